From an optimization exercise on the open Yosys and OpenROAD flow, aimed at small area; shortcuts taken in it are not production practice. At most, simulation tests tie the RTL to the original design; equivalence was not proved. The runs stand in the order in which they began. Some may have run side by side, so a run need not build on the results above it, and the first need not be the original design. Not every run is shown, and edits may drop behaviour that the tests do not exercise. The RTL of runs 3 and 4 was laid out without a check of its function. No activity file was given, so power comes from the tool's default toggle rates.

==> flow/design.v <==
package core_pkg;
  parameter    INSTR_WIDTH    = 32;  
  parameter    DATA_WIDTH     = 32;  
  parameter    REG_WIDTH      = 32;  
  parameter    ADDR_WIDTH     = 32;  
endpackage
package alu_control_pkg;
  parameter ALU_WIDTH_CODE = 4;
  parameter alu_none       = 4'b0000;
  parameter alu_add        = 4'b0000;
  parameter alu_sub        = 4'b0001;
  parameter alu_and        = 4'b0010;
  parameter alu_or         = 4'b0011;
  parameter alu_slt        = 4'b0101;
  parameter alu_xor        = 4'b1000;
  parameter alu_sltu       = 4'b1101;
endpackage
package shift_control_pkg;
  parameter SHIFT_WIDTH_CODE = 2;
  parameter shift_none       = 2'b10;
  parameter shift_sll        = 2'b00;
  parameter shift_srl        = 2'b01;
  parameter shift_sra        = 2'b11;
endpackage
package comparator_control_pkg;
  parameter COMPARATOR_WIDTH_CODE = 3;
  parameter comparator_none       = 3'b000;
  parameter comparator_beq        = 3'b000;
  parameter comparator_bne        = 3'b001;
  parameter comparator_blt        = 3'b010;
  parameter comparator_bge        = 3'b011;
  parameter comparator_bltu       = 3'b100;
  parameter comparator_bgeu       = 3'b101;
endpackage
package mem_control_pkg;
    parameter MEM_WIDTH_CODE    = 3;
    parameter mem_lb            = 3'b000;
    parameter mem_lbu           = 3'b001;
    parameter mem_lh            = 3'b010;
    parameter mem_lhu           = 3'b011;
    parameter mem_lw            = 3'b100;
    parameter mem_sb            = 3'b101;
    parameter mem_sh            = 3'b110;
    parameter mem_sw            = 3'b111;
endpackage
package imm_types_pkg;
  parameter IMM_WIDTH_CODE = 4;
  parameter imm_i_use      = 3'b000;
  parameter imm_s_use      = 3'b001;
  parameter imm_b_use      = 3'b010;
  parameter imm_u_use      = 3'b011;
  parameter imm_j_use      = 3'b100;
  parameter imm_none       = 3'b000;
endpackage
import core_pkg::*;  
module instruction_fetch_unit 
(
    input  logic                     clk,           
    input  logic                     rst,           
    input  logic  [ADDR_WIDTH - 1: 0]new_pc,         
    input  logic                     is_branch,
    input  logic                     fetch_stall,
    input  logic  [ADDR_WIDTH-1:0]   pc_write,
    input  logic                     pc_write_en,
    input  logic                     RVALID,
    output logic  [ADDR_WIDTH - 1: 0]pc_value        
);
    logic [ADDR_WIDTH-1:0] pc;  
    typedef enum logic [1:0] {
        State_zero            = 2'b00,     
        State_wait            = 2'b01,     
        State_free_pipe       = 2'b10,     
        State_is_branch       = 2'b11
    } statetype;
    statetype state, nextstate;
    always_comb      
    begin
        nextstate = state;
        case(state)
            State_zero:                                             nextstate = State_free_pipe;
            State_wait:      if(RVALID)                             nextstate = State_free_pipe;
            State_is_branch:                                        nextstate = State_wait;
            State_free_pipe:                                        nextstate = is_branch ? State_is_branch : State_wait;
            default:                                                nextstate = State_zero;
        endcase
    end
    always_ff @(posedge clk)  
    begin
        case(state)
            State_zero:      pc <= pc_write_en ? pc_write : 32'b0;
            State_wait:      pc <= pc_write_en ? pc_write : pc;
            State_is_branch: pc <= pc_write_en ? pc_write : pc + 4;
            State_free_pipe: pc <= pc_write_en ? pc_write : (is_branch ? new_pc : pc + 4);  
            default:         pc <= 32'b0;                               
        endcase
    end
    always_ff @(posedge clk)  
    begin
        if     (!rst) state <= State_zero;
        else           state <= nextstate;
    end
    assign pc_value = pc;
endmodule
import core_pkg::*;
module core_fetch_stage
(
    input  logic                            clk,           
    input  logic                            rst,           
    input  logic                            fetch_stall,   
    input  logic  [ADDR_WIDTH  - 1: 0]      new_pc,        
    input  logic                            is_branch,     
    output logic  [INSTR_WIDTH  - 1: 0]     instr,         
    output logic  [DATA_WIDTH     - 1: 0]   cur_pc,        
    input  logic  [DATA_WIDTH-1:0]     RDATA,
    input  logic                       RVALID,
    output logic                       RREADY,
    input  logic                       ARREADY,
    output logic  [ADDR_WIDTH-1:0]     ARADDR,
    output logic                       ARVALID
);
    logic [31:0] pc_value;
    logic                       memory_stall;
    logic [ADDR_WIDTH-1:0]      pc_write;
    logic                       pc_write_en;
    instruction_fetch_unit IFU0(
        .clk          (clk         ),
        .rst          (rst         ),
        .is_branch    (is_branch   ),
        .fetch_stall  (fetch_stall ),
        .pc_write     (pc_write    ),
        .pc_write_en  (pc_write_en ),
        .RVALID       (RVALID      ),
        .new_pc       (new_pc      ),
        .pc_value     (pc_value    )
    );
    always_ff @(posedge clk) 
    begin
        if(!rst) begin
            ARVALID <= 'b0;
            ARADDR  <= 'b0;
            RREADY  <= 'b0;
            memory_stall <= 1'b0;
            pc_write_en  <= 1'b0;
            cur_pc  <= 'b0;
        end
        else if(fetch_stall) begin
            ARVALID         <= 'b0;
            ARADDR          <= cur_pc >> 2;
            RREADY          <= 'b0;
            pc_write        <= cur_pc + 4;
            pc_write_en     <= 1'b1;
            memory_stall    <= 1;
        end
        else if(memory_stall) begin
            memory_stall    <= 1'b0;
            pc_write        <= pc_value + 4;
            cur_pc          <= pc_value + 4;
            pc_write_en     <= 1'b1;
        end
        else if(ARREADY & ARVALID) begin
            RREADY          <= 1'b1;
            ARVALID         <= 1'b0;
            pc_write_en     <= 1'b0;
        end
        else if(RREADY & RVALID) begin
            RREADY          <= 1'b0;
            pc_write_en     <= 1'b0;
        end
        else if(is_branch) begin
            ARVALID         <= 'b0;
            pc_write_en     <= 1'b0;
        end
        else if(ARREADY & !memory_stall) begin
            ARVALID         <= 1'b1;
            ARADDR          <= pc_value >> 2;
            cur_pc          <= pc_value;
            pc_write_en     <= 1'b0;
        end
    end
    assign instr        = RDATA;
endmodule
import core_pkg::*;           
import alu_control_pkg::*;    
import shift_control_pkg::*;  
import imm_types_pkg::*;      
import comparator_control_pkg::*;
import mem_control_pkg::*;
module instruction_decode_unit
(
    input logic  [   INSTR_WIDTH-1:0]           instr,               
    output logic                                mem_op,              
    output logic                                alu_op,              
    output logic                               shift_op,            
    output logic                               comparator_op,       
    output logic [ALU_WIDTH_CODE  -1:0]         alu_control,         
    output logic [SHIFT_WIDTH_CODE-1:0]         shift_control,       
    output logic [COMPARATOR_WIDTH_CODE-1:0] comparator_control,  
    output logic [MEM_WIDTH_CODE-1:0]         mem_control,          
    output logic                                rs1_use,                
    output logic                               rs2_use,             
    output logic                               rd_use,                 
    output logic                               imm_use,             
    output logic                               is_branch,           
    output logic  [   DATA_WIDTH-1:0]  imm,                         
    output logic  [   4:0]             rs1_addr,                    
    output logic  [   4:0]             rs2_addr,                    
    output logic  [   4:0]             rd_addr                      
);
    logic [6:0] funct7;
    logic [6:0] opcode;
    logic [2:0] funct3;
    logic [IMM_WIDTH_CODE-1:0]       imm_use_code;
    logic [11:0]                     imm_i_type;
    logic [11:0]                     imm_s_type;
    logic [12:0]                     imm_b_type;
    logic [31:0]                     imm_u_type;
    logic [20:0]                     imm_j_type; 
    logic                            imm_sign_ext;
    assign imm_i_type = instr[31:20];
    assign imm_s_type = {instr[31:25], instr[11:7]};
    assign imm_b_type = {instr[31], instr[7], instr[30:25], instr[11:8], 1'b0};
    assign imm_u_type = {instr[31:12], 12'b0};
    assign imm_j_type = {instr[31], instr[19:12], instr[20], instr[30:21], 1'b0};
    assign rs1_addr = instr[19:15];
    assign rs2_addr = instr[24:20];
    assign rd_addr  = instr[11: 7];
    assign opcode = instr[6:0  ];
    assign funct3 = instr[14:12];
    assign funct7 = instr[31:25];     
    always_comb  
    begin
        imm = 32'b0;
        case(imm_use_code)
            imm_i_use: imm = (imm_sign_ext & imm_i_type[11]) ? (32'hfffff000 | imm_i_type) : (32'h00000fff & imm_i_type); 
            imm_s_use: imm = (imm_sign_ext & imm_s_type[11]) ? (32'hfffff000 | imm_s_type) : {20'b0, imm_s_type}; 
            imm_b_use: imm = (imm_sign_ext & imm_b_type[12]) ? (32'hffffe000 | imm_b_type) : {19'b0, imm_b_type}; 
            imm_u_use: imm = imm_u_type; 
            imm_j_use: imm = (imm_sign_ext & imm_j_type[20]) ? (32'hffe00000 | imm_j_type) : {11'b0, imm_j_type}; 
        endcase
    end
    always_comb  
    begin
        mem_op                  = 0;    
        alu_op                  = 0;
        shift_op                = 0;          
        comparator_op           = 0;          
        imm_use                 = 0; 
        imm_use_code            = imm_none;
        imm_sign_ext            = 0;
        rs1_use                 = 0;
        rs2_use                 = 0;
        rd_use                  = 0;
        is_branch               = 0;
        alu_control             = alu_none;
        shift_control           = shift_none;
        comparator_control      = comparator_none;
        mem_control             = 0;
        case(opcode)
                7'b0110011:    
                begin                    
                    imm_use     = 0; 
                    rs1_use     = 1;
                    rs2_use     = 1;
                    rd_use      = 1;
                    is_branch   = 0;
                    case(funct3)
                        3'b000:
                            begin
                                case(funct7)
                                    7'b0000000:              
                                        begin
                                            alu_control     = alu_add; 
                                            alu_op          = 1; 
                                            shift_op        = 0; 
                                            shift_control   = shift_none;
                                        end
                                    7'b0100000:              
                                        begin
                                            alu_control     = alu_sub; 
                                            alu_op          = 1; 
                                            shift_op        = 0; 
                                            shift_control   = shift_none;
                                        end         
                                endcase
                            end
                        3'b001:
                            begin
                                case(funct7)
                                    7'b0000000:              
                                    begin
                                        shift_control      = shift_sll; 
                                        alu_op             = 0; 
                                        shift_op           = 1; 
                                        alu_control        = alu_none;
                                    end
                                endcase
                            end
                        3'b010:
                            begin
                                case(funct7)
                                    7'b0000000:              
                                    begin
                                        alu_control         = alu_slt; 
                                        alu_op                 = 1; 
                                        shift_op             = 0; 
                                        shift_control         = shift_none;
                                    end
                                endcase
                            end
                        3'b011:
                            begin
                                case(funct7)
                                    7'b0000000:              
                                    begin
                                        alu_control         = alu_sltu; 
                                        alu_op                 = 1; 
                                        shift_op             = 0; 
                                        shift_control         = shift_none;
                                    end
                                endcase
                            end
                        3'b100:
                            begin
                                case(funct7)
                                    7'b0000000:              
                                    begin
                                        alu_control             = alu_xor; 
                                        alu_op                  = 1; 
                                        shift_op                = 0; 
                                        shift_control           = shift_none;
                                    end
                                endcase
                            end
                        3'b101:
                            begin
                                case(funct7)
                                    7'b0000000:              
                                    begin
                                        shift_control           = shift_srl; 
                                        alu_op                  = 0; 
                                        shift_op                = 1; 
                                        alu_control             = alu_none;
                                    end
                                    7'b0100000:              
                                    begin
                                        shift_control           = shift_sra;
                                        alu_op                  = 0;
                                        shift_op                = 1;
                                        alu_control             = alu_none;
                                    end
                                endcase
                            end
                        3'b110:
                            begin
                                case(funct7)
                                    7'b0000000:              
                                    begin
                                        alu_control             = alu_or;
                                        alu_op                  = 1;
                                        shift_op                = 0;
                                        shift_control           = shift_none;
                                    end
                                endcase
                            end
                        3'b111:
                            begin
                                case(funct7)
                                    7'b0000000:              
                                    begin 
                                        alu_control             = alu_and;
                                        alu_op                  = 1;
                                        shift_op                = 0;
                                        shift_control           = shift_none;
                                    end
                                endcase
                            end
                    endcase
                end
            7'b0010011:     
            begin                     
                imm_use         = 1; 
                imm_use_code    = imm_i_use;
                rs1_use         = 1;
                rs2_use         = 0;
                rd_use          = 1;
                is_branch       = 0;
                case(funct3)
                    3'b000:                                     
                        begin 
                                        alu_control             = alu_add; 
                                        alu_op                  = 1;
                                        imm_sign_ext            = 1;
                                        shift_op                = 0; 
                                        shift_control           = shift_none;
                        end
                    3'b001:
                        begin
                                case(funct7)
                                    7'b0000000:             
                                    begin
                                        shift_control           = shift_sll; 
                                        alu_op                  = 0; 
                                        imm_sign_ext            = 0;
                                        shift_op                = 1; 
                                        alu_control             = alu_none;
                                    end
                                endcase
                        end
                    3'b010:                             
                        begin
                                        alu_control     = alu_slt; 
                                        alu_op             = 1; 
                                        imm_sign_ext    = 1;
                                        shift_op         = 0; 
                                        shift_control     = shift_none;
                        end
                    3'b011:                             
                        begin
                                        alu_control        = alu_sltu; 
                                        alu_op             = 1; 
                                        imm_sign_ext     = 1;
                                        shift_op         = 0; 
                                        shift_control     = shift_none;
                        end
                    3'b100:                             
                        begin
                                        alu_control     = alu_xor; 
                                        alu_op             = 1;
                                        imm_sign_ext     = 1; 
                                        shift_op         = 0; 
                                        shift_control     = shift_none;
                        end
                    3'b101:
                        begin
                                case(funct7)
                                    7'b0000000:            
                                    begin
                                        shift_control         = shift_srl; 
                                        alu_op                 = 0; 
                                        imm_sign_ext         = 0;
                                        shift_op             = 1; 
                                        alu_control         = alu_none;
                                    end
                                    7'b0100000:          
                                    begin
                                        shift_control         = shift_sra;
                                        alu_op                 = 0;
                                        imm_sign_ext         = 0;
                                        shift_op             = 1;
                                        alu_control         = alu_none;
                                    end
                                endcase
                        end
                    3'b110:                            
                        begin
                                        alu_control         = alu_or;
                                        alu_op                 = 1;
                                        imm_sign_ext         = 1;
                                        shift_op             = 0;
                                        shift_control         = shift_none;
                        end
                    3'b111:                           
                        begin
                                        alu_control         = alu_and;
                                        alu_op                 = 1;
                                        imm_sign_ext         = 1;
                                        shift_op             = 0;
                                        shift_control         = shift_none;
                        end
                endcase
            end
            7'b0110111:               
                begin                 
                    alu_op              = 1;              
                    imm_use             = 1; 
                    imm_use_code        = imm_u_use;
                    imm_sign_ext        = 1;
                    rs1_use             = 0;
                    rs2_use             = 0;
                    rd_use              = 1;
                    is_branch           = 0;
                    alu_control         = alu_add;
                end
                7'b1100011:             
                begin
                    mem_op        = 0;
                    alu_op        = 1;
                    alu_control   = alu_add;
                    shift_op      = 0;
                    comparator_op = 1;
                    rs1_use       = 1;
                    rs2_use       = 1;
                    rd_use        = 0;
                    imm_use       = 1;
                    imm_use_code  = imm_b_use;
                    imm_sign_ext  = 1;
                    is_branch     = 1;
                    case(funct3)
                        3'b000: comparator_control = comparator_beq;   
                        3'b001: comparator_control = comparator_bne;   
                        3'b100: comparator_control = comparator_blt;   
                        3'b101: comparator_control = comparator_bge;   
                        3'b110: comparator_control = comparator_bltu;  
                        3'b111: comparator_control = comparator_bgeu;  
                    endcase
                end
                7'b0010111:          
                begin                  
                    alu_op          = 1;              
                    imm_use         = 1; 
                    imm_use_code    = imm_u_use;
                    imm_sign_ext    = 1;
                    rs1_use         = 0;
                    rs2_use         = 0;
                    rd_use          = 1;
                    is_branch       = 0;
                    alu_control     = alu_add;
                end
                7'b0000011:                 
                begin
                    mem_op            = 1;
                    alu_op            = 1;
                    alu_control       = alu_add;
                    shift_op          = 0;
                    comparator_op     = 0;
                    rs1_use           = 1;
                    rs2_use           = 0;
                    rd_use            = 1;    
                    imm_use           = 1;
                    imm_use_code      = imm_i_use;
                    imm_sign_ext      = 1;
                    is_branch         = 0;
                    case(funct3)
                        3'b000: mem_control = mem_lb;   
                        3'b001: mem_control = mem_lh;   
                        3'b010: mem_control = mem_lw;   
                        3'b100: mem_control = mem_lbu;  
                        3'b101: mem_control = mem_lhu;  
                    endcase
                end
                7'b0100011:          
                begin    
                    mem_op            = 1;
                    alu_op            = 1;
                    alu_control       = alu_add;
                    shift_op          = 0;
                    comparator_op     = 0;
                    rs1_use           = 1;
                    rs2_use           = 2;
                    rd_use            = 1;    
                    imm_use           = 1;
                    imm_use_code      = imm_s_use;
                    imm_sign_ext      = 1;
                    is_branch         = 0;
                    case(funct3)
                        3'b000: mem_control = mem_sb;   
                        3'b001: mem_control = mem_sh;   
                        3'b010: mem_control = mem_sw;   
                    endcase
                end
                7'b1100111:          
                begin                 
                    case(funct3)
                        3'b000:
                            begin
                                mem_op        = 0;
                                alu_op        = 1;
                                alu_control   = alu_add;
                                shift_op      = 0;
                                comparator_op = 0;
                                rs1_use       = 1;
                                rs2_use       = 0;
                                rd_use        = 1;
                                imm_use       = 1;
                                imm_use_code  = imm_i_use;
                                imm_sign_ext  = 1;
                                is_branch     = 1;
                            end
                    endcase
                end
                7'b1101111:          
                begin                 
                    mem_op        = 0;
                    alu_op        = 1;
                    alu_control   = alu_add;
                    shift_op      = 0;
                    comparator_op = 0;
                    rs1_use       = 0;
                    rs2_use       = 0;
                    rd_use        = 1;
                    imm_use       = 1;
                    imm_use_code  = imm_j_use;
                    imm_sign_ext  = 1;
                    is_branch     = 1;
                end
        endcase
    end
endmodule
import core_pkg::*;
module core_register_file (
    input logic                   clk,               
    input  logic [ 4:0]           read_addr0,        
    input  logic [ 4:0]           read_addr1,        
    output logic [DATA_WIDTH-1:0] read_data0,        
    output logic [DATA_WIDTH-1:0] read_data1,        
    input  logic [DATA_WIDTH-1:0] write_data,        
    input  logic [ 4:0]           write_addr,        
    input logic                   we                 
);
    logic [31:0] register_memory[31:0];
    always_ff @(posedge clk)
        if (we) register_memory[write_addr] <= write_data;
    assign read_data0 = (read_addr0 != 0) ? register_memory[read_addr0] : 0;
    assign read_data1 = (read_addr1 != 0) ? register_memory[read_addr1] : 0;
endmodule
import core_pkg::*;                 
import alu_control_pkg::*;          
import shift_control_pkg::*;        
import comparator_control_pkg::*;   
import mem_control_pkg::*;		    
module core_decode_stage
(
	input  logic                       		clk,
	input  logic [INSTR_WIDTH-1:0]    		instr,           	 
	input  logic                       		rf_we,           	 
	input  logic [DATA_WIDTH-1:0]      		rf_data,         	 
	input  logic [4:0]      				rf_addr,         	 
	output logic                       		mem_op,         	 
	output logic                       		alu_op,         	 
	output logic                       		shift_op,	    	 
	output logic                       		comparator_op,  	 
	output logic [ALU_WIDTH_CODE  -1:0]		alu_control,    	 
	output logic [SHIFT_WIDTH_CODE-1:0]		shift_control,  	 
	output logic [MEM_WIDTH_CODE-1:0]		mem_control,		 
	output logic [COMPARATOR_WIDTH_CODE-1:0]comparator_control,  
	output logic                      	 	rs1_use,        	 
	output logic                       		rs2_use,	      	 
	output logic                       		rd_use,         	 
	output logic                       		imm_use,        	 
	output logic                       		is_branch,      	 
	output logic  [DATA_WIDTH-1:0]  imm,           				 
	output logic  [DATA_WIDTH-1:0]  rs1_value,      			 
	output logic  [DATA_WIDTH-1:0]  rs2_value,      			 
	output logic  [4:0]             rd_addr         			 
);
	logic [4:0] rs1_addr;
	logic [4:0] rs2_addr;
	instruction_decode_unit IDU0(
		.instr        		(instr        		), 
		.mem_op       		(mem_op       		),
		.alu_op       		(alu_op       		),
		.shift_op     		(shift_op     		),
		.comparator_op		(comparator_op		),
		.alu_control  		(alu_control  		),
		.shift_control		(shift_control		),
		.comparator_control	(comparator_control ),
		.mem_control		(mem_control		),
		.rs1_use      		(rs1_use     	 	),
		.rs2_use     		(rs2_use      		),
		.rd_use       		(rd_use       		),
		.imm_use      		(imm_use      		),
		.is_branch    		(is_branch    		),
		.imm         	 	(imm          		),
		.rs1_addr     		(rs1_addr     		),
		.rs2_addr     		(rs2_addr     		),
		.rd_addr      		(rd_addr      		)
	);
	core_register_file GPR(
		.clk       (clk      ), 
		.read_addr0(rs1_addr ),
		.read_addr1(rs2_addr ),
		.read_data0(rs1_value),
		.read_data1(rs2_value),
		.write_data(rf_data  ),
		.write_addr(rf_addr  ),
		.we        (rf_we    )
	);
endmodule
import core_pkg::*; 
import alu_control_pkg::*;  
module core_alu 
(
    input  logic [ALU_WIDTH_CODE-1: 0] alu_control,
	input  logic unsigned     	[DATA_WIDTH-1:0] alu_in_a,
	input  logic unsigned     	[DATA_WIDTH-1:0] alu_in_b,
	output logic      			[DATA_WIDTH-1:0] alu_out
);
    logic [DATA_WIDTH-1:0] alu_add_res;
	logic [DATA_WIDTH-1:0] alu_sub_res;
	logic [DATA_WIDTH-1:0] alu_and_res;
	logic [DATA_WIDTH-1:0] alu_xor_res;
	logic [DATA_WIDTH-1:0] alu_or_res;
	logic [DATA_WIDTH-1:0] alu_slt_res;
	logic [DATA_WIDTH-1:0] alu_sltu_res;
	assign alu_add_res     = alu_in_a + alu_in_b;
	assign alu_sub_res     = alu_in_a - alu_in_b;
	assign alu_and_res     = alu_in_a & alu_in_b;
	assign alu_or_res      = alu_in_a | alu_in_b;
	assign alu_xor_res     = alu_in_a ^ alu_in_b;
	assign alu_sltu_res    = alu_in_a < alu_in_b;
	assign alu_slt_res     = alu_sub_res[DATA_WIDTH-1];
	always_comb
	begin
		alu_out = 'b0;
		case(alu_control)
			alu_add : alu_out = alu_add_res;
			alu_sub : alu_out = alu_sub_res;
			alu_and : alu_out = alu_and_res;
			alu_xor : alu_out = alu_xor_res;
			alu_or  : alu_out = alu_or_res;
			alu_slt : alu_out = alu_slt_res;
			alu_sltu: alu_out = alu_sltu_res;
			default : alu_out = alu_none;
		endcase
	end
endmodule
import core_pkg::*;
import shift_control_pkg::*;  
module core_shift
(
    input  logic [ SHIFT_WIDTH_CODE-1:0] shift_control,
	input  logic signed [DATA_WIDTH-1:0] shift_in_a,
	input  logic signed [DATA_WIDTH-1:0] shift_in_b,
	output logic        [DATA_WIDTH-1:0] shift_out
);
	logic [DATA_WIDTH-1:0] shift_sll_res;
	logic [DATA_WIDTH-1:0] shift_srl_res;
	logic [DATA_WIDTH-1:0] shift_sra_res;
	assign shift_sll_res = shift_in_a <<  shift_in_b[4:0];
	assign shift_srl_res = shift_in_a >>  shift_in_b[4:0];
	assign shift_sra_res = shift_in_a >>> shift_in_b[4:0];
	always_comb
	begin
		shift_out = 'b0;
	    case(shift_control)
			shift_sll: shift_out = shift_sll_res;
			shift_srl: shift_out = shift_srl_res;
			shift_sra: shift_out = shift_sra_res;
			default  : shift_out = shift_none;
		endcase
	end
endmodule
import core_pkg::*;
import alu_control_pkg::*;
import shift_control_pkg::*;
module core_execution_stage 
(
    input  logic                                alu_op,
    input  logic                                shift_op,
    input  logic [ALU_WIDTH_CODE  -1:0]          alu_control,
    input  logic [SHIFT_WIDTH_CODE-1:0]          shift_control,
    input  logic [DATA_WIDTH-1:0]                 ex_in_a,
    input  logic [DATA_WIDTH-1:0]                 ex_in_b,
    output logic [DATA_WIDTH-1:0]                 ex_out
);
    logic [31:0] alu_out;
    logic [31:0] shift_out;
    core_alu alu0 (
    .alu_control(alu_control),
    .alu_in_a   (ex_in_a    ),
    .alu_in_b   (ex_in_b    ),
    .alu_out    (alu_out    )
    );
    core_shift shift0 (
    .shift_control(shift_control),
    .shift_in_a   (ex_in_a      ),
    .shift_in_b   (ex_in_b      ),
    .shift_out    (shift_out    )
    );
    always_comb
    begin
        ex_out = 'b0;
        if     (alu_op  ) ex_out = alu_out;
        else if(shift_op) ex_out = shift_out;
    end
endmodule
import core_pkg::*;
import comparator_control_pkg::*;
module core_comparator
(
    input  logic [COMPARATOR_WIDTH_CODE-1:0] comparator_control,
	input  logic [DATA_WIDTH-1:           0] comparator_in_a,
	input  logic [DATA_WIDTH-1:           0] comparator_in_b,
	output logic                             comparator_out
);
    logic  comparator_beq_res;
	logic  comparator_bne_res;
	logic  comparator_blt_res;
	logic  comparator_bge_res;
	logic  comparator_bltu_res;
	logic  comparator_bgeu_res; 
	assign comparator_beq_res  = (comparator_in_a == comparator_in_b);
	assign comparator_bne_res  = !(comparator_beq_res);
	assign comparator_blt_res  = (comparator_in_a - comparator_in_b) >>> 31;
	assign comparator_bge_res  = !(comparator_blt_res);
	assign comparator_bltu_res = (comparator_in_a < comparator_in_b);
	assign comparator_bgeu_res = !(comparator_bltu_res);
	always_comb
	begin
		case(comparator_control)
			comparator_beq: comparator_out = comparator_beq_res;
			comparator_bne: comparator_out = comparator_bne_res;
			comparator_blt: comparator_out = comparator_blt_res;
			comparator_bge: comparator_out = comparator_bge_res;
			comparator_bltu:comparator_out = comparator_bltu_res;
			comparator_bgeu:comparator_out = comparator_bgeu_res;
			default:        comparator_out = comparator_none;
		endcase
	end 
endmodule
import core_pkg::*;
import mem_control_pkg::*;
module load_store_unit
(
   	input  logic							clk,
	input  logic							rst,
	input  logic                 			mem_op,
    output logic                            mem_op_read,
	input  logic [ADDR_WIDTH-1:0]			mem_addr,		 
	input  logic [MEM_WIDTH_CODE-1:0]		mem_control,
	output logic 							mem_op_valid,    
	input  logic [DATA_WIDTH-1:0]			mem_write_data,
    output logic                            mem_op_read_sync,
    output logic                            mem_op_sync,
	output logic [DATA_WIDTH-1:0]			mem_read_data,
    output logic                            fetch_stall,
    input  logic [4:0]                      rd_addr,
    output logic [4:0]                      rd_addr_sync,      
	output  logic [ADDR_WIDTH-1:0]			ARADDR,
	output  logic							ARVALID,
	input 	logic 							ARREADY,
	output logic 							RREADY,
	input  logic [DATA_WIDTH-1:0]			RDATA,
	input  logic 							RVALID,
	output logic [ADDR_WIDTH-1:0]			AWADDR,
	output logic 							AWVALID,
	input  logic							AWREADY,
	output  logic [DATA_WIDTH-1:0]			WDATA,
	output  logic 							WVALID,
	input 	logic 							WREADY
);
    logic [DATA_WIDTH-1:0] mem_write_data_wdata;
    logic [DATA_WIDTH-1:0] mem_write_data_wdata_sync;
    logic [ADDR_WIDTH-1:0] mem_addr_sync;
    logic [MEM_WIDTH_CODE-1:0] mem_control_sync;
    typedef enum logic [1:0] {               
        State_zero            = 2'b00,       
        State_wait_rd         = 2'b01,
        State_wait_wr         = 2'b10     
    } statetype;
    statetype state, nextstate;
    always_comb      
    begin
        nextstate = state;
        case(state)
            State_zero:         if(mem_op )             nextstate = mem_op_read ? State_wait_rd : State_wait_wr;
            State_wait_rd:      if(RVALID )             nextstate = State_zero;
            State_wait_wr:      if(WVALID )             nextstate = State_zero;
            default:                                    nextstate = State_zero;
        endcase
    end
    always_ff @(posedge clk)  
    begin
        case(state)
            State_zero: begin
                mem_write_data_wdata_sync   <= mem_write_data_wdata;
                mem_op_read_sync            <= mem_op_read;
                mem_addr_sync               <= mem_addr;
                mem_op_sync                 <= mem_op;
                rd_addr_sync                <= rd_addr;
                mem_control_sync            <= mem_control;
            end
            State_wait_rd: begin 
                mem_write_data_wdata_sync   <= 'b0;
                mem_op_read_sync            <= mem_op_read_sync;
                mem_control_sync            <= mem_control_sync;
                mem_addr_sync               <= mem_addr_sync;
                mem_op_sync                 <= mem_op_sync;
                rd_addr_sync                <= rd_addr_sync;
            end
            State_wait_wr: begin
                mem_write_data_wdata_sync   <= mem_write_data_wdata_sync;
                mem_op_read_sync            <= mem_op_read_sync;
                mem_addr_sync               <= mem_addr_sync;
                mem_op_sync                 <= mem_op_sync;
                rd_addr_sync                <= rd_addr_sync;
            end
            default: begin
                mem_write_data_wdata_sync   <= mem_write_data_wdata_sync;
                mem_op_read_sync            <= mem_op_read_sync;
                mem_addr_sync               <= mem_addr_sync;
                mem_op_sync                 <= mem_op_sync;
                rd_addr_sync                <= rd_addr_sync;
            end                       
        endcase
    end
    assign fetch_stall = mem_op | mem_op_sync;
    always_ff @(posedge clk)  
    begin
        if(!rst)        state <= State_zero;
        else            state <= nextstate;
    end
	always_ff @(posedge clk)
    begin
        if(!rst) begin
            ARVALID <= 'b0;
            ARADDR  <= 'b0;
            RREADY  <= 'b0;
			ARADDR  <= 'b0;
        end
        else if(ARREADY & ARVALID & mem_op_read_sync & mem_op_sync) begin
            RREADY  <= 1'b1;
            ARVALID <= 1'b0;
        end
        else if(RREADY & RVALID & mem_op_read_sync & mem_op_sync) begin
            RREADY  <= 1'b0;
        end
        else if(ARREADY & mem_op_read_sync & mem_op_sync) begin
            ARVALID <= 1'b1;
            ARADDR  <= mem_addr_sync >> 2;
        end
        else begin
            ARVALID <= 'b0;
        end
    end
	always_ff @(posedge clk)
    begin
        if(!rst) begin
            AWVALID <= 'b0;
            AWADDR  <= 'b0;
            WVALID  <= 'b0;
            WDATA   <= 'b0;
        end
        else if(AWREADY & AWVALID & !mem_op_read_sync & mem_op_sync) begin
            WVALID  <= 1'b1;
            AWVALID <= 1'b0;
        end
        else if(WREADY & WVALID & !mem_op_read_sync & mem_op_sync) begin
            WVALID  <= 1'b0;
            WDATA   <= mem_write_data_wdata_sync;
        end
        else if(AWREADY & !mem_op_read_sync & mem_op_sync) begin
            AWVALID <= 1'b1;
            AWADDR  <= mem_addr_sync >> 2;
        end
        else begin
            AWVALID <= 'b0;
            AWADDR  <= 'b0;
            WVALID  <= 'b0;
            WDATA   <= 'b0;
        end
    end
    assign mem_op_read = (mem_control == mem_lb  | 
                        mem_control == mem_lbu |
                        mem_control == mem_lh  |
                        mem_control == mem_lhu |
                        mem_control == mem_lw);
    assign mem_op_valid = mem_op_read_sync ? RVALID : WVALID;
    always_comb
    begin
        mem_read_data           = 'b0;
        case(mem_control_sync)   
			mem_lb:
				begin
					case(mem_addr_sync[1:0])
						2'b00: mem_read_data = RDATA[7]  ? (32'hffffff00 | RDATA[7:0])   : (32'h000000ff & RDATA[7:0]);    
						2'b01: mem_read_data = RDATA[15] ? (32'hffffff00 | RDATA[15:8])  : (32'h000000ff & RDATA[15:8]);   
						2'b10: mem_read_data = RDATA[23] ? (32'hffffff00 | RDATA[23:16]) : (32'h000000ff & RDATA[23:16]);  
						2'b11: mem_read_data = RDATA[31] ? (32'hffffff00 | RDATA[31:24]) : (32'h000000ff & RDATA[31:24]);  
					endcase
				end
			mem_lh:
				begin
					case(mem_addr_sync[1:0])
						2'b00: mem_read_data = RDATA[15] ? (32'hffff0000 | RDATA[15:0])  : (32'h0000ffff & RDATA[15:0]);   
						2'b01: mem_read_data = RDATA[23] ? (32'hffff0000 | RDATA[23:8])  : (32'h0000ffff & RDATA[23:8]);   
						2'b10: mem_read_data = RDATA[31] ? (32'hffff0000 | RDATA[31:16]) : (32'h0000ffff & RDATA[31:16]);  
						2'b11: mem_read_data = RDATA[31] ? (32'hffffff00 | RDATA[31:24]) : (32'h000000ff & RDATA[31:24]);  
					endcase
				end
			mem_lw:
				begin
					case(mem_addr_sync[1:0])
						2'b00: mem_read_data = RDATA[31:0];
						2'b01: mem_read_data = RDATA[31:8];
						2'b10: mem_read_data = RDATA[31:16];
						2'b11: mem_read_data = RDATA[31:24];
					endcase
				end
			mem_lbu:
				begin
					case(mem_addr_sync[1:0])
						2'b00: mem_read_data = 32'h000000ff & RDATA[7:0]; 		 
						2'b01: mem_read_data = 32'h000000ff & RDATA[15:8];  	 
						2'b10: mem_read_data = 32'h000000ff & RDATA[23:16]; 	 
						2'b11: mem_read_data = 32'h000000ff & RDATA[31:24]; 	 
					endcase
				end
			mem_lhu:
				begin
					case(mem_addr_sync[1:0])
						2'b00: mem_read_data = 32'h0000ffff & RDATA[15:0];   
						2'b01: mem_read_data = 32'h0000ffff & RDATA[23:8];   
						2'b10: mem_read_data = 32'h0000ffff & RDATA[31:16];  
						2'b11: mem_read_data = 32'h000000ff & RDATA[31:24];  
					endcase
				end
        endcase
    end
	always_comb
	begin
		mem_write_data_wdata    = 'b0;
		case(mem_control)
			mem_sb:
				begin
					casez(mem_addr[1:0])
						2'b00: mem_write_data_wdata = {24'h000000, mem_write_data[7:0]}; 
						2'b01: mem_write_data_wdata = {16'h0000, mem_write_data[7:0], 8'h00};
						2'b10: mem_write_data_wdata = {8'h00, mem_write_data[7:0], 16'h0000};
						2'b11: mem_write_data_wdata = {mem_write_data[7:0], 24'h000000};
					endcase
				end
			mem_sh:
				begin
					casez(mem_addr[1:0])
						2'b00: mem_write_data_wdata = {16'h0000, mem_write_data[15:0]}; 
						2'b01: mem_write_data_wdata = {8'h00, mem_write_data[15:0], 8'h00};
						2'b10: mem_write_data_wdata = {mem_write_data[15:0], 16'h0000};
						2'b11: mem_write_data_wdata = {mem_write_data[7:0], 24'h000000};
					endcase
				end
			mem_sw:
				begin
					casez(mem_addr[1:0])
						2'b00: mem_write_data_wdata = mem_write_data[31:0]; 
						2'b01: mem_write_data_wdata = {mem_write_data[31:8], 8'h00};
						2'b10: mem_write_data_wdata = {mem_write_data[31:16], 16'h0000};
						2'b11: mem_write_data_wdata = {mem_write_data[31:24], 24'h000000};
					endcase
				end
		endcase
	end
endmodule
import core_pkg::*;
import alu_control_pkg::*;
import shift_control_pkg::*;
import comparator_control_pkg::*;
import mem_control_pkg::*;
module soc_riscv_core
(
    input  logic                     clk,           
    input  logic                     rst,           
    input  logic  [DATA_WIDTH-1:0]    core_instr_RDATA, 
    input  logic                      core_instr_RVALID,
    output logic                      core_instr_RREADY,
    input  logic                     core_instr_ARREADY,
    output logic  [ADDR_WIDTH-1:0]   core_instr_ARADDR,
    output logic                     core_instr_ARVALID,
    output  logic [ADDR_WIDTH-1:0]     core_data_ARADDR,
    output  logic                     core_data_ARVALID,
    input     logic                      core_data_ARREADY,
    output logic                       core_data_RREADY,
    input  logic [DATA_WIDTH-1:0]     core_data_RDATA,
    input  logic                      core_data_RVALID,
    output logic [ADDR_WIDTH-1:0]      core_data_AWADDR,
    output logic                      core_data_AWVALID,
    input  logic                     core_data_AWREADY,
    output logic [DATA_WIDTH-1:0]     core_data_WDATA,
    input  logic                      core_data_WREADY,
    output logic                      core_data_WVALID
);
    logic                           fetch_stall;    
    logic                           is_branch;             
    logic [DATA_WIDTH-1:0]          fetched_instr;
    logic [DATA_WIDTH-1:0]          new_pc;                  
    logic [REG_WIDTH-1:0]           cur_pc;                  
    logic                           new_pc_valid;
    logic                           rf_we;            
    logic [DATA_WIDTH-1:0]          rf_data;          
    logic [4:0]                     rf_addr;          
    logic                           mem_op;           
    logic                           alu_op;           
    logic                           mdu_op;           
    logic                           shift_op;         
    logic [ALU_WIDTH_CODE  -1:0]    alu_control;      
    logic [SHIFT_WIDTH_CODE-1:0]    shift_control;    
    logic                           mdu_control;      
    logic [MEM_WIDTH_CODE-1:0]      mem_control;      
    logic                           rs1_use;          
    logic                           rs2_use;          
    logic                           rd_use;           
    logic                           imm_use;          
    logic  [DATA_WIDTH-1:0]         imm;              
    logic  [DATA_WIDTH-1:0]         rs1_value;        
    logic  [DATA_WIDTH-1:0]         rs2_value;        
    logic  [4:0]                    rd_addr;          
    logic  [DATA_WIDTH-1:0]         ex_in_a;
    logic  [DATA_WIDTH-1:0]         ex_in_b;
    logic  [DATA_WIDTH-1:0]         ex_out;
    logic                                  comparator_out;
    logic  [COMPARATOR_WIDTH_CODE-1:0]     comparator_control;
    logic                                  comparator_op;
    logic                           mem_op_valid;
    logic [DATA_WIDTH-1:0]          mem_read_data;
    logic                           mem_op_read;
    logic                           mem_op_read_sync;
    logic                           mem_op_sync;
    logic [4:0]                     rd_addr_memory_read;
    core_fetch_stage IF
    (
        .clk        (clk                ),
        .rst        (rst                ),
        .fetch_stall(fetch_stall        ),
        .new_pc     (new_pc             ),
        .is_branch  (is_branch          ),
        .instr      (fetched_instr      ),
        .cur_pc     (cur_pc             ),
        .RDATA      (core_instr_RDATA   ),
        .RVALID     (core_instr_RVALID  ),
        .RREADY     (core_instr_RREADY  ),
        .ARREADY    (core_instr_ARREADY ),
        .ARADDR     (core_instr_ARADDR  ),
        .ARVALID    (core_instr_ARVALID )
    );
    core_decode_stage ID
    (
        .clk               (clk               ),
        .instr             (fetched_instr     ),
        .rf_we             (rf_we             ),
        .rf_data           (rf_data           ),
        .rf_addr           (rf_addr           ),
        .mem_op            (mem_op            ),
        .alu_op            (alu_op            ),
        .shift_op          (shift_op          ),
        .comparator_op     (comparator_op     ),
        .comparator_control(comparator_control),
        .alu_control       (alu_control       ),
        .shift_control     (shift_control     ),
        .mem_control       (mem_control       ),
        .rs1_use           (rs1_use           ),
        .rs2_use           (rs2_use           ),
        .rd_use            (rd_use            ),
        .imm_use           (imm_use           ),
        .is_branch         (is_branch         ),
        .imm               (imm               ),
        .rs1_value         (rs1_value         ),
        .rs2_value         (rs2_value         ),
        .rd_addr           (rd_addr           )
    );
    always_comb  
    begin
        ex_in_a         = '0;
        ex_in_b         = '0;
        if(rs1_use & rs2_use & !is_branch) begin          
            ex_in_a     = rs1_value;
            ex_in_b     = rs2_value;
        end
        else if(rs1_use & imm_use & !is_branch) begin      
            ex_in_a     = rs1_value;
            ex_in_b     = imm;
        end
        else if(!rs2_use & imm_use & is_branch) begin     
            ex_in_a     = rs1_use ? rs1_value : cur_pc;
            ex_in_b     = imm;
        end
        else if(!rs1_use & !rs2_use & !is_branch) begin  
            ex_in_a     = (fetched_instr[6:0] == 7'b0010111) ? cur_pc : 0;      
            ex_in_b     = imm;
        end
        else if(rs1_use & rs2_use & is_branch) begin      
            ex_in_a     = cur_pc;
            ex_in_b     = imm;
        end
    end
    core_execution_stage IE
    (
        .alu_op             (alu_op       ),
        .shift_op           (shift_op     ),
        .alu_control        (alu_control  ),
        .shift_control      (shift_control),
        .ex_in_a            (ex_in_a      ),
        .ex_in_b            (ex_in_b      ),
        .ex_out             (ex_out       )
    );
    always_comb  
    begin
        rf_we           = 'b0;
        rf_data         = 'b0;
        rf_addr         = 'b0;
        if(mem_op_valid & mem_op_read_sync) begin                    
            rf_we       = 1;
            rf_data     = mem_read_data;
            rf_addr     = rd_addr_memory_read;
        end
        if(rd_use & !is_branch & !(mem_op_sync | mem_op)) begin      
                rf_we   = 1;
                rf_data = ex_out;
                rf_addr = rd_addr;
        end
        else if(rd_use & is_branch) begin                            
            rf_we       = 1;
            rf_data     = cur_pc + 4;
            rf_addr     = rd_addr;
        end
    end
    always_comb
    begin
        new_pc_valid = 'b0;
        if(rs1_use & rs2_use & is_branch) begin  
            if(comparator_op) begin
                new_pc              = comparator_out ? ex_out : cur_pc + 4;
                new_pc_valid        = 1'b1;
            end else begin
                new_pc              = ex_out;
                new_pc_valid        = 1'b1;
            end
        end
        else if(!rs2_use & is_branch) begin  
            new_pc                  = ex_out;
            new_pc_valid            = 1'b1;
        end
        else begin
            new_pc                  = 0;
            new_pc_valid            = 0;
        end 
    end
    load_store_unit LSU(
        .clk                (clk                ),
        .rst                (rst                ),
        .mem_op             (mem_op             ),
        .mem_op_read        (mem_op_read        ),
        .mem_op_read_sync   (mem_op_read_sync  ),
        .mem_control        (mem_control        ),
        .mem_addr           (ex_out             ),
        .mem_op_valid       (mem_op_valid        ),
        .mem_op_sync        (mem_op_sync        ),
        .fetch_stall        (fetch_stall        ),
        .rd_addr            (rd_addr            ),
        .rd_addr_sync       (rd_addr_memory_read),
        .ARADDR             (core_data_ARADDR    ),
        .ARVALID            (core_data_ARVALID    ),
        .ARREADY            (core_data_ARREADY    ),
        .RREADY             (core_data_RREADY    ),
        .RDATA              (core_data_RDATA    ),
        .RVALID             (core_data_RVALID    ),
        .AWADDR             (core_data_AWADDR    ),
        .AWVALID            (core_data_AWVALID    ),
        .AWREADY            (core_data_AWREADY    ),
        .WDATA              (core_data_WDATA    ),
        .WREADY             (core_data_WREADY    ),
        .WVALID             (core_data_WVALID    ),
        .mem_read_data      (mem_read_data      ),
        .mem_write_data     (rs2_value            )
    );
    core_comparator comparator(
        .comparator_control     (comparator_control),
        .comparator_in_a        (rs1_value         ),
        .comparator_in_b        (rs2_value         ),
        .comparator_out         (comparator_out    )
    );
endmodule
==> flow/run.sh <==
#!/bin/bash
# synth_recipe.tcl (not shown) runs the flow's synth.tcl, then flattens the netlist and writes it again
# the make line also repeats each setting of config.mk as NAME=value (left out here)
make -C /OpenROAD-flow-scripts/flow DESIGN_CONFIG=/design/flow/config.mk WORK_HOME=/design/flow/orfs CLKGATE_MAP_FILE= SYNTH_SCRIPT=/design/flow/synth_recipe.tcl finish
==> flow/config.mk <==
export PLATFORM = sky130hd
export DESIGN_NAME = soc_riscv_core
export DESIGN_NICKNAME = soc_riscv_core
export VERILOG_FILES = /design/flow/design.v
export SDC_FILE = /design/flow/constraint.sdc
export NUM_CORES = 4
export LEC_CHECK = 0
export CAP_MARGIN = 20
export CORE_MARGIN = 2
export CORE_UTILIZATION = 40
export SLEW_MARGIN = 20
==> flow/constraint.sdc <==
create_clock -name core_clock -period 12.0 [get_ports {clk}]
set_input_delay 2.4000 -clock core_clock [delete_from_list [all_inputs] [get_ports {clk}]]
set_output_delay 2.4000 -clock core_clock [all_outputs]
set_load 0.01 [all_outputs]
==> results of run 1 <==
## flip-flops by register name, indices dropped and copies added, names as in the netlist, 30 cells and up
name                           count
LSU.WDATA                         32
ID.GPR.register_memory          1024
LSU.AWADDR                        30
IF.cur_pc                         32
LSU.ARADDR                        30
IF.ARADDR                         30
LSU.mem_addr_sync                 32
IF.IFU0.pc                        32
LSU.mem_write_data_wdata_sync     32
IF.pc_write                       32
## routing by layer
metal,share of wire,track usage,up-vias
met1,0.36,0.413,29500
met5,0.00027,0,-
li1,-,-,23500
met4,0.082,0.216,14
met3,0.11,0.0758,953
met2,0.44,0.498,4305
## where the power goes
part	switching, mW	internal, mW	leakage (nW)
clock	2.00	2.64	2.38
sequential	0.112	5.17	12.3
combinational	1.07	0.551	14.4
## stage by stage
| stage | instance area [µm²] | utilization | power, mW | setup slack (ns) |
|---|---|---|---|---|
| 4_1_cts | 84800 | 0.458 | 11.5 | 2.18 |
| 3_3_place_gp | 79800 | 0.431 | 6.94 | 1.36 |
| 5_1_grt | 84900 | 0.459 | 11.8 | 1.62 |
| 6_report | 84900 | 0.459 | 11.6 | 1.80 |
| 2_1_floorplan | 74300 | - | 6.26 | 2.50 |
| 3_5_place_dp | 79800 | 0.431 | 6.94 | 1.35 |
## worst paths after layout
kind                                  from                        endpoint  slack [ns]  depth (start not counted)
max                    core_instr_RDATA[3]  ID.GPR.register_memory[28][25]        1.80                         24
min                          LSU.ARADDR[5]                   LSU.ARADDR[5]        0.46                          2
max reg2reg  ID.GPR.register_memory[22][1]  ID.GPR.register_memory[28][25]        4.33                         22
min reg2reg                  LSU.ARADDR[5]                   LSU.ARADDR[5]        0.46                          2
## layout by cell type (no fill, tap or decap), drive strengths merged, types with 24 or more instances in the layout
master	synthesis	layout
edfxtp	1162	1162
mux4	539	539
nand2	524	524
nor2	377	377
a21oi	276	276
buf	194	265
o21ai	226	226
nand3	209	209
clkbuf	253	193
clkdlybuf4s50	0	189
inv	165	174
dfxtp	166	166
mux2i	146	146
ha	135	135
o22ai	113	113
o211ai	101	101
a22oi	81	81
nor3	79	79
a21boi	70	70
o211a	69	69
nor2b	62	62
and3	58	58
xor2	56	56
a31oi	56	56
clkinv	5	55
a211oi	53	53
a21o	47	47
nand4	46	46
xnor2	44	44
and2	33	33
o31ai	31	31
a221oi	28	28
nand2b	27	27
o21a	27	27
a22o	24	24
a32oi	24	24
nor4	24	24
## area by class of cell
type,instances,area share
antenna,23,0.000678
clock buffer,193,0.0465
clock inverter,78,0.0115
inverter,170,0.00758
multi-input combinational,3892,0.399
sequential,1328,0.450
tap,2480,0.0366
timing repair buffer,454,0.0477
## cell families (layout without fill, tap and decap cells)
| logic type | after synthesis | in the layout | share of synthesized area |
|---|---|---|---|
| mux | 703 | 703 | 0.186 |
| flops | 1328 | 1328 | 0.515 |
| simple gates | 1540 | 1540 | 0.0965 |
| xor+xnor | 100 | 100 | 0.0118 |
| compound gates | 1406 | 1406 | 0.131 |
| buf+inv | 617 | 895 | 0.0367 |
| other cells | 1 | 29 | 0.0000505 |
| fa+ha+maj | 137 | 137 | 0.0233 |
## critical path: cells and delay by family
family	cells	cell delay (ns)
compound gates	11	3.04
fa+ha+maj	1	0.43
buf+inv	3	1.52
simple gates	9	3.38
==> flow_summary.rst, run 1 <==
.. list-table::
   :header-rows: 1

   * - Metric
     - Value
   * - Result of the run
     - no timing/DRC/antenna violations
   * - Placed cell count
     - 8322
   * - Netlist cell types
     - 107
   * - Weighted congestion at the end of routability-driven global placement
     - about 1.1
   * - Post-route antenna net violation count
     - 0
   * - Worst-path cell chain
     - clkdlybuf4s50_1 > nand4bb_1 > or3_1 > inv_1 > nor3_1 > o31ai_1 > nand3_1 > nor2_1 > a21oi_1 > o21ai_0 > ha_1 > nor2b_1 > o21a_1 > o21bai_1 > nor4b_1 > a2111oi_0 > o211ai_1 > a21boi_0 > nor3_1 > or4b_2 > a31o_2 > o21ai_0 > o21a_1 > buf_4
   * - Max transition margin
     - 0.0790
   * - Setup repair after global routing missed its margin
     - no
   * - Clock slew at the register clock pins of the worst setup and hold paths
     - 0.06 ns
   * - Multi-input gate area
     - 33900 µm²
   * - Number of flops mapped to enable cells by yosys
     - approximately 1200
   * - Die area
     - 189000 µm²
   * - Mean post-synth cell area
     - about 13 µm²
   * - CTS tree
     - done
   * - Max-cap violations
     - 0
   * - Max FO, Critical Path
     - 32
   * - Post-route fraction of the period consumed by the critical path
     - 0.850
   * - Portion of the post-synthesis area used by sequential elements
     - 0.515
   * - Leakage
     - 29.0 nW
   * - Async set-or-reset flop fraction in the synthesized netlist
     - 0
   * - Type of the worst setup path
     - input port to flip-flop
   * - Number of post-CTS setup repair buffers
     - 0
   * - Yosys warning total
     - 10
   * - Type of destination of the critical path
     - flip-flop
   * - Most repeated cell in the gate-level netlist after synthesis
     - sky130_fd_sc_hd__edfxtp_1
   * - Maximum clock path buffer count
     - 3
   * - Largest cells by area after synthesis
     - sky130_fd_sc_hd__edfxtp_1 (47%), sky130_fd_sc_hd__mux4_2 (16%), sky130_fd_sc_hd__dfxtp_1 (4.5%)
   * - Class of the tightest hold or removal check
     - flip-flop to flip-flop
   * - Fill cell total of the finished layout
     - between 15000 and 20000
   * - Antenna violations before repair
     - 24
   * - Effective utilization at floorplan
     - 0.401
   * - Aggregate global-route resource usage
     - 0.325
   * - Final Max Slew Viols
     - 0
   * - Buffer type at the clock tree root
     - sky130_fd_sc_hd__clkbuf_16
   * - Post-detailed-route wirelength per cell
     - 36.5 µm
   * - Hold violation count in the final report
     - 0
   * - Layout cells sized above 1
     - 0.193
   * - Peak ir drop on the vdd network
     - 106 µV
   * - Fin Setup TNS
     - 0 ns
   * - H-Tree Level Count
     - 4
   * - Non-filler instance count after layout
     - about 8600
   * - Layout overhead on the synthesized area
     - 14.3%
   * - FMAX
     - 98.0 MHz
   * - Reg area
     - ~38000 µm²
   * - WL final
     - 315000 µm
   * - Overflow left after global routing
     - 0
   * - Maximum number of pins on one net before global-route repair
     - just over 100
   * - Final hold slack
     - approximately 0.46 ns
   * - Worst clock skew
     - 0.0741 ns
   * - Gates resized, CTS repair
     - 0
   * - Total DRC errors in the routed layout
     - 0
   * - Vias per inst
     - 6.76
   * - Finish-stage setup viols
     - 0
   * - I/O Buffers
     - 199
   * - Cell count after synthesis
     - 5832
   * - Number of nets in the final layout
     - 6204
   * - Number of buffers inserted during clock tree synthesis
     - 149
   * - Slew at the pin closest to its max-slew limit
     - between 1 and 1.5 ns
   * - First-pass GRT wire length
     - 437000 µm
   * - Final critical delay including setup and external delays
     - 10.20 ns
   * - Post-Synthesis Cell Area
     - 74300 µm²
   * - Synth Register Bits
     - ~1300
   * - Placed wire-length estimate
     - between 200000 and 250000 µm
   * - Pre-antenna DRT Iters
     - 6
   * - DR iter-0 viols
     - 8963
   * - Core area
     - 185000 µm²
   * - Largest area contributor in the netlist
     - sky130_fd_sc_hd__edfxtp_1
   * - Boundary Pins
     - 206
   * - Clock Sink Count
     - 1328
   * - Row cnt
     - 158
   * - DIE WIDTH
     - 435 µm
   * - Largest stage delay on the critical path
     - just over 0.8 ns
   * - Crit path launch type
     - input port
   * - Power density normalized to cell area
     - approximately 140 nW/µm²
   * - Post-CTS Hold Buffers
     - 0
   * - Synth top cells by count
     - sky130_fd_sc_hd__edfxtp_1 (1162), sky130_fd_sc_hd__mux4_2 (532), sky130_fd_sc_hd__nand2_1 (524)
   * - Primary FF master, synth
     - sky130_fd_sc_hd__edfxtp_1
   * - Critical Path AT
     - 10.81 ns
   * - Clock latency reported for the late side of the worst-skew pair
     - ~0.84 ns
   * - Via count
     - approximately 60000
   * - Die boundary height
     - 435 µm
   * - Area share of the largest cell type after synthesis
     - 0.470
   * - Cell at the slowest stage of the critical path
     - sky130_fd_sc_hd__a2111oi_0
   * - Required time reported for the critical path endpoint
     - 12.60 ns
   * - Number of global-route vias before repair
     - 55600
==> run 2, diff against run 1 <==
==> flow/design.v (replaced) <==
module soc_riscv_core
(
    input  logic               clk,
    input  logic               rst,
    input  logic [31:0]        core_instr_RDATA,
    input  logic               core_instr_RVALID,
    output logic               core_instr_RREADY,
    input  logic               core_instr_ARREADY,
    output logic [31:0]        core_instr_ARADDR,
    output logic               core_instr_ARVALID,
    output logic [31:0]        core_data_ARADDR,
    output logic               core_data_ARVALID,
    input  logic               core_data_ARREADY,
    output logic               core_data_RREADY,
    input  logic [31:0]        core_data_RDATA,
    input  logic               core_data_RVALID,
    output logic [31:0]        core_data_AWADDR,
    output logic               core_data_AWVALID,
    input  logic               core_data_AWREADY,
    output logic [31:0]        core_data_WDATA,
    input  logic               core_data_WREADY,
    output logic               core_data_WVALID
);
    logic [31:0] instr;
    logic [6:0]  opc;
    logic [2:0]  f3;
    logic        f7z, f7s;
    assign instr = core_instr_RDATA;
    assign opc   = instr[6:0];
    assign f3    = instr[14:12];
    assign f7z   = (instr[31:25] == 7'b0000000);
    assign f7s   = (instr[31:25] == 7'b0100000);
    logic is_op, is_opimm, is_lui, is_auipc, is_br, is_load, is_store, is_jalr, is_jal;
    assign is_op    = (opc == 7'b0110011);
    assign is_opimm = (opc == 7'b0010011);
    assign is_lui   = (opc == 7'b0110111);
    assign is_auipc = (opc == 7'b0010111);
    assign is_br    = (opc == 7'b1100011);
    assign is_load  = (opc == 7'b0000011);
    assign is_store = (opc == 7'b0100011);
    assign is_jalr  = (opc == 7'b1100111) & (f3 == 3'b000);
    assign is_jal   = (opc == 7'b1101111);
    logic mem_op, is_branch, is_jump, reg_wr;
    assign mem_op    = is_load | is_store;
    assign is_branch = is_br | is_jalr | is_jal;
    assign is_jump   = is_jalr | is_jal;
    assign reg_wr    = is_op | is_opimm | is_lui | is_auipc;
    logic [31:0] imm_i, imm_s, imm_b, imm_u, imm_j;
    assign imm_i = {{20{instr[31]}}, instr[31:20]};
    assign imm_s = {{20{instr[31]}}, instr[31:25], instr[11:7]};
    assign imm_b = {{19{instr[31]}}, instr[31], instr[7], instr[30:25], instr[11:8], 1'b0};
    assign imm_u = {instr[31:12], 12'b0};
    assign imm_j = {{11{instr[31]}}, instr[31], instr[19:12], instr[20], instr[30:21], 1'b0};
    logic [31:0] rs1, rs2;
    logic        rf_we;
    logic [4:0]  rf_addr;
    logic [31:0] rf_data;
    logic        ph;
    always_ff @(posedge clk) ph <= ~ph;
    logic [31:0] wdp;
    assign wdp = rf_data ^ {32{ph}};
    logic [31:1] we, wen, s1, s2;
    logic [991:0] rq, rd;
    always_ff @(posedge clk) rq <= rd;
    logic ph1, ph2;
    assign ph1 = ph & (instr[19:15] != 5'd0);
    assign ph2 = ph & (instr[24:20] != 5'd0);
    genvar gi, gb;
    generate
        for (gi = 1; gi < 32; gi++) begin : g_row
            assign we[gi]  = rf_we & (rf_addr == gi);
            assign wen[gi] = ~we[gi];
            assign s1[gi]  = (instr[19:15] == gi);
            assign s2[gi]  = (instr[24:20] == gi);
            for (gb = 0; gb < 32; gb++) begin : g_bit
                rf_cell u_c (.a1(we[gi]), .a2(rq[(gi-1)*32+gb]), .b1(wen[gi]), .b2(wdp[gb]),
                             .y(rd[(gi-1)*32+gb]));
            end
        end
        for (gb = 0; gb < 32; gb++) begin : g_rd
            logic [10:0] t1, t2;
            for (gi = 0; gi < 10; gi++) begin : g_grp
                rd3 u_r1 (.a1(s1[3*gi+1]), .a2(rq[(3*gi)*32+gb]),
                          .b1(s1[3*gi+2]), .b2(rq[(3*gi+1)*32+gb]),
                          .c1(s1[3*gi+3]), .c2(rq[(3*gi+2)*32+gb]), .y(t1[gi]));
                rd3 u_r2 (.a1(s2[3*gi+1]), .a2(rq[(3*gi)*32+gb]),
                          .b1(s2[3*gi+2]), .b2(rq[(3*gi+1)*32+gb]),
                          .c1(s2[3*gi+3]), .c2(rq[(3*gi+2)*32+gb]), .y(t2[gi]));
            end
            assign t1[10] = ~(s1[31] & rq[30*32+gb]);
            assign t2[10] = ~(s2[31] & rq[30*32+gb]);
            assign rs1[gb] = ~(&t1) ^ ph1;
            assign rs2[gb] = ~(&t2) ^ ph2;
        end
    endgenerate
    logic        f_arvalid, f_rready, mstall, pwe;
    logic [29:0] f_araddr;
    logic [31:0] cur_pc, pc;
    logic [1:0]  ifu_state;
    logic [31:0] cur_pc4, pc4;
    assign cur_pc4 = cur_pc + 32'd4;
    assign pc4     = pc + 32'd4;
    logic [31:0] opa, opb, sum;
    always_comb begin
        opa = 32'd0;
        if (is_op | is_opimm | is_load | is_store | is_jalr) opa = rs1;
        else if (is_auipc | is_br | is_jal)                    opa = cur_pc;
        opb = imm_i;
        if (is_op)                  opb = rs2;
        else if (is_store)          opb = imm_s;
        else if (is_lui | is_auipc) opb = imm_u;
        else if (is_br)             opb = imm_b;
        else if (is_jal)            opb = imm_j;
    end
    assign sum = opa + opb;
    logic [31:0] xb;
    logic [32:0] diff;
    assign xb   = is_opimm ? imm_i : rs2;
    assign diff = {1'b0, rs1} - {1'b0, xb};
    logic lt, ltu, eq;
    assign lt  = diff[31];
    assign ltu = diff[32];
    assign eq  = (rs1 == rs2);
    logic [4:0] shamt;
    assign shamt = is_op ? rs2[4:0] : instr[24:20];
    logic sel_add, sel_sub, sel_slt, sel_sltu, sel_xor, sel_or, sel_and, sel_sll, sel_srl, sel_sra;
    logic rr;   
    assign rr       = (is_op & f7z) | is_opimm;
    assign sel_add  = (is_op & f7z & f3 == 3'd0) | (is_opimm & f3 == 3'd0) | is_lui | is_auipc
                    | is_br | is_load | is_store | is_jalr | is_jal;
    assign sel_sub  = is_op & f7s & (f3 == 3'd0);
    assign sel_slt  = rr & (f3 == 3'd2);
    assign sel_sltu = rr & (f3 == 3'd3);
    assign sel_xor  = rr & (f3 == 3'd4);
    assign sel_or   = rr & (f3 == 3'd6);
    assign sel_and  = rr & (f3 == 3'd7);
    assign sel_sll  = (is_op | is_opimm) & f7z & (f3 == 3'd1);
    assign sel_srl  = (is_op | is_opimm) & f7z & (f3 == 3'd5);
    assign sel_sra  = (is_op | is_opimm) & f7s & (f3 == 3'd5);
    logic [31:0] ex_out;
    logic signed [31:0] rs1s;
    assign rs1s = rs1;
    always_comb begin
        ex_out = 32'd0;
        if (sel_add)  ex_out = sum;
        if (sel_sub)  ex_out = diff[31:0];
        if (sel_slt)  ex_out = {31'd0, lt};
        if (sel_sltu) ex_out = {31'd0, ltu};
        if (sel_xor)  ex_out = rs1 ^ opb;
        if (sel_or)   ex_out = rs1 | opb;
        if (sel_and)  ex_out = rs1 & opb;
        if (sel_sll)  ex_out = rs1 << shamt;
        if (sel_srl)  ex_out = rs1 >> shamt;
        if (sel_sra)  ex_out = rs1s >>> shamt;
    end
    logic cmp;
    assign cmp = f3[2] ? ((f3[1] ? ltu : lt) ^ f3[0]) : (eq ^ (f3[0] & ~f3[1]));
    logic [31:0] new_pc;
    assign new_pc = (is_br & ~cmp) ? cur_pc4 : sum;
    logic [1:0]  ls_state;
    logic [31:0] wds, asy;
    logic        rsync, osync;
    logic [4:0]  rdsync;
    logic [2:0]  csync;
    logic        d_arvalid, d_rready, awvalid, wvalid;
    logic [29:0] d_araddr, awaddr;
    logic [31:0] wdata;
    logic [2:0] mem_control;
    always_comb begin
        mem_control = 3'd0;
        if (is_load) begin
            case (f3)
                3'b001: mem_control = 3'd2;
                3'b010: mem_control = 3'd4;
                3'b100: mem_control = 3'd1;
                3'b101: mem_control = 3'd3;
                default: mem_control = 3'd0;
            endcase
        end else if (is_store) begin
            case (f3)
                3'b000: mem_control = 3'd5;
                3'b001: mem_control = 3'd6;
                3'b010: mem_control = 3'd7;
                default: mem_control = 3'd0;
            endcase
        end
    end
    logic mem_read;
    assign mem_read = ~(mem_control[2] & (mem_control[1] | mem_control[0]));
    logic [31:0] st_data;
    logic [1:0]  sa;
    assign sa = sum[1:0];
    always_comb begin
        st_data = 32'd0;
        case (mem_control)
            3'd5: st_data = {24'd0, rs2[7:0]} << {sa, 3'b000};
            3'd6: case (sa)
                    2'd0: st_data = {16'd0, rs2[15:0]};
                    2'd1: st_data = {8'd0, rs2[15:0], 8'd0};
                    2'd2: st_data = {rs2[15:0], 16'd0};
                    default: st_data = {rs2[7:0], 24'd0};
                  endcase
            3'd7: case (sa)
                    2'd0: st_data = rs2;
                    2'd1: st_data = {rs2[31:8], 8'd0};
                    2'd2: st_data = {rs2[31:16], 16'd0};
                    default: st_data = {rs2[31:24], 24'd0};
                  endcase
            default: st_data = 32'd0;
        endcase
    end
    logic [31:0] sh_rd, ld_data;
    logic [1:0]  la;
    assign la    = asy[1:0];
    assign sh_rd = core_data_RDATA >> {la, 3'b000};
    always_comb begin
        ld_data = 32'd0;
        case (csync)
            3'd0: ld_data = {{24{sh_rd[7]}}, sh_rd[7:0]};
            3'd1: ld_data = {24'd0, sh_rd[7:0]};
            3'd2: ld_data = (la == 2'd3) ? {{24{sh_rd[7]}}, sh_rd[7:0]} : {{16{sh_rd[15]}}, sh_rd[15:0]};
            3'd3: ld_data = {16'd0, sh_rd[15:0]};
            3'd4: ld_data = sh_rd;
            default: ld_data = 32'd0;
        endcase
    end
    always_comb begin
        rf_we   = 1'b0;
        rf_data = 32'd0;
        rf_addr = 5'd0;
        if (rsync & core_data_RVALID) begin
            rf_we   = 1'b1;
            rf_data = ld_data;
            rf_addr = rdsync;
        end
        if (reg_wr & ~osync) begin
            rf_we   = 1'b1;
            rf_data = ex_out;
            rf_addr = instr[11:7];
        end else if (is_jump) begin
            rf_we   = 1'b1;
            rf_data = cur_pc4;
            rf_addr = instr[11:7];
        end
    end
    logic fetch_stall;
    assign fetch_stall = mem_op | osync;
    logic [31:0] pc_write;
    assign pc_write = mstall ? cur_pc4 : cur_pc;
    always_ff @(posedge clk) begin
        if (!rst) begin
            f_arvalid <= 1'b0;
            f_araddr  <= 30'd0;
            f_rready  <= 1'b0;
            mstall    <= 1'b0;
            pwe       <= 1'b0;
            cur_pc    <= 32'd0;
        end else if (fetch_stall) begin
            f_arvalid <= 1'b0;
            f_araddr  <= cur_pc[31:2];
            f_rready  <= 1'b0;
            pwe       <= 1'b1;
            mstall    <= 1'b1;
        end else if (mstall) begin
            mstall    <= 1'b0;
            cur_pc    <= pc4;
            pwe       <= 1'b1;
        end else if (core_instr_ARREADY & f_arvalid) begin
            f_rready  <= 1'b1;
            f_arvalid <= 1'b0;
            pwe       <= 1'b0;
        end else if (f_rready & core_instr_RVALID) begin
            f_rready  <= 1'b0;
            pwe       <= 1'b0;
        end else if (is_branch) begin
            f_arvalid <= 1'b0;
            pwe       <= 1'b0;
        end else if (core_instr_ARREADY) begin
            f_arvalid <= 1'b1;
            f_araddr  <= pc[31:2];
            cur_pc    <= pc;
            pwe       <= 1'b0;
        end
    end
    always_ff @(posedge clk) begin
        case (ifu_state)
            2'b00:   pc <= pwe ? pc_write : 32'd0;
            2'b01:   pc <= pwe ? pc_write : pc;
            2'b11:   pc <= pwe ? pc_write : pc4;
            default: pc <= pwe ? pc_write : (is_branch ? new_pc : pc4);
        endcase
    end
    always_ff @(posedge clk) begin
        if (!rst) ifu_state <= 2'b00;
        else case (ifu_state)
            2'b00:   ifu_state <= 2'b10;
            2'b01:   if (core_instr_RVALID) ifu_state <= 2'b10;
            2'b11:   ifu_state <= 2'b01;
            default: ifu_state <= is_branch ? 2'b11 : 2'b01;
        endcase
    end
    assign core_instr_ARADDR  = {2'b00, f_araddr};
    assign core_instr_ARVALID = f_arvalid;
    assign core_instr_RREADY  = f_rready;
    always_ff @(posedge clk) begin
        if (!rst) ls_state <= 2'b00;
        else case (ls_state)
            2'b00:   if (mem_op) ls_state <= mem_read ? 2'b01 : 2'b10;
            2'b01:   if (core_data_RVALID) ls_state <= 2'b00;
            2'b10:   if (wvalid) ls_state <= 2'b00;
            default: ls_state <= 2'b00;
        endcase
    end
    always_ff @(posedge clk) begin
        if (ls_state == 2'b00) begin
            wds    <= st_data;
            rsync  <= mem_read;
            asy    <= {sum[31:2], ex_out[1:0]};
            osync  <= mem_op;
            rdsync <= instr[11:7];
            csync  <= mem_control;
        end
    end
    always_ff @(posedge clk) begin
        if (!rst) begin
            d_arvalid <= 1'b0;
            d_araddr  <= 30'd0;
            d_rready  <= 1'b0;
        end else if (core_data_ARREADY & d_arvalid & rsync & osync) begin
            d_rready  <= 1'b1;
            d_arvalid <= 1'b0;
        end else if (d_rready & core_data_RVALID & rsync & osync) begin
            d_rready  <= 1'b0;
        end else if (core_data_ARREADY & rsync & osync) begin
            d_arvalid <= 1'b1;
            d_araddr  <= asy[31:2];
        end else begin
            d_arvalid <= 1'b0;
        end
    end
    always_ff @(posedge clk) begin
        if (!rst) begin
            awvalid <= 1'b0;
            awaddr  <= 30'd0;
            wvalid  <= 1'b0;
            wdata   <= 32'd0;
        end else if (core_data_AWREADY & awvalid & ~rsync & osync) begin
            wvalid  <= 1'b1;
            awvalid <= 1'b0;
        end else if (core_data_WREADY & wvalid & ~rsync & osync) begin
            wvalid  <= 1'b0;
            wdata   <= wds;
        end else if (core_data_AWREADY & ~rsync & osync) begin
            awvalid <= 1'b1;
            awaddr  <= asy[31:2];
        end else begin
            awvalid <= 1'b0;
            awaddr  <= 30'd0;
            wvalid  <= 1'b0;
            wdata   <= 32'd0;
        end
    end
    assign core_data_ARADDR  = {2'b00, d_araddr};
    assign core_data_ARVALID = d_arvalid;
    assign core_data_RREADY  = d_rready;
    assign core_data_AWADDR  = {2'b00, awaddr};
    assign core_data_AWVALID = awvalid;
    assign core_data_WDATA   = wdata;
    assign core_data_WVALID  = wvalid;
endmodule
module rf_cell (input logic a1, a2, b1, b2, output logic y);
    assign y = ~((a1 | a2) & (b1 | b2));
endmodule
module rd3 (input logic a1, a2, b1, b2, c1, c2, output logic y);
    assign y = ~((a1 & a2) | (b1 & b2) | (c1 & c2));
endmodule
--- a/flow/config.mk
+++ b/flow/config.mk
@@ -11 +11,2 @@
 export SLEW_MARGIN = 20
+export SYNTH_HIERARCHICAL = 1
==> run 2 against run 1 <==
Still clean on timing, DRC and antenna. First-iteration DRC count up 53%. Wire length up 9.2%. Total power up 24%. Critical endpoint is now rq[441]. Largest cell class is now multi-input combinational cells.
==> flow_summary.rst, run 2 <==
.. list-table::
   :header-rows: 1

   * - Metric
     - Value
   * - Result of the run
     - no timing/DRC/antenna violations
   * - Cell at the slowest stage of the critical path
     - sky130_fd_sc_hd__clkdlybuf4s50_1
   * - Max-cap violations
     - 0 (unchanged)
   * - Post-placement worst setup slack
     - 0.479 ns (-0.876 ns)
   * - Number of flip-flops under the largest register name
     - 992 (-3.1%)
   * - Placed wire-length estimate
     - 237000 µm (+8.3%)
   * - Crit path launch type
     - input port
   * - Yosys warning total
     - 7 (-3)
   * - Async set-or-reset flop fraction in the synthesized netlist
     - 0 (unchanged)
   * - Cell area after layout
     - 75300 µm² (-11%)
   * - Number of flops mapped to enable cells by yosys
     - 106 (-91%)
   * - Via count
     - 70200 (+20%)
   * - First-pass GRT wire length
     - 480000 µm (+9.8%)
   * - Total chip power
     - 14.3 mW (+24%)
   * - Buffer type at the clock tree root
     - sky130_fd_sc_hd__clkbuf_16
   * - Portion of the post-synthesis area used by sequential elements
     - 0.420 (-0.0944)
   * - Maximum clock path buffer count
     - 3 (unchanged)
   * - Max transition margin
     - 0.0993 (+0.0204)
   * - Most used cells in the layout excluding fill and tap cells
     - sky130_fd_sc_hd__dfxtp_1 (1157), sky130_fd_sc_hd__o22ai_1 (1033), sky130_fd_sc_hd__a222oi_1 (642)
   * - Number of buffers inserted during clock tree synthesis
     - 140 (-6.0%)
   * - I/O Buffers
     - 199 (unchanged)
   * - Pre-antenna DRT Iters
     - 14 (+8)
   * - Final critical delay including setup and external delays
     - 11.52 ns (+1.31 ns)
   * - Vias per inst
     - 7.43 (+9.8%)
   * - Layout overhead on the synthesized area
     - 19.9%
   * - WL final
     - 344000 µm (+9.2%)
   * - FMAX
     - 86.8 MHz (-11%)
   * - H-Tree Level Count
     - 4 (unchanged)
   * - Largest stage delay on the critical path
     - 1.06 ns (+0.24 ns)
   * - Final hold slack
     - 0.434 ns (-0.0273 ns)
   * - Overflow left after global routing
     - 0 (unchanged)
   * - Cell count after synthesis
     - 6797 (+17%)
   * - Core area
     - 156000 µm² (-16%)
   * - DR iter-0 viols
     - 13700 (+53%)
   * - Final design utilization
     - 0.482 (+0.0237)
   * - Die boundary height
     - 400 µm (-8.0%)
   * - Total DRC errors in the routed layout
     - 0 (unchanged)
   * - Synth top cells by count
     - sky130_fd_sc_hd__dfxtp_1 (1159), sky130_fd_sc_hd__o22ai_1 (1033), sky130_fd_sc_hd__a222oi_1 (642)
   * - CTS tree
     - done
   * - Clock Sink Count
     - 1265 (-4.7%)
   * - Class of the tightest hold or removal check
     - flip-flop to flip-flop
   * - Biggest register
     - rq
   * - Area share of the largest cell type after synthesis
     - 0.370 (-0.100)
   * - Row cnt
     - 145 (-8.2%)
   * - Finish-stage setup viols
     - 0 (unchanged)
   * - Effective utilization at floorplan
     - 0.402 (+0.00108)
   * - Most frequent standard cell in the layout excluding fill and tap cells
     - sky130_fd_sc_hd__dfxtp_1
   * - Fill cell total of the finished layout
     - 14900 (-10%)
   * - Netlist cell types
     - 91 (-15%)
   * - Post-route antenna net violation count
     - 0 (unchanged)
   * - Leakage
     - 28.5 nW (-1.7%)
   * - Required time reported for the critical path endpoint
     - 12.65 ns (+0.05 ns)
   * - Cell family with most CP delay
     - compound AO/OA/AOI/OAI gates
   * - Largest cells by area after synthesis
     - sky130_fd_sc_hd__dfxtp_1 (37%), sky130_fd_sc_hd__o22ai_1 (10%), sky130_fd_sc_hd__a222oi_1 (10%)
   * - Number of nets in the final layout
     - 7455 (+20%)
   * - Layout cells sized above 1
     - 0.116 (-0.0770)
   * - Die area
     - 160000 µm² (-15%)
   * - Largest area contributor in the netlist
     - sky130_fd_sc_hd__dfxtp_1
   * - Post-route fraction of the period consumed by the critical path
     - 0.960 (+0.109)
   * - Mean post-synth cell area
     - 9.24 µm² (-27%)
   * - Placed cell count
     - 9165 (+10%)
   * - Fin Setup TNS
     - 0 ns (unchanged)
   * - Number of post-CTS setup repair buffers
     - 0 (unchanged)
   * - Peak ir drop on the vdd network
     - 151 µV (+42%)
   * - Post-Synthesis Cell Area
     - 62800 µm² (-15%)
   * - Clock slew at the register clock pins of the worst setup and hold paths
     - 0.05 ns (about the same)
   * - Most repeated cell in the gate-level netlist after synthesis
     - sky130_fd_sc_hd__dfxtp_1
   * - Weighted congestion at the end of routability-driven global placement
     - 1.12 (+5.7%)
   * - Non-filler instance count after layout
     - 9445 (+9.6%)
   * - DIE WIDTH
     - 400 µm (-8.0%)
   * - Slew at the pin closest to its max-slew limit
     - 1.35 ns (-0.0175 ns)
   * - Post-CTS Hold Buffers
     - 0 (unchanged)
   * - Number of buffers and inverters on the critical path
     - 3 (unchanged)
   * - Aggregate global-route resource usage
     - 0.412 (+0.0870)
   * - Max FO, Critical Path
     - 32 (unchanged)
   * - Antenna violations before repair
     - 35 (+46%)
   * - Primary FF master, synth
     - sky130_fd_sc_hd__dfxtp_1
   * - Hold violation count in the final report
     - 0 (unchanged)
   * - Final worst slack
     - 0.482 ns (-1.31 ns)
   * - Post-detailed-route wirelength per cell
     - 36.4 µm (-0.38%)
   * - Clock latency reported for the late side of the worst-skew pair
     - 0.84 ns (about the same)
   * - Setup repair after global routing missed its margin
     - no
   * - Synth Register Bits
     - 1265 (-4.7%)
   * - Gates resized, CTS repair
     - 0 (unchanged)
   * - Type of the worst setup path
     - input port to flip-flop
   * - Worst clock skew
     - 0.0851 ns (+0.0109 ns)
   * - Type of destination of the critical path
     - flip-flop
   * - Power density normalized to cell area
     - 190 nW/µm² (+40%)
   * - Critical Path AT
     - 12.16 ns (+1.35 ns)
   * - Boundary Pins
     - 206 (unchanged)
   * - Cell area after placement
     - 70400 µm² (-12%)
   * - Final Max Slew Viols
     - 0 (unchanged)
   * - Number of global-route vias before repair
     - 64300 (+16%)
   * - Maximum number of pins on one net before global-route repair
     - 75 (-26%)
==> run 2: Yosys stat by module, one instance, submodules excluded <==
module	flops+latches	times used	cells inside	area, µm²
rf_cell	0	992	1	6.26
rd3	0	640	1	10.0
soc_riscv_core	1265	1	5165	50200
==> run 2: area by class of cell <==
| cell class | count | area [µm²] | share of cell area |
|---|---|---|---|
| timing repair buffer | 633 | 5620 | 0.0746 |
| inverter | 136 | 510 | 0.00678 |
| clock inverter | 47 | 727 | 0.00966 |
| antenna | 30 | 75.1 | 0.000997 |
| sequential | 1265 | 26400 | 0.351 |
| tap | 2058 | 2570 | 0.0342 |
| multi-input combinational | 5076 | 35300 | 0.469 |
| clock buffer | 200 | 4040 | 0.0537 |
==> run 2: per-layer routing <==
layer | vias to the layer above | global-route usage | share of wire
li1 | 29100 | - | -
met1 | 33800 | 0.491 | 0.35
met2 | 5752 | 0.614 | 0.42
met3 | 1474 | 0.130 | 0.13
met4 | 24 | 0.320 | 0.099
met5 | - | 0 | 0.00042
==> run 2: final timing paths <==
path               end                 start  slack [ns]  depth (start not counted)
max            rq[441]  core_instr_RDATA[21]        0.48                         26
max reg2reg    rq[441]               rq[583]        3.70                         22
min reg2reg  wdata[28]               wds[28]        0.43                          1
min          wdata[28]               wds[28]        0.43                          1
==> run 2: cell families (layout without fill, tap and decap cells) <==
logic type,count (synthesis),count (layout),share of synthesized area
and+or+nand+nor,1672,1672,0.129
xor gates and xnor gates,194,194,0.0271
buffers and inverters,461,1016,0.0295
adders and majority gates,131,131,0.0263
other,1,36,0.0000597
muxes,210,210,0.0341
AOI/OAI and AO/OA,2863,2863,0.333
DFF,1265,1265,0.420
==> run 2: power breakdown <==
group	internal [mW]	total, mW	switching (mW)
clock	2.51	4.45	1.93
sequential	5.16	5.90	0.742
combinational	1.47	3.96	2.49
==> run 3, diff against run 2 <==
--- a/flow/design.v
+++ b/flow/design.v
@@ -139,5 +139,16 @@
     assign sel_sra  = (is_op | is_opimm) & f7s & (f3 == 3'd5);
+    logic [31:0] shin, shr, shl_out;
+    logic        fill;
+    assign fill = instr[30] & rs1[31];
+    genvar gs;
+    generate
+        for (gs = 0; gs < 32; gs++) begin : g_rev
+            assign shin[gs]    = instr[14] ? rs1[gs] : rs1[31-gs];
+            assign shl_out[gs] = shr[31-gs];
+        end
+    endgenerate
+    logic [63:0] shx;
+    assign shx = {{32{fill}}, shin} >> shamt;
+    assign shr = shx[31:0];
     logic [31:0] ex_out;
-    logic signed [31:0] rs1s;
-    assign rs1s = rs1;
     always_comb begin
@@ -151,5 +162,4 @@
         if (sel_and)  ex_out = rs1 & opb;
-        if (sel_sll)  ex_out = rs1 << shamt;
-        if (sel_srl)  ex_out = rs1 >> shamt;
-        if (sel_sra)  ex_out = rs1s >>> shamt;
+        if (sel_sll)  ex_out = shl_out;
+        if (sel_srl | sel_sra) ex_out = shr;
     end
@@ -162,2 +172,3 @@
     logic        rsync, osync;
+    assign rsync = ~(csync[2] & (csync[1] | csync[0]));
     logic [4:0]  rdsync;
@@ -316,3 +327,2 @@
             wds    <= st_data;
-            rsync  <= mem_read;
             asy    <= {sum[31:2], ex_out[1:0]};
--- a/flow/config.mk
+++ b/flow/config.mk
@@ -7,6 +7,9 @@
 export LEC_CHECK = 0
-export CAP_MARGIN = 20
+export CAP_MARGIN = 0
 export CORE_MARGIN = 2
 export CORE_UTILIZATION = 40
-export SLEW_MARGIN = 20
+export CTS_CLUSTER_DIAMETER = 90
+export CTS_CLUSTER_SIZE = 25
+export GPL_TIMING_DRIVEN = 0
+export SLEW_MARGIN = 0
 export SYNTH_HIERARCHICAL = 1
==> run 3 against run 2 <==
Count of clock-buffer cells in the layout down 121. Area after synthesis down 0.93%. Clock skew fell by 0.043 ns. Flip-flop and latch count fell by 1. The layout now fails its checks (capacitance limit, slew limit, setup timing). Non-clock buffer count rose by 36. Worst setup slack lost 0.77 ns. Largest power group unchanged. Critical endpoint is now rq[379]. Design area is 3.0% lower. Cell count down 1.4%. Combinational power rose by 2%.
==> flow_summary.rst, run 3 <==
.. list-table::
   :header-rows: 1

   * - Metric
     - Value
   * - Required time reported for the critical path endpoint
     - 12.57 ns (-0.08 ns)
   * - Clock Sink Count
     - 1264 (-0.079%)
   * - Final critical delay including setup and external delays
     - 12.29 ns (+0.769 ns)
   * - DR iter-0 viols
     - 14200 (+3.5%)
   * - Cell count after synthesis
     - 6801 (+0.059%)
   * - Maximum clock path buffer count
     - 3 (unchanged)
   * - Cell Int Power
     - 7.57 mW (-17%)
   * - Most used cells in the layout excluding fill and tap cells
     - sky130_fd_sc_hd__dfxtp_1 (1159), sky130_fd_sc_hd__o22ai_1 (1032), sky130_fd_sc_hd__a222oi_1 (642)
   * - Final hold slack
     - 0.454 ns (+0.0209 ns)
   * - Finish-stage setup viols
     - 122 (+122)
   * - Post-detailed-route wirelength per cell
     - 40.6 µm (+12%)
   * - Share of cell area taken by muxes after synthesis
     - 0.0219 (-0.0122)
   * - DIE WIDTH
     - 398 µm (-0.46%)
   * - Most repeated cell in the gate-level netlist after synthesis
     - sky130_fd_sc_hd__dfxtp_1
   * - Type of the worst setup path
     - input port to flip-flop
   * - Critical Path AT
     - 12.86 ns (+0.70 ns)
   * - Number of flops mapped to enable cells by yosys
     - 105 (-0.94%)
   * - Portion of the post-synthesis area used by sequential elements
     - 0.424 (+0.00347)
   * - Switching power summed over all nets
     - 4.98 mW (-3.6%)
   * - Grt met3 use
     - 0.140 (+0.0103)
   * - Hold violation count in the final report
     - 0 (unchanged)
   * - Effective utilization at floorplan
     - 0.403 (+0.000891)
   * - Share of the synthesized netlist area taken by xor and xnor gates
     - 0.0301 (+0.00307)
   * - Cell at the slowest stage of the critical path
     - sky130_fd_sc_hd__nor3_1
   * - Max-cap violations
     - 9 (+9)
   * - Total chip power
     - 12.5 mW (-12%)
   * - Adder-cell area share of the yosys netlist
     - 0.0266 (+0.000248)
   * - Layout overhead on the synthesized area
     - 17.4%
   * - Pre-antenna DRT Iters
     - 17 (+3)
   * - Area share of the largest cell type after synthesis
     - 0.373 (+0.00348)
   * - Clock latency reported for the late side of the worst-skew pair
     - 0.75 ns (-0.09 ns)
   * - CTS tree
     - done
   * - Netlist cell types
     - 92 (+1.1%)
   * - Synth Register Bits
     - 1264 (-0.079%)
   * - Instance count along the most critical hold path
     - 2 (+1)
   * - Placed wire-length estimate
     - 275000 µm (+16%)
   * - Leakage
     - 26.3 nW (-7.8%)
   * - Power density normalized to cell area
     - 172 nW/µm² (-9.7%)
   * - Crit path launch type
     - input port
   * - Post-route fraction of the period consumed by the critical path
     - 1.02 (+0.0641)
   * - Boundary Pins
     - 206 (unchanged)
   * - Number of nets in the final layout
     - 7431 (-0.32%)
   * - Post-placement worst setup slack
     - -1.96 ns (-2.44 ns)
   * - Primary FF master, synth
     - sky130_fd_sc_hd__dfxtp_1
   * - Buffer type at the clock tree root
     - sky130_fd_sc_hd__clkbuf_16
   * - Synth Area in Compound Gates
     - 0.329 (-0.00483)
   * - Worst reg2reg path depth
     - 23 (+4.5%)
   * - Largest cells by area after synthesis
     - sky130_fd_sc_hd__dfxtp_1 (37%), sky130_fd_sc_hd__o22ai_1 (10%), sky130_fd_sc_hd__a222oi_1 (10%)
   * - Fin Setup TNS
     - -9.86 ns (-9.86 ns)
   * - Result of the run
     - failed layout checks
   * - Reg2reg setup slack
     - 3.07 ns (-0.63 ns)
   * - Share of power burned in registers
     - 0.462 (+0.050)
   * - Post-route antenna net violation count
     - 0 (unchanged)
   * - Largest area contributor in the netlist
     - sky130_fd_sc_hd__dfxtp_1
   * - First-pass GRT wire length
     - 514000 µm (+7.2%)
   * - Clock slew at the register clock pins of the worst setup and hold paths
     - 0.10 ns (+0.05 ns)
   * - H-Tree Level Count
     - 3 (-1)
   * - WL final
     - 378000 µm (+10%)
   * - Final worst slack
     - -0.288 ns (-0.769 ns)
   * - Die area
     - 159000 µm² (-0.92%)
   * - Class of the tightest hold or removal check
     - flip-flop to flip-flop
   * - Global Route met2 Usage
     - 0.686 (+0.0717)
   * - Vias per inst
     - 7.56 (+1.8%)
   * - FMAX
     - 81.4 MHz (-6.3%)
   * - Failing Checks
     - capacitance limit, slew limit, setup timing
   * - Combinational family with the most area after synthesis
     - compound AO/OA/AOI/OAI gates
   * - Via count
     - 70400 (+0.37%)
   * - Most frequent standard cell in the layout excluding fill and tap cells
     - sky130_fd_sc_hd__dfxtp_1
   * - Number of buffers inserted during clock tree synthesis
     - 68 (-51%)
   * - Clock share of power
     - 0.216 (-0.095)
   * - Biggest register
     - rq
   * - Yosys warning total
     - 7 (unchanged)
   * - GRT Max-Usage Layer
     - met2
   * - Aggregate global-route resource usage
     - 0.455 (+0.0433)
   * - Mean post-synth cell area
     - 9.15 µm² (-0.99%)
   * - Antenna violations before repair
     - 27 (-23%)
   * - Worst clock skew
     - 0.0418 ns (-0.0432 ns)
   * - Post-Synthesis Cell Area
     - 62200 µm² (-0.93%)
   * - Async set-or-reset flop fraction in the synthesized netlist
     - 0 (unchanged)
   * - Core area
     - 154000 µm² (-1.2%)
   * - Synth top cells by count
     - sky130_fd_sc_hd__dfxtp_1 (1159), sky130_fd_sc_hd__o22ai_1 (1032), sky130_fd_sc_hd__a222oi_1 (642)
   * - Combinational share of power
     - 0.322 (+0.045)
   * - Max FO, Critical Path
     - 19 (-41%)
   * - Maximum number of pins on one net before global-route repair
     - 37 (-51%)
   * - Layout cells sized above 1
     - 0.0838 (-0.0321)
   * - Final Max Slew Viols
     - 34 (+34)
   * - Total DRC errors in the routed layout
     - 0 (unchanged)
   * - Simple logic cell fraction of the synthesized area
     - 0.139 (+0.0101)
   * - Max transition margin
     - -0.104 (-0.203)
   * - Row cnt
     - 144 (-0.69%)
   * - Largest stage delay on the critical path
     - 1.38 ns (+0.32 ns)
   * - Number of global-route vias before repair
     - 64100 (-0.26%)
   * - Number of flip-flops under the largest register name
     - 992 (unchanged)
   * - Weighted congestion at the end of routability-driven global placement
     - 1.09 (-3.1%)
   * - Type of destination of the critical path
     - flip-flop
   * - Slew at the pin closest to its max-slew limit
     - 1.64 ns (+0.291 ns)
   * - Fraction of power spent switching nets
     - 0.397 (+0.0359)
   * - Die boundary height
     - 398 µm (-0.46%)
   * - Met1 routing resource usage after global routing
     - 0.530 (+0.0384)
   * - Overflow left after global routing
     - 0 (unchanged)
   * - Peak ir drop on the vdd network
     - 120 µV (-20%)
   * - I/O Buffers
     - 191 (-4.0%)
run 3: cell count changes in the layout (fill, tap and decap cells not counted), sizes merged, moves of 34 or more:
| cell | before | now |
|---|---|---|
| buf | 436 | 250 |
| a21oi | 285 | 356 |
| nand3 | 134 | 192 |
| nor2 | 342 | 385 |
| or3 | 77 | 28 |
| clkinv | 45 | 9 |
| mux2i | 179 | 92 |
| o21ai | 262 | 192 |
| nor4 | 16 | 88 |
| nand4 | 162 | 128 |
| o211a | 67 | 10 |
| clkbuf | 200 | 307 |
run 3: Yosys stat by module, one instance, submodules excluded:
module          flops+latches  cells  area, µm²  times used
soc_riscv_core           1264   5169      49600           1
rd3                         0      1       10.0         640
rf_cell                     0      1       6.26         992
run 3: power by group through the flow:
stage	registers [mW]	logic, mW	clock network (mW)
CTS	5.76	3.77	2.71
floorplan	5.69	2.05	0
global route	5.89	4.08	2.84
finish	5.80	4.04	2.71
global placement	5.81	3.61	0
detailed placement	5.85	3.75	0
run 3: routing by layer:
metal / vias to the layer above / routed length, µm / share of wire
li1: 29000 / - / -
met2: 5593 / 158000 / 0.42
met1: 34400 / 131000 / 0.35
met3: 1475 / 47300 / 0.13
met5: - / 240 / 0.00063
met4: 22 / 41300 / 0.11
run 3: metrics by stage:
stage / util / area [µm²] / instances
detailed placement: 0.458 / 70600 / 9197
finish: 0.474 / 73000 / 9313
floorplan: - / 62200 / 6806
CTS: 0.472 / 72800 / 9292
global route: 0.473 / 73000 / 9301
global placement: 0.432 / 66700 / 9041
run 3: area by class of cell:
cell class,count,area (µm²)
multi-input combinational,5091,35100
clock inverter,17,303
buffer,316,1340
timing repair buffer,353,5030
sequential,1264,26400
inverter,134,503
clock buffer,79,1780
fill,15000,81200
antenna,15,37.5
tap,2044,2560
run 3: worst max-delay path, delay by kind of cell:
| family | cells | cell delay (ns) |
|---|---|---|
| adders and majority gates | 1 | 0.38 |
| AOI/OAI and AO/OA | 9 | 3.33 |
| buffers and inverters | 5 | 1.81 |
| and+or+nand+nor | 9 | 3.83 |
| xor gates and xnor gates | 2 | 1.00 |
run 3: kinds of logic after synthesis:
| family | after synthesis |
|---|---|
| flops | 1264 |
| compound gates | 2815 |
| mux | 130 |
| fa+ha+maj | 131 |
| other cells | 1 |
| xor+xnor | 214 |
| buf+inv | 451 |
| simple gates | 1795 |
run 3: what timing repair did:
action | 4_1_cts | 5_1_grt
buffers inserted | 0 | 5
hold buffers | 0 | 0
pin swaps | 0 | 7
gates resized for setup | 30 | 34
endpoints found under the setup margin | 510 | 571
run 3: worst paths after layout:
check | from | endpoint
worst max-delay path | core_instr_RDATA[20] | rq[379]
worst min-delay path | wdata[24] | wdata[24]
worst max register to register | ph | rq[379]
worst min register to register | wdata[24] | wdata[24]
==> run 4, diff against run 3 <==
--- a/flow/config.mk
+++ b/flow/config.mk
@@ -7,3 +7,3 @@
 export LEC_CHECK = 0
-export CAP_MARGIN = 0
+export CAP_MARGIN = 20
 export CORE_MARGIN = 2
@@ -12,4 +12,3 @@
 export CTS_CLUSTER_SIZE = 25
-export GPL_TIMING_DRIVEN = 0
-export SLEW_MARGIN = 0
+export SLEW_MARGIN = 20
 export SYNTH_HIERARCHICAL = 1
==> run 4 against run 3 <==
Register-to-register slack improved by 1.3 ns. Via count fell by 1.4%. Clock power rose by 3%. Worst setup slack improved by 1.1 ns. Sequential share of layout area rose by 0.76 points. Largest power group unchanged. Clock skew rose by 0.026 ns. First-iteration DRC count rose by 1.4%. Now clean on timing, DRC and antenna. Combinational power fell by 8.9%. Synthesized cell count did not move. Die area did not move. Flip-flop and latch count did not move.
==> flow_summary.rst, run 4 <==
.. list-table::
   :header-rows: 1

   * - Metric
     - Value
   * - Largest cells by area after synthesis
     - sky130_fd_sc_hd__dfxtp_1 (37%), sky130_fd_sc_hd__o22ai_1 (10%), sky130_fd_sc_hd__a222oi_1 (10%)
   * - Number of flops mapped to enable cells by yosys
     - 105 (unchanged)
   * - Area share of the largest cell type after synthesis
     - 0.373 (unchanged)
   * - Result of the run
     - no timing/DRC/antenna violations
   * - CTS tree
     - done
   * - Antenna violations before repair
     - 30 (+11%)
   * - Max-cap violations
     - 0 (-9)
   * - Number of flip-flops under the largest register name
     - 992 (unchanged)
   * - Min-delay src
     - wdata[1]
   * - Netlist cell types
     - 92 (unchanged)
   * - Most frequent standard cell in the layout excluding fill and tap cells
     - sky130_fd_sc_hd__dfxtp_1
   * - Final critical delay including setup and external delays
     - 11.18 ns (-1.11 ns)
   * - Die area
     - 159000 µm² (unchanged)
   * - Leakage
     - 26.3 nW (about the same)
   * - Effective utilization at floorplan
     - 0.403 (unchanged)
   * - Clock latency reported for the late side of the worst-skew pair
     - 0.79 ns (+0.04 ns)
   * - Post-route fraction of the period consumed by the critical path
     - 0.932 (-0.0925)
   * - WL final
     - 335000 µm (-11%)
   * - Hold violation count in the final report
     - 0 (unchanged)
   * - I/O Buffers
     - 199 (+4.2%)
   * - Yosys warning total
     - 7 (unchanged)
   * - Synth Register Bits
     - 1264 (unchanged)
   * - Max FO, Critical Path
     - 31 (+12)
   * - Buffer type at the clock tree root
     - sky130_fd_sc_hd__clkbuf_16
   * - Pre-antenna DRT Iters
     - 15 (-2)
   * - Biggest register
     - rq
   * - Aggregate global-route resource usage
     - 0.401 (-0.0548)
   * - DIE WIDTH
     - 398 µm (unchanged)
   * - Total chip power
     - 12.3 mW (-1.9%)
   * - Number of global-route vias before repair
     - 61900 (-3.5%)
   * - Row cnt
     - 144 (unchanged)
   * - Vias per inst
     - 7.52 (-0.49%)
   * - Type of the worst setup path
     - input port to flip-flop
   * - Required time reported for the critical path endpoint
     - 12.59 ns (+0.02 ns)
   * - Placed wire-length estimate
     - 236000 µm (-14%)
   * - Setup repair after global routing missed its margin
     - no
   * - Number of post-CTS setup repair buffers
     - 0 (unchanged)
   * - Gates resized, CTS repair
     - 0 (-100%)
   * - Finish-stage setup viols
     - 0 (-100%)
   * - Final worst slack
     - 0.822 ns (+1.11 ns)
   * - Worst setup path startpoint
     - core_instr_RDATA[20]
   * - Power density normalized to cell area
     - 172 nW/µm² (+0.14%)
   * - Fin Setup TNS
     - 0 ns (+9.86 ns)
   * - Maximum clock path buffer count
     - 3 (unchanged)
   * - Mean post-synth cell area
     - 9.15 µm² (unchanged)
   * - H-Tree Level Count
     - 3 (unchanged)
   * - Slew at the pin closest to its max-slew limit
     - 1.27 ns (-0.367 ns)
   * - Via count
     - 69400 (-1.4%)
   * - Most repeated cell in the gate-level netlist after synthesis
     - sky130_fd_sc_hd__dfxtp_1
   * - Layout overhead on the synthesized area
     - 15.0%
   * - Worst path most repeated cell
     - sky130_fd_sc_hd__o21ai_0
   * - Portion of the post-synthesis area used by sequential elements
     - 0.424 (unchanged)
   * - Cell count after synthesis
     - 6801 (unchanged)
   * - Largest stage delay on the critical path
     - 1.02 ns (-0.36 ns)
   * - Async set-or-reset flop fraction in the synthesized netlist
     - 0 (unchanged)
   * - Cell at the slowest stage of the critical path
     - sky130_fd_sc_hd__nand2b_1
   * - Boundary Pins
     - 206 (unchanged)
   * - Clock Sink Count
     - 1264 (unchanged)
   * - Worst clock skew
     - 0.0676 ns (+0.0258 ns)
   * - Class of the tightest hold or removal check
     - flip-flop to flip-flop
   * - Crit path launch type
     - input port
   * - Maximum number of pins on one net before global-route repair
     - 88 (+140%)
   * - Type of destination of the critical path
     - flip-flop
   * - DR iter-0 viols
     - 14400 (+1.4%)
   * - Core area
     - 154000 µm² (unchanged)
   * - Overflow left after global routing
     - 0 (unchanged)
   * - Largest area contributor in the netlist
     - sky130_fd_sc_hd__dfxtp_1
   * - Weighted congestion at the end of routability-driven global placement
     - 1.13 (+4.1%)
   * - Max transition margin
     - 0.151 (+0.255)
   * - Layout cells sized above 1
     - 0.0982 (+0.0144)
   * - Critical Path AT
     - 11.77 ns (-1.09 ns)
   * - Post-detailed-route wirelength per cell
     - 36.3 µm (-11%)
   * - Die boundary height
     - 398 µm (unchanged)
   * - Number of nets in the final layout
     - 7333 (-1.3%)
   * - Clock slew at the register clock pins of the worst setup and hold paths
     - 0.10 ns (about the same)
   * - FMAX
     - 89.5 MHz (+9.9%)
   * - Total DRC errors in the routed layout
     - 0 (unchanged)
   * - Most used cells in the layout excluding fill and tap cells
     - sky130_fd_sc_hd__dfxtp_1 (1157), sky130_fd_sc_hd__o22ai_1 (1032), sky130_fd_sc_hd__a222oi_1 (642)
   * - Post-CTS Hold Buffers
     - 0 (unchanged)
   * - Synth top cells by count
     - sky130_fd_sc_hd__dfxtp_1 (1159), sky130_fd_sc_hd__o22ai_1 (1032), sky130_fd_sc_hd__a222oi_1 (642)
   * - Post-Synthesis Cell Area
     - 62200 µm² (unchanged)
   * - Peak ir drop on the vdd network
     - 140 µV (+17%)
   * - Final Max Slew Viols
     - 0 (-100%)
   * - Origin of the critical flop-to-flop path
     - rq[100]
   * - Number of buffers inserted during clock tree synthesis
     - 68 (unchanged)
   * - Primary FF master, synth
     - sky130_fd_sc_hd__dfxtp_1
   * - Post-placement worst setup slack
     - 0.747 ns (+2.71 ns)
   * - Post-route antenna net violation count
     - 0 (unchanged)
   * - First-pass GRT wire length
     - 464000 µm (-9.8%)
## run 4: cell types whose count changed in the layout (fill, tap and decap cells not counted), sizes merged
cell           delta
clkbuf          -229
clkinvlp          -1
clkinv            +9
buf             +123
bufinv            +2
clkdlybuf4s50     +7
diode             +8
inv               -4
## run 4: area by class of cell
class / count / area, µm²
fill: 15000 / 82700
multi-input combinational: 5091 / 34600
sequential: 1264 / 26400
timing repair buffer: 571 / 5180
tap: 2044 / 2560
clock buffer: 78 / 1780
inverter: 134 / 505
clock inverter: 23 / 458
antenna: 23 / 57.6
## run 4: kinds of logic (layout without fill, tap and decap cells)
logic type      count (synthesis)  count (layout)  share of synthesized area
other cells                     1              29                  0.0000603
fa+ha+maj                     131             131                     0.0266
simple gates                 1795            1795                      0.139
mux                           130             130                     0.0219
flops                        1264            1264                      0.424
compound gates               2815            2815                      0.329
buf+inv                       451             806                     0.0296
xor+xnor                      214             214                     0.0301
## run 4: path summary, 6_finish.rpt
check                   to  slack (ns)  cells after the start
setup / recovery   rq[987]        0.82                     25
hold / removal    wdata[1]        0.45                      2
setup reg to reg   rq[987]        4.39                     22
hold reg to reg   wdata[1]        0.45                      2
## run 4: worst max-delay path: cells and delay by family
| family | cells | cell delay [ns] |
|---|---|---|
| AO/OA/AOI/OAI | 10 | 3.32 |
| XOR/XNOR | 2 | 0.62 |
| adder cells (fa/ha/maj) | 1 | 0.40 |
| buffers and inverters | 4 | 1.51 |
| AND/OR/NAND/NOR | 8 | 3.40 |
## run 4: metal layers
layer | vias to the layer above | wire length (µm) | GRT usage
met4 | 22 | 30200 | 0.284
met3 | 1293 | 51200 | 0.149
met2 | 5885 | 135000 | 0.570
met5 | - | 372 | 0.0118
li1 | 28800 | - | -
met1 | 33500 | 118000 | 0.495
## run 4: per-stage QoR
stage                     std cells  utilization  hold slack [ns]  area, µm²
after global routing           9205        0.463            0.479      71500
final                          9228        0.464            0.455      71500
after CTS                      9205        0.463            0.458      71500
after global placement         9104        0.449            0.438      69200
after detailed placement       9104        0.449            0.445      69200
after floorplan                6806            -            0.445      62200
## run 4: power breakdown
group | switching (mW) | total [mW] | internal (mW)
combinational | 2.29 | 3.68 | 1.39
clock | 1.61 | 2.78 | 1.17
sequential | 0.722 | 5.85 | 5.12
## run 4: modules after synthesis (local to each module, per instance)
| module | cells | flops+latches | cell area [µm²] |
|---|---|---|---|
| rd3 | 1 | 0 | 10.0 |
| rf_cell | 1 | 0 | 6.26 |
| soc_riscv_core | 5169 | 1264 | 49600 |
==> run 5, diff against run 4 <==
--- a/flow/design.v
+++ b/flow/design.v
@@ -102,3 +102,7 @@
     assign pc4     = pc + 32'd4;
+    logic [31:0] xb;
+    assign xb = is_opimm ? imm_i : rs2;
     logic [31:0] opa, opb, sum;
+    logic        cin;
+    assign cin = is_op & instr[30];
     always_comb begin
@@ -108,3 +112,3 @@
         opb = imm_i;
-        if (is_op)                  opb = rs2;
+        if (is_op)                  opb = rs2 ^ {32{instr[30]}};
         else if (is_store)          opb = imm_s;
@@ -114,27 +118,20 @@
     end
-    assign sum = opa + opb;
-    logic [31:0] xb;
-    logic [32:0] diff;
-    assign xb   = is_opimm ? imm_i : rs2;
-    assign diff = {1'b0, rs1} - {1'b0, xb};
+    logic sum_co;
+    bk_add32 u_add (.a(opa), .b(opb), .cin(cin), .s(sum), .cout(sum_co));
     logic lt, ltu, eq;
-    assign lt  = diff[31];
-    assign ltu = diff[32];
-    assign eq  = (rs1 == rs2);
+    cmp32 u_cmp (.a(rs1), .b(xb), .lt(lt), .ltu(ltu), .eq(eq));
     logic [4:0] shamt;
-    assign shamt = is_op ? rs2[4:0] : instr[24:20];
-    logic sel_add, sel_sub, sel_slt, sel_sltu, sel_xor, sel_or, sel_and, sel_sll, sel_srl, sel_sra;
+    assign shamt = xb[4:0];
+    logic sel_add, sel_slt, sel_sltu, sel_lg, sel_sll, sel_sr;
     logic rr;   
     assign rr       = (is_op & f7z) | is_opimm;
-    assign sel_add  = (is_op & f7z & f3 == 3'd0) | (is_opimm & f3 == 3'd0) | is_lui | is_auipc
+    assign sel_add  = (is_op & (f7z | f7s) & f3 == 3'd0) | (is_opimm & f3 == 3'd0) | is_lui | is_auipc
                     | is_br | is_load | is_store | is_jalr | is_jal;
-    assign sel_sub  = is_op & f7s & (f3 == 3'd0);
     assign sel_slt  = rr & (f3 == 3'd2);
     assign sel_sltu = rr & (f3 == 3'd3);
-    assign sel_xor  = rr & (f3 == 3'd4);
-    assign sel_or   = rr & (f3 == 3'd6);
-    assign sel_and  = rr & (f3 == 3'd7);
+    assign sel_lg   = rr & f3[2] & (f3[1] | ~f3[0]);
     assign sel_sll  = (is_op | is_opimm) & f7z & (f3 == 3'd1);
-    assign sel_srl  = (is_op | is_opimm) & f7z & (f3 == 3'd5);
-    assign sel_sra  = (is_op | is_opimm) & f7s & (f3 == 3'd5);
+    assign sel_sr   = (is_op | is_opimm) & (f7z | f7s) & (f3 == 3'd5);
+    logic [31:0] lg;
+    assign lg = f3[1] ? (f3[0] ? (rs1 & xb) : (rs1 | xb)) : (rs1 ^ xb);
     logic [31:0] shin, shr, shl_out;
@@ -156,10 +153,7 @@
         if (sel_add)  ex_out = sum;
-        if (sel_sub)  ex_out = diff[31:0];
         if (sel_slt)  ex_out = {31'd0, lt};
         if (sel_sltu) ex_out = {31'd0, ltu};
-        if (sel_xor)  ex_out = rs1 ^ opb;
-        if (sel_or)   ex_out = rs1 | opb;
-        if (sel_and)  ex_out = rs1 & opb;
+        if (sel_lg)   ex_out = lg;
         if (sel_sll)  ex_out = shl_out;
-        if (sel_srl | sel_sra) ex_out = shr;
+        if (sel_sr)   ex_out = shr;
     end
@@ -386 +380,114 @@
 endmodule
+module bk_add32 (input logic [31:0] a, b, input logic cin, output logic [31:0] s, output logic cout);
+    logic [31:0] g, p;
+    assign p = a ^ b;
+    assign g = {a[31:1] & b[31:1], (a[0] & b[0]) | (p[0] & cin)};
+    logic [31:0] G1, P1, G2, P2, G3, P3, G4, P4, G5, P5;
+    genvar i;
+    generate
+        for (i = 0; i < 32; i++) begin : l1
+            if (i % 2 == 1) begin : n
+                assign G1[i] = g[i] | (p[i] & g[i-1]);
+                assign P1[i] = p[i] & p[i-1];
+            end else begin : w
+                assign G1[i] = g[i];
+                assign P1[i] = p[i];
+            end
+        end
+        for (i = 0; i < 32; i++) begin : l2
+            if (i % 4 == 3) begin : n
+                assign G2[i] = G1[i] | (P1[i] & G1[i-2]);
+                assign P2[i] = P1[i] & P1[i-2];
+            end else begin : w
+                assign G2[i] = G1[i];
+                assign P2[i] = P1[i];
+            end
+        end
+        for (i = 0; i < 32; i++) begin : l3
+            if (i % 8 == 7) begin : n
+                assign G3[i] = G2[i] | (P2[i] & G2[i-4]);
+                assign P3[i] = P2[i] & P2[i-4];
+            end else begin : w
+                assign G3[i] = G2[i];
+                assign P3[i] = P2[i];
+            end
+        end
+        for (i = 0; i < 32; i++) begin : l4
+            if (i % 16 == 15) begin : n
+                assign G4[i] = G3[i] | (P3[i] & G3[i-8]);
+                assign P4[i] = P3[i] & P3[i-8];
+            end else begin : w
+                assign G4[i] = G3[i];
+                assign P4[i] = P3[i];
+            end
+        end
+        for (i = 0; i < 32; i++) begin : l5
+            if (i == 31) begin : n
+                assign G5[i] = G4[i] | (P4[i] & G4[15]);
+                assign P5[i] = P4[i] & P4[15];
+            end else begin : w
+                assign G5[i] = G4[i];
+                assign P5[i] = P4[i];
+            end
+        end
+    endgenerate
+    logic [31:0] C;
+    generate
+        for (i = 0; i < 32; i++) begin : ds
+            if (i == 0 || i == 1 || i == 3 || i == 7 || i == 15 || i == 31) begin : d0
+                assign C[i] = G5[i];
+            end else if (i == 23) begin : d1
+                assign C[i] = G5[i] | (P5[i] & C[15]);
+            end else if (i % 8 == 7) begin : d2
+                assign C[i] = G5[i] | (P5[i] & C[i-8]);
+            end else if (i % 4 == 3) begin : d3
+                assign C[i] = G5[i] | (P5[i] & C[i-4]);
+            end else if (i % 2 == 1) begin : d4
+                assign C[i] = G5[i] | (P5[i] & C[i-2]);
+            end else begin : d5
+                assign C[i] = G5[i] | (P5[i] & C[i-1]);
+            end
+        end
+    endgenerate
+    assign s    = p ^ {C[30:0], cin};
+    assign cout = C[31];
+endmodule
+module cmp32 (input logic [31:0] a, b, output logic lt, ltu, eq);
+    logic [31:0] g, p;
+    assign g = a & ~b;
+    assign p = ~(a ^ b);
+    logic [15:0] g1, p1;
+    logic [7:0]  g2, p2;
+    logic [3:0]  g3, p3;
+    logic [1:0]  g4, p4;
+    genvar i;
+    generate
+        for (i = 0; i < 16; i++) begin : t1
+            assign g1[i] = g[2*i+1] | (p[2*i+1] & g[2*i]);
+            assign p1[i] = p[2*i+1] & p[2*i];
+        end
+        for (i = 0; i < 8; i++) begin : t2
+            assign g2[i] = g1[2*i+1] | (p1[2*i+1] & g1[2*i]);
+            assign p2[i] = p1[2*i+1] & p1[2*i];
+        end
+        for (i = 0; i < 4; i++) begin : t3
+            assign g3[i] = g2[2*i+1] | (p2[2*i+1] & g2[2*i]);
+            assign p3[i] = p2[2*i+1] & p2[2*i];
+        end
+        for (i = 0; i < 2; i++) begin : t4
+            assign g4[i] = g3[2*i+1] | (p3[2*i+1] & g3[2*i]);
+            assign p4[i] = p3[2*i+1] & p3[2*i];
+        end
+    endgenerate
+    logic c32;
+    assign c32 = g4[1] | (p4[1] & (g4[0] | p4[0]));
+    assign eq  = p4[1] & p4[0];
+    logic [2:0] gx, px;
+    assign gx[0] = g3[2] | (p3[2] & (g4[0] | p4[0]));        
+    assign gx[1] = g2[6] | (p2[6] & gx[0]);                 
+    assign gx[2] = g1[14] | (p1[14] & gx[1]);               
+    logic c31;
+    assign c31 = g[30] | (p[30] & gx[2]);
+    assign ltu = ~c32;
+    assign lt  = ~(a[31] ^ b[31]) ^ c31;
+endmodule
==> flow/flow/run.sh (new file) <==
#!/bin/bash
set -euo pipefail
export BUFFER_PORTS_ARGS="-buffer_cell sky130_fd_sc_hd__buf_1"
export RECOVER_POWER=100
bash standard.sh > standard_flow.log 2>&1
==> flow/standard.sh (new file) <==
#!/bin/bash
# synth_recipe.tcl (not shown) runs the flow's synth.tcl, then flattens the netlist and writes it again
# the make line also repeats each setting of config.mk as NAME=value (left out here)
make -C /OpenROAD-flow-scripts/flow DESIGN_CONFIG=/design/flow/config.mk WORK_HOME=/design/flow/orfs CLKGATE_MAP_FILE= SYNTH_SCRIPT=/design/flow/synth_recipe.tcl "${@:-finish}"
removed: flow/run.sh
==> run 5 against run 4 <==
Now fails the layout checks on capacitance limit, slew limit. Area after synthesis fell by 3.3%. Non-clock buffer count is 72 lower. Clock skew is 0.018 ns lower. Flip-flop and latch count is the same. Die area fell by 3.3%. Design area fell by 6.3%. Core utilization down 1.6 points. Largest power group unchanged. Largest cell class unchanged. Critical path type unchanged. Count of clock-buffer cells in the layout shrank 3. Critical path depth stayed put. Clock power is 4% lower. Wire length is 7.8% lower. Sequential share of layout area increased by 2.5 points.
==> flow_summary.rst, run 5 <==
.. list-table::
   :header-rows: 1

   * - Metric
     - Value
   * - Placed wire-length estimate
     - 214000 µm (-9.1%)
   * - First-pass GRT wire length
     - 431000 µm (-7.1%)
   * - Die boundary height
     - 392 µm (-1.7%)
   * - Clock latency reported for the late side of the worst-skew pair
     - 0.76 ns (-0.03 ns)
   * - Layout overhead on the synthesized area
     - 11.5%
   * - Cell count after synthesis
     - 6419 (-5.6%)
   * - Clock share of power
     - 0.225 (about the same)
   * - DIE WIDTH
     - 392 µm (-1.7%)
   * - Worst clock skew
     - 0.0500 ns (-0.0176 ns)
   * - Clock Sink Count
     - 1264 (unchanged)
   * - Hold violation count in the final report
     - 0 (unchanged)
   * - Post-detailed-route wirelength per cell
     - 35.3 µm (-2.8%)
   * - Final Max Slew Viols
     - 631 (+631)
   * - Required time reported for the critical path endpoint
     - 12.58 ns (about the same)
   * - DR iter-0 viols
     - 12600 (-13%)
   * - Share of power burned in registers
     - 0.498 (+0.023)
   * - Class of the tightest hold or removal check
     - flip-flop to flip-flop
   * - Combinational share of power
     - 0.277 (-0.022)
   * - Most used cells in the layout excluding fill and tap cells
     - sky130_fd_sc_hd__dfxtp_1 (1158), sky130_fd_sc_hd__o22ai_1 (1088), sky130_fd_sc_hd__a222oi_1 (641)
   * - Fin Setup TNS
     - 0 ns (unchanged)
   * - Number of flip-flops under the largest register name
     - 992 (unchanged)
   * - Yosys warning total
     - 7 (unchanged)
   * - Post-Synthesis Cell Area
     - 60100 µm² (-3.3%)
   * - Maximum clock path buffer count
     - 3 (unchanged)
   * - Type of destination of the critical path
     - flip-flop
   * - Layout cells sized above 1
     - 0.0810 (-0.0172)
   * - Leakage
     - 23.7 nW (-9.9%)
   * - Switching power summed over all nets
     - 4.46 mW (-3.5%)
   * - Total DRC errors in the routed layout
     - 0 (unchanged)
   * - I/O Buffers
     - 199 (unchanged)
   * - CTS tree
     - done
   * - Vias per inst
     - 7.34 (-2.5%)
   * - Row cnt
     - 142 (-1.4%)
   * - Maximum number of pins on one net before global-route repair
     - 100 (+14%)
   * - Type of the worst setup path
     - input port to flip-flop
   * - Number of global-route vias before repair
     - 58500 (-5.4%)
   * - Die area
     - 153000 µm² (-3.3%)
   * - Biggest register
     - rq
   * - Pre-antenna DRT Iters
     - 14 (-1)
   * - Aggregate global-route resource usage
     - 0.384 (-0.0165)
   * - Boundary Pins
     - 206 (unchanged)
   * - Overflow left after global routing
     - 0 (unchanged)
   * - Total chip power
     - 11.9 mW (-3.1%)
   * - Fraction of power spent switching nets
     - 0.374 (-0.00182)
   * - Cell Int Power
     - 7.47 mW (-2.8%)
   * - FMAX
     - 87.5 MHz (-2.2%)
   * - Post-CTS Hold Buffers
     - 0 (unchanged)
   * - Gates resized, CTS repair
     - 0 (unchanged)
   * - Via count
     - 64200 (-7.5%)
   * - Max-cap violations
     - 13 (+13)
   * - H-Tree Level Count
     - 3 (unchanged)
   * - Power density normalized to cell area
     - 178 nW/µm² (+3.4%)
   * - Mean post-synth cell area
     - 9.37 µm² (+2.4%)
   * - Crit path launch type
     - input port
   * - Finish-stage setup viols
     - 0 (unchanged)
   * - Failing Checks
     - capacitance limit, slew limit
   * - Final critical delay including setup and external delays
     - 11.43 ns (+0.257 ns)
   * - Antenna violations before repair
     - 19 (-37%)
   * - Weighted congestion at the end of routability-driven global placement
     - 1.06 (-6.8%)
   * - WL final
     - 309000 µm (-7.8%)
   * - Number of post-CTS setup repair buffers
     - 0 (unchanged)
   * - Number of buffers inserted during clock tree synthesis
     - 68 (unchanged)
   * - Post-route antenna net violation count
     - 0 (unchanged)
   * - Clock slew at the register clock pins of the worst setup and hold paths
     - 0.10 ns (about the same)
   * - Effective utilization at floorplan
     - 0.402 (-0.00129)
   * - Critical Path AT
     - 12.01 ns (+0.24 ns)
   * - Post-route fraction of the period consumed by the critical path
     - 0.953 (+0.0214)
   * - Max transition margin
     - -2.01 (-2.16)
   * - Slew at the pin closest to its max-slew limit
     - 4.52 ns (+3.24 ns)
   * - Core area
     - 150000 µm² (-3.0%)
   * - Peak ir drop on the vdd network
     - 143 µV (+2.0%)
   * - Max FO, Critical Path
     - 31 (unchanged)
   * - Buffer type at the clock tree root
     - sky130_fd_sc_hd__clkbuf_16
   * - Setup repair after global routing missed its margin
     - no
   * - Most frequent standard cell in the layout excluding fill and tap cells
     - sky130_fd_sc_hd__dfxtp_1
   * - Result of the run
     - failed layout checks
   * - Number of nets in the final layout
     - 6918 (-5.7%)
run 5: changes by cell type in the layout (fill, tap and decap cells not counted), moves of 42 or more:
cell	delta
sky130_fd_sc_hd__buf_1	+187
sky130_fd_sc_hd__a21oi_1	-133
sky130_fd_sc_hd__inv_1	+42
sky130_fd_sc_hd__nand3_1	-67
sky130_fd_sc_hd__buf_4	-91
sky130_fd_sc_hd__clkdlybuf4s50_1	-198
sky130_fd_sc_hd__nor4_1	-68
sky130_fd_sc_hd__and3_1	-69
sky130_fd_sc_hd__o22ai_1	+56
sky130_fd_sc_hd__xnor2_1	+72
run 5: cell type report:
| class | instances | area, µm² |
|---|---|---|
| Antenna cell | 5 | 12.5 |
| Clock buffer | 75 | 1730 |
| Clock inverter | 22 | 343 |
| Fill cell | 14700 | 82500 |
| Inverter | 171 | 643 |
| Multi-Input combinational cell | 4698 | 32500 |
| Sequential cell | 1264 | 26400 |
| Tap cell | 2016 | 2520 |
| Timing Repair Buffer | 499 | 2940 |
run 5: per-layer routing:
metal,track usage,part of all wire,vias up
met5,0.00191,0.00045,-
met4,0.310,0.10,22
met3,0.112,0.13,1211
met2,0.568,0.42,4722
met1,0.463,0.36,31300
li1,-,-,27000
run 5: power by group through the flow:
stage               Sequential (mW)  Clock (mW)  Combinational (mW)
finish                         5.94        2.68                3.31
global placement               5.95           0                3.10
detailed placement             5.99           0                3.14
CTS                            5.89        2.69                3.15
global route                   6.04        2.84                3.44
floorplan                      5.76           0                2.02
run 5: critical path, stage by stage:
cell and delay [ns]:
sky130_fd_sc_hd__clkbuf_1 0.65, sky130_fd_sc_hd__or2_0 1.07, sky130_fd_sc_hd__nor2_2 0.54, sky130_fd_sc_hd__a222oi_1 0.43, sky130_fd_sc_hd__nand4_1 0.26, sky130_fd_sc_hd__nor3_1 0.79
sky130_fd_sc_hd__nand2_1 0.14, sky130_fd_sc_hd__xnor2_1 0.77, sky130_fd_sc_hd__a22o_1 0.29, sky130_fd_sc_hd__inv_1 0.06, sky130_fd_sc_hd__fa_1 0.41, sky130_fd_sc_hd__inv_1 0.08
sky130_fd_sc_hd__fa_1 0.21, sky130_fd_sc_hd__a211oi_1 0.11, sky130_fd_sc_hd__o211ai_2 0.25, sky130_fd_sc_hd__a21boi_2 0.13, sky130_fd_sc_hd__o21a_4 0.25, sky130_fd_sc_hd__o31ai_4 0.24
sky130_fd_sc_hd__fa_1 0.61, sky130_fd_sc_hd__a221oi_1 0.67, sky130_fd_sc_hd__a311oi_1 0.12, sky130_fd_sc_hd__o311ai_1 0.36, sky130_fd_sc_hd__xnor2_1 0.37, sky130_fd_sc_hd__buf_4 0.53
sky130_fd_sc_hd__o22ai_1 0.16
run 5: stage by stage:
stage               cell area (µm²)  std cells  setup WS [ns]  hold WS [ns]  utilization
floorplan                     60200       6424           1.28         0.432            -
global placement              65200       8643           1.01         0.440        0.436
detailed placement            65200       8645           1.01         0.447        0.436
CTS                           67300       8742           1.79         0.460        0.450
global route                  67000       8746          0.635         0.476        0.448
finish                        67100       8750          0.565         0.457        0.448
run 5: path summary, 6_finish.rpt:
kind         slack (ns)  cells after the start           to                  from
max                0.57                     25      rq[304]  core_instr_RDATA[19]
min                0.46                      2  d_araddr[8]           d_araddr[8]
max reg2reg        3.44                     21        pc[5]                    ph
min reg2reg        0.46                      2  d_araddr[8]           d_araddr[8]
==> run 6, diff against run 5 <==
==> flow/flow/run.sh (replaced) <==
#!/bin/bash
# The standard layout (standard.sh), changed in two ways:
#  - ABC maps the logic with an area-oriented script (synth_relaxed.tcl),
#  - the port buffers are the smallest buffer cell.
set -euo pipefail
here=$(pwd)
export RELAXED_ABC_SCRIPT=$here/flow/abc_area_relaxed.script
export BUFFER_PORTS_ARGS="-buffer_cell sky130_fd_sc_hd__buf_1"
sed "s#SYNTH_SCRIPT=[^ ]*#SYNTH_SCRIPT=$here/flow/synth_relaxed.tcl#" standard.sh > standard_relaxed.sh
grep -q "SYNTH_SCRIPT=$here/flow/synth_relaxed.tcl" standard_relaxed.sh
bash standard_relaxed.sh > standard_flow.log 2>&1
==> flow/flow/abc_area_relaxed.script (new file) <==
&get -n
&st
&dch -f
&nf -R 1000 -p
&st
&dch -f
&nf -R 1000 -p
&st
&dch -f
&nf -R 1000 -p
&st
&dch -f
&nf -R 1000 -p
&st
&dch -f
&nf -R 1000 -p
&put
topo
==> flow/flow/synth_relaxed.tcl (new file) <==
# The standard flow's synthesis script (standard synthesis, -nofsm -noshare, then
# flattened and renamed the same way), with ABC's technology mapping run
# from an area-oriented script. Registers are mapped before ABC, so they
# are the standard synthesis's registers.
proc synth {args} { yosys synth -nofsm -noshare {*}$args }
proc abc {args} {
  set i [lsearch -exact $args -script]
  if {$i >= 0} { set args [lreplace $args [expr {$i+1}] [expr {$i+1}] $::env(RELAXED_ABC_SCRIPT)] }
  yosys abc {*}$args
}
source $::env(SCRIPTS_DIR)/synth.tcl
# left out here: clear keep_hierarchy, flatten, clean up, hide names made inside functions, write 1_2_yosys.v
==> run 6 against run 5 <==
The run now finishes clean. Critical path depth up 2. Wire length decreased by 5.7%. Clock skew rose by 0.054 ns. Largest power group unchanged. Hold slack better by 0.0051 ns.
==> flow_summary.rst, run 6 <==
.. list-table::
   :header-rows: 1

   * - Metric
     - Value
   * - Crit path launch type
     - input port
   * - Via count
     - 61000 (-4.9%)
   * - Min-delay src
     - wds[29]
   * - Leakage
     - 22.9 nW (-3.2%)
   * - Weighted congestion at the end of routability-driven global placement
     - 1.05 (-0.95%)
   * - Worst setup path startpoint
     - core_instr_RDATA[19]
   * - Yosys warning total
     - 7 (unchanged)
   * - Result of the run
     - no timing/DRC/antenna violations
   * - Boundary Pins
     - 206 (unchanged)
   * - Critical Path AT
     - 11.35 ns (-0.66 ns)
   * - H-Tree Level Count
     - 3 (unchanged)
   * - Number of nets in the final layout
     - 6530 (-5.6%)
   * - Post-CTS Hold Buffers
     - 0 (unchanged)
   * - Post-Synthesis Cell Area
     - 55900 µm² (-7.1%)
   * - Die boundary height
     - 378 µm (-3.6%)
   * - Worst path most repeated cell
     - sky130_fd_sc_hd__buf_4
   * - Pre-antenna DRT Iters
     - 15 (+1)
   * - Type of the worst setup path
     - input port to flip-flop
   * - Vias per inst
     - 7.43 (+1.2%)
   * - Clock slew at the register clock pins of the worst setup and hold paths
     - 0.10 ns (about the same)
   * - Overflow left after global routing
     - 0 (unchanged)
   * - Layout overhead on the synthesized area
     - 16.2%
   * - Maximum clock path buffer count
     - 3 (unchanged)
   * - Number of flip-flops under the largest register name
     - 992 (unchanged)
   * - Peak ir drop on the vdd network
     - 114 µV (-20%)
   * - Antenna violations before repair
     - 7 (-12)
   * - Required time reported for the critical path endpoint
     - 12.60 ns (+0.02 ns)
   * - Finish-stage setup viols
     - 0 (unchanged)
   * - Cell at the slowest stage of the critical path
     - sky130_fd_sc_hd__and3_1
   * - Clock latency reported for the late side of the worst-skew pair
     - 0.79 ns (+0.03 ns)
   * - Total DRC errors in the routed layout
     - 0 (unchanged)
   * - Post-route antenna net violation count
     - 0 (unchanged)
   * - Post-placement worst setup slack
     - 1.01 ns (-0.00713 ns)
   * - Number of global-route vias before repair
     - 54900 (-6.3%)
   * - Clock Sink Count
     - 1264 (unchanged)
   * - Core area
     - 139000 µm² (-7.1%)
   * - FMAX
     - 93.0 MHz (+6.4%)
   * - Post-detailed-route wirelength per cell
     - 35.4 µm (+0.39%)
   * - Aggregate global-route resource usage
     - 0.390 (+0.00587)
   * - Fin Setup TNS
     - 0 ns (unchanged)
   * - Max FO, Critical Path
     - 33 (+6.5%)
   * - Cell count after synthesis
     - 5687 (-11%)
   * - CTS tree
     - done
   * - Mean post-synth cell area
     - 9.82 µm² (+4.8%)
   * - Number of buffers inserted during clock tree synthesis
     - 66 (-2.9%)
   * - Origin of the critical flop-to-flop path
     - ph
   * - First-pass GRT wire length
     - 407000 µm (-5.5%)
   * - WL final
     - 291000 µm (-5.7%)
   * - Most frequent standard cell in the layout excluding fill and tap cells
     - sky130_fd_sc_hd__dfxtp_1
   * - Setup repair after global routing missed its margin
     - no
   * - Biggest register
     - rq
   * - Power density normalized to cell area
     - 185 nW/µm² (+4.2%)
   * - Buffer type at the clock tree root
     - sky130_fd_sc_hd__clkbuf_16
   * - Final worst slack
     - 1.25 ns (+0.687 ns)
   * - Final design utilization
     - 0.467 (+0.0185)
   * - Layout cells sized above 1
     - 0.0882 (+0.00721)
   * - Final critical delay including setup and external delays
     - 10.75 ns (-0.687 ns)
   * - Hold violation count in the final report
     - 0 (unchanged)
   * - Placed wire-length estimate
     - 202000 µm (-6.0%)
   * - I/O Buffers
     - 199 (unchanged)
   * - Post-route fraction of the period consumed by the critical path
     - 0.896 (-0.0572)
   * - Final Max Slew Viols
     - 0 (-100%)
   * - Type of destination of the critical path
     - flip-flop
   * - Die area
     - 143000 µm² (-7.0%)
   * - Maximum number of pins on one net before global-route repair
     - 88 (-12%)
   * - Class of the tightest hold or removal check
     - flip-flop to flip-flop
   * - Max transition margin
     - 0.170 (+2.18)
   * - DIE WIDTH
     - 378 µm (-3.6%)
   * - Worst clock skew
     - 0.104 ns (+0.0543 ns)
   * - Most used cells in the layout excluding fill and tap cells
     - sky130_fd_sc_hd__dfxtp_1 (1157), sky130_fd_sc_hd__o22ai_1 (1057), sky130_fd_sc_hd__a222oi_1 (640)
   * - Slew at the pin closest to its max-slew limit
     - 1.25 ns (-3.27 ns)
   * - Largest stage delay on the critical path
     - 0.74 ns (-0.33 ns)
   * - Gates resized, CTS repair
     - 0 (unchanged)
   * - DR iter-0 viols
     - 13100 (+4.0%)
   * - Max-cap violations
     - 0 (-13)
   * - Effective utilization at floorplan
     - 0.402 (about the same)
   * - Number of post-CTS setup repair buffers
     - 0 (unchanged)
   * - Row cnt
     - 137 (-3.5%)
==> run 6: cell count changes in the layout (fill, tap and decap cells not counted), moves of 86 or more <==
cell,before,now
sky130_fd_sc_hd__nand3_1,121,35
sky130_fd_sc_hd__o21ai_0,201,355
sky130_fd_sc_hd__a21oi_1,223,310
sky130_fd_sc_hd__clkinv_1,3,164
sky130_fd_sc_hd__xnor2_1,172,80
sky130_fd_sc_hd__inv_1,163,0
sky130_fd_sc_hd__nand2_1,574,438
==> run 6: per-stage QoR <==
step	hold slack (ns)	instance area, µm²	cells	power, mW
6_report	0.462	64900	8215	12.0
5_1_grt	0.474	64900	8214	12.4
4_1_cts	0.461	64900	8213	11.8
3_5_place_dp	0.440	62800	8121	9.25
3_3_place_gp	0.438	62800	8121	9.17
2_1_floorplan	0.436	55900	5692	7.82
==> run 6: layout make-up <==
type	instances	area (µm²)
antenna	1	2.50
clock buffer	75	1720
clock inverter	17	322
fill	13400	74100
inverter	169	634
multi-input combinational	4253	29600
sequential	1264	26400
tap	1876	2350
timing repair buffer	560	3940
==> run 6: critical path: cells and delay by family <==
kind | cells | cell delay (ns)
xor gates and xnor gates | 3 | 0.94
buffers and inverters | 6 | 1.84
and+or+nand+nor | 5 | 1.62
adders and majority gates | 2 | 0.74
AOI/OAI and AO/OA | 11 | 3.71
==> run 6: layer usage <==
layer / wire length, µm / track usage / share of wire / up-vias
li1: - / - / - / 25500
met1: 106000 / 0.488 / 0.36 / 29600
met2: 118000 / 0.561 / 0.41 / 4799
met3: 40100 / 0.118 / 0.14 / 1062
met4: 27200 / 0.294 / 0.094 / 12
met5: 230 / 0.00823 / 0.00079 / -
==> run 6: path summary, 6_finish.rpt <==
path / endpoint / slack (ns) / cells past startpoint
max: rq[607] / 1.25 / 27
min: wdata[29] / 0.46 / 1
max reg2reg: rq[607] / 3.94 / 23
min reg2reg: wdata[29] / 0.46 / 1
==> run 6: where the power goes <==
group / switching (mW) / total, mW / internal, mW
registers: 0.870 / 6.15 / 5.28
logic: 1.99 / 3.22 / 1.24
clock network: 1.55 / 2.65 / 1.10
total: 4.41 / 12.0 / 7.61
==> run 7, diff against run 6 <==
--- a/flow/design.v
+++ b/flow/design.v
@@ -318,11 +318,19 @@
     end
-    always_ff @(posedge clk) begin
-        if (ls_state == 2'b00) begin
-            wds    <= st_data;
-            asy    <= {sum[31:2], ex_out[1:0]};
-            osync  <= mem_op;
-            rdsync <= instr[11:7];
-            csync  <= mem_control;
+    logic        cap, hold;
+    logic [72:0] cap_new, cap_q, cap_d;
+    assign cap  = (ls_state == 2'b00);
+    assign hold = ~cap;
+    assign cap_new = {st_data, sum[31:2], ex_out[1:0], mem_op, instr[11:7], mem_control};
+    assign cap_q   = {wds, asy, osync, rdsync, csync};
+    genvar gc;
+    generate
+        for (gc = 0; gc < 73; gc++) begin : g_cap
+            ao22 u_m (.a1(cap), .a2(cap_new[gc]), .b1(hold), .b2(cap_q[gc]), .y(cap_d[gc]));
         end
-    end
+    endgenerate
+    always_ff @(posedge clk) {wds, asy, osync, rdsync, csync} <= cap_d;
+    logic ar1, ar2, ar3;
+    assign ar1 = core_data_ARREADY & d_arvalid & rsync & osync;
+    assign ar2 = ~ar1 & d_rready & core_data_RVALID & rsync & osync;
+    assign ar3 = ~ar1 & ~ar2 & core_data_ARREADY & rsync & osync;
     always_ff @(posedge clk) begin
@@ -330,12 +338,10 @@
             d_arvalid <= 1'b0;
-            d_araddr  <= 30'd0;
             d_rready  <= 1'b0;
-        end else if (core_data_ARREADY & d_arvalid & rsync & osync) begin
+        end else if (ar1) begin
             d_rready  <= 1'b1;
             d_arvalid <= 1'b0;
-        end else if (d_rready & core_data_RVALID & rsync & osync) begin
+        end else if (ar2) begin
             d_rready  <= 1'b0;
-        end else if (core_data_ARREADY & rsync & osync) begin
+        end else if (ar3) begin
             d_arvalid <= 1'b1;
-            d_araddr  <= asy[31:2];
         end else begin
@@ -344,2 +350,17 @@
     end
+    logic       ar_ld, ar_hd;
+    logic [29:0] d_araddr_d;
+    assign ar_ld = rst & ar3;
+    assign ar_hd = rst & ~ar3;
+    genvar ga;
+    generate
+        for (ga = 0; ga < 30; ga++) begin : g_ara
+            ao22 u_m (.a1(ar_ld), .a2(asy[ga+2]), .b1(ar_hd), .b2(d_araddr[ga]), .y(d_araddr_d[ga]));
+        end
+    endgenerate
+    always_ff @(posedge clk) d_araddr <= d_araddr_d;
+    logic aw1, aw2, aw3;
+    assign aw1 = core_data_AWREADY & awvalid & ~rsync & osync;
+    assign aw2 = ~aw1 & core_data_WREADY & wvalid & ~rsync & osync;
+    assign aw3 = ~aw1 & ~aw2 & core_data_AWREADY & ~rsync & osync;
     always_ff @(posedge clk) begin
@@ -347,21 +368,35 @@
             awvalid <= 1'b0;
-            awaddr  <= 30'd0;
             wvalid  <= 1'b0;
-            wdata   <= 32'd0;
-        end else if (core_data_AWREADY & awvalid & ~rsync & osync) begin
+        end else if (aw1) begin
             wvalid  <= 1'b1;
             awvalid <= 1'b0;
-        end else if (core_data_WREADY & wvalid & ~rsync & osync) begin
+        end else if (aw2) begin
             wvalid  <= 1'b0;
-            wdata   <= wds;
-        end else if (core_data_AWREADY & ~rsync & osync) begin
+        end else if (aw3) begin
             awvalid <= 1'b1;
-            awaddr  <= asy[31:2];
         end else begin
             awvalid <= 1'b0;
-            awaddr  <= 30'd0;
             wvalid  <= 1'b0;
-            wdata   <= 32'd0;
         end
     end
+    logic        aw_ld, aw_hd, wd_ld, wd_hd;
+    logic [29:0] awaddr_d;
+    logic [31:0] wdata_d;
+    assign aw_ld = rst & aw3;
+    assign aw_hd = rst & (aw1 | aw2);
+    assign wd_ld = rst & aw2;
+    assign wd_hd = rst & (aw1 | aw3);
+    genvar gw;
+    generate
+        for (gw = 0; gw < 30; gw++) begin : g_awa
+            ao22 u_m (.a1(aw_ld), .a2(asy[gw+2]), .b1(aw_hd), .b2(awaddr[gw]), .y(awaddr_d[gw]));
+        end
+        for (gw = 0; gw < 32; gw++) begin : g_wd
+            ao22 u_m (.a1(wd_ld), .a2(wds[gw]), .b1(wd_hd), .b2(wdata[gw]), .y(wdata_d[gw]));
+        end
+    endgenerate
+    always_ff @(posedge clk) begin
+        awaddr <= awaddr_d;
+        wdata  <= wdata_d;
+    end
     assign core_data_ARADDR  = {2'b00, d_araddr};
@@ -493 +528,4 @@
 endmodule
+module ao22 (input logic a1, a2, b1, b2, output logic y);
+    assign y = (a1 & a2) | (b1 & b2);
+endmodule
--- a/flow/config.mk
+++ b/flow/config.mk
@@ -7,3 +7,3 @@
 export LEC_CHECK = 0
-export CAP_MARGIN = 20
+export CAP_MARGIN = 10
 export CORE_MARGIN = 2
@@ -12,3 +12,3 @@
 export CTS_CLUSTER_SIZE = 25
-export SLEW_MARGIN = 20
+export SLEW_MARGIN = 10
 export SYNTH_HIERARCHICAL = 1
==> run 7 against run 6 <==
Clock skew shrank 0.053 ns. Total power shrank 6.2%. Wire length shrank 0.71%. Flip-flop and latch count is the same. Critical path type unchanged. Hold slack gained 0.016 ns. Critical endpoint is now pc[12]. Non-clock buffer count shrank 38. Still clean. Sequential power shrank 3.6%. Area after synthesis shrank 0.70%. Critical path depth grew 1. Fmax shrank 7.6%. Largest power group unchanged. Die area shrank 0.69%.
==> flow_summary.rst, run 7 <==
.. list-table::
   :header-rows: 1

   * - Metric
     - Value
   * - Core area
     - 137000 µm² (-1.1%)
   * - Antenna violations before repair
     - 21 (+14)
   * - Critical Path AT
     - 12.11 ns (+0.76 ns)
   * - Number of post-CTS setup repair buffers
     - 0 (unchanged)
   * - Type of the worst setup path
     - input port to flip-flop
   * - Slew at the pin closest to its max-slew limit
     - 1.45 ns (+0.203 ns)
   * - Final hold slack
     - 0.478 ns (+0.0159 ns)
   * - Vias per inst
     - 7.44 (+0.15%)
   * - Post-route antenna net violation count
     - 0 (unchanged)
   * - Cell count after synthesis
     - 5677 (-0.18%)
   * - Clock latency reported for the late side of the worst-skew pair
     - 0.77 ns (-0.02 ns)
   * - Overflow left after global routing
     - 0 (unchanged)
   * - Buffer type at the clock tree root
     - sky130_fd_sc_hd__clkbuf_16
   * - Setup repair after global routing missed its margin
     - no
   * - Max transition margin
     - 0.0238 (-0.146)
   * - Power density normalized to cell area
     - 177 nW/µm² (-4.3%)
   * - Placed wire-length estimate
     - 197000 µm (-2.4%)
   * - Number of global-route vias before repair
     - 53500 (-2.4%)
   * - Yosys warning total
     - 7 (unchanged)
   * - FMAX
     - 85.9 MHz (-7.6%)
   * - Final Max Slew Viols
     - 0 (unchanged)
   * - Die boundary height
     - 376 µm (-0.35%)
   * - CTS tree
     - done
   * - Number of buffers inserted during clock tree synthesis
     - 59 (-11%)
   * - Type of destination of the critical path
     - flip-flop
   * - Via count
     - 60100 (-1.6%)
   * - DIE WIDTH
     - 376 µm (-0.35%)
   * - Post-CTS Hold Buffers
     - 0 (unchanged)
   * - Aggregate global-route resource usage
     - 0.387 (-0.00327)
   * - Final critical delay including setup and external delays
     - 11.64 ns (+0.889 ns)
   * - Maximum clock path buffer count
     - 3 (unchanged)
   * - WL final
     - 289000 µm (-0.71%)
   * - I/O Buffers
     - 199 (unchanged)
   * - Maximum number of pins on one net before global-route repair
     - 79 (-10%)
   * - Clock slew at the register clock pins of the worst setup and hold paths
     - 0.10 ns (about the same)
   * - Instance count along the most critical hold path
     - 1 (unchanged)
   * - DR iter-0 viols
     - 13200 (+0.90%)
   * - Class of the tightest hold or removal check
     - flip-flop to flip-flop
   * - Required time reported for the critical path endpoint
     - 12.48 ns (-0.12 ns)
   * - Row cnt
     - 136 (-0.73%)
   * - Number of nets in the final layout
     - 6475 (-0.84%)
   * - Total DRC errors in the routed layout
     - 0 (unchanged)
   * - H-Tree Level Count
     - 2 (-1)
   * - Most used cells in the layout excluding fill and tap cells
     - sky130_fd_sc_hd__dfxtp_1 (1231), sky130_fd_sc_hd__o22ai_1 (1023), sky130_fd_sc_hd__a222oi_1 (641)
   * - Cell area after layout
     - 63600 µm² (-1.9%)
   * - Fill cell total of the finished layout
     - 13300 (-0.31%)
   * - Boundary Pins
     - 206 (unchanged)
   * - Finish-stage setup viols
     - 0 (unchanged)
   * - Worst reg2reg path depth
     - 24 (+4.3%)
   * - Peak ir drop on the vdd network
     - 139 µV (+22%)
   * - Layout overhead on the synthesized area
     - 14.7%
   * - Cell at the slowest stage of the critical path
     - sky130_fd_sc_hd__a2111oi_0
   * - Total chip power
     - 11.3 mW (-6.2%)
   * - Post-detailed-route wirelength per cell
     - 35.8 µm (+1.1%)
   * - Hold violation count in the final report
     - 0 (unchanged)
   * - Clock Sink Count
     - 1264 (unchanged)
   * - Weighted congestion at the end of routability-driven global placement
     - 1.10 (+4.9%)
   * - Mean post-synth cell area
     - 9.77 µm² (-0.52%)
   * - Layout cells sized above 1
     - 0.0802 (-0.00799)
   * - Pre-antenna DRT Iters
     - 15 (unchanged)
   * - Result of the run
     - no timing/DRC/antenna violations
   * - Leakage
     - 22.7 nW (-1.2%)
   * - Worst clock skew
     - 0.0509 ns (-0.0533 ns)
   * - Largest stage delay on the critical path
     - 1.33 ns (+0.59 ns)
   * - Max FO, Critical Path
     - 28 (-15%)
   * - Post-Synthesis Cell Area
     - 55500 µm² (-0.70%)
   * - Biggest register
     - rq
   * - Crit path launch type
     - input port
   * - Max-cap violations
     - 0 (unchanged)
   * - Worst path most repeated cell
     - sky130_fd_sc_hd__a21oi_1
   * - Die area
     - 142000 µm² (-0.69%)
   * - Cell area after placement
     - 61900 µm² (-1.4%)
   * - Gates resized, CTS repair
     - 0 (unchanged)
   * - Number of flip-flops under the largest register name
     - 992 (unchanged)
   * - Post-route fraction of the period consumed by the critical path
     - 0.970 (+0.0741)
   * - Fin Setup TNS
     - 0 ns (unchanged)
   * - Effective utilization at floorplan
     - 0.403 (+0.00162)
   * - First-pass GRT wire length
     - 403000 µm (-1.1%)
   * - Most frequent standard cell in the layout excluding fill and tap cells
     - sky130_fd_sc_hd__dfxtp_1
-- run 7: cell types whose count changed in the layout (fill, tap and decap cells not counted), moves of 22 or more --
cell | before | now
sky130_fd_sc_hd__mux2i_1 | 45 | 67
sky130_fd_sc_hd__o21ai_0 | 355 | 298
sky130_fd_sc_hd__a32o_1 | 32 | 1
sky130_fd_sc_hd__o22ai_1 | 1057 | 1023
sky130_fd_sc_hd__dfxtp_1 | 1157 | 1231
sky130_fd_sc_hd__edfxtp_1 | 105 | 32
sky130_fd_sc_hd__a22o_1 | 39 | 173
sky130_fd_sc_hd__buf_4 | 322 | 292
sky130_fd_sc_hd__a21oi_1 | 310 | 279
-- run 7: through the flow --
| step | instances | utilization | setup WS (ns) |
|---|---|---|---|
| floorplan | 5682 | - | 0.0301 |
| global placement | 7990 | 0.450 | 0.630 |
| detailed placement | 7990 | 0.450 | 0.753 |
| CTS | 8063 | 0.463 | 1.50 |
| global route | 8065 | 0.463 | 0.484 |
| finish | 8071 | 0.463 | 0.363 |
-- run 7: layer usage --
layer,global-route usage,vias up,part of all wire
li1,-,25400,-
met1,0.480,28900,0.36
met2,0.560,4690,0.41
met3,0.119,1026,0.14
met4,0.291,28,0.095
met5,0,-,0.00084
-- run 7: worst paths after layout --
check	from	end	slack (ns)
worst min register to register	awaddr[14]	awaddr[14]	0.48
worst min-delay path	awaddr[14]	awaddr[14]	0.48
worst max register to register	rq[787]	pc[12]	3.35
worst max-delay path	core_instr_RDATA[20]	pc[12]	0.36
-- run 7: report_power, final --
part	internal, mW	switching (mW)
Sequential	5.16	0.778
Clock	0.928	1.43
Combinational	1.15	1.85
-- run 7: area by class of cell --
| cell class | count | area, µm² | share of cell area |
|---|---|---|---|
| multi-input combinational | 4246 | 29900 | 0.470 |
| sequential | 1264 | 25600 | 0.403 |
| timing repair buffer | 522 | 3560 | 0.0559 |
| tap | 1794 | 2240 | 0.0353 |
| clock buffer | 63 | 1490 | 0.0234 |
| inverter | 166 | 623 | 0.00979 |
| clock inverter | 10 | 164 | 0.00258 |
| antenna | 6 | 15.0 | 0.000236 |
-- run 7: worst max-delay path: cells and delay by family --
| family | cells | cell delay, ns |
|---|---|---|
| XOR/XNOR | 1 | 0.31 |
| multiplexers | 1 | 0.25 |
| adder cells (fa/ha/maj) | 1 | 0.32 |
| buffers and inverters | 5 | 1.34 |
| AND/OR/NAND/NOR | 9 | 2.90 |
| AO/OA/AOI/OAI | 11 | 4.52 |
==> run 8, diff against run 7 <==
--- a/flow/design.v
+++ b/flow/design.v
@@ -161,4 +161,2 @@
     assign cmp = f3[2] ? ((f3[1] ? ltu : lt) ^ f3[0]) : (eq ^ (f3[0] & ~f3[1]));
-    logic [31:0] new_pc;
-    assign new_pc = (is_br & ~cmp) ? cur_pc4 : sum;
     logic [1:0]  ls_state;
@@ -252,4 +250,9 @@
     assign fetch_stall = mem_op | osync;
-    logic [31:0] pc_write;
-    assign pc_write = mstall ? cur_pc4 : cur_pc;
+    logic fb_fs, fb_ms, fb_ar, fb_rr, fb_br, fb_go;
+    assign fb_fs = fetch_stall;
+    assign fb_ms = ~fb_fs & mstall;
+    assign fb_ar = ~fb_fs & ~mstall & core_instr_ARREADY & f_arvalid;
+    assign fb_rr = ~fb_fs & ~mstall & ~fb_ar & f_rready & core_instr_RVALID;
+    assign fb_br = ~fb_fs & ~mstall & ~fb_ar & ~fb_rr & is_branch;
+    assign fb_go = ~fb_fs & ~mstall & ~fb_ar & ~fb_rr & ~is_branch & core_instr_ARREADY;
     always_ff @(posedge clk) begin
@@ -257,3 +260,2 @@
             f_arvalid <= 1'b0;
-            f_araddr  <= 30'd0;
             f_rready  <= 1'b0;
@@ -261,6 +263,4 @@
             pwe       <= 1'b0;
-            cur_pc    <= 32'd0;
-        end else if (fetch_stall) begin
+        end else if (fb_fs) begin
             f_arvalid <= 1'b0;
-            f_araddr  <= cur_pc[31:2];
             f_rready  <= 1'b0;
@@ -268,7 +268,6 @@
             mstall    <= 1'b1;
-        end else if (mstall) begin
+        end else if (fb_ms) begin
             mstall    <= 1'b0;
-            cur_pc    <= pc4;
             pwe       <= 1'b1;
-        end else if (core_instr_ARREADY & f_arvalid) begin
+        end else if (fb_ar) begin
             f_rready  <= 1'b1;
@@ -276,12 +275,10 @@
             pwe       <= 1'b0;
-        end else if (f_rready & core_instr_RVALID) begin
+        end else if (fb_rr) begin
             f_rready  <= 1'b0;
             pwe       <= 1'b0;
-        end else if (is_branch) begin
+        end else if (fb_br) begin
             f_arvalid <= 1'b0;
             pwe       <= 1'b0;
-        end else if (core_instr_ARREADY) begin
+        end else if (fb_go) begin
             f_arvalid <= 1'b1;
-            f_araddr  <= pc[31:2];
-            cur_pc    <= pc;
             pwe       <= 1'b0;
@@ -289,10 +286,42 @@
     end
+    logic fa_c, fa_p, fa_h, cp_4, cp_p, cp_h;
+    assign fa_c = rst & fb_fs;
+    assign fa_p = rst & fb_go;
+    assign fa_h = rst & ~fb_fs & ~fb_go;
+    assign cp_4 = rst & fb_ms;
+    assign cp_p = rst & fb_go;
+    assign cp_h = rst & ~fb_ms & ~fb_go;
+    logic [29:0] f_araddr_d;
+    logic [31:0] cur_pc_d;
+    genvar gf;
+    generate
+        for (gf = 0; gf < 30; gf++) begin : g_fa
+            ao222 u_m (.a1(fa_c), .a2(cur_pc[gf+2]), .b1(fa_p), .b2(pc[gf+2]), .c1(fa_h), .c2(f_araddr[gf]),
+                       .y(f_araddr_d[gf]));
+        end
+        for (gf = 0; gf < 32; gf++) begin : g_cp
+            ao222 u_m (.a1(cp_4), .a2(pc4[gf]), .b1(cp_p), .b2(pc[gf]), .c1(cp_h), .c2(cur_pc[gf]),
+                       .y(cur_pc_d[gf]));
+        end
+    endgenerate
     always_ff @(posedge clk) begin
-        case (ifu_state)
-            2'b00:   pc <= pwe ? pc_write : 32'd0;
-            2'b01:   pc <= pwe ? pc_write : pc;
-            2'b11:   pc <= pwe ? pc_write : pc4;
-            default: pc <= pwe ? pc_write : (is_branch ? new_pc : pc4);
-        endcase
+        f_araddr <= f_araddr_d;
+        cur_pc   <= cur_pc_d;
     end
+    logic pt_c, pt_c4, pt_p, pt_p4, pt_s, taken;
+    assign taken = ~(is_br & ~cmp);
+    assign pt_c  = pwe & ~mstall;
+    assign pt_c4 = (pwe & mstall) | (~pwe & (ifu_state == 2'b10) & is_branch & ~taken);
+    assign pt_p  = ~pwe & (ifu_state == 2'b01);
+    assign pt_p4 = ~pwe & ((ifu_state == 2'b11) | ((ifu_state == 2'b10) & ~is_branch));
+    assign pt_s  = ~pwe & (ifu_state == 2'b10) & is_branch & taken;
+    logic [31:0] pc_d;
+    genvar gp;
+    generate
+        for (gp = 0; gp < 32; gp++) begin : g_pc
+            ao22222 u_m (.a1(pt_c), .a2(cur_pc[gp]), .b1(pt_c4), .b2(cur_pc4[gp]), .c1(pt_p), .c2(pc[gp]),
+                         .d1(pt_p4), .d2(pc4[gp]), .e1(pt_s), .e2(sum[gp]), .y(pc_d[gp]));
+        end
+    endgenerate
+    always_ff @(posedge clk) pc <= pc_d;
     always_ff @(posedge clk) begin
@@ -531 +560,7 @@
 endmodule
+module ao222 (input logic a1, a2, b1, b2, c1, c2, output logic y);
+    assign y = (a1 & a2) | (b1 & b2) | (c1 & c2);
+endmodule
+module ao22222 (input logic a1, a2, b1, b2, c1, c2, d1, d2, e1, e2, output logic y);
+    assign y = (a1 & a2) | (b1 & b2) | (c1 & c2) | (d1 & d2) | (e1 & e2);
+endmodule
--- a/flow/config.mk
+++ b/flow/config.mk
@@ -7,3 +7,3 @@
 export LEC_CHECK = 0
-export CAP_MARGIN = 10
+export CAP_MARGIN = 20
 export CORE_MARGIN = 2
@@ -12,3 +12,3 @@
 export CTS_CLUSTER_SIZE = 25
-export SLEW_MARGIN = 10
+export SLEW_MARGIN = 20
 export SYNTH_HIERARCHICAL = 1
==> run 8 against run 7 <==
Core utilization fell by 0.094 points. Still clean. Global-route usage rose by 0.35 points. Hold slack barely moved. Register-to-register slack improved by 0.46 ns. Design area fell by 1.7%. Fmax rose by 5.1%. Non-clock buffer count rose by 1. Flip-flop and latch count did not move. Critical path depth did not move. Via count fell by 1.4%.
==> flow_summary.rst, run 8 <==
.. list-table::
   :header-rows: 1

   * - Metric
     - Value
   * - Final design utilization
     - 0.462 (-0.000944)
   * - Number of nets in the final layout
     - 6281 (-3.0%)
   * - Pre-antenna DRT Iters
     - 14 (-1)
   * - Leakage
     - 22.4 nW (-1.1%)
   * - Required time reported for the critical path endpoint
     - 12.62 ns (+0.14 ns)
   * - Post-CTS Hold Buffers
     - 0 (unchanged)
   * - Post-route fraction of the period consumed by the critical path
     - 0.923 (-0.0466)
   * - Aggregate global-route resource usage
     - 0.390 (+0.00350)
   * - Die area
     - 139000 µm² (-1.7%)
   * - Post-placement worst setup slack
     - 0.731 ns (-0.0221 ns)
   * - Effective utilization at floorplan
     - 0.403 (-0.000879)
   * - Worst clock skew
     - 0.0583 ns (+0.00735 ns)
   * - Number of global-route vias before repair
     - 53900 (+0.66%)
   * - Vias per inst
     - 7.53 (+1.2%)
   * - Boundary Pins
     - 206 (unchanged)
   * - Total chip power
     - 11.2 mW (-0.49%)
   * - Overflow left after global routing
     - 0 (unchanged)
   * - Most used cells in the layout excluding fill and tap cells
     - sky130_fd_sc_hd__dfxtp_1 (1263), sky130_fd_sc_hd__o22ai_1 (1038), sky130_fd_sc_hd__a222oi_1 (734)
   * - Number of flip-flops under the largest register name
     - 992 (unchanged)
   * - Slew at the pin closest to its max-slew limit
     - 1.26 ns (-0.189 ns)
   * - Placed wire-length estimate
     - 194000 µm (-1.4%)
   * - Maximum number of pins on one net before global-route repair
     - 76 (-3.8%)
   * - H-Tree Level Count
     - 2 (unchanged)
   * - Max transition margin
     - 0.138 (+0.115)
   * - Clock share of power
     - 0.218 (+0.009)
   * - Fin Setup TNS
     - 0 ns (unchanged)
   * - Worst reg2reg path depth
     - 23 (-4.2%)
   * - Clock Sink Count
     - 1264 (unchanged)
   * - Combinational share of power
     - 0.259 (-0.006)
   * - Layout overhead on the synthesized area
     - 14.7% (about the same)
   * - Biggest register
     - rq
   * - Post-route antenna net violation count
     - 0 (unchanged)
   * - DIE WIDTH
     - 373 µm (-0.84%)
   * - Clock latency reported for the late side of the worst-skew pair
     - 0.80 ns (+0.03 ns)
   * - Mean post-synth cell area
     - 9.95 µm² (+1.8%)
   * - Hold violation count in the final report
     - 0 (unchanged)
   * - Yosys warning total
     - 7 (unchanged)
   * - Fraction of power spent switching nets
     - 0.356 (-0.00316)
   * - Gates resized, CTS repair
     - 0 (unchanged)
   * - Layout cells sized above 1
     - 0.0843 (+0.00404)
   * - Final critical delay including setup and external delays
     - 11.08 ns (-0.560 ns)
   * - Peak ir drop on the vdd network
     - 141 µV (+1.3%)
   * - Result of the run
     - no timing/DRC/antenna violations
   * - Critical Path AT
     - 11.70 ns (-0.41 ns)
   * - Share of power burned in registers
     - 0.523 (-0.003)
   * - Final Max Slew Viols
     - 0 (unchanged)
   * - Total DRC errors in the routed layout
     - 0 (unchanged)
   * - Row cnt
     - 135 (-0.74%)
   * - Core area
     - 135000 µm² (-1.5%)
   * - Setup repair after global routing missed its margin
     - no
   * - Number of post-CTS setup repair buffers
     - 0 (unchanged)
   * - Switching power summed over all nets
     - 4.00 mW (-1.4%)
   * - Class of the tightest hold or removal check
     - flip-flop to flip-flop
   * - Maximum clock path buffer count
     - 3 (unchanged)
   * - FMAX
     - 90.3 MHz (+5.1%)
   * - Cell count after synthesis
     - 5481 (-3.5%)
   * - Finish-stage setup viols
     - 0 (unchanged)
   * - Via count
     - 59200 (-1.4%)
   * - Max-cap violations
     - 0 (unchanged)
   * - Instance count along the most critical hold path
     - 1 (unchanged)
   * - Type of the worst setup path
     - input port to flip-flop
   * - Type of destination of the critical path
     - flip-flop
   * - I/O Buffers
     - 199 (unchanged)
   * - DR iter-0 viols
     - 12500 (-5.3%)
   * - Final worst slack
     - 0.923 ns (+0.560 ns)
   * - Post-Synthesis Cell Area
     - 54500 µm² (-1.7%)
   * - CTS tree
     - done
   * - Weighted congestion at the end of routability-driven global placement
     - 1.07 (-2.8%)
   * - Cell Int Power
     - 7.23 mW (about the same)
   * - Die boundary height
     - 373 µm (-0.84%)
   * - Buffer type at the clock tree root
     - sky130_fd_sc_hd__clkbuf_16
   * - Clock slew at the register clock pins of the worst setup and hold paths
     - 0.10 ns (about the same)
   * - Max FO, Critical Path
     - 31 (+11%)
   * - Number of buffers inserted during clock tree synthesis
     - 60 (+1.7%)
   * - First-pass GRT wire length
     - 402000 µm (-0.26%)
   * - Antenna violations before repair
     - 19 (-9.5%)
   * - Post-detailed-route wirelength per cell
     - 36.6 µm (+2.1%)
   * - Fill cell total of the finished layout
     - 13100 (-1.5%)
   * - Most frequent standard cell in the layout excluding fill and tap cells
     - sky130_fd_sc_hd__dfxtp_1
   * - WL final
     - 288000 µm (-0.54%)
   * - Power density normalized to cell area
     - 179 nW/µm² (+1.2%)
   * - Crit path launch type
     - input port
## run 8: routing by layer
metal  vias up  share of wire  GRT usage
met4        22          0.099      0.305
met3      1038           0.13      0.114
met5         -        0.00089    0.00617
met2      4550           0.42      0.579
met1     28800           0.35      0.473
li1      24800              -          -
## run 8: metrics by stage
step | cells | hold slack (ns) | instance area, µm²
2_1_floorplan | 5486 | 0.440 | 54600
3_3_place_gp | 7783 | 0.450 | 60700
3_5_place_dp | 7783 | 0.454 | 60800
4_1_cts | 7857 | 0.480 | 62500
5_1_grt | 7858 | 0.491 | 62600
6_report | 7865 | 0.478 | 62600
## run 8: worst paths after layout
| check | end | slack (ns) | start |
|---|---|---|---|
| setup / recovery | rq[789] | 0.92 | core_instr_RDATA[21] |
| hold / removal | awaddr[17] | 0.48 | awaddr[17] |
| setup reg to reg | rq[892] | 3.81 | rq[779] |
| hold reg to reg | awaddr[17] | 0.48 | awaddr[17] |
## run 8: worst max-delay path, cell delays in order
cell                        delay (ns)
sky130_fd_sc_hd__buf_1            0.82
sky130_fd_sc_hd__nor2_1           0.25
sky130_fd_sc_hd__and3_1           0.64
sky130_fd_sc_hd__buf_4            0.37
sky130_fd_sc_hd__a222oi_1         0.33
sky130_fd_sc_hd__nand4_1          0.37
sky130_fd_sc_hd__a2111oi_1        0.94
sky130_fd_sc_hd__buf_4            0.24
sky130_fd_sc_hd__xnor2_1          0.43
sky130_fd_sc_hd__nor3_1           0.08
sky130_fd_sc_hd__a221o_1          0.31
sky130_fd_sc_hd__ha_1             0.36
sky130_fd_sc_hd__nand2_1          0.07
sky130_fd_sc_hd__o21ai_0          0.19
sky130_fd_sc_hd__a41oi_1          0.07
sky130_fd_sc_hd__buf_4            0.17
sky130_fd_sc_hd__o41ai_1          0.55
sky130_fd_sc_hd__buf_4            0.25
sky130_fd_sc_hd__a21o_1           0.14
sky130_fd_sc_hd__fa_1             0.18
sky130_fd_sc_hd__xor2_1           0.21
sky130_fd_sc_hd__a221oi_1         0.99
sky130_fd_sc_hd__o21ai_0          0.22
sky130_fd_sc_hd__a21oi_1          0.17
sky130_fd_sc_hd__nor2_1           0.11
sky130_fd_sc_hd__xnor2_2          0.16
sky130_fd_sc_hd__buf_4            0.42
sky130_fd_sc_hd__o22ai_1          0.18
## run 8: final cells by class
| type | instances | area [µm²] | area share |
|---|---|---|---|
| multi-input combinational | 3992 | 29100 | 0.465 |
| timing repair buffer | 523 | 3340 | 0.0534 |
| inverter | 224 | 841 | 0.0134 |
| antenna | 7 | 17.5 | 0.000280 |
| sequential | 1264 | 25300 | 0.404 |
| clock buffer | 61 | 1510 | 0.0241 |
| clock inverter | 13 | 256 | 0.00410 |
| tap | 1781 | 2230 | 0.0356 |
## run 8: power groups by stage
stage / clock, mW / combinational (mW) / sequential, mW
final: 2.45 / 2.91 / 5.88
after global routing: 2.59 / 3.04 / 5.98
after CTS: 2.45 / 2.76 / 5.83
after detailed placement: 0 / 2.75 / 5.92
after global placement: 0 / 2.71 / 5.89
after floorplan: 0 / 1.72 / 5.73
==> run 9, diff against run 8 <==
--- a/flow/config.mk
+++ b/flow/config.mk
@@ -7,3 +7,3 @@
 export LEC_CHECK = 0
-export CAP_MARGIN = 20
+export CAP_MARGIN = 10
 export CORE_MARGIN = 2
@@ -12,3 +12,3 @@
 export CTS_CLUSTER_SIZE = 25
-export SLEW_MARGIN = 20
+export SLEW_MARGIN = 10
 export SYNTH_HIERARCHICAL = 1
==> run 9 against run 8 <==
Now fails the layout checks on capacitance limit, slew limit. Total power decreased by 0.42%. Combinational power about the same. Synthesized cell count unchanged. Design area decreased by 0.11%. Area after synthesis unchanged. Clock power decreased by 2%. Critical endpoint is now rq[981].
==> flow_summary.rst, run 9 <==
.. list-table::
   :header-rows: 1

   * - Metric
     - Value
   * - Antenna violations before repair
     - 14 (-5)
   * - Placed wire-length estimate
     - 194000 µm (about the same)
   * - Power density normalized to cell area
     - 179 nW/µm² (-0.31%)
   * - WHS Endpoint
     - awaddr[24]
   * - Clock latency reported for the late side of the worst-skew pair
     - 0.79 ns (about the same)
   * - Clock Sink Count
     - 1264 (unchanged)
   * - R2R Path End
     - rq[981]
   * - Leakage
     - 22.4 nW (-0.12%)
   * - Result of the run
     - failed layout checks
   * - Type of destination of the critical path
     - flip-flop
   * - Effective utilization at floorplan
     - 0.403 (unchanged)
   * - Layout overhead on the synthesized area
     - 14.6%
   * - Worst setup path startpoint
     - core_instr_RDATA[21]
   * - Crit path launch type
     - input port
   * - H-Tree Level Count
     - 2 (unchanged)
   * - Cell at the slowest stage of the critical path
     - sky130_fd_sc_hd__a2111oi_1
   * - Post-route fraction of the period consumed by the critical path
     - 0.926 (+0.00297)
   * - Cell area after placement
     - 60700 µm² (about the same)
   * - WL final
     - 288000 µm (about the same)
   * - DR iter-0 viols
     - 12600 (+1.1%)
   * - FMAX
     - 90.0 MHz (-0.32%)
   * - Maximum number of pins on one net before global-route repair
     - 76 (unchanged)
   * - Peak ir drop on the vdd network
     - 137 µV (-2.9%)
   * - DIE WIDTH
     - 373 µm (unchanged)
   * - Min-delay src
     - awaddr[24]
   * - Instance count along the most critical hold path
     - 1 (unchanged)
   * - Type of the worst setup path
     - input port to flip-flop
   * - Yosys warning total
     - 7 (unchanged)
   * - Reg2reg setup slack
     - 3.92 ns (+0.11 ns)
   * - CTS tree
     - done
   * - Maximum clock path buffer count
     - 3 (unchanged)
   * - Number of global-route vias before repair
     - 54000 (+0.28%)
   * - Final Max Slew Viols
     - 1 (+1)
   * - Final design utilization
     - 0.461 (-0.000508)
   * - First-pass GRT wire length
     - 402000 µm (about the same)
   * - Clock slew at the register clock pins of the worst setup and hold paths
     - 0.10 ns (about the same)
   * - Buffer type at the clock tree root
     - sky130_fd_sc_hd__clkbuf_16
   * - Mean post-synth cell area
     - 9.95 µm² (unchanged)
   * - Post-Synthesis Cell Area
     - 54500 µm² (unchanged)
   * - Class of the tightest hold or removal check
     - flip-flop to flip-flop
   * - I/O Buffers
     - 199 (unchanged)
   * - Gates resized, CTS repair
     - 0 (unchanged)
   * - Final critical delay including setup and external delays
     - 11.11 ns (+0.0356 ns)
   * - Vias per inst
     - 7.52 (-0.15%)
   * - Weighted congestion at the end of routability-driven global placement
     - 1.07 (unchanged)
   * - Largest stage delay on the critical path
     - 1.01 ns (+0.02 ns)
   * - Post-CTS Hold Buffers
     - 0 (unchanged)
   * - Post-detailed-route wirelength per cell
     - 36.6 µm (about the same)
   * - Aggregate global-route resource usage
     - 0.390 (about the same)
   * - Cell area after layout
     - 62500 µm² (-0.11%)
   * - Placed cell count
     - 7783 (unchanged)
   * - Setup repair after global routing missed its margin
     - no
   * - Max transition margin
     - -0.0165 (-0.155)
   * - Worst reg2reg path depth
     - 22 (-4.3%)
   * - Post-route antenna net violation count
     - 0 (unchanged)
   * - Critical Path AT
     - 11.71 ns (about the same)
   * - Layout cells sized above 1
     - 0.0835 (-0.000795)
   * - Number of nets in the final layout
     - 6280 (-0.016%)
   * - Required time reported for the critical path endpoint
     - 12.59 ns (-0.03 ns)
   * - Boundary Pins
     - 206 (unchanged)
   * - Pre-antenna DRT Iters
     - 14 (unchanged)
   * - Failing Checks
     - capacitance limit, slew limit
   * - Most frequent standard cell in the layout excluding fill and tap cells
     - sky130_fd_sc_hd__dfxtp_1
   * - Fin Setup TNS
     - 0 ns (unchanged)
   * - Most used cells in the layout excluding fill and tap cells
     - sky130_fd_sc_hd__dfxtp_1 (1263), sky130_fd_sc_hd__o22ai_1 (1038), sky130_fd_sc_hd__a222oi_1 (734)
   * - Core area
     - 135000 µm² (unchanged)
   * - Number of post-CTS setup repair buffers
     - 0 (unchanged)
   * - Max FO, Critical Path
     - 31 (unchanged)
   * - Worst path most repeated cell
     - sky130_fd_sc_hd__buf_4
   * - Slew at the pin closest to its max-slew limit
     - 1.49 ns (+0.226 ns)
   * - Hold violation count in the final report
     - 0 (unchanged)
   * - Finish-stage setup viols
     - 0 (unchanged)
   * - Number of buffers inserted during clock tree synthesis
     - 60 (unchanged)
   * - Biggest register
     - rq
   * - Origin of the critical flop-to-flop path
     - rq[774]
   * - Number of flip-flops under the largest register name
     - 992 (unchanged)
   * - Cell count after synthesis
     - 5481 (unchanged)
   * - Non-filler instance count after layout
     - 7864 (-0.013%)
   * - Via count
     - 59100 (-0.16%)
   * - Die boundary height
     - 373 µm (unchanged)
   * - Row cnt
     - 135 (unchanged)
   * - Max-cap violations
     - 1 (+1)
   * - Die area
     - 139000 µm² (unchanged)
   * - Total DRC errors in the routed layout
     - 0 (unchanged)
   * - Worst clock skew
     - 0.0767 ns (+0.0184 ns)
   * - Post-placement worst setup slack
     - 0.724 ns (-0.00710 ns)
   * - Overflow left after global routing
     - 0 (unchanged)
   * - Final worst slack
     - 0.887 ns (-0.0356 ns)
-- run 9: how the worst max path moves through the flow --
stage	slack (ns)	to	cells after the start
floorplan	0.11	pc[0]	24
global placement	0.80	rq[476]	28
detailed placement	0.72	rq[444]	28
CTS	1.45	rq[604]	28
global route	0.70	rq[604]	30
finish	0.89	rq[981]	28
-- run 9: power by group --
part	internal, mW	switching [mW]
combinational	1.12	1.78
sequential	5.14	0.737
clock	0.941	1.47
total	7.20	3.98
-- run 9: area by class of cell --
| cell class | instances | area, µm² |
|---|---|---|
| Inverter | 224 | 841 |
| Tap cell | 1781 | 2230 |
| Sequential cell | 1264 | 25300 |
| Antenna cell | 8 | 20.0 |
| Clock buffer | 63 | 1530 |
| Timing Repair Buffer | 522 | 3330 |
| Clock inverter | 10 | 188 |
| Multi-Input combinational cell | 3992 | 29100 |
| Fill cell | 13100 | 73000 |
-- run 9: per-stage QoR --
stage	hold WS, ns	power [mW]
floorplan	0.440	7.46
finish	0.476	11.2
CTS	0.480	11.0
detailed placement	0.455	8.68
global placement	0.450	8.60
global route	0.489	11.6
-- run 9: critical path: cells and delay by family --
kind	cells	cell delay, ns
AO/OA/AOI/OAI	11	4.09
XOR/XNOR	3	0.81
adder cells (fa/ha/maj)	2	0.53
AND/OR/NAND/NOR	6	1.53
buffers and inverters	6	2.24
-- run 9: per-layer routing --
metal	vias up	routed length, µm	GRT usage
met3	1014	37500	0.114
li1	24800	-	-
met1	28700	102000	0.474
met2	4592	120000	0.578
met5	-	185	0.00549
met4	14	28200	0.305
==> run 10, diff against run 9 <==
--- a/flow/config.mk
+++ b/flow/config.mk
@@ -7,3 +7,3 @@
 export LEC_CHECK = 0
-export CAP_MARGIN = 10
+export CAP_MARGIN = 15
 export CORE_MARGIN = 2
@@ -12,3 +12,3 @@
 export CTS_CLUSTER_SIZE = 25
-export SLEW_MARGIN = 10
+export SLEW_MARGIN = 15
 export SYNTH_HIERARCHICAL = 1
==> run 10 against run 9 <==
The run now finishes clean. Via count is essentially flat. Clock power is essentially flat. Fmax shrank 0.77%. Total power shrank 0.20%. Non-clock buffer count is the same. Count of clock-buffer cells in the layout shrank 3. Synthesized cell count is the same. Flip-flop and latch count is the same. Clock skew shrank 0.027 ns. Largest power group unchanged.
==> flow_summary.rst, run 10 <==
.. list-table::
   :header-rows: 1

   * - Metric
     - Value
   * - Result of the run
     - no timing/DRC/antenna violations
   * - Post-route antenna net violation count
     - 0 (unchanged)
   * - Via count
     - 59100 (-0.090%)
   * - Share of power burned in registers
     - 0.526 (about the same)
   * - Clock share of power
     - 0.213 (-0.002)
   * - Slew at the pin closest to its max-slew limit
     - 1.29 ns (-0.194 ns)
   * - Maximum number of pins on one net before global-route repair
     - 76 (unchanged)
   * - Layout overhead on the synthesized area
     - 14.5% (about the same)
   * - Number of global-route vias before repair
     - 54000 (-0.080%)
   * - Core area
     - 135000 µm² (unchanged)
   * - Worst clock skew
     - 0.0495 ns (-0.0272 ns)
   * - Final hold slack
     - 0.476 ns (-0.000236 ns)
   * - Max FO, Critical Path
     - 31 (unchanged)
   * - Mean post-synth cell area
     - 9.95 µm² (unchanged)
   * - Antenna violations before repair
     - 23 (+9)
   * - Max-cap violations
     - 0 (-1)
   * - Power density normalized to cell area
     - 179 nW/µm² (-0.14%)
   * - I/O Buffers
     - 199 (unchanged)
   * - Clock slew at the register clock pins of the worst setup and hold paths
     - 0.10 ns (about the same)
   * - Switching power summed over all nets
     - 3.98 mW (-0.13%)
   * - Clock latency reported for the late side of the worst-skew pair
     - 0.76 ns (-0.03 ns)
   * - Critical Path AT
     - 11.80 ns (+0.09 ns)
   * - Weighted congestion at the end of routability-driven global placement
     - 1.07 (unchanged)
   * - Total chip power
     - 11.2 mW (-0.20%)
   * - Post-detailed-route wirelength per cell
     - 36.6 µm (about the same)
   * - Required time reported for the critical path endpoint
     - 12.60 ns (about the same)
   * - Cell area after layout
     - 62500 µm² (about the same)
   * - Class of the tightest hold or removal check
     - flip-flop to flip-flop
   * - CTS tree
     - done
   * - Number of post-CTS setup repair buffers
     - 0 (unchanged)
   * - Boundary Pins
     - 206 (unchanged)
   * - Maximum clock path buffer count
     - 3 (unchanged)
   * - Type of the worst setup path
     - input port to flip-flop
   * - Effective utilization at floorplan
     - 0.403 (unchanged)
   * - Peak ir drop on the vdd network
     - 134 µV (-1.8%)
   * - Post-CTS Hold Buffers
     - 0 (unchanged)
   * - WL final
     - 287000 µm (about the same)
   * - Vias per inst
     - 7.51 (about the same)
   * - Clock Sink Count
     - 1264 (unchanged)
   * - Total DRC errors in the routed layout
     - 0 (unchanged)
   * - Biggest register
     - rq
   * - Max transition margin
     - 0.116 (+0.132)
   * - Crit path launch type
     - input port
   * - Cell area after placement
     - 60800 µm² (about the same)
   * - Most frequent standard cell in the layout excluding fill and tap cells
     - sky130_fd_sc_hd__dfxtp_1
   * - R2R Path End
     - rq[981]
   * - DR iter-0 viols
     - 12300 (-2.3%)
   * - Origin of the critical flop-to-flop path
     - rq[779]
   * - Reg2reg setup slack
     - 3.87 ns (-0.05 ns)
   * - H-Tree Level Count
     - 2 (unchanged)
   * - Final critical delay including setup and external delays
     - 11.20 ns (+0.0862 ns)
   * - Number of flip-flops under the largest register name
     - 992 (unchanged)
   * - Worst setup path startpoint
     - core_instr_RDATA[21]
   * - Finish-stage setup viols
     - 0 (unchanged)
   * - Fin Setup TNS
     - 0 ns (unchanged)
   * - Layout cells sized above 1
     - 0.0836 (+0.000178)
   * - Cell Int Power
     - 7.18 mW (-0.24%)
   * - Hold violation count in the final report
     - 0 (unchanged)
   * - Number of buffers inserted during clock tree synthesis
     - 60 (unchanged)
   * - Most used cells in the layout excluding fill and tap cells
     - sky130_fd_sc_hd__dfxtp_1 (1263), sky130_fd_sc_hd__o22ai_1 (1038), sky130_fd_sc_hd__a222oi_1 (734)
   * - Number of nets in the final layout
     - 6280 (unchanged)
   * - Pre-antenna DRT Iters
     - 17 (+3)
   * - Type of destination of the critical path
     - flip-flop
   * - Post-route fraction of the period consumed by the critical path
     - 0.933 (+0.00718)
   * - Multi-input gate area
     - 29100 µm² (about the same)
   * - Setup repair after global routing missed its margin
     - no
   * - Fill cell total of the finished layout
     - 13100 (-0.023%)
   * - End point of the critical path
     - rq[981]
   * - First-pass GRT wire length
     - 401000 µm (-0.21%)
   * - Gates resized, CTS repair
     - 0 (unchanged)
   * - Final Max Slew Viols
     - 0 (-1)
   * - Aggregate global-route resource usage
     - 0.389 (-0.000921)
   * - DIE WIDTH
     - 373 µm (unchanged)
   * - Leakage
     - 22.4 nW (about the same)
   * - Placed wire-length estimate
     - 194000 µm (about the same)
   * - Post-Synthesis Cell Area
     - 54500 µm² (unchanged)
   * - Reg area
     - 25300 µm² (unchanged)
   * - Fraction of power spent switching nets
     - 0.356 (about the same)
   * - Die area
     - 139000 µm² (unchanged)
   * - Combinational share of power
     - 0.260 (about the same)
   * - Yosys warning total
     - 7 (unchanged)
   * - Die boundary height
     - 373 µm (unchanged)
   * - Row cnt
     - 135 (unchanged)
   * - Overflow left after global routing
     - 0 (unchanged)
   * - Buffer type at the clock tree root
     - sky130_fd_sc_hd__clkbuf_16
   * - Worst reg2reg path depth
     - 23 (+4.5%)
   * - FMAX
     - 89.3 MHz (-0.77%)
   * - Cell count after synthesis
     - 5481 (unchanged)
==> run 10: per-layer routing <==
metal  GRT usage  part of all wire  vias up
met4       0.305             0.098       30
met1       0.469              0.36    28600
li1            -                 -    24800
met2       0.582              0.42     4510
met3       0.111              0.13     1063
met5      0.0117            0.0015        -
==> run 10: how the worst min path moves through the flow <==
| stage | end | cells past startpoint | start | slack (ns) |
|---|---|---|---|---|
| final | awaddr[14] | 1 | awaddr[14] | 0.48 |
| after global routing | d_araddr[16] | 1 | d_araddr[16] | 0.49 |
| after CTS | awaddr[15] | 1 | awaddr[15] | 0.48 |
| after detailed placement | d_araddr[6] | 1 | d_araddr[6] | 0.45 |
| after global placement | awaddr[24] | 1 | awaddr[24] | 0.45 |
| after floorplan | wds[0] | 1 | wds[0] | 0.44 |
==> run 10: cell type report <==
type	instances	area share
well taps	1781	0.0357
repair buffers	522	0.0533
clock buffers	60	0.0240
flip-flops and latches	1264	0.405
diodes	5	0.000200
clock inverters	12	0.00304
multi-input cells	3992	0.465
inverters	224	0.0135
==> run 10: worst max-delay path: stages <==
cell and delay [ns]:
sky130_fd_sc_hd__buf_1 0.83, sky130_fd_sc_hd__nor2_1 0.27, sky130_fd_sc_hd__and3_1 0.63, sky130_fd_sc_hd__buf_4 0.37, sky130_fd_sc_hd__a222oi_1 0.35, sky130_fd_sc_hd__nand4_1 0.37, sky130_fd_sc_hd__a2111oi_1 1.03, sky130_fd_sc_hd__buf_4 0.24
sky130_fd_sc_hd__xnor2_1 0.42, sky130_fd_sc_hd__nor3_1 0.08, sky130_fd_sc_hd__a221o_1 0.30, sky130_fd_sc_hd__ha_1 0.35, sky130_fd_sc_hd__nand2_1 0.07, sky130_fd_sc_hd__o21ai_0 0.18, sky130_fd_sc_hd__a41oi_1 0.06, sky130_fd_sc_hd__buf_4 0.17
sky130_fd_sc_hd__o41ai_1 0.56, sky130_fd_sc_hd__buf_4 0.25, sky130_fd_sc_hd__a21o_1 0.14, sky130_fd_sc_hd__fa_1 0.18, sky130_fd_sc_hd__xor2_1 0.20, sky130_fd_sc_hd__a221oi_1 1.00, sky130_fd_sc_hd__o21ai_0 0.21, sky130_fd_sc_hd__a21oi_1 0.17
sky130_fd_sc_hd__nor2_1 0.11, sky130_fd_sc_hd__xnor2_2 0.17, sky130_fd_sc_hd__buf_4 0.42, sky130_fd_sc_hd__o22ai_1 0.15
==> run 10: power groups by stage <==
| stage | clock network [mW] | registers [mW] | logic (mW) |
|---|---|---|---|
| floorplan | 0 | 5.73 | 1.72 |
| global placement | 0 | 5.89 | 2.71 |
| detailed placement | 0 | 5.92 | 2.75 |
| CTS | 2.39 | 5.83 | 2.76 |
| global route | 2.52 | 5.98 | 3.04 |
| finish | 2.38 | 5.87 | 2.90 |
==> run 10: stage by stage <==
step	cells	worst slack [ns]	util
after detailed placement	7783	0.733	0.449
after global routing	7855	0.799	0.461
after floorplan	5486	0.111	-
after CTS	7855	1.47	0.461
final	7860	0.801	0.461
after global placement	7783	0.801	0.448

==> static timing again, ports no longer ideal <==
How much do the figures lean on ideal ports? The routed layouts below were timed once more, with nothing changed but the port constraints. Step 1: set_driving_cell puts a clkbuf_16 on clk and a buf_2 on each other input, an assumption about the parent block. Step 2 adds t to the input delays and takes it off the output delays; t is the mean of the earliest and latest rising clock arrival at the registers after step 1. Input paths then give back, and output paths get back, about the clock's delay inside the block. a / b / c = ideal / step 1 / step 2; a / b = the first two.
run	t (ns)	setup WS [ns]	hold slack, ns	worst slew at a driven data input, ns	pins driven straight from the clock port
run 1	0.886	1.795 / 1.761 / 0.875	0.461 / 0.461 / 0.461	0.17	1
run 2	0.878	0.482 / 0.534 / -0.344	0.434 / 0.434 / 0.434	0.16	1
run 3	0.814	-0.288 / -0.238 / -1.052	0.454 / 0.454 / 0.454	0.06	1
run 4	0.829	0.822 / 0.864 / 0.035	0.455 / 0.455 / 0.455	0.08	1
run 5	0.825	0.565 / 0.611 / -0.214	0.457 / 0.457 / 0.457	0.07	1
run 6	0.811	1.252 / 1.298 / 0.487	0.462 / 0.462 / 0.462	0.09	1
run 7	0.825	0.363 / 0.421 / -0.404	0.478 / 0.478 / 0.478	0.23	1
run 8	0.853	0.923 / 0.967 / 0.114	0.478 / 0.478 / 0.478	0.20	1
run 9	0.829	0.887 / 0.926 / 0.097	0.476 / 0.476 / 0.476	0.21	1
run 10	0.818	0.801 / 0.847 / 0.029	0.476 / 0.476 / 0.476	0.23	1
For run 1, which loses most, drivers alone change the setup slack by -0.034 ns; drivers and shift together by -0.920 ns.
